This design comes from an exercise in tuning for small area on the open sky130 flow, not from production work. Where RTL was checked, it was by simulation tests only, not by an equivalence proof against the original. The runs stand in the order in which they began. Some may have run side by side, so a run need not build on the results above it, and the first need not be the original design. Not every run is shown, and edits may drop behaviour that the tests do not exercise. The RTL of runs 4 and 5 was laid out without a check of its function. The flow treats the clock pin as an ideal source, which a real chip does not have. Power and IR drop assume default switching activity.

`flow/config.mk`:
```
export PLATFORM = sky130hd
export DESIGN_NAME = t11_cpu
export DESIGN_NICKNAME = t11_cpu
export VERILOG_FILES = /design/flow/design.v
export SDC_FILE = /design/flow/constraint.sdc
export NUM_CORES = 4
export LEC_CHECK = 0
export CAP_MARGIN = 20
export CORE_MARGIN = 2
export CORE_UTILIZATION = 40
export SLEW_MARGIN = 20
```
`flow/constraint.sdc`:
```
create_clock -name core_clock -period 11.0 [get_ports {clk}]
set_input_delay 2.2000 -clock core_clock [delete_from_list [all_inputs] [get_ports {clk}]]
set_output_delay 2.2000 -clock core_clock [all_outputs]
set_load 0.01 [all_outputs]
```
`flow/design.v`:
```
localparam na    = 4'h0;
localparam sel_a = 4'h0;  
localparam sel_b = 4'h1;  
localparam coma  = 4'h2;  
localparam adc_d = 4'h3;  
localparam adec  = 4'h4;  
localparam ainc  = 4'h5;  
localparam axorb = 4'h6;  
localparam aandb = 4'h7;  
localparam asifd = 4'h8;  
localparam alsfb = 4'h9;  
localparam aplsb = 4'ha;  
localparam aplb1 = 4'hb;  
localparam amnsb = 4'hc;  
localparam amns1 = 4'he;  
localparam mask  = 4'hf;  
localparam nwr = 2'b00;  
localparam wra = 2'b01;  
localparam wrb = 2'b10;  
localparam wen = 2'b11;  
localparam inc = 4'h0;  
localparam jmp = 4'h1;  
localparam jz  = 4'h2;  
localparam jnz = 4'h3;  
localparam jc  = 4'h4;  
localparam jnc = 4'h5;  
localparam js  = 4'h6;  
localparam jns = 4'h7;  
localparam cal = 4'h8;  
localparam ret = 4'h9;  
localparam cip = 4'ha;  
localparam csd = 4'hb;  
localparam cdd = 4'hc;  
localparam next = 13'h0;  
localparam sp_r0 = 4'h0;  
localparam sp_r1 = 4'h1;  
localparam sp_r2 = 4'h2;  
localparam sp_r3 = 4'h3;  
localparam sp_r4 = 4'h4;  
localparam sp_r5 = 4'h5;  
localparam sp_sp = 4'h6;  
localparam sp_pc = 4'h7;  
localparam sp_w1 = 4'h8;  
localparam sp_sc = 4'h9;  
localparam sp_di = 4'ha;  
localparam sp_dt = 4'hb;  
localparam sp_ir = 4'hc;  
localparam sp_ab = 4'hd;  
localparam sp_s1 = 4'he;  
localparam sp_s2 = 4'hf;  
localparam ps_carry    = 2'd0;
localparam ps_overflow = 2'd1;
localparam ps_zero     = 2'd2;
localparam ps_neg      = 2'd3;
module microrom(
  input clk,
  input [8:0] addr,
  output reg [26:0] data
);
localparam na    = 4'h0;
localparam sel_a = 4'h0;  
localparam sel_b = 4'h1;  
localparam coma  = 4'h2;  
localparam adc_d = 4'h3;  
localparam adec  = 4'h4;  
localparam ainc  = 4'h5;  
localparam axorb = 4'h6;  
localparam aandb = 4'h7;  
localparam asifd = 4'h8;  
localparam alsfb = 4'h9;  
localparam aplsb = 4'ha;  
localparam aplb1 = 4'hb;  
localparam amnsb = 4'hc;  
localparam amns1 = 4'he;  
localparam mask  = 4'hf;  
localparam nwr = 2'b00;  
localparam wra = 2'b01;  
localparam wrb = 2'b10;  
localparam wen = 2'b11;  
localparam inc = 4'h0;  
localparam jmp = 4'h1;  
localparam jz  = 4'h2;  
localparam jnz = 4'h3;  
localparam jc  = 4'h4;  
localparam jnc = 4'h5;  
localparam js  = 4'h6;  
localparam jns = 4'h7;  
localparam cal = 4'h8;  
localparam ret = 4'h9;  
localparam cip = 4'ha;  
localparam csd = 4'hb;  
localparam cdd = 4'hc;  
localparam next = 13'h0;  
localparam sp_r0 = 4'h0;  
localparam sp_r1 = 4'h1;  
localparam sp_r2 = 4'h2;  
localparam sp_r3 = 4'h3;  
localparam sp_r4 = 4'h4;  
localparam sp_r5 = 4'h5;  
localparam sp_sp = 4'h6;  
localparam sp_pc = 4'h7;  
localparam sp_w1 = 4'h8;  
localparam sp_sc = 4'h9;  
localparam sp_di = 4'ha;  
localparam sp_dt = 4'hb;  
localparam sp_ir = 4'hc;  
localparam sp_ab = 4'hd;  
localparam sp_s1 = 4'he;  
localparam sp_s2 = 4'hf;  
localparam ps_carry    = 2'd0;
localparam ps_overflow = 2'd1;
localparam ps_zero     = 2'd2;
localparam ps_neg      = 2'd3;
always @(*)
  case (addr)
    9'h000: data = { sel_a, sp_pc, sp_ab, wrb, next };
    9'h001: data = { sel_a, sp_di, sp_ir, wrb, next };
    9'h002: data = { ainc, sp_pc, sp_pc, wrb, cip, 9'h0 };
    9'h003: data = { na, na, na, nwr, jmp, 9'h0 };
    9'h008: data = { na, na, na, nwr, jz, 9'h00e };
    9'h009: data = { mask, na, sp_w1, wrb, next };
    9'h00a: data = { aandb, sp_ir, sp_w1, wrb, next };
    9'h00b: data = { aplsb, sp_w1, sp_w1, wrb, next };
    9'h00c: data = { coma, sp_w1, sp_w1, wrb, next };
    9'h00d: data = { aplb1, sp_pc, sp_w1, wra, ret, 9'h0 };
    9'h00e: data = { na, na, na, nwr, ret, 9'h0 };
    9'h028: data = { na, na, na, nwr, csd, 9'h0 };
    9'h029: data = { amns1, sp_w1, na, wra, next };
    9'h02a: data = { na, na, na, nwr, cdd, 9'h0 };
    9'h040: data = { na, na, na, nwr, csd, 9'h0 };
    9'h041: data = { na, na, na, nwr, cdd, 9'h0 };
    9'h042: data = { na, na, na, nwr, ret, 9'h0 };
    9'h100: data = { sel_a, sp_sc, sp_w1, wrb, ret, 9'h0 };
    9'h110: data = { sel_a, sp_w1, sp_dt, wrb, ret, 9'h0 };
    9'h120: data = { sel_a, sp_sc, sp_ab, wrb, next };
    9'h121: data = { sel_a, sp_di, sp_w1, wrb, ret, 9'h0 };
    9'h130: data = { sel_a, sp_dt, sp_ab, wen, ret, 9'h0 };
    9'h140: data = { sel_a, sp_sc, sp_ab, wrb, next };
    9'h141: data = { sel_a, sp_di, sp_w1, wrb, next };
    9'h142: data = { ainc, sp_sc, sp_sc, wrb, ret, 9'h0 };
    9'h150: data = { sel_a, sp_dt, sp_ab, wen, next };
    9'h151: data = { ainc, sp_dt, sp_dt, wrb, ret, 9'h0 };
    9'h160: data = { sel_a, sp_sc, sp_ab, wrb, next };
    9'h161: data = { sel_a, sp_di, sp_ab, wrb, next };
    9'h162: data = { sel_a, sp_di, sp_w1, wrb, next };
    9'h163: data = { ainc, sp_sc, sp_sc, wrb, ret, 9'h0 };
    9'h170: data = { sel_a, sp_dt, sp_ab, wrb, next };
    9'h171: data = { sel_a, sp_di, sp_ab, wen, next };
    9'h172: data = { ainc, sp_dt, sp_dt, wrb, ret, 9'h0 };
    9'h1a0: data = { sel_a, sp_sc, sp_ab, wrb, next };
    9'h1a1: data = { sel_a, sp_di, sp_ab, wrb, next };
    9'h1a2: data = { sel_a, sp_di, sp_w1, wrb, next };
    9'h1a3: data = { adec, sp_sc, sp_sc, wrb, ret, 9'h0 };
    9'h1b0: data = { sel_a, sp_dt, sp_ab, wrb, next };
    9'h1b1: data = { sel_a, sp_di, sp_ab, wen, next };
    9'h1b2: data = { adec, sp_dt, sp_dt, wrb, ret, 9'h0 };
    9'h180: data = { sel_a, sp_sc, sp_ab, wrb, next };
    9'h181: data = { sel_a, sp_di, sp_w1, wrb, next };
    9'h182: data = { adec, sp_sc, sp_sc, wra, ret, 9'h0 };
    9'h190: data = { sel_a, sp_dt, sp_ab, wen, next };
    9'h191: data = { adec, sp_dt, sp_dt, wra, ret, 9'h0 };
    9'h1ff: data = { na, na, na, nwr, jmp, 9'h0 };
    default: data = { na, na, na, nwr, jmp, 9'h0 };
  endcase
endmodule
module T11(
  input reset,
  input clk,
  output [15:0] addr,
  input [15:0] din,
  output [15:0] dout,
  output wr_n,
  output reg [8:0] microrom_addr,
  input [26:0] microrom_data
);
localparam na    = 4'h0;
localparam sel_a = 4'h0;  
localparam sel_b = 4'h1;  
localparam coma  = 4'h2;  
localparam adc_d = 4'h3;  
localparam adec  = 4'h4;  
localparam ainc  = 4'h5;  
localparam axorb = 4'h6;  
localparam aandb = 4'h7;  
localparam asifd = 4'h8;  
localparam alsfb = 4'h9;  
localparam aplsb = 4'ha;  
localparam aplb1 = 4'hb;  
localparam amnsb = 4'hc;  
localparam amns1 = 4'he;  
localparam mask  = 4'hf;  
localparam nwr = 2'b00;  
localparam wra = 2'b01;  
localparam wrb = 2'b10;  
localparam wen = 2'b11;  
localparam inc = 4'h0;  
localparam jmp = 4'h1;  
localparam jz  = 4'h2;  
localparam jnz = 4'h3;  
localparam jc  = 4'h4;  
localparam jnc = 4'h5;  
localparam js  = 4'h6;  
localparam jns = 4'h7;  
localparam cal = 4'h8;  
localparam ret = 4'h9;  
localparam cip = 4'ha;  
localparam csd = 4'hb;  
localparam cdd = 4'hc;  
localparam next = 13'h0;  
localparam sp_r0 = 4'h0;  
localparam sp_r1 = 4'h1;  
localparam sp_r2 = 4'h2;  
localparam sp_r3 = 4'h3;  
localparam sp_r4 = 4'h4;  
localparam sp_r5 = 4'h5;  
localparam sp_sp = 4'h6;  
localparam sp_pc = 4'h7;  
localparam sp_w1 = 4'h8;  
localparam sp_sc = 4'h9;  
localparam sp_di = 4'ha;  
localparam sp_dt = 4'hb;  
localparam sp_ir = 4'hc;  
localparam sp_ab = 4'hd;  
localparam sp_s1 = 4'he;  
localparam sp_s2 = 4'hf;  
localparam ps_carry    = 2'd0;
localparam ps_overflow = 2'd1;
localparam ps_zero     = 2'd2;
localparam ps_neg      = 2'd3;
reg [15:0] MR;   
reg [15:0] SP[15:0];  
wire [15:0] IR = SP[sp_ir];
wire       i6 = IR[15];
wire [2:0] i5 = IR[14:12];
wire [2:0] i4 = IR[11:9];
wire [3:0] i3 = IR[8:6];
wire [2:0] i2 = IR[5:3];
wire [3:0] i1 = IR[2:0];
wire [3:0] ALU_OPE   = microrom_data[26:23];  
wire [3:0] ALU_ASL   = microrom_data[22:19];  
wire [3:0] ALU_BSL   = microrom_data[18:15];  
wire [1:0] ALU_WB    = microrom_data[14:13];  
wire [3:0] MW_P1     = microrom_data[12:9];   
wire [8:0] MW_SEQ    = microrom_data[8:0];    
wire [8:0] ivect = i5 != 0 ? { i5, 6'd0 } : { 3'b0, i4, 3'd0 };
wire [8:0] next_seq =
  MW_P1 == cip ? ivect :
  MW_P1 == csd ? { 1'b1, i5 ? i4 : i2, 5'h0 } :  
  MW_P1 == cdd ? { 1'b1, i2, 5'h10 } :
  MW_P1 == ret ? SP[sp_s1] :
  MW_P1 == jmp || MW_P1 == cal  ? MW_SEQ :
  MW_P1 == jz  &  PSW[ps_zero]  ? MW_SEQ :
  MW_P1 == jnz & ~PSW[ps_zero]  ? MW_SEQ :
  MW_P1 == jc  &  PSW[ps_carry] ? MW_SEQ :
  MW_P1 == jnc & ~PSW[ps_carry] ? MW_SEQ :
  MW_P1 == js  &  PSW[ps_neg]   ? MW_SEQ :
  MW_P1 == jns & ~PSW[ps_neg]   ? MW_SEQ : microrom_addr + 9'd1;
wire call = MW_P1 == cip || MW_P1 == csd || MW_P1 == cdd || MW_P1 == cal;
assign addr = ALU_BSL == sp_ab ? AOUT : 16'd0;
assign dout = ALU_BSL == sp_ab ? SP[sp_w1] : 16'd0;
assign wr_n = ALU_WB == wen ? 1'b0 : 1'b1;
wire [15:0] AIN =
  ALU_ASL == sp_sc ? SP[i5 ? i3 : i1] :  
  ALU_ASL == sp_dt ? SP[i1] : SP[ALU_ASL];
wire [15:0] BIN =
  ALU_BSL == sp_sc ? SP[i5 ? i3 : i1] :  
  ALU_BSL == sp_dt ? SP[i1] : SP[ALU_BSL];
wire updateflags =
  ALU_OPE == aplsb |
  ALU_OPE == amnsb |
  ALU_OPE == amns1;
reg [15:0] PSW;
always @(posedge clk)
  if (updateflags)
    PSW <= {
      12'd0,
      AOUT[15],       
      AOUT == 15'd0,  
      1'b0,           
      AC              
    };
wire [15:0] winc = i6 && i1 != sp_pc && i1 != sp_sp ? 16'd1 : 16'd2;
wire AC;
wire [15:0] AOUT;
assign { AC, AOUT } =
  ALU_OPE == sel_a ? AIN :
  ALU_OPE == sel_b ? BIN :
  ALU_OPE == aplsb ? AIN + BIN :
  ALU_OPE == amnsb ? AIN - BIN :
  ALU_OPE == ainc ? AIN + winc :
  ALU_OPE == adec ? AIN - winc :
  ALU_OPE == amns1 ? AIN - 16'd1 :
  ALU_OPE == mask ? 16'hf :
  ALU_OPE == aandb ? AIN & BIN :
  ALU_OPE == coma ? ~AIN :
  ALU_OPE == aplb1 ? AIN + BIN + 16'd1 : 17'd0;
wire [3:0] AWB = ALU_ASL == sp_sc ? i3 : ALU_ASL == sp_dt ? i1 : ALU_ASL;
wire [3:0] BWB = ALU_BSL == sp_sc ? i3 : ALU_BSL == sp_dt ? i1 : ALU_BSL;
reg started, powered;
always @(posedge clk) begin
  if (reset) begin
    powered <= 1'b1;
    microrom_addr <= 9'h1ff;
    SP[sp_ir] <= 16'd0;
    MR <= din;
    SP[sp_pc] <=
      (MR[15:13] == 3'd0 ? 16'hc000 : 16'd0) |
      (MR[15:13] == 3'd1 ? 16'h8000 : 16'd0) |
      (MR[15:13] == 3'd3 ? 16'h2000 : 16'd0) |
      (MR[15:13] == 3'd2 ? 16'h4000 : 16'd0) |
      (MR[15:13] == 3'd4 ? 16'h1000 : 16'd0) |
      (MR[15:13] == 3'd5 ? 16'h0000 : 16'd0) |
      (MR[15:13] == 3'd6 ? 16'hf600 : 16'd0) |
      (MR[15:13] == 3'd7 ? 16'hf400 : 16'd0);
    if (started) SP[sp_pc][2] <= 1'b1;
  end
  else begin
    started <= powered;
    microrom_addr <= next_seq;
    SP[sp_di] <= din;
    if (ALU_WB[0]) SP[AWB] <= { i6 ? SP[AWB][15:8] : AOUT[15:8], AOUT[7:0] };
    if (ALU_WB[1]) SP[BWB] <= { i6 ? SP[BWB][15:8] : AOUT[15:8], AOUT[7:0] };
    if (call) { SP[sp_s2], SP[sp_s1] } <= { SP[sp_s1], {7'd0, microrom_addr+9'd1}};
    if (MW_P1 == ret) { SP[sp_s2], SP[sp_s1] } <= { 16'd0, SP[sp_s2] };
  end
end
wire [15:0] debug_sp0 = SP[4'h0];
wire [15:0] debug_sp1 = SP[4'h1];
wire [15:0] debug_sp2 = SP[4'h2];
wire [15:0] debug_sp3 = SP[4'h3];
wire [15:0] debug_sp4 = SP[4'h4];
wire [15:0] debug_sp5 = SP[4'h5];
wire [15:0] debug_sp6 = SP[4'h6];
wire [15:0] debug_sp7 = SP[4'h7];
wire [15:0] debug_sp8 = SP[4'h8];
wire [15:0] debug_sp9 = SP[4'h9];
wire [15:0] debug_spa = SP[4'ha];
wire [15:0] debug_spb = SP[4'hb];
wire [15:0] debug_spc = SP[4'hc];
wire [15:0] debug_spd = SP[4'hd];
wire [15:0] debug_spe = SP[4'he];
wire [15:0] debug_spf = SP[4'hf];
endmodule
module t11_cpu(
  input         clk,
  input         reset,
  output [15:0] addr,
  input  [15:0] din,
  output [15:0] dout,
  output        wr_n
);
wire [8:0]  microrom_addr;
wire [26:0] microrom_data;
T11 cpu(
  .reset(reset),
  .clk(clk),
  .addr(addr),
  .din(din),
  .dout(dout),
  .wr_n(wr_n),
  .microrom_addr(microrom_addr),
  .microrom_data(microrom_data)
);
microrom rom(
  .clk(clk),
  .addr(microrom_addr),
  .data(microrom_data)
);
endmodule
```
`flow/run.sh`:
```
#!/bin/bash
# synth_recipe.tcl (not shown) runs the flow's synth.tcl, then flattens the netlist and writes it again
# the make line also repeats each setting of config.mk as NAME=value (left out here)
make -C /OpenROAD-flow-scripts/flow DESIGN_CONFIG=/design/flow/config.mk WORK_HOME=/design/flow/orfs CLKGATE_MAP_FILE= SYNTH_SCRIPT=/design/flow/synth_recipe.tcl finish
```
==> results of run 1 <==
through the flow:
step	hold slack, ns	total power [W]
after global routing	0.605	0.00312
after floorplan	0.468	0.00167
final	0.567	0.00304
after detailed placement	0.558	0.00200
after global placement	0.557	0.00201
after CTS	0.572	0.00299
final cells by class:
| cell class | instances | share of cell area (%) |
|---|---|---|
| antenna | 1 | 0.0112 |
| clock buffer | 31 | 3.39 |
| clock inverter | 21 | 0.954 |
| inverter | 60 | 1.02 |
| multi-input combinational | 1770 | 50.9 |
| sequential | 252 | 33.6 |
| tap | 615 | 3.45 |
| timing repair buffer | 178 | 6.76 |
final timing paths:
kind                        startpoint                   end  slack [ns]  depth (start not counted)
hold / removal           cpu.SP[14][4]  cpu.microrom_addr[4]        0.57                          2
setup reg to reg  cpu.microrom_addr[2]            cpu.PSW[2]        2.58                         29
hold reg to reg          cpu.SP[14][4]  cpu.microrom_addr[4]        0.57                          2
setup / recovery  cpu.microrom_addr[2]              addr[15]        0.35                         27
flip-flops by register name, summed over array words and instances (netlist names):
name,cells
cpu.SP,239
cpu.PSW,1
cpu.microrom_addr,9
cpu.MR,3
cells by family after synthesis:
| kind of cell | after synthesis | synth area share, % |
|---|---|---|
| multiplexers | 95 | 7.15 |
| flip-flops | 252 | 38.3 |
| AO/OA/AOI/OAI | 604 | 21.5 |
| buffers and inverters | 231 | 5.12 |
| XOR/XNOR | 50 | 2.24 |
| adder cells (fa/ha/maj) | 29 | 1.97 |
| AND/OR/NAND/NOR | 976 | 23.7 |
| other | 1 | 0.0192 |
power groups by stage:
stage	registers [W]	logic [W]	clock network, W
finish	0.00114	0.000900	0.000998
global route	0.00114	0.000941	0.00104
CTS	0.00114	0.000847	0.00101
detailed placement	0.00116	0.000842	0
global placement	0.00116	0.000846	0
floorplan	0.00114	0.000535	0
layer usage:
metal	global-route usage (%)	share of wire, %	up-vias
met5	0	0.049	-
met4	17.6	6.3	6
met3	9.26	13	320
met2	51.6	42	1483
met1	47.9	39	9878
li1	-	-	8546
cells in the final DEF (no fill, tap or decap), drive strengths merged, types with 30 or more instances in the layout:
master / Yosys / routed
nand2: 403 / 403
edfxtp: 243 / 243
nor2: 167 / 168
nand3: 150 / 150
a21oi: 140 / 140
buf: 73 / 128
o21ai: 114 / 114
a211oi: 60 / 60
inv: 59 / 60
nor3: 54 / 54
clkdlybuf4s50: 0 / 50
and3: 41 / 41
xnor2: 36 / 36
a31oi: 36 / 36
mux2i: 35 / 35
a311oi: 35 / 35
mux4: 33 / 33
clkbuf: 98 / 31
a221oi: 30 / 30
critical path, delay by kind of cell, from the launching register on:
kind,cells,cell delay [ns]
xor+xnor,2,0.36
simple gates,5,0.84
compound gates,15,4.27
buf+inv,4,1.37
flops,1,0.69
fa+ha+maj,1,0.31
repair_timing:
| item | 4_1_cts | 5_1_grt |
|---|---|---|
| pin swaps | 0 | 4 |
| buffers inserted | 0 | 5 |
| hold endpoints to repair | 0 | 0 |
| gates cloned | 0 | 1 |
| resized for setup | 2 | 18 |
| endpoints found under the setup margin | 5 | 10 |
==> results.py, run 1 <==
metrics = {
    "status": {
        "run_status": "finished clean",
    },
    "sta": {
        "period_share_pct": 96.8,
        "fin_crit_ns": 10.65,
        "fin_setup_tns_ns": 0,
        "finalHoldViolCount": 0,
        "timing.final.ws_setup_ns": 0.351,
        "clock_skew_ns": 0.0167,
        "relSlewSlack_pct": 19.6,
        "setup_viol": 0,
        "max_freq_mhz": 93.9,
        "rsz0062_at_grt": "no",
        "tightestPinTransition_ns": 1.20,
        "slew_violations": 0,
    },
    "grt": {
        "track_usage_pct": 35.2,
        "antenna_found_initial": 4,
        "grt_max_degree": 54,
        "grt_pass1_wl_mm": 131,
        "grt_pass1_vias": 18620,
        "gr-total-overflow": 0,
    },
    "detailed_routing": {
        "drc_errors": 0,
        "wl_per_cell_um": 31.1,
        "first_pass_iters": 6,
        "num_vias": 20233,
        "first_iter_violations": 3155,
        "avgViaCountPerCell": 6.91,
        "ant_nets": 0,
        "drt-total-wl_mm": 91.0,
    },
    "cells_and_area": {
        "post-route-util_pct": 46.5,
        "drive_gt1_share_pct": 14.4,
        "final_cells": 2928,
        "finalNetCount": 2339,
        "multi_input_area_um2": 11300,
        "seq_area_um2": 7480,
        "syn2layout_area_growth_pct": 14.1,
        "finish.instance_area_um2": 22300,
        "fill_cells": 4583,
    },
    "critical_path": {
        "cp_slowest_cell": "a21oi_4",
        "worstSetupPathType": "register to primary output",
        "cp_slowest_stage_delay_ns": 0.82,
        "cp-start-kind": "register",
        "required_ns": 8.80,
        "cpMostUsedCell": "a21oi_1",
        "worst-path-max-fanout": 21,
        "worstSetupEndpointType": "primary output",
        "arrival_ns": 8.45,
    },
    "clock_network": {
        "clkLatencyLatePin_ns": 0.61,
        "cts_buffers": 30,
        "cts_root_buf": "clkbuf_16",
        "cts_tree": "done",
        "clockBufferDepth": 3,
        "tritoncts_num_sinks": 252,
        "htreeDepth": 1,
        "clkTransAtPathRegs_ns": 0.06,
        "cts_hold_buf": 0,
    },
    "floorplan": {
        "die_x_um": 225,
        "num_rows": 80,
        "initial_utilization_pct": 40.7,
        "dieArea_um2": 50600,
        "ios": 51,
        "die_h_um": 225,
        "core-area_um2": 47900,
    },
    "synthesis": {
        "yosysMostFrequentCell": "nand2_1",
        "postSynthAreaPerCell_um2": 8.73,
        "yosys-top-cells-area": "edfxtp_1 37%, nand2_1 7.7%, nand3_1 3.8%, mux4_2 3.8%, a21oi_1 3.6%",
        "synth_cell_types": 112,
        "synth-seq-area-share_pct": 38.3,
        "synth_top_area_share_pct": 37.4,
        "ys_ff_latch": 252,
        "synth-edff-count": 243,
        "synth_area_um2": 19500,
        "ys.warnings.count": 2,
        "synthCells": 2238,
        "netlist.top_cell.by_area": "edfxtp_1",
        "ys.flop_type": "edfxtp_1",
        "async_flop_share_pct": 0,
        "synthTopCellsByCount": "402 x nand2_1, 243 x edfxtp_1, 166 x nor2_1",
    },
    "placement": {
        "place_hpwl_mm": 66.6,
        "finalWeightedCongestion": 1.06,
        "post-place-ws_ns": 0.500,
        "portBuffers": 50,
        "post_dp_cell_area_um2": 21200,
        "numPlacedInstances": 2869,
    },
    "flow_run": {
        "cap_violations": 0,
    },
    "hold_path": {
        "worst_hold_path_type": "register to register",
    },
    "power_and_ir_drop": {
        "powerDensity_nw_per_um2": 136,
        "pwr-share-seq_pct": 37.5,
        "vdd_drop_max_mv": 0.129,
        "p_sw_w": 0.00108,
        "clkPwrFrac_pct": 32.8,
        "cellLeakagePower_nw": 7.80,
        "pwr-share-comb_pct": 29.6,
        "switching_share_pct": 35.4,
        "internal_power_w": 0.00196,
    },
}
==> inputs of run 2 (changes only) <==
==> flow/design.v (replaced) <==
module t11_cpu(
  input         clk,
  input         reset,
  output [15:0] addr,
  input  [15:0] din,
  output [15:0] dout,
  output        wr_n
);
localparam F0 = 5'd0;   
localparam F1 = 5'd1;   
localparam F2 = 5'd2;   
localparam J0 = 5'd3;   
localparam N2 = 5'd4;   
localparam B0 = 5'd5;   
localparam B1 = 5'd6;
localparam B2 = 5'd7;
localparam B3 = 5'd8;   
localparam B4 = 5'd9;
localparam B5 = 5'd10;  
localparam PS = 5'd11;  
localparam D1 = 5'd12;  
localparam PD = 5'd13;  
localparam S0 = 5'd16;
localparam T0 = 5'd20;
reg [127:0] RF;         
reg [15:0]  W1, IR, DI;
reg         Z;
reg [4:0]   st;
wire       i6 = IR[15];
wire [2:0] i5 = IR[14:12];
wire [2:0] i4 = IR[11:9];
wire [2:0] i3 = IR[8:6];
wire [2:0] i2 = IR[5:3];
wire [2:0] i1 = IR[2:0];
wire rt   = st[4];
wire dst  = st[2];
wire [1:0] step = st[1:0];
wire src  = rt & ~dst;
wire dstr = rt & dst;
wire [2:0] smode = i5 == 3'd0 ? i2 : i5 == 3'd1 ? i4 : {i5[1:0], 1'b0};
wire [2:0] mode  = dst ? i2 : smode;
wire m0   = mode == 3'd0;
wire m1   = mode == 3'd1;
wire m24  = mode == 3'd2 || mode == 3'd4;    
wire m35  = mode == 3'd3 || mode == 3'd5;    
wire mdec = mode[2];                          
wire m67  = mode[2] & mode[1];
wire s_addr_r  = (st == F0) | (rt & step == 2'd0 & ~m0 & ~m67);
wire s_addr_di = rt & step == 2'd1 & m35;
wire s_wr      = dstr & ((step == 2'd0 & (m1 | m24)) | (step == 2'd1 & m35));
wire s_w1_rd   = src & step == 2'd0 & m0;                        
wire s_w1_di   = src & ((step == 2'd1 & (m1 | m24)) | (step == 2'd2 & m35));
wire s_incdec  = rt & ((step == {~dst, dst} & m24) | (step == {1'b1, ~dst} & m35));
wire s_t0      = dstr & step == 2'd0 & m0;                       
wire last      = rt & (m0 | m67 & step == 2'd0 | s_incdec | (m1 & step == {1'b0, ~dst}));
wire use_pc = (st == F0) | (st == F2) | (st == B5);
wire [2:0] ridx = use_pc ? 3'd7 : (src & i5 == 3'd0) ? i1 : dst ? i1 : i3;
wire [15:0] rval = RF[ridx*16 +: 16];
wire sel_w1 = (st == D1) | s_t0;
wire sel_di = s_addr_di | s_w1_di;
wire [15:0] X = sel_w1 ? W1 : sel_di ? DI : rval;
wire w2 = ~i6 | (i1[2:1] == 2'b11);
wire sub = (s_incdec & mdec) | (st == D1) | (st == B5);
wire [4:0] K = (st == B5) ? {IR[3:0], 1'b0} :
               (st == F2 | s_incdec) ? {3'b000, w2, ~w2} :
               (st == D1) ? 5'd1 : 5'd0;
wire [15:0] Kx = {11'd0, K} ^ {16{sub}};
wire [15:0] ALU = X + Kx + {15'd0, sub};
assign addr = (s_addr_r | s_addr_di) ? X : 16'd0;
assign dout = W1;
assign wr_n = ~s_wr;
wire rf_we = ~reset & ((st == F2) | (st == B5) | s_incdec | s_t0);
wire [2:0] widx = use_pc ? 3'd7 : src ? i3 : i1;
reg [15:0] pc_rst;
always @(*)
  case (din[15:13])
    3'd0: pc_rst = 16'hc004;
    3'd1: pc_rst = 16'h8004;
    3'd2: pc_rst = 16'h4004;
    3'd3: pc_rst = 16'h2004;
    3'd4: pc_rst = 16'h1004;
    3'd5: pc_rst = 16'h0004;
    3'd6: pc_rst = 16'hf604;
    default: pc_rst = 16'hf404;
  endcase
integer r;
always @(posedge clk) begin
  for (r = 0; r < 8; r = r + 1) begin
    if (rf_we && widx == r) begin
      RF[r*16 +: 8] <= ALU[7:0];
      if (!i6) RF[r*16+8 +: 8] <= ALU[15:8];
    end
  end
  if (reset) RF[112 +: 16] <= pc_rst;
end
wire w1_we = ~reset & (s_w1_rd | s_w1_di | (st == D1));
always @(posedge clk) begin
  if (w1_we) W1[7:0] <= ALU[7:0];
  if (~reset & ~i6) begin
    if (w1_we) W1[15:8] <= ALU[15:8];
    else if (st == B1) W1[15:8] <= 8'h00;
    else if (st == B4) W1[15:8] <= 8'hff;
  end
end
always @(posedge clk) begin
  DI <= din;
  if (reset) IR <= 16'd0;
  else if (st == F1) IR <= {i6 ? IR[15:8] : DI[15:8], DI[7:0]};
end
always @(posedge clk) begin
  if (st == D1) Z <= ALU == 16'd0;
  else if (st == B3) Z <= IR[3:0] == 4'd0 && (~i6 || W1[14:8] == 7'd0);
end
reg [4:0] nst;
always @(*) begin
  case (st)
    F0: nst = F1;
    F1: nst = F2;
    F2: nst = i5 == 3'd0 ? (i4 == 3'd0 ? F0 : i4 == 3'd1 ? B0 : i4 == 3'd5 ? PS : J0) :
              i5 == 3'd1 ? PS :
              (i5 == 3'd4 || i5 == 3'd5 || i5 == 3'd6) ? S0 : J0;
    N2: nst = J0;
    B0: nst = Z ? N2 : B1;
    B1: nst = B2;
    B2: nst = B3;
    B3: nst = B4;
    B4: nst = B5;
    B5: nst = J0;
    PS: nst = S0;
    D1: nst = PD;
    PD: nst = T0;
    default:
      if (rt) begin
        if (m67 && step == 2'd0) nst = F0;
        else if (last) nst = dst ? (i5 == 3'd1 ? N2 : J0) :
                                   (i5 == 3'd1 ? PD : i5 == 3'd0 ? D1 : J0);
        else nst = st + 5'd1;
      end else nst = F0;    
  endcase
end
always @(posedge clk)
  if (reset) st <= J0;
  else st <= nst;
endmodule
--- a/flow/config.mk
+++ b/flow/config.mk
@@ -6,4 +6,5 @@
 export NUM_CORES = 4
 export LEC_CHECK = 0
+export ABC_AREA = 1
 export CAP_MARGIN = 20
 export CORE_MARGIN = 2
==> results.py, run 2 <==
metrics = {
    "critical_path": {
        "critPathTopFamily": "buffers and inverters",
        "r2r_start": "st[2]",
        "critical_path_buf_inv_count": 3,
        "r2r_cells": 30,
        "reg2reg_to": "Z",
        "worst-r2r-setup-slack_ns": 4.13,
        "path_depth": 12,
        "critPathCapture": "addr[6]",
        "crit_chain": "inv_2, nand2_2, nor2_2, nor2_8, nand3_4, inv_2, nand2_1, a32o_1, nand2_1, nand3_1, a211oi_1, clkdlybuf4s50_1",
        "worstSetupPathType": "register to primary output",
        "worst-path-max-fanout": 68,
        "arrival_ns": 5.04,
        "worstSetupEndpointType": "primary output",
        "cp_slowest_cell": "inv_2",
        "cp_slowest_stage_delay_ns": 0.98,
        "crit_start": "st[2]",
        "cp-start-kind": "register",
        "required_ns": 8.80,
    },
    "hold_path": {
        "worst_hold_path_type": "register to register",
    },
    "clock_network": {
        "cts_hold_buf": 0,
        "clkTransAtPathRegs_ns": 0.07,
        "htreeDepth": 4,
        "cts_buffers": 17,
        "clkLatencyLatePin_ns": 0.44,
        "clockBufferDepth": 2,
        "postCtsSetupRepairBufs": 0,
        "cts-resized-gates": 0,
        "cts_root_buf": "clkbuf_16",
        "tritoncts_num_sinks": 182,
        "cts_tree": "done",
    },
    "cells_and_area": {
        "final_common_cell": "nand2_1",
        "finalNetCount": 1078,
        "syn2layout_area_growth_pct": 15.1,
        "fill_cells": 2124,
        "drive_gt1_share_pct": 10.4,
        "top_register": "RF",
        "antenna_cells": 0,
        "post-route-util_pct": 46.8,
        "final_cells": 1342,
        "largest_register_ffs": 128,
        "mostFrequentLayoutCells": "230 x nand2_1, 145 x edfxtp_1, 97 x nor2_1",
    },
    "floorplan": {
        "core-area_um2": 22600,
        "die_x_um": 156,
        "initial_utilization_pct": 40.6,
        "dieArea_um2": 24200,
        "die_h_um": 156,
        "ios": 51,
        "num_rows": 55,
    },
    "sta": {
        "clock_skew_ns": 0.0125,
        "period_share_pct": 65.8,
        "tightestPinTransition_ns": 1.07,
        "slew_violations": 0,
        "fin_setup_tns_ns": 0,
        "relSlewSlack_pct": 28.1,
        "setup_viol": 0,
        "max_freq_mhz": 138,
        "finalHoldViolCount": 0,
        "rsz0062_at_grt": "no",
        "fin_crit_ns": 7.24,
    },
    "grt": {
        "antenna_found_initial": 0,
        "grt_pass1_wl_mm": 40.1,
        "track_usage_pct": 21.9,
        "grt_pass1_vias": 7124,
        "grt_max_degree": 69,
        "gr-total-overflow": 0,
    },
    "detailed_routing": {
        "top_layer_used": "met4",
        "drc_errors": 0,
        "first_iter_violations": 745,
        "num_vias": 7459,
        "wl_met1_mm": 11.1,
        "first_pass_iters": 5,
        "routed-wl-met2_mm": 12.4,
        "wl_per_cell_um": 19.3,
        "avgViaCountPerCell": 5.56,
        "ant_nets": 0,
        "drt-total-wl_mm": 25.9,
        "wl_met3_mm": 1.67,
    },
    "placement": {
        "place_hpwl_mm": 18.2,
        "numPlacedInstances": 1310,
        "portBuffers": 50,
        "finalWeightedCongestion": 0.973,
    },
    "synthesis": {
        "yosys-top-cells-area": "edfxtp_1 47%, nand2_1 9.4%, dfxtp_1 8.1%, nor2_1 4.0%, nand3_1 3.7%",
        "synth_cell_types": 50,
        "synthTopCellsByCount": "230 x nand2_1, 145 x edfxtp_1, 97 x nor2_1",
        "ys_ff_latch": 182,
        "async_flop_share_pct": 0,
        "synth-edff-count": 145,
        "postSynthAreaPerCell_um2": 9.17,
        "ys.flop_type": "edfxtp_1",
        "ys.warnings.count": 1,
        "synth_area_um2": 9200,
        "yosysMostFrequentCell": "nand2_1",
        "netlist.top_cell.by_area": "edfxtp_1",
        "synth_top_area_share_pct": 47.3,
        "synthCells": 1003,
        "synth-seq-area-share_pct": 55.4,
    },
    "status": {
        "run_status": "finished clean",
    },
    "flow_run": {
        "cap_violations": 0,
    },
}
[run 2: per-layer routing]
layer	up-vias	global-route usage, %
li1	3578	-
met4	0	8.30
met3	57	4.03
met1	3553	28.4
met5	-	0
met2	271	36.5
[run 2: layout make-up]
class | count | area (um2) | share of cell area, %
clock buffers | 18 | 429 | 4.05
clock inverters | 14 | 168 | 1.58
inverters | 84 | 320 | 3.02
multi-input cells | 699 | 3640 | 34.4
flip-flops and latches | 182 | 5090 | 48.1
well taps | 285 | 357 | 3.37
repair buffers | 60 | 576 | 5.44
[run 2: kinds of logic after synthesis]
family / share of synthesized area [%]
xor+xnor: 0.666
flops: 55.4
buf+inv: 5.36
compound gates: 12.4
simple gates: 24.0
fa+ha+maj: 2.26
[run 2: tightest hold or removal path: stages, from the launching register on]
cell and delay (ns):
dfxtp_1 0.30, inv_1 0.08, a21oi_1 0.06
[run 2: worst min-delay path by stage]
stage	slack [ns]	startpoint	to	cells after the start
after floorplan	0.43	IR[5]	IR[5]	2
after global placement	0.48	DI[15]	IR[15]	2
after detailed placement	0.48	IR[5]	IR[5]	2
after CTS	0.49	IR[5]	IR[5]	2
after global routing	0.51	IR[5]	IR[5]	2
final	0.49	IR[5]	IR[5]	2
[run 2: through the flow]
step / setup slack (ns) / area, um2 / hold WS (ns)
2_1_floorplan: 6.27 / 9200 / 0.430
3_3_place_gp: 4.36 / 9990 / 0.485
3_5_place_dp: 4.28 / 9990 / 0.480
4_1_cts: 3.82 / 10600 / 0.490
5_1_grt: 3.29 / 10600 / 0.509
6_report: 3.76 / 10600 / 0.490
Power of run 2 is not shown: default switching activity piles up to over one toggle a cycle in this logic, so the estimate is an artifact.
==> inputs of run 3 (changes only) <==
--- a/flow/config.mk
+++ b/flow/config.mk
@@ -6,5 +6,4 @@
 export NUM_CORES = 4
 export LEC_CHECK = 0
-export ABC_AREA = 1
 export CAP_MARGIN = 20
 export CORE_MARGIN = 2
==> results.py, run 3 <==
metrics = {
    "status": {
        "run_status": "finished clean",
    },
    "sta": {
        "slew_violations": 0,
        "rsz0062_at_grt": "no",
        "period_share_pct": 66.6,
        "fin_crit_ns": 7.33,
        "max_freq_mhz": 137,
        "clock_skew_ns": 0.0185,
        "fin_setup_tns_ns": 0,
        "finalHoldViolCount": 0,
        "setup_viol": 0,
        "relSlewSlack_pct": 24.6,
        "tightestPinTransition_ns": 1.13,
    },
    "floorplan": {
        "dieArea_um2": 23900,
        "die_h_um": 155,
        "initial_utilization_pct": 40.4,
        "core-area_um2": 22400,
        "die_x_um": 155,
        "num_rows": 55,
        "ios": 51,
    },
    "synthesis": {
        "synthTopCellsByCount": "170 x nand2_1, 145 x edfxtp_1, 60 x nor2_1",
        "yosysMostFrequentCell": "nand2_1",
        "synth-edff-count": 145,
        "synth_top_area_share_pct": 48.0,
        "ys_ff_latch": 182,
        "synth-seq-area-share_pct": 56.2,
        "postSynthAreaPerCell_um2": 10.3,
        "netlist.top_cell.by_area": "edfxtp_1",
        "synth_cell_types": 75,
        "synth_area_um2": 9070,
        "yosys-top-cells-area": "edfxtp_1 48%, dfxtp_1 8.2%, nand2_1 7.0%, mux2i_1 3.1%, a21oi_1 2.5%",
        "ys.warnings.count": 1,
        "async_flop_share_pct": 0,
        "ys.flop_type": "edfxtp_1",
        "synthCells": 877,
    },
    "clock_network": {
        "clkLatencyLatePin_ns": 0.44,
        "tritoncts_num_sinks": 182,
        "cts-resized-gates": 0,
        "clkTransAtPathRegs_ns": 0.08,
        "cts_tree": "done",
        "cts_root_buf": "clkbuf_16",
        "htreeDepth": 4,
        "postCtsSetupRepairBufs": 0,
        "cts_hold_buf": 0,
        "clockBufferDepth": 2,
        "cts_buffers": 17,
    },
    "grt": {
        "antenna_found_initial": 0,
        "grt_pass1_wl_mm": 40.4,
        "grt.busiest_layer": "met2",
        "track_usage_pct": 22.6,
        "grt_use_met2_pct": 34.8,
        "grt.met3_usage_pct": 4.48,
        "use_met1_pct": 30.9,
        "grt_max_degree": 53,
        "grt_pass1_vias": 6804,
        "gr-total-overflow": 0,
    },
    "detailed_routing": {
        "first_pass_iters": 6,
        "num_vias": 7023,
        "drc_errors": 0,
        "ant_nets": 0,
        "drt-total-wl_mm": 26.1,
        "first_iter_violations": 594,
        "avgViaCountPerCell": 5.81,
        "wl_per_cell_um": 21.6,
    },
    "cells_and_area": {
        "antenna_cells": 0,
        "finalNetCount": 945,
        "mostFrequentLayoutCells": "170 x nand2_1, 145 x edfxtp_1, 60 x nor2_1",
        "top_register": "RF",
        "syn2layout_area_growth_pct": 15.1,
        "largest_register_ffs": 128,
        "drive_gt1_share_pct": 8.01,
        "final_common_cell": "nand2_1",
    },
    "critical_path": {
        "critical_path_buf_inv_count": 2,
        "worstSetupEndpointType": "primary output",
        "worst-path-max-fanout": 28,
        "arrival_ns": 5.13,
        "cp_slowest_cell": "dfxtp_1",
        "cp_slowest_stage_delay_ns": 0.98,
        "cp-start-kind": "register",
        "critPathTopFamily": "compound AO/OA/AOI/OAI gates",
        "required_ns": 8.80,
        "crit_chain": "inv_1, a221oi_1, o21ai_2, o21a_1, o21a_2, or4_4, and3_1, nor2_1, clkdlybuf4s50_1",
        "worstSetupPathType": "register to primary output",
    },
    "hold_path": {
        "worst_hold_path_type": "register to register",
    },
    "flow_run": {
        "cap_violations": 0,
    },
    "placement": {
        "finalWeightedCongestion": 0.922,
        "place_hpwl_mm": 18.2,
        "portBuffers": 50,
    },
}
run 3: cell count changes after synthesis, moves of 20 or more:
cell     change
mux2i_1     +28
nand2_1     -60
nor2_1      -37
inv_1       -27
o21ai_0     -27
nand2_2     -20
nand3_1     -27
run 3: tightest hold or removal path: stages, from the launching register on:
cell and delay [ns]:
dfxtp_1 0.32, nand2_1 0.05, a21oi_1 0.06
run 3: cells by family (layout without fill, tap and decap cells):
kind of cell	count (synthesis)	in the layout	synth area share [%]
mux	30	30	3.34
xor+xnor	21	21	2.03
flops	182	182	56.2
buf+inv	90	137	4.12
simple gates	354	354	18.1
compound gates	184	184	14.0
fa+ha+maj	16	16	2.29
run 3: path summary, 6_finish.rpt:
kind / startpoint / cells after the start / slack (ns) / to
max: st[2] / 9 / 3.67 / addr[0]
min: IR[4] / 2 / 0.47 / IR[4]
max reg2reg: st[2] / 21 / 4.13 / Z
min reg2reg: IR[4] / 2 / 0.47 / IR[4]
run 3: metal layers:
layer / routed length (um) / vias up
met5: 0 / -
met4: 1030 / 0
met3: 1710 / 50
met2: 11900 / 293
met1: 11400 / 3416
li1: - / 3264
run 3: metrics by stage:
step / worst slack (ns) / util [%] / area (um2) / cells / hold WS, ns
floorplan: 5.45 / - / 9070 / 877 / 0.432
global placement: 4.28 / 43.8 / 9830 / 1177 / 0.450
detailed placement: 4.20 / 43.8 / 9830 / 1177 / 0.455
CTS: 3.72 / 46.6 / 10400 / 1209 / 0.467
global route: 3.42 / 46.6 / 10400 / 1209 / 0.501
finish: 3.67 / 46.6 / 10400 / 1209 / 0.467
run 3: final cells by class:
class                      count  area (um2)
tap                          285         357
sequential                   182        5090
clock inverter                15         190
fill                        2150       12000
timing repair buffer          62         591
clock buffer                  17         425
inverter                      43         161
multi-input combinational    605        3620
Power of run 3 is not shown: the default activity estimate is doubtful for this run.
==> inputs of run 4 (changes only) <==
--- a/flow/design.v
+++ b/flow/design.v
@@ -56,20 +56,8 @@
 wire use_pc = (st == F0) | (st == F2) | (st == B5);
 wire [2:0] ridx = use_pc ? 3'd7 : (src & i5 == 3'd0) ? i1 : dst ? i1 : i3;
-wire [15:0] rval = RF[ridx*16 +: 16];
 wire sel_w1 = (st == D1) | s_t0;
 wire sel_di = s_addr_di | s_w1_di;
-wire [15:0] X = sel_w1 ? W1 : sel_di ? DI : rval;
-wire w2 = ~i6 | (i1[2:1] == 2'b11);
-wire sub = (s_incdec & mdec) | (st == D1) | (st == B5);
-wire [4:0] K = (st == B5) ? {IR[3:0], 1'b0} :
-               (st == F2 | s_incdec) ? {3'b000, w2, ~w2} :
-               (st == D1) ? 5'd1 : 5'd0;
-wire [15:0] Kx = {11'd0, K} ^ {16{sub}};
-wire [15:0] ALU = X + Kx + {15'd0, sub};
-assign addr = (s_addr_r | s_addr_di) ? X : 16'd0;
-assign dout = W1;
-assign wr_n = ~s_wr;
-wire rf_we = ~reset & ((st == F2) | (st == B5) | s_incdec | s_t0);
-wire [2:0] widx = use_pc ? 3'd7 : src ? i3 : i1;
+wire sel_rf = use_pc | s_addr_r | s_w1_rd | s_incdec;
+wire sel_ps = reset & (st == J0);
 reg [15:0] pc_rst;
 always @(*)
@@ -84,27 +72,52 @@
     default: pc_rst = 16'hf404;
   endcase
+reg [15:0] X;
+integer k;
+always @(*) begin
+  X = ({16{sel_w1}} & W1) | ({16{sel_di}} & DI) | ({16{sel_ps}} & pc_rst);
+  for (k = 0; k < 8; k = k + 1)
+    X = X | ({16{sel_rf && ridx == k}} & RF[k*16 +: 16]);
+end
+wire w2 = ~i6 | (i1[2:1] == 2'b11);
+wire sub = (s_incdec & mdec) | (st == D1) | (st == B5) | (st == B4);
+wire [4:0] K = (st == B5) ? {IR[3:0], 1'b0} :
+               (st == F2 | s_incdec) ? {3'b000, w2, ~w2} :
+               (st == D1 | st == B4) ? 5'd1 : 5'd0;
+wire [15:0] Kx = {11'd0, K} ^ {16{sub}};
+reg [15:0] ALU;
+reg c;
+integer b;
+always @(*) begin
+  c = sub;
+  for (b = 0; b < 16; b = b + 1) begin
+    ALU[b] = X[b] ^ Kx[b] ^ c;
+    c = (X[b] & Kx[b]) | (c & (X[b] ^ Kx[b]));
+  end
+end
+assign addr = (s_addr_r | s_addr_di) ? X : 16'd0;
+assign dout = W1;
+assign wr_n = ~s_wr;
+wire rf_we = ~reset & ((st == F2) | (st == B5) | s_incdec | s_t0);
+wire [2:0] widx = use_pc ? 3'd7 : src ? i3 : i1;
 integer r;
 always @(posedge clk) begin
   for (r = 0; r < 8; r = r + 1) begin
-    if (rf_we && widx == r) begin
+    if ((rf_we && widx == r) || (reset && r == 7)) begin
       RF[r*16 +: 8] <= ALU[7:0];
-      if (!i6) RF[r*16+8 +: 8] <= ALU[15:8];
+      if (!i6 || reset) RF[r*16+8 +: 8] <= ALU[15:8];
     end
   end
-  if (reset) RF[112 +: 16] <= pc_rst;
 end
-wire w1_we = ~reset & (s_w1_rd | s_w1_di | (st == D1));
+wire w1_we = ~reset & (s_w1_rd | s_w1_di | (st == D1) | (st == B1) | (st == B4));
 always @(posedge clk) begin
   if (w1_we) W1[7:0] <= ALU[7:0];
-  if (~reset & ~i6) begin
-    if (w1_we) W1[15:8] <= ALU[15:8];
-    else if (st == B1) W1[15:8] <= 8'h00;
-    else if (st == B4) W1[15:8] <= 8'hff;
-  end
+  if (w1_we & ~i6) W1[15:8] <= ALU[15:8];
 end
 always @(posedge clk) begin
   DI <= din;
-  if (reset) IR <= 16'd0;
-  else if (st == F1) IR <= {i6 ? IR[15:8] : DI[15:8], DI[7:0]};
+  if (st == F1) IR[7:0] <= DI[7:0];
+  if (st == F1 && !i6) IR[14:8] <= DI[14:8];
+  if (reset) IR[15] <= 1'b0;
+  else if (st == F1 && !i6) IR[15] <= DI[15];
 end
 always @(posedge clk) begin
==> results.py, run 4 <==
metrics = {
    "hold_path": {
        "worst_hold_path_type": "register to register",
        "hp-start": "DI[10]",
        "holdPathEnd": "IR[10]",
        "hold_depth": 0,
    },
    "grt": {
        "grt_pass1_vias": 5642,
        "gr-total-overflow": 0,
        "antenna_found_initial": 0,
        "track_usage_pct": 21.3,
        "grt_pass1_wl_mm": 34.1,
        "grt_max_degree": 35,
    },
    "placement": {
        "place_hpwl_mm": 15.2,
        "finalWeightedCongestion": 0.887,
        "portBuffers": 50,
        "post-place-ws_ns": 0.931,
    },
    "sta": {
        "fin_setup_tns_ns": 0,
        "clock_skew_ns": 0.0151,
        "slew_violations": 0,
        "period_share_pct": 90.6,
        "finalHoldViolCount": 0,
        "max_freq_mhz": 100,
        "timing.final.ws_setup_ns": 1.03,
        "rsz0062_at_grt": "no",
        "relSlewSlack_pct": 21.0,
        "fin_crit_ns": 9.97,
        "setup_viol": 0,
        "tightestPinTransition_ns": 1.17,
    },
    "clock_network": {
        "clkTransAtPathRegs_ns": 0.07,
        "cts-resized-gates": 0,
        "cts_root_buf": "clkbuf_16",
        "postCtsSetupRepairBufs": 0,
        "htreeDepth": 4,
        "clkLatencyLatePin_ns": 0.44,
        "cts_buffers": 17,
        "clockBufferDepth": 2,
        "cts_tree": "done",
        "tritoncts_num_sinks": 182,
        "cts_hold_buf": 0,
    },
    "critical_path": {
        "worstSetupPathType": "register to register",
        "r2r_start": "IR[12]",
        "worst-path-max-fanout": 14,
        "r2r_cells": 29,
        "cpMostUsedCell": "fa_1",
        "cp-start-kind": "register",
        "cp_slowest_stage_delay_ns": 0.65,
        "worstSetupEndpointType": "register",
        "critPathTopFamily": "adder cells",
        "reg2reg_to": "Z",
        "worst-r2r-setup-slack_ns": 1.03,
        "arrival_ns": 10.14,
        "critical_path_buf_inv_count": 4,
        "required_ns": 11.17,
        "cp_slowest_cell": "o2111ai_2",
    },
    "floorplan": {
        "dieArea_um2": 21400,
        "die_x_um": 146,
        "die_h_um": 146,
        "num_rows": 52,
        "initial_utilization_pct": 40.4,
        "core-area_um2": 20000,
        "ios": 51,
    },
    "power_and_ir_drop": {
        "internal_power_w": 0.00154,
        "vdd_drop_max_mv": 0.118,
        "pwr-share-comb_pct": 31.6,
        "pwr-share-seq_pct": 43.4,
        "p_sw_w": 0.000882,
        "cellLeakagePower_nw": 3.27,
        "powerDensity_nw_per_um2": 253,
        "p_total_w": 0.00242,
        "switching_share_pct": 36.4,
        "clkPwrFrac_pct": 25.0,
    },
    "synthesis": {
        "ys_ff_latch": 182,
        "yosys-top-cells-area": "edfxtp_1 59%, dfxtp_1 5.4%, a222oi_1 4.2%, fa_1 3.5%, nand2_1 2.6%",
        "synthTopCellsByCount": "160 x edfxtp_1, 57 x nand2_1, 34 x a222oi_1",
        "ys.flop_type": "edfxtp_1",
        "synth_area_um2": 8090,
        "postSynthAreaPerCell_um2": 13.5,
        "synth-edff-count": 160,
        "synth_top_area_share_pct": 59.4,
        "async_flop_share_pct": 0,
        "synthCells": 599,
        "ys.warnings.count": 1,
        "synth-seq-area-share_pct": 64.8,
        "yosysMostFrequentCell": "edfxtp_1",
        "synth_cell_types": 72,
        "netlist.top_cell.by_area": "edfxtp_1",
    },
    "cells_and_area": {
        "final_common_cell": "edfxtp_1",
        "syn2layout_area_growth_pct": 18.5,
        "top_register": "RF",
        "drive_gt1_share_pct": 11.0,
        "finalNetCount": 697,
        "largest_register_ffs": 128,
        "mostFrequentLayoutCells": "160 x edfxtp_1, 57 x nand2_1, 50 x clkdlybuf4s50_1",
        "fill_cells": 1807,
        "post-route-util_pct": 47.9,
        "antenna_cells": 0,
    },
    "status": {
        "run_status": "finished clean",
    },
    "flow_run": {
        "cap_violations": 0,
    },
    "detailed_routing": {
        "first_pass_iters": 6,
        "ant_nets": 0,
        "avgViaCountPerCell": 6.04,
        "num_vias": 5697,
        "wl_per_cell_um": 23.8,
        "drc_errors": 0,
        "drt-total-wl_mm": 22.5,
        "first_iter_violations": 808,
    },
}
[run 4: cell count changes after synthesis, sizes merged, moves of 15 or more]
cell / previous run / this run
o21ai: 40 / 20
mux2i: 28 / 9
a21oi: 47 / 21
inv: 43 / 21
edfxtp: 145 / 160
nand2: 170 / 57
nand3: 41 / 14
nor2: 60 / 30
a222oi: 0 / 34
dfxtp: 37 / 22
[run 4: worst max path at each step]
stage / from / endpoint / cells past startpoint
2_1_floorplan: reset / Z / 24
3_3_place_gp: reset / Z / 25
3_5_place_dp: reset / Z / 25
4_1_cts: IR[12] / Z / 29
5_1_grt: IR[14] / Z / 29
6_report: IR[12] / Z / 29
[run 4: area by class of cell]
cell class                      count  area (um2)  area share [%]
Timing Repair Buffer               74         681            7.10
Multi-Input combinational cell    364        2640            27.5
Tap cell                          270         338            3.52
Clock buffer                       17         425            4.44
Clock inverter                     15         188            1.96
Inverter                           21        78.8           0.822
Sequential cell                   182        5250            54.7
[run 4: logic make-up after synthesis]
family,count (synthesis),share of synthesized area [%]
XOR/XNOR,8,0.866
AO/OA/AOI/OAI,144,14.4
flip-flops,182,64.8
adder cells (fa/ha/maj),19,4.24
multiplexers,11,1.39
AND/OR/NAND/NOR,182,11.6
buffers and inverters,53,2.72
[run 4: per-layer routing]
metal  global-route usage, %  part of all wire [%]  vias to the layer above
met2                    33.7                    48                      311
li1                        -                     -                     2500
met1                    29.1                    42                     2850
met3                    4.19                   8.2                       36
met4                    8.54                   2.5                        0
met5                       0                     0                        -
[run 4: power by group through the flow]
stage               logic (W)  registers [W]  clock network [W]
CTS                  0.000761        0.00105           0.000612
floorplan            0.000503        0.00104                  0
global route         0.000831        0.00106           0.000637
detailed placement   0.000757        0.00107                  0
global placement     0.000740        0.00106                  0
finish               0.000766        0.00105           0.000606
[run 4: through the flow]
stage          hold WS [ns]  instances  instance area [um2]
2_1_floorplan         0.407        599                 8090
3_3_place_gp          0.434        911                 8980
3_5_place_dp          0.436        911                 8980
4_1_cts               0.453        943                 9590
5_1_grt               0.459        943                 9590
6_report              0.448        943                 9590
==> inputs of run 5 (changes only) <==
==> flow/flow/run.sh (new file) <==
#!/bin/bash
cp standard.sh standard_sh_copy.log
export BUFFER_PORTS_ARGS="-buffer_cell sky130_fd_sc_hd__buf_1"
export CTS_ARGS="-sink_clustering_enable -repair_clock_nets -dont_use_dummy_load -buf_list sky130_fd_sc_hd__clkbuf_8"
bash standard.sh > standard_sh.log 2>&1
==> flow/standard.sh (new file) <==
#!/bin/bash
# synth_recipe.tcl (not shown) runs the flow's synth.tcl, then flattens the netlist and writes it again
# the make line also repeats each setting of config.mk as NAME=value (left out here)
make -C /OpenROAD-flow-scripts/flow DESIGN_CONFIG=/design/flow/config.mk WORK_HOME=/design/flow/orfs CLKGATE_MAP_FILE= SYNTH_SCRIPT=/design/flow/synth_recipe.tcl "${@:-finish}"
removed: flow/run.sh
==> results.py, run 5 <==
metrics = {
    "detailed_routing": {
        "drt-total-wl_mm": 22.6,
        "first_pass_iters": 6,
        "ant_nets": 0,
        "avgViaCountPerCell": 6.01,
        "drc_errors": 0,
        "num_vias": 5573,
        "first_iter_violations": 798,
        "wl_per_cell_um": 24.4,
    },
    "grt": {
        "gr-total-overflow": 0,
        "grt_max_degree": 34,
        "grt_pass1_wl_mm": 33.9,
        "grt_pass1_vias": 5497,
        "track_usage_pct": 21.4,
        "antenna_found_initial": 0,
    },
    "clock_network": {
        "clkLatencyLatePin_ns": 0.46,
        "htreeDepth": 4,
        "postCtsSetupRepairBufs": 0,
        "tritoncts_num_sinks": 182,
        "cts_buffers": 17,
        "clkTransAtPathRegs_ns": 0.08,
        "cts_root_buf": "clkbuf_8",
        "cts_tree": "done",
        "clockBufferDepth": 2,
        "cts_hold_buf": 0,
        "cts-resized-gates": 0,
    },
    "sta": {
        "clock_skew_ns": 0.0355,
        "slew_violations": 0,
        "setup_viol": 0,
        "fin_crit_ns": 9.93,
        "relSlewSlack_pct": 33.1,
        "tightestPinTransition_ns": 0.999,
        "rsz0062_at_grt": "no",
        "max_freq_mhz": 101,
        "finalHoldViolCount": 0,
        "period_share_pct": 90.3,
        "fin_setup_tns_ns": 0,
    },
    "hold_path": {
        "worst_hold_path_type": "register to register",
        "hp-start": "DI[9]",
    },
    "synthesis": {
        "ys.warnings.count": 1,
        "synth_top_family_by_area": "compound AO/OA/AOI/OAI gates",
        "synth_fa_ha_area_share_pct": 4.24,
        "async_flop_share_pct": 0,
        "yosys-top-cells-area": "edfxtp_1 59%, dfxtp_1 5.4%, a222oi_1 4.2%, fa_1 3.5%, nand2_1 2.6%",
        "yosysMostFrequentCell": "edfxtp_1",
        "synthXorXnorAreaFrac_pct": 0.866,
        "synth_top_area_share_pct": 59.4,
        "ys.flop_type": "edfxtp_1",
        "netlist.top_cell.by_area": "edfxtp_1",
        "synth-edff-count": 160,
        "synth_compound_area_share_pct": 14.4,
        "postSynthAreaPerCell_um2": 13.5,
        "synth_simple_gate_area_share_pct": 11.6,
        "synthTopCellsByCount": "160 x edfxtp_1, 57 x nand2_1, 34 x a222oi_1",
        "synth_cell_types": 72,
        "synth-seq-area-share_pct": 64.8,
        "ys_ff_latch": 182,
        "synth_area_um2": 8090,
        "synth.area.mux_share_pct": 1.39,
        "synthCells": 599,
    },
    "cells_and_area": {
        "antenna_cells": 0,
        "final_common_cell": "edfxtp_1",
        "final_cells": 927,
        "syn2layout_area_growth_pct": 9.89,
        "drive_gt1_share_pct": 8.83,
        "finalNetCount": 696,
        "mostFrequentLayoutCells": "160 x edfxtp_1, 57 x nand2_1, 50 x buf_1",
        "largest_register_ffs": 128,
        "top_register": "RF",
    },
    "floorplan": {
        "core-area_um2": 20000,
        "ios": 51,
        "die_h_um": 146,
        "num_rows": 52,
        "dieArea_um2": 21400,
        "die_x_um": 146,
        "initial_utilization_pct": 40.4,
    },
    "critical_path": {
        "r2r_start": "IR[12]",
        "required_ns": 11.17,
        "worst-path-max-fanout": 14,
        "cp_slowest_cell": "or4b_1",
        "crit_start": "IR[12]",
        "worstSetupPathType": "register to register",
        "arrival_ns": 10.10,
        "cpMostUsedCell": "fa_1",
        "cp_slowest_stage_delay_ns": 0.60,
        "cp-start-kind": "register",
        "worstSetupEndpointType": "register",
    },
    "status": {
        "run_status": "finished clean",
    },
    "power_and_ir_drop": {
        "vdd_drop_max_mv": 0.0965,
        "powerDensity_nw_per_um2": 242,
        "cellLeakagePower_nw": 2.96,
    },
    "placement": {
        "numPlacedInstances": 910,
        "portBuffers": 50,
        "place_hpwl_mm": 15.8,
        "finalWeightedCongestion": 0.952,
    },
    "flow_run": {
        "cap_violations": 0,
    },
}
run 5: cell counts after synthesis:
No cell type changed its count.
run 5: worst max-delay path, delay by kind of cell (launching register included):
kind,cells,cell delay [ns]
simple gates,3,1.19
xor+xnor,2,0.72
buf+inv,3,0.20
flops,1,0.54
mux,1,0.22
compound gates,5,1.66
fa+ha+maj,14,5.09
run 5: layer usage:
layer	vias up	routed length, um	track usage (%)
li1	2478	-	-
met1	2790	9630	29.4
met5	-	0	0
met2	269	10800	34.7
met3	36	1670	3.66
met4	0	480	7.23
run 5: kinds of logic after synthesis:
| family | Yosys count |
|---|---|
| flops | 182 |
| buf+inv | 53 |
| xor+xnor | 8 |
| simple gates | 182 |
| fa+ha+maj | 19 |
| mux | 11 |
| compound gates | 144 |
run 5: cell type report:
type                            instances  area [um2]
Clock buffer                           17         234
Fill cell                            1882       11100
Inverter                               21        78.8
Multi-Input combinational cell        364        2640
Sequential cell                       182        5250
Tap cell                              270         338
Timing Repair Buffer                   73         360
run 5: stage by stage:
stage	hold WS (ns)	worst slack [ns]	instance area [um2]	utilization [%]	total power, W
after floorplan	0.407	2.06	8090	-	0.00154
after global placement	0.432	1.35	8650	43.2	0.00180
after detailed placement	0.431	1.12	8650	43.2	0.00182
after CTS	0.454	1.07	8880	44.3	0.00215
after global routing	0.472	0.542	8890	44.4	0.00225
final	0.451	1.07	8890	44.4	0.00215
run 5: worst paths after layout:
kind         cells after the start  endpoint  slack (ns)
max                             28         Z        1.07
max reg2reg                     28         Z        1.07
min                              0     IR[9]        0.45
min reg2reg                      0     IR[9]        0.45
run 5: power breakdown:
group	total (W)	switching (W)	internal, W
Clock	0.000341	0.000205	0.000137
Combinational	0.000757	0.000534	0.000223
Sequential	0.00105	0.0000559	0.000995
==> inputs of run 6 (changes only) <==
--- a/flow/design.v
+++ b/flow/design.v
@@ -55,5 +55,5 @@
 wire last      = rt & (m0 | m67 & step == 2'd0 | s_incdec | (m1 & step == {1'b0, ~dst}));
 wire use_pc = (st == F0) | (st == F2) | (st == B5);
-wire [2:0] ridx = use_pc ? 3'd7 : (src & i5 == 3'd0) ? i1 : dst ? i1 : i3;
+wire [2:0] ridx = ~rt ? 3'd7 : (dst | i5 == 3'd0) ? i1 : i3;
 wire sel_w1 = (st == D1) | s_t0;
 wire sel_di = s_addr_di | s_w1_di;
@@ -122,5 +122,5 @@
 end
 always @(posedge clk) begin
-  if (st == D1) Z <= ALU == 16'd0;
+  if (st == D1) Z <= W1 == 16'd1;    
   else if (st == B3) Z <= IR[3:0] == 4'd0 && (~i6 || W1[14:8] == 7'd0);
 end
==> flow/flow/run.sh (replaced) <==
#!/bin/bash
cp standard.sh standard_sh_copy.log
export BUFFER_PORTS_ARGS="-buffer_cell sky130_fd_sc_hd__buf_1"
export CTS_ARGS="-sink_clustering_enable -repair_clock_nets -dont_use_dummy_load -buf_list sky130_fd_sc_hd__clkbuf_8 -sink_clustering_size 30 -sink_clustering_max_diameter 150"
bash standard.sh > standard_sh.log 2>&1
==> results.py, run 6 <==
metrics = {
    "synthesis": {
        "netlist.top_cell.by_area": "edfxtp_1",
        "synth_top_area_share_pct": 59.3,
        "synth_cell_types": 69,
        "yosys-top-cells-area": "edfxtp_1 59%, dfxtp_1 5.4%, fa_1 3.5%, a22oi_1 2.4%, nand2_1 2.2%",
        "synth-seq-area-share_pct": 64.7,
        "synthCells": 617,
        "postSynthAreaPerCell_um2": 13.1,
        "async_flop_share_pct": 0,
        "ys.warnings.count": 1,
        "ys.flop_type": "edfxtp_1",
        "yosysMostFrequentCell": "edfxtp_1",
        "ys_ff_latch": 182,
        "synthTopCellsByCount": "160 x edfxtp_1, 48 x nand2_1, 37 x nor2_1",
        "synth_area_um2": 8110,
        "synth-edff-count": 160,
    },
    "grt": {
        "gr-total-overflow": 0,
        "antenna_found_initial": 0,
        "grt_pass1_wl_mm": 32.3,
        "track_usage_pct": 20.2,
        "grt_pass1_vias": 5383,
        "grt_max_degree": 20,
    },
    "power_and_ir_drop": {
        "pwr-share-comb_pct": 36.3,
        "switching_share_pct": 36.5,
        "p_total_w": 0.00218,
        "vdd_drop_max_mv": 0.0998,
        "clkPwrFrac_pct": 15.3,
        "internal_power_w": 0.00138,
        "cellLeakagePower_nw": 2.94,
        "pwr-share-seq_pct": 48.4,
        "powerDensity_nw_per_um2": 248,
        "p_sw_w": 0.000797,
    },
    "floorplan": {
        "die_h_um": 146,
        "initial_utilization_pct": 40.5,
        "ios": 51,
        "core-area_um2": 20000,
        "dieArea_um2": 21400,
        "num_rows": 52,
        "die_x_um": 146,
    },
    "cells_and_area": {
        "final_common_cell": "edfxtp_1",
        "finalNetCount": 702,
        "top_register": "RF",
        "finish.instance_area_um2": 8810,
        "drive_gt1_share_pct": 6.34,
        "antenna_cells": 0,
        "syn2layout_area_growth_pct": 8.63,
        "post-route-util_pct": 43.9,
        "largest_register_ffs": 128,
        "mostFrequentLayoutCells": "160 x edfxtp_1, 50 x buf_1, 48 x nand2_1",
    },
    "sta": {
        "rsz0062_at_grt": "no",
        "finalHoldViolCount": 0,
        "clock_skew_ns": 0.0370,
        "fin_setup_tns_ns": 0,
        "slew_violations": 0,
        "timing.hold.ws_ns": 0.432,
        "setup_viol": 0,
        "period_share_pct": 94.3,
        "tightestPinTransition_ns": 1.01,
        "fin_crit_ns": 10.37,
        "max_freq_mhz": 96.5,
        "relSlewSlack_pct": 32.7,
    },
    "detailed_routing": {
        "first_iter_violations": 641,
        "drc_errors": 0,
        "avgViaCountPerCell": 5.99,
        "num_vias": 5584,
        "ant_nets": 0,
        "drt-total-wl_mm": 21.5,
        "wl_per_cell_um": 23.0,
        "first_pass_iters": 6,
    },
    "placement": {
        "place_hpwl_mm": 15.3,
        "portBuffers": 50,
        "finalWeightedCongestion": 0.933,
        "post_dp_cell_area_um2": 8560,
    },
    "critical_path": {
        "cp-start-kind": "register",
        "arrival_ns": 10.51,
        "worstSetupPathType": "register to register",
        "r2r_start": "IR[14]",
        "crit_start": "IR[14]",
        "required_ns": 11.14,
        "worst-path-max-fanout": 14,
        "worstSetupEndpointType": "register",
    },
    "clock_network": {
        "cts_root_buf": "clkbuf_8",
        "tritoncts_num_sinks": 182,
        "htreeDepth": 4,
        "clockBufferDepth": 2,
        "cts-resized-gates": 0,
        "clkLatencyLatePin_ns": 0.45,
        "cts_buffers": 17,
        "cts_tree": "done",
        "postCtsSetupRepairBufs": 0,
        "clkTransAtPathRegs_ns": 0.09,
        "cts_hold_buf": 0,
    },
    "hold_path": {
        "hp-start": "DI[12]",
        "worst_hold_path_type": "register to register",
    },
    "flow_run": {
        "cap_violations": 0,
    },
    "status": {
        "run_status": "finished clean",
    },
}
## run 6: changes by cell type after synthesis, moves of 9 or more
cell,delta
o21ai_1,+9
nand2_1,-9
a222oi_1,-17
inv_1,-11
a22oi_1,+22
a21oi_1,+10
## run 6: path summary, 6_finish.rpt
path                                to  depth (start not counted)  slack (ns)
worst max-delay path            W1[15]                         23        0.63
worst min-delay path            IR[12]                          0        0.43
worst max register to register  W1[15]                         23        0.63
worst min register to register  IR[12]                          0        0.43
## run 6: cell type report
type / instances / area (um2)
fill: 1859 / 11200
sequential: 182 / 5250
multi-input combinational: 389 / 2670
tap: 270 / 338
timing repair buffer: 62 / 278
clock buffer: 17 / 234
inverter: 12 / 45.0
## run 6: power by group through the flow
stage          combinational (W)  sequential, W  clock (W)
2_1_floorplan           0.000533        0.00104          0
5_1_grt                 0.000857        0.00106   0.000364
4_1_cts                 0.000783        0.00106   0.000340
3_5_place_dp            0.000779        0.00107          0
6_report                0.000791        0.00106   0.000334
3_3_place_gp            0.000769        0.00107          0
## run 6: critical path: stages, from the launching register on
cell and delay, ns:
edfxtp_1 0.53, nor3_2 0.50, nor4_1 0.12, o21a_1 0.43, a222oi_1 0.41, nor2_1 0.07
a2111oi_0 0.58, o21ai_1 0.23, fa_1 0.45, fa_1 0.46, fa_1 0.46, fa_1 0.46
fa_1 0.46, fa_1 0.46, fa_1 0.50, fa_1 0.48, fa_1 0.46, fa_1 0.46
fa_1 0.47, fa_1 0.46, fa_1 0.46, fa_1 0.44, xnor2_1 0.15, xnor2_1 0.54
## run 6: layer usage
metal  vias up  global-route usage [%]  wire, um  part of all wire, %
li1       2490                       -         -                    -
met1      2778                    25.1      8560                   40
met2       262                    33.8     10700                   50
met3        54                    5.13      1510                  7.0
met4         0                    8.30       755                  3.5
met5         -                       0         0                    0
## run 6: through the flow
| step | setup slack [ns] | cells |
|---|---|---|
| floorplan | 1.40 | 617 |
| global placement | 0.936 | 914 |
| detailed placement | 0.748 | 914 |
| CTS | 0.650 | 931 |
| global route | 0.0545 | 932 |
| finish | 0.632 | 932 |
## run 6: cells by family after synthesis
kind of cell / Yosys count / share of synthesized area (%)
compound gates: 173 / 15.5
xor+xnor: 7 / 0.756
fa+ha+maj: 20 / 4.38
buf+inv: 46 / 2.47
flops: 182 / 64.7
mux: 6 / 0.772
simple gates: 183 / 11.5
==> inputs of run 7 (changes only) <==
==> flow/flow/run.sh (replaced) <==
#!/bin/bash
cp standard.sh standard_sh_copy.log
export BUFFER_PORTS_ARGS="-buffer_cell sky130_fd_sc_hd__buf_1"
export CTS_ARGS="-sink_clustering_enable -repair_clock_nets -dont_use_dummy_load -buf_list sky130_fd_sc_hd__clkbuf_16 -sink_clustering_size 50 -sink_clustering_max_diameter 200"
bash standard.sh > standard_sh.log 2>&1
==> results.py, run 7 <==
metrics = {
    "cells_and_area": {
        "finalNetCount": 702,
        "final_common_cell": "edfxtp_1",
        "drive_gt1_share_pct": 6.34,
        "antenna_cells": 0,
        "largest_register_ffs": 128,
        "top_register": "RF",
        "post-route-util_pct": 44.9,
        "mostFrequentLayoutCells": "160 x edfxtp_1, 50 x buf_1, 48 x nand2_1",
        "syn2layout_area_growth_pct": 11.0,
    },
    "synthesis": {
        "yosysMostFrequentCell": "edfxtp_1",
        "synth_fa_ha_area_share_pct": 4.38,
        "synth_area_um2": 8110,
        "synth_cell_types": 69,
        "synth_compound_area_share_pct": 15.5,
        "async_flop_share_pct": 0,
        "ys_ff_latch": 182,
        "synthCells": 617,
        "ys.warnings.count": 1,
        "postSynthAreaPerCell_um2": 13.1,
        "synth.area.mux_share_pct": 0.772,
        "netlist.top_cell.by_area": "edfxtp_1",
        "synth-edff-count": 160,
        "synth-seq-area-share_pct": 64.7,
        "synthXorXnorAreaFrac_pct": 0.756,
        "yosys-top-cells-area": "edfxtp_1 59%, dfxtp_1 5.4%, fa_1 3.5%, a22oi_1 2.4%, nand2_1 2.2%",
        "synth_simple_gate_area_share_pct": 11.5,
        "synth_top_family_by_area": "compound AO/OA/AOI/OAI gates",
        "synth_top_area_share_pct": 59.3,
        "synthTopCellsByCount": "160 x edfxtp_1, 48 x nand2_1, 37 x nor2_1",
        "ys.flop_type": "edfxtp_1",
    },
    "critical_path": {
        "cp-start-kind": "register",
        "cp_slowest_stage_delay_ns": 0.57,
        "crit_chain": "nor3_2, nor4_1, o21a_1, a222oi_1, nor2_1, a2111oi_0, o21ai_1, fa_1, fa_1, fa_1, fa_1, fa_1, fa_1, fa_1, fa_1, fa_1, fa_1, fa_1, fa_1, fa_1, fa_1, xnor2_1, xnor2_1",
        "r2r_cells": 23,
        "path_depth": 23,
        "worstSetupPathType": "register to register",
        "worst-path-max-fanout": 14,
        "required_ns": 11.12,
        "cp_slowest_cell": "a2111oi_0",
        "critical_path_buf_inv_count": 0,
        "cpMostUsedCell": "fa_1",
        "arrival_ns": 10.47,
        "critPathTopFamily": "adder cells",
        "worstSetupEndpointType": "register",
    },
    "sta": {
        "clock_skew_ns": 0.0223,
        "period_share_pct": 94.1,
        "max_freq_mhz": 96.6,
        "timing.final.ws_setup_ns": 0.653,
        "tightestPinTransition_ns": 1.02,
        "setup_viol": 0,
        "timing.hold.ws_ns": 0.439,
        "slew_violations": 0,
        "fin_crit_ns": 10.35,
        "finalHoldViolCount": 0,
        "rsz0062_at_grt": "no",
        "relSlewSlack_pct": 31.7,
        "fin_setup_tns_ns": 0,
    },
    "hold_path": {
        "worst_hold_path_type": "register to register",
        "hold_depth": 0,
    },
    "detailed_routing": {
        "wl_per_cell_um": 23.2,
        "num_vias": 5639,
        "first_pass_iters": 7,
        "drc_errors": 0,
        "drt-total-wl_mm": 21.6,
        "avgViaCountPerCell": 6.05,
        "first_iter_violations": 595,
        "ant_nets": 0,
    },
    "power_and_ir_drop": {
        "powerDensity_nw_per_um2": 259,
        "cellLeakagePower_nw": 3.02,
        "p_total_w": 0.00233,
        "vdd_drop_max_mv": 0.128,
    },
    "clock_network": {
        "tritoncts_num_sinks": 182,
        "htreeDepth": 4,
        "clkLatencyLatePin_ns": 0.42,
        "cts_tree": "done",
        "cts_hold_buf": 0,
        "postCtsSetupRepairBufs": 0,
        "cts-resized-gates": 0,
        "clkTransAtPathRegs_ns": 0.06,
        "clockBufferDepth": 2,
        "cts_root_buf": "clkbuf_16",
        "cts_buffers": 17,
    },
    "floorplan": {
        "die_h_um": 146,
        "initial_utilization_pct": 40.5,
        "num_rows": 52,
        "core-area_um2": 20000,
        "die_x_um": 146,
        "dieArea_um2": 21400,
        "ios": 51,
    },
    "placement": {
        "portBuffers": 50,
        "post-place-ws_ns": 0.748,
        "place_hpwl_mm": 15.3,
        "finalWeightedCongestion": 0.933,
    },
    "grt": {
        "grt.busiest_layer": "met2",
        "track_usage_pct": 20.3,
        "antenna_found_initial": 0,
        "use_met1_pct": 25.0,
        "grt_pass1_vias": 5395,
        "grt_pass1_wl_mm": 32.5,
        "grt_use_met2_pct": 33.8,
        "grt.met3_usage_pct": 4.91,
        "gr-total-overflow": 0,
        "grt_max_degree": 20,
    },
    "status": {
        "run_status": "finished clean",
    },
    "flow_run": {
        "cap_violations": 0,
    },
}
==> run 7: cell count changes in the layout (fill, tap and decap cells not counted) <==
| cell | delta |
|---|---|
| clkbuf_8 | -17 |
| clkbuf_16 | +17 |
==> run 7: cells by family after synthesis <==
kind of cell	after synthesis
compound gates	173
xor+xnor	7
fa+ha+maj	20
buf+inv	46
flops	182
mux	6
simple gates	183
==> run 7: worst reg2reg max path: cells and delay by family, from the launching register on <==
| kind | cells | cell delay, ns |
|---|---|---|
| adders and majority gates | 14 | 6.52 |
| and+or+nand+nor | 3 | 0.67 |
| DFF | 1 | 0.52 |
| xor gates and xnor gates | 2 | 0.68 |
| AOI/OAI and AO/OA | 4 | 1.66 |
==> run 7: power by group <==
part / internal (W) / leakage [nW] / switching [W] / total [W]
clock network: 0.000269 / 0.209 / 0.000218 / 0.000487
logic: 0.000246 / 1.14 / 0.000542 / 0.000788
registers: 0.00100 / 1.67 / 0.0000537 / 0.00106
==> run 7: through the flow <==
stage	cells	instance area (um2)
floorplan	617	8110
global placement	914	8560
detailed placement	914	8560
CTS	931	8990
global route	932	9000
finish	932	9000
==> run 7: layout make-up <==
cell class	instances	area [um2]
inverter	12	45.0
tap	270	338
sequential	182	5250
timing repair buffer	62	278
multi-input combinational	389	2670
clock buffer	17	425
fill	1844	11000
==> run 7: metal layers <==
layer	routed length (um)	part of all wire (%)
met2	10700	50
met3	1690	7.8
met4	769	3.6
met5	0	0
met1	8430	39
==> run 7: final timing paths <==
check | start | end | slack, ns
worst max-delay path | IR[14] | W1[15] | 0.65
worst min-delay path | DI[3] | IR[3] | 0.44
worst max register to register | IR[14] | W1[15] | 0.65
worst min register to register | DI[3] | IR[3] | 0.44
==> inputs of run 8 (changes only) <==
==> flow/flow/run.sh (replaced) <==
#!/bin/bash
cp standard.sh standard_sh_copy.log
export BUFFER_PORTS_ARGS="-buffer_cell sky130_fd_sc_hd__buf_1"
export CTS_ARGS="-sink_clustering_enable -repair_clock_nets -dont_use_dummy_load -buf_list sky130_fd_sc_hd__clkbuf_16 -wire_unit 80"
bash standard.sh > standard_sh.log 2>&1
==> results.py, run 8 <==
metrics = {
    "status": {
        "run_status": "finished clean",
    },
    "cells_and_area": {
        "antenna_cells": 0,
        "drive_gt1_share_pct": 8.01,
        "top_register": "RF",
        "final_common_cell": "edfxtp_1",
        "mostFrequentLayoutCells": "160 x edfxtp_1, 50 x buf_1, 48 x nand2_1",
        "finalNetCount": 714,
        "syn2layout_area_growth_pct": 14.7,
        "largest_register_ffs": 128,
    },
    "clock_network": {
        "cts-resized-gates": 0,
        "clockBufferDepth": 4,
        "clkLatencyLatePin_ns": 0.55,
        "cts_hold_buf": 0,
        "htreeDepth": 4,
        "postCtsSetupRepairBufs": 0,
        "tritoncts_num_sinks": 182,
        "clkTransAtPathRegs_ns": 0.06,
        "cts_buffers": 29,
        "cts_root_buf": "clkbuf_16",
        "cts_tree": "done",
    },
    "detailed_routing": {
        "num_vias": 5746,
        "ant_nets": 0,
        "wl_per_cell_um": 23.3,
        "drt-total-wl_mm": 22.0,
        "first_pass_iters": 7,
        "drc_errors": 0,
        "first_iter_violations": 710,
        "avgViaCountPerCell": 6.09,
    },
    "grt": {
        "grt_pass1_vias": 5565,
        "grt_pass1_wl_mm": 33.0,
        "grt_max_degree": 20,
        "gr-total-overflow": 0,
        "antenna_found_initial": 0,
        "track_usage_pct": 20.5,
    },
    "critical_path": {
        "cp-start-kind": "register",
        "crit_start": "IR[14]",
        "required_ns": 11.23,
        "worstSetupEndpointType": "register",
        "r2r_start": "IR[14]",
        "arrival_ns": 10.74,
        "worst-r2r-setup-slack_ns": 0.50,
        "worstSetupPathType": "register to register",
        "worst-path-max-fanout": 14,
    },
    "placement": {
        "finalWeightedCongestion": 0.933,
        "place_hpwl_mm": 15.3,
        "post-place-ws_ns": 0.748,
        "portBuffers": 50,
    },
    "floorplan": {
        "num_rows": 52,
        "dieArea_um2": 21400,
        "initial_utilization_pct": 40.5,
        "die_h_um": 146,
        "ios": 51,
        "core-area_um2": 20000,
        "die_x_um": 146,
    },
    "sta": {
        "setup_viol": 0,
        "tightestPinTransition_ns": 1.01,
        "clock_skew_ns": 0.0306,
        "fin_crit_ns": 10.50,
        "timing.final.ws_setup_ns": 0.498,
        "finalHoldViolCount": 0,
        "rsz0062_at_grt": "no",
        "max_freq_mhz": 95.2,
        "fin_setup_tns_ns": 0,
        "period_share_pct": 95.5,
        "slew_violations": 0,
        "relSlewSlack_pct": 32.2,
    },
    "synthesis": {
        "postSynthAreaPerCell_um2": 13.1,
        "synth_top_family_by_area": "compound AO/OA/AOI/OAI gates",
        "synth_top_area_share_pct": 59.3,
        "synth_compound_area_share_pct": 15.5,
        "async_flop_share_pct": 0,
        "synthXorXnorAreaFrac_pct": 0.756,
        "ys_ff_latch": 182,
        "yosysMostFrequentCell": "edfxtp_1",
        "ys.warnings.count": 1,
        "synth-edff-count": 160,
        "netlist.top_cell.by_area": "edfxtp_1",
        "synth.area.mux_share_pct": 0.772,
        "synthTopCellsByCount": "160 x edfxtp_1, 48 x nand2_1, 37 x nor2_1",
        "synth-seq-area-share_pct": 64.7,
        "yosys-top-cells-area": "edfxtp_1 59%, dfxtp_1 5.4%, fa_1 3.5%, a22oi_1 2.4%, nand2_1 2.2%",
        "ys.flop_type": "edfxtp_1",
        "synth_area_um2": 8110,
        "synth_fa_ha_area_share_pct": 4.38,
        "synthCells": 617,
        "synth_cell_types": 69,
        "synth_simple_gate_area_share_pct": 11.5,
    },
    "flow_run": {
        "cap_violations": 0,
    },
    "hold_path": {
        "hp-start": "DI[9]",
        "worst_hold_path_type": "register to register",
    },
    "power_and_ir_drop": {
        "vdd_drop_max_mv": 0.0967,
        "cellLeakagePower_nw": 3.17,
        "powerDensity_nw_per_um2": 276,
    },
}
-- run 8: cell types whose count changed in the layout (fill, tap and decap cells not counted) --
| cell | change |
|---|---|
| clkbuf_16 | +12 |
-- run 8: critical path, stage by stage (launching register included) --
cell and delay (ns):
edfxtp_1 0.52, nor3_2 0.50, nor4_1 0.13, o21a_1 0.43
a222oi_1 0.42, nor2_1 0.07, a2111oi_0 0.59, o21ai_1 0.24
fa_1 0.45, fa_1 0.46, fa_1 0.49, fa_1 0.48
fa_1 0.46, fa_1 0.47, fa_1 0.52, fa_1 0.48
fa_1 0.46, fa_1 0.47, fa_1 0.48, fa_1 0.46
fa_1 0.46, fa_1 0.44, xnor2_1 0.15, xnor2_1 0.54
-- run 8: per-layer routing --
layer | wire length (um) | share of wire [%] | track usage (%)
met1 | 8740 | 40 | 25.3
met2 | 10900 | 49 | 34.2
met3 | 1640 | 7.5 | 5.72
met4 | 715 | 3.3 | 8.59
met5 | 0 | 0 | 0
-- run 8: report_power, final --
| group | switching [W] | leakage, nW | total (W) | internal, W |
|---|---|---|---|---|
| sequential | 0.0000544 | 1.67 | 0.00106 | 0.00100 |
| combinational | 0.000549 | 1.14 | 0.000795 | 0.000246 |
| clock | 0.000254 | 0.357 | 0.000715 | 0.000461 |
-- run 8: through the flow --
stage | cells | utilization, % | power [W] | area [um2] | hold WS [ns]
after floorplan | 617 | - | 0.00157 | 8110 | 0.408
after global placement | 914 | 42.7 | 0.00184 | 8560 | 0.444
after detailed placement | 914 | 42.7 | 0.00185 | 8560 | 0.428
after CTS | 943 | 46.3 | 0.00256 | 9290 | 0.432
after global routing | 944 | 46.4 | 0.00268 | 9300 | 0.442
final | 944 | 46.4 | 0.00257 | 9300 | 0.426
-- run 8: logic make-up after synthesis --
kind of cell,Yosys count
mux,6
flops,182
compound gates,173
fa+ha+maj,20
simple gates,183
buf+inv,46
xor+xnor,7
-- run 8: area by class of cell --
cell class | instances | area (um2)
clock buffers | 29 | 726
fillers | 1812 | 10700
inverters | 12 | 45.0
multi-input cells | 389 | 2670
flip-flops and latches | 182 | 5250
well taps | 270 | 338
repair buffers | 62 | 278
-- run 8: path summary, 6_finish.rpt --
path | cells past startpoint | endpoint
max | 23 | RF[95]
min | 0 | IR[9]
max reg2reg | 23 | RF[95]
min reg2reg | 0 | IR[9]
==> inputs of run 9 (changes only) <==
==> flow/flow/run.sh (replaced) <==
#!/bin/bash
cp standard.sh standard_sh_copy.log
export BUFFER_PORTS_ARGS="-buffer_cell sky130_fd_sc_hd__buf_1"
export CTS_ARGS="-sink_clustering_enable -repair_clock_nets -dont_use_dummy_load -buf_list sky130_fd_sc_hd__clkbuf_8 -wire_unit 40"
bash standard.sh > standard_sh.log 2>&1
==> results.py, run 9 <==
metrics = {
    "status": {
        "run_status": "finished clean",
    },
    "synthesis": {
        "synth_cell_types": 69,
        "yosys-top-cells-area": "edfxtp_1 59%, dfxtp_1 5.4%, fa_1 3.5%, a22oi_1 2.4%, nand2_1 2.2%",
        "netlist.top_cell.by_area": "edfxtp_1",
        "ys.warnings.count": 1,
        "synthTopCellsByCount": "160 x edfxtp_1, 48 x nand2_1, 37 x nor2_1",
        "postSynthAreaPerCell_um2": 13.1,
        "synthCells": 617,
        "yosysMostFrequentCell": "edfxtp_1",
        "async_flop_share_pct": 0,
        "synth_area_um2": 8110,
        "ys.flop_type": "edfxtp_1",
        "synth-edff-count": 160,
        "synth-seq-area-share_pct": 64.7,
        "synth_top_area_share_pct": 59.3,
        "ys_ff_latch": 182,
    },
    "critical_path": {
        "crit_start": "IR[14]",
        "worst-r2r-setup-slack_ns": 0.63,
        "worst-path-max-fanout": 14,
        "cp-start-kind": "register",
        "worstSetupEndpointType": "register",
        "r2r_cells": 23,
        "required_ns": 11.14,
        "r2r_start": "IR[14]",
        "worstSetupPathType": "register to register",
        "arrival_ns": 10.51,
        "reg2reg_to": "W1[15]",
    },
    "grt": {
        "grt_use_met2_pct": 33.8,
        "grt_pass1_wl_mm": 32.3,
        "grt.met3_usage_pct": 5.13,
        "use_met1_pct": 25.1,
        "track_usage_pct": 20.2,
        "grt_max_degree": 20,
        "antenna_found_initial": 0,
        "grt_pass1_vias": 5383,
        "gr-total-overflow": 0,
        "grt.busiest_layer": "met2",
    },
    "sta": {
        "relSlewSlack_pct": 32.7,
        "fin_crit_ns": 10.37,
        "tightestPinTransition_ns": 1.01,
        "setup_viol": 0,
        "fin_setup_tns_ns": 0,
        "rsz0062_at_grt": "no",
        "clock_skew_ns": 0.0370,
        "slew_violations": 0,
        "max_freq_mhz": 96.5,
        "period_share_pct": 94.3,
        "timing.hold.ws_ns": 0.432,
        "finalHoldViolCount": 0,
    },
    "hold_path": {
        "worst_hold_path_type": "register to register",
        "holdPathEnd": "IR[12]",
        "hold_depth": 0,
        "hp-start": "DI[12]",
    },
    "cells_and_area": {
        "mostFrequentLayoutCells": "160 x edfxtp_1, 50 x buf_1, 48 x nand2_1",
        "final_common_cell": "edfxtp_1",
        "drive_gt1_share_pct": 6.34,
        "fill_cells": 1859,
        "antenna_cells": 0,
        "largest_register_ffs": 128,
        "top_register": "RF",
        "seq_area_um2": 5250,
        "syn2layout_area_growth_pct": 8.63,
        "multi_input_area_um2": 2670,
        "finalNetCount": 702,
    },
    "placement": {
        "portBuffers": 50,
        "place_hpwl_mm": 15.3,
        "finalWeightedCongestion": 0.933,
    },
    "clock_network": {
        "cts-resized-gates": 0,
        "cts_root_buf": "clkbuf_8",
        "htreeDepth": 4,
        "postCtsSetupRepairBufs": 0,
        "clockBufferDepth": 2,
        "clkTransAtPathRegs_ns": 0.09,
        "cts_tree": "done",
        "clkLatencyLatePin_ns": 0.45,
        "tritoncts_num_sinks": 182,
        "cts_buffers": 17,
        "cts_hold_buf": 0,
    },
    "detailed_routing": {
        "drt-total-wl_mm": 21.5,
        "num_vias": 5584,
        "ant_nets": 0,
        "wl_per_cell_um": 23.0,
        "first_iter_violations": 641,
        "drc_errors": 0,
        "first_pass_iters": 6,
        "avgViaCountPerCell": 5.99,
    },
    "floorplan": {
        "die_x_um": 146,
        "die_h_um": 146,
        "initial_utilization_pct": 40.5,
        "ios": 51,
        "num_rows": 52,
        "core-area_um2": 20000,
        "dieArea_um2": 21400,
    },
    "power_and_ir_drop": {
        "vdd_drop_max_mv": 0.0998,
        "powerDensity_nw_per_um2": 248,
        "cellLeakagePower_nw": 2.94,
    },
    "flow_run": {
        "cap_violations": 0,
    },
}
-- run 9: stage by stage --
stage                     instance area, um2  cells  total power [W]  setup slack, ns  util (%)
after global placement                  8560    914          0.00184            0.936      42.7
final                                   8810    932          0.00218            0.632      43.9
after global routing                    8810    932          0.00229           0.0545      43.9
after CTS                               8790    931          0.00218            0.650      43.9
after detailed placement                8560    914          0.00185            0.748      42.7
after floorplan                         8110    617          0.00157             1.40         -
-- run 9: layout make-up --
class / instances / share of cell area, %
Inverter: 12 / 0.511
Multi-Input combinational cell: 389 / 30.3
Tap cell: 270 / 3.84
Timing Repair Buffer: 62 / 3.15
Sequential cell: 182 / 59.6
Clock buffer: 17 / 2.66
-- run 9: how the worst max path moves through the flow --
stage,endpoint
detailed placement,RF[31]
finish,W1[15]
floorplan,RF[111]
global placement,RF[47]
global route,RF[95]
CTS,W1[15]
-- run 9: layer usage --
metal / routed length, um / part of all wire, %
met5: 0 / 0
met3: 1510 / 7.0
met2: 10700 / 50
met1: 8560 / 40
met4: 755 / 3.5
-- run 9: worst max-delay path: stages (launching register included) --
cell and delay, ns:
edfxtp_1 0.53, nor3_2 0.50, nor4_1 0.12, o21a_1 0.43, a222oi_1 0.41, nor2_1 0.07, a2111oi_0 0.58, o21ai_1 0.23
fa_1 0.45, fa_1 0.46, fa_1 0.46, fa_1 0.46, fa_1 0.46, fa_1 0.46, fa_1 0.50, fa_1 0.48
fa_1 0.46, fa_1 0.46, fa_1 0.47, fa_1 0.46, fa_1 0.46, fa_1 0.44, xnor2_1 0.15, xnor2_1 0.54
-- run 9: cell families (layout without fill, tap and decap cells) --
family                   Yosys count  after routing  share of synthesized area (%)
AO/OA/AOI/OAI                    173            173                           15.5
XOR/XNOR                           7              7                          0.756
adder cells (fa/ha/maj)           20             20                           4.38
buffers and inverters             46             91                           2.47
flip-flops                       182            182                           64.7
multiplexers                       6              6                          0.772
AND/OR/NAND/NOR                  183            183                           11.5
-- run 9: where the power goes --
| part | internal [W] | switching [W] | leakage (nW) |
|---|---|---|---|
| logic | 0.000246 | 0.000546 | 1.14 |
| clock network | 0.000137 | 0.000198 | 0.122 |
| registers | 0.00100 | 0.0000540 | 1.67 |
==> inputs of run 10 (changes only) <==
==> flow/flow/run.sh (replaced) <==
#!/bin/bash
cp standard.sh standard_sh_copy.log
export BUFFER_PORTS_ARGS="-buffer_cell sky130_fd_sc_hd__buf_1"
export CTS_ARGS="-sink_clustering_enable -repair_clock_nets -dont_use_dummy_load -buf_list \"sky130_fd_sc_hd__clkbuf_4 sky130_fd_sc_hd__clkbuf_8\""
bash standard.sh > standard_sh.log 2>&1
==> results.py, run 10 <==
metrics = {
    "status": {
        "run_status": "finished clean",
    },
    "synthesis": {
        "synth_compound_area_share_pct": 15.5,
        "synthCells": 617,
        "synth-edff-count": 160,
        "synth_simple_gate_area_share_pct": 11.5,
        "ys_ff_latch": 182,
        "netlist.top_cell.by_area": "edfxtp_1",
        "async_flop_share_pct": 0,
        "synth_fa_ha_area_share_pct": 4.38,
        "synth_top_area_share_pct": 59.3,
        "synth-seq-area-share_pct": 64.7,
        "synth.area.mux_share_pct": 0.772,
        "postSynthAreaPerCell_um2": 13.1,
        "ys.warnings.count": 1,
        "synthXorXnorAreaFrac_pct": 0.756,
        "synth_cell_types": 69,
        "synth_area_um2": 8110,
        "synth_top_family_by_area": "compound AO/OA/AOI/OAI gates",
        "ys.flop_type": "edfxtp_1",
        "yosysMostFrequentCell": "edfxtp_1",
        "synthTopCellsByCount": "160 x edfxtp_1, 48 x nand2_1, 37 x nor2_1",
        "yosys-top-cells-area": "edfxtp_1 59%, dfxtp_1 5.4%, fa_1 3.5%, a22oi_1 2.4%, nand2_1 2.2%",
    },
    "sta": {
        "setup_viol": 0,
        "timing.hold.ws_ns": 0.432,
        "relSlewSlack_pct": 32.7,
        "finalHoldViolCount": 0,
        "rsz0062_at_grt": "no",
        "slew_violations": 0,
        "fin_setup_tns_ns": 0,
        "max_freq_mhz": 96.5,
        "period_share_pct": 94.3,
        "clock_skew_ns": 0.0370,
        "timing.final.ws_setup_ns": 0.632,
        "tightestPinTransition_ns": 1.01,
        "fin_crit_ns": 10.37,
    },
    "cells_and_area": {
        "mostFrequentLayoutCells": "160 x edfxtp_1, 50 x buf_1, 48 x nand2_1",
        "largest_register_ffs": 128,
        "syn2layout_area_growth_pct": 8.63,
        "multi_input_area_um2": 2670,
        "antenna_cells": 0,
        "fill_cells": 1859,
        "drive_gt1_share_pct": 6.34,
        "final_common_cell": "edfxtp_1",
        "top_register": "RF",
        "final_cells": 932,
        "finalNetCount": 702,
        "seq_area_um2": 5250,
    },
    "clock_network": {
        "clkTransAtPathRegs_ns": 0.09,
        "postCtsSetupRepairBufs": 0,
        "htreeDepth": 4,
        "cts_buffers": 17,
        "cts-resized-gates": 0,
        "clockBufferDepth": 2,
        "cts_root_buf": "clkbuf_8",
        "clkLatencyLatePin_ns": 0.45,
        "cts_tree": "done",
        "tritoncts_num_sinks": 182,
        "cts_hold_buf": 0,
    },
    "detailed_routing": {
        "drt-total-wl_mm": 21.5,
        "ant_nets": 0,
        "wl_per_cell_um": 23.0,
        "avgViaCountPerCell": 5.99,
        "num_vias": 5584,
        "drc_errors": 0,
        "first_iter_violations": 641,
        "first_pass_iters": 6,
    },
    "floorplan": {
        "core-area_um2": 20000,
        "dieArea_um2": 21400,
        "die_x_um": 146,
        "num_rows": 52,
        "initial_utilization_pct": 40.5,
        "ios": 51,
        "die_h_um": 146,
    },
    "grt": {
        "grt_pass1_wl_mm": 32.3,
        "grt_pass1_vias": 5383,
        "antenna_found_initial": 0,
        "track_usage_pct": 20.2,
        "grt_max_degree": 20,
        "gr-total-overflow": 0,
    },
    "placement": {
        "post-place-ws_ns": 0.748,
        "place_hpwl_mm": 15.3,
        "numPlacedInstances": 914,
        "portBuffers": 50,
        "finalWeightedCongestion": 0.933,
    },
    "hold_path": {
        "worst_hold_path_type": "register to register",
    },
    "critical_path": {
        "worstSetupPathType": "register to register",
        "worstSetupEndpointType": "register",
        "arrival_ns": 10.51,
        "worst-path-max-fanout": 14,
        "required_ns": 11.14,
        "cp-start-kind": "register",
    },
    "flow_run": {
        "cap_violations": 0,
    },
    "power_and_ir_drop": {
        "cellLeakagePower_nw": 2.94,
        "powerDensity_nw_per_um2": 248,
        "vdd_drop_max_mv": 0.0998,
    },
}
run 10: critical path: stages (launching register included):
cell and delay, ns:
edfxtp_1 0.53, nor3_2 0.50, nor4_1 0.12, o21a_1 0.43
a222oi_1 0.41, nor2_1 0.07, a2111oi_0 0.58, o21ai_1 0.23
fa_1 0.45, fa_1 0.46, fa_1 0.46, fa_1 0.46
fa_1 0.46, fa_1 0.46, fa_1 0.50, fa_1 0.48
fa_1 0.46, fa_1 0.46, fa_1 0.47, fa_1 0.46
fa_1 0.46, fa_1 0.44, xnor2_1 0.15, xnor2_1 0.54
run 10: layer usage:
layer / vias to the layer above / global-route usage (%) / share of wire [%]
met5: - / 0 / 0
met4: 0 / 8.30 / 3.5
met3: 54 / 5.13 / 7.0
met2: 262 / 33.8 / 50
met1: 2778 / 25.1 / 40
li1: 2490 / - / -
run 10: worst paths after layout:
path               start  endpoint  slack, ns  cells past startpoint
setup / recovery  IR[14]    W1[15]       0.63                     23
hold / removal    DI[12]    IR[12]       0.43                      0
setup reg to reg  IR[14]    W1[15]       0.63                     23
hold reg to reg   DI[12]    IR[12]       0.43                      0
run 10: final cells by class:
type / instances / area share, %
Tap cell: 270 / 3.84
Clock buffer: 17 / 2.66
Sequential cell: 182 / 59.6
Timing Repair Buffer: 62 / 3.15
Inverter: 12 / 0.511
Multi-Input combinational cell: 389 / 30.3
run 10: per-stage QoR:
stage / area (um2) / total power (W) / util, %
floorplan: 8110 / 0.00157 / -
global placement: 8560 / 0.00184 / 42.7
detailed placement: 8560 / 0.00185 / 42.7
CTS: 8790 / 0.00218 / 43.9
global route: 8810 / 0.00229 / 43.9
finish: 8810 / 0.00218 / 43.9
run 10: kinds of logic after synthesis:
group / count (synthesis)
and+or+nand+nor: 183
AOI/OAI and AO/OA: 173
muxes: 6
xor gates and xnor gates: 7
DFF: 182
buffers and inverters: 46
adders and majority gates: 20
run 10: power breakdown:
group | internal [W] | switching [W] | total [W]
combinational | 0.000246 | 0.000546 | 0.000791
clock | 0.000137 | 0.000198 | 0.000334
sequential | 0.00100 | 0.0000540 | 0.00106
total | 0.00138 | 0.000797 | 0.00218
==> inputs of run 11 (changes only) <==
==> flow/flow/run.sh (replaced) <==
#!/bin/bash
cp standard.sh standard_sh_copy.log
export BUFFER_PORTS_ARGS="-buffer_cell sky130_fd_sc_hd__buf_1"
export CTS_ARGS="-sink_clustering_enable -repair_clock_nets -dont_use_dummy_load -buf_list sky130_fd_sc_hd__clkbuf_8"
bash standard.sh > standard_sh.log 2>&1
--- a/flow/config.mk
+++ b/flow/config.mk
@@ -8,4 +8,4 @@
 export CAP_MARGIN = 20
 export CORE_MARGIN = 2
-export CORE_UTILIZATION = 40
+export CORE_UTILIZATION = 70
 export SLEW_MARGIN = 20
==> results.py, run 11 <==
metrics = {
    "critical_path": {
        "required_ns": 11.16,
        "worst-r2r-setup-slack_ns": 0.52,
        "worst-path-max-fanout": 13,
        "cp-start-kind": "register",
        "r2r_start": "IR[14]",
        "arrival_ns": 10.63,
        "worstSetupEndpointType": "register",
        "reg2reg_to": "RF[111]",
        "worstSetupPathType": "register to register",
        "r2r_cells": 25,
    },
    "synthesis": {
        "ys.warnings.count": 1,
        "ys.flop_type": "edfxtp_1",
        "yosysMostFrequentCell": "edfxtp_1",
        "synthTopCellsByCount": "160 x edfxtp_1, 48 x nand2_1, 37 x nor2_1",
        "netlist.top_cell.by_area": "edfxtp_1",
        "ys_ff_latch": 182,
        "async_flop_share_pct": 0,
        "synth-seq-area-share_pct": 64.7,
        "synth_cell_types": 69,
        "yosys-top-cells-area": "edfxtp_1 59%, dfxtp_1 5.4%, fa_1 3.5%, a22oi_1 2.4%, nand2_1 2.2%",
        "synth_top_area_share_pct": 59.3,
        "synth_area_um2": 8110,
        "postSynthAreaPerCell_um2": 13.1,
        "synthCells": 617,
        "synth-edff-count": 160,
    },
    "cells_and_area": {
        "post-route-util_pct": 76.1,
        "syn2layout_area_growth_pct": 6.67,
        "drive_gt1_share_pct": 6.34,
        "antenna_cells": 0,
        "top_register": "RF",
        "finalNetCount": 702,
        "final_common_cell": "edfxtp_1",
        "largest_register_ffs": 128,
        "mostFrequentLayoutCells": "160 x edfxtp_1, 50 x buf_1, 48 x nand2_1",
    },
    "floorplan": {
        "die_x_um": 112,
        "initial_utilization_pct": 71.3,
        "die_h_um": 112,
        "ios": 51,
        "dieArea_um2": 12500,
        "core-area_um2": 11400,
        "num_rows": 39,
    },
    "sta": {
        "slew_violations": 0,
        "rsz0062_at_grt": "no",
        "finalHoldViolCount": 0,
        "max_freq_mhz": 95.5,
        "tightestPinTransition_ns": 1.03,
        "timing.final.ws_setup_ns": 0.524,
        "relSlewSlack_pct": 30.7,
        "fin_crit_ns": 10.48,
        "fin_setup_tns_ns": 0,
        "clock_skew_ns": 0.0319,
        "period_share_pct": 95.2,
        "timing.hold.ws_ns": 0.443,
        "setup_viol": 0,
    },
    "detailed_routing": {
        "drt-total-wl_mm": 21.6,
        "drc_errors": 0,
        "num_vias": 5926,
        "avgViaCountPerCell": 7.36,
        "first_pass_iters": 8,
        "first_iter_violations": 1196,
        "ant_nets": 0,
        "wl_per_cell_um": 26.8,
    },
    "grt": {
        "track_usage_pct": 35.5,
        "grt_max_degree": 24,
        "grt_pass1_wl_mm": 32.8,
        "gr-total-overflow": 0,
        "antenna_found_initial": 0,
        "grt_pass1_vias": 5834,
    },
    "power_and_ir_drop": {
        "powerDensity_nw_per_um2": 254,
        "cellLeakagePower_nw": 2.94,
        "p_total_w": 0.00220,
        "vdd_drop_max_mv": 0.245,
    },
    "clock_network": {
        "clockBufferDepth": 2,
        "clkTransAtPathRegs_ns": 0.07,
        "cts_root_buf": "clkbuf_8",
        "cts-resized-gates": 0,
        "htreeDepth": 4,
        "tritoncts_num_sinks": 182,
        "cts_tree": "done",
        "postCtsSetupRepairBufs": 0,
        "cts_hold_buf": 0,
        "clkLatencyLatePin_ns": 0.48,
        "cts_buffers": 17,
    },
    "hold_path": {
        "holdPathEnd": "IR[14]",
        "worst_hold_path_type": "register to register",
        "hold_depth": 0,
        "hp-start": "DI[14]",
    },
    "placement": {
        "finalWeightedCongestion": 0.982,
        "post-place-ws_ns": 0.722,
        "place_hpwl_mm": 15.0,
        "portBuffers": 50,
    },
    "flow_run": {
        "cap_violations": 0,
    },
    "status": {
        "run_status": "finished clean",
    },
}
[run 11: routing by layer]
metal | up-vias | global-route usage, % | wire length (um)
met5 | - | 0 | 0
met1 | 2843 | 47.8 | 7920
met4 | 0 | 15.5 | 741
met3 | 84 | 9.15 | 2400
li1 | 2501 | - | -
met2 | 498 | 55.7 | 10500
[run 11: logic make-up after synthesis]
| kind of cell | Yosys count | synth area share (%) |
|---|---|---|
| AO/OA/AOI/OAI | 173 | 15.5 |
| XOR/XNOR | 7 | 0.756 |
| AND/OR/NAND/NOR | 183 | 11.5 |
| flip-flops | 182 | 64.7 |
| multiplexers | 6 | 0.772 |
| buffers and inverters | 46 | 2.47 |
| adder cells (fa/ha/maj) | 20 | 4.38 |
[run 11: report_power, final]
part | switching (W) | leakage, nW | internal, W
sequential | 0.0000557 | 1.67 | 0.00100
combinational | 0.000554 | 1.14 | 0.000246
clock | 0.000203 | 0.122 | 0.000137
total | 0.000813 | 2.94 | 0.00139
[run 11: worst max-delay path: stages (launching register included)]
cell and delay, ns:
edfxtp_1 0.53, nor3_2 0.54, o21ai_0 0.28, and2_1 0.38
buf_4 0.28, nand3_1 0.10, and3_1 0.19, nand3_1 0.11
a21oi_1 0.30, mux2i_1 0.16, fa_1 0.48, fa_1 0.47
fa_1 0.47, fa_1 0.46, fa_1 0.46, fa_1 0.46
fa_1 0.52, fa_1 0.48, fa_1 0.46, fa_1 0.47
fa_1 0.48, fa_1 0.48, fa_1 0.46, fa_1 0.44
xnor2_1 0.15, xnor2_1 0.56
[run 11: area by class of cell]
type / count / area (um2)
repair buffers: 62 / 278
clock buffers: 17 / 234
flip-flops and latches: 182 / 5250
fillers: 693 / 2720
multi-input cells: 389 / 2670
inverters: 12 / 45.0
well taps: 143 / 179
[run 11: worst max path at each step]
stage               startpoint       to  slack, ns  cells past startpoint
floorplan                reset  RF[111]       1.40                     20
global placement         st[2]   RF[47]       1.03                     25
detailed placement      IR[14]   W1[15]       0.72                     25
CTS                     IR[14]   RF[95]       0.58                     25
global route            IR[14]   W1[15]       0.04                     25
finish                  IR[14]  RF[111]       0.52                     25
[run 11: through the flow]
step,instances,area [um2]
finish,805,8650
global route,805,8650
CTS,805,8640
detailed placement,788,8410
global placement,788,8410
floorplan,617,8110
==> inputs of run 12 (changes only) <==
==> flow/flow/run.sh (replaced) <==
#!/bin/bash
# The standard layout (standard.sh) with three changes:
#  - synthesis maps the logic with ABC's area-oriented mapper (flow/abc_area.script,
#    used through ABC_AREA=1 from a copy of the ORFS scripts folder); the synthesis
#    script itself and every register it makes are unchanged;
#  - ports are buffered with the smallest buffer (buf_1);
#  - CTS builds its tree from clkbuf_8 and adds no dummy loads.
set -e
cp standard.sh standard_sh_copy.log
rm -rf scripts_abc_area
cp -r "$FLOW_HOME/scripts" scripts_abc_area
cp flow/abc_area.script scripts_abc_area/abc_area.script
SCRIPTS_DIR="$PWD/scripts_abc_area" bash standard.sh synth > standard_synth.log 2>&1
export BUFFER_PORTS_ARGS="-buffer_cell sky130_fd_sc_hd__buf_1"
export CTS_ARGS="-sink_clustering_enable -repair_clock_nets -dont_use_dummy_load -buf_list sky130_fd_sc_hd__clkbuf_8"
bash standard.sh > standard_finish.log 2>&1
==> flow/flow/abc_area.script (new file) <==
strash; dch -f; amap; topo; stime -c
--- a/flow/config.mk
+++ b/flow/config.mk
@@ -6,6 +6,8 @@
 export NUM_CORES = 4
 export LEC_CHECK = 0
-export CAP_MARGIN = 20
+export ABC_AREA = 1
+export CAP_MARGIN = 0
 export CORE_MARGIN = 2
-export CORE_UTILIZATION = 70
-export SLEW_MARGIN = 20
+export CORE_UTILIZATION = 40
+export GPL_TIMING_DRIVEN = 0
+export SLEW_MARGIN = 0
==> results.py, run 12 <==
metrics = {
    "cells_and_area": {
        "final_cells": 855,
        "final_common_cell": "edfxtp_1",
        "mostFrequentLayoutCells": "160 x edfxtp_1, 52 x nor2_1, 50 x buf_1",
        "top_register": "RF",
        "multi_input_area_um2": 2290,
        "finish.instance_area_um2": 8650,
        "finalNetCount": 661,
        "post-route-util_pct": 46.7,
        "largest_register_ffs": 128,
        "seq_area_um2": 5250,
        "syn2layout_area_growth_pct": 15.6,
        "drive_gt1_share_pct": 13.2,
        "antenna_cells": 0,
        "fill_cells": 1628,
    },
    "critical_path": {
        "crit_start": "IR[14]",
        "worst-path-max-fanout": 10,
        "cp_slowest_cell": "fa_1",
        "cp-start-kind": "register",
        "worstSetupPathType": "register to register",
        "r2r_start": "IR[14]",
        "cp_slowest_stage_delay_ns": 0.47,
        "cpMostUsedCell": "fa_2",
        "worstSetupEndpointType": "register",
        "arrival_ns": 10.80,
        "required_ns": 11.19,
        "r2r_cells": 38,
    },
    "synthesis": {
        "ys.flop_type": "edfxtp_1",
        "yosysMostFrequentCell": "edfxtp_1",
        "yosys-top-cells-area": "edfxtp_1 64%, dfxtp_1 5.9%, fa_1 3.7%, a222oi_1 3.6%, nor2_1 2.9%",
        "async_flop_share_pct": 0,
        "ys.warnings.count": 1,
        "synthCells": 528,
        "postSynthAreaPerCell_um2": 14.2,
        "netlist.top_cell.by_area": "edfxtp_1",
        "synth_area_um2": 7480,
        "ys_ff_latch": 182,
        "synth-seq-area-share_pct": 70.1,
        "synth_top_area_share_pct": 64.2,
        "synth-edff-count": 160,
        "synthTopCellsByCount": "160 x edfxtp_1, 57 x nor2_1, 38 x clkinv_1",
        "synth_cell_types": 38,
    },
    "sta": {
        "fin_crit_ns": 10.61,
        "finalHoldViolCount": 0,
        "rsz0062_at_grt": "no",
        "setup_viol": 0,
        "tightestPinTransition_ns": 1.44,
        "clock_skew_ns": 0.0428,
        "fin_setup_tns_ns": 0,
        "relSlewSlack_pct": 4.16,
        "timing.final.ws_setup_ns": 0.388,
        "max_freq_mhz": 94.2,
        "period_share_pct": 96.5,
        "slew_violations": 0,
    },
    "status": {
        "run_status": "finished clean",
    },
    "grt": {
        "grt_pass1_wl_mm": 30.1,
        "grt_max_degree": 18,
        "antenna_found_initial": 0,
        "gr-total-overflow": 0,
        "track_usage_pct": 20.5,
        "grt_pass1_vias": 5062,
    },
    "placement": {
        "post_dp_cell_area_um2": 8230,
        "numPlacedInstances": 828,
        "post-place-ws_ns": -1.96,
        "portBuffers": 50,
        "place_hpwl_mm": 13.9,
        "finalWeightedCongestion": 0.887,
    },
    "clock_network": {
        "clockBufferDepth": 2,
        "cts_buffers": 17,
        "cts_tree": "done",
        "clkTransAtPathRegs_ns": 0.07,
        "tritoncts_num_sinks": 182,
        "cts_root_buf": "clkbuf_8",
        "htreeDepth": 4,
        "clkLatencyLatePin_ns": 0.46,
    },
    "detailed_routing": {
        "ant_nets": 0,
        "avgViaCountPerCell": 6.09,
        "drc_errors": 0,
        "wl_per_cell_um": 23.4,
        "first_pass_iters": 6,
        "drt-total-wl_mm": 20.0,
        "first_iter_violations": 690,
        "num_vias": 5211,
    },
    "floorplan": {
        "die_h_um": 141,
        "core-area_um2": 18500,
        "num_rows": 50,
        "dieArea_um2": 19800,
        "die_x_um": 141,
        "initial_utilization_pct": 40.4,
        "ios": 51,
    },
    "flow_run": {
        "cap_violations": 0,
    },
    "hold_path": {
        "hp-start": "DI[14]",
        "hold_depth": 0,
        "worst_hold_path_type": "register to register",
    },
    "power_and_ir_drop": {
        "powerDensity_nw_per_um2": 257,
        "vdd_drop_max_mv": 0.0862,
        "cellLeakagePower_nw": 2.73,
    },
}
## run 12: changes by cell type after synthesis, moves of 18 or more
cell      delta
nor2_1      +20
nand2_1     -22
nor3_1      +21
clkbuf_1    -21
clkinv_1    +37
nand3_1     -18
## run 12: layout make-up
cell class / count / share of cell area [%]
Timing Repair Buffer: 76 / 5.16
Sequential cell: 182 / 60.6
Inverter: 38 / 1.68
Clock buffer: 17 / 2.70
Multi-Input combinational cell: 308 / 26.4
Tap cell: 234 / 3.38
## run 12: worst paths after layout
path	end	slack (ns)
setup reg to reg	W1[15]	0.39
setup / recovery	W1[15]	0.39
hold reg to reg	IR[14]	0.43
hold / removal	IR[14]	0.43
## run 12: cells by family (layout without fill, tap and decap cells)
kind of cell,count (synthesis),count (layout),share of synthesized area (%)
XOR/XNOR,1,1,0.117
buffers and inverters,38,131,1.91
flip-flops,182,182,70.1
AND/OR/NAND/NOR,163,163,10.4
adder cells (fa/ha/maj),20,20,4.75
AO/OA/AOI/OAI,124,124,12.8
## run 12: stage by stage
stage | total power [W] | hold slack [ns]
floorplan | 0.00154 | 0.407
global placement | 0.00175 | 0.421
detailed placement | 0.00181 | 0.420
CTS | 0.00221 | 0.428
global route | 0.00233 | 0.458
finish | 0.00222 | 0.426
## run 12: critical path, delay by kind of cell (launching register included)
kind,cells,cell delay [ns]
fa+ha+maj,14,6.10
simple gates,11,1.72
compound gates,6,1.15
buf+inv,6,0.86
flops,1,0.39
xor+xnor,1,0.17
## run 12: per-layer routing
metal	vias to the layer above	wire length, um	GRT usage [%]	share of wire, %
met5	-	0	0	0
met3	38	1560	3.50	7.8
met4	0	349	6.74	1.7
li1	2294	-	-	-
met2	254	10000	34.8	50
met1	2625	8070	27.1	40
## run 12: what timing repair did
| action | in CTS | in global routing |
|---|---|---|
| endpoints found under the setup margin | 45 | 18 |
| setup buffers | 8 | 2 |
| pin swaps | 5 | 3 |
| hold buffers | 0 | 0 |
| resized for setup | 25 | 9 |
## run 12: report_power, final
group | total, W | switching, W | internal [W] | leakage [nW]
logic | 0.000795 | 0.000522 | 0.000273 | 0.937
registers | 0.00109 | 0.0000491 | 0.00104 | 1.67
clock network | 0.000336 | 0.000199 | 0.000137 | 0.122
total | 0.00222 | 0.000770 | 0.00145 | 2.73
==> inputs of run 13 (changes only) <==
--- a/flow/config.mk
+++ b/flow/config.mk
@@ -7,7 +7,7 @@
 export LEC_CHECK = 0
 export ABC_AREA = 1
-export CAP_MARGIN = 0
+export CAP_MARGIN = 20
 export CORE_MARGIN = 2
 export CORE_UTILIZATION = 40
 export GPL_TIMING_DRIVEN = 0
-export SLEW_MARGIN = 0
+export SLEW_MARGIN = 20
==> results.py, run 13 <==
metrics = {
    "status": {
        "run_status": "finished clean",
    },
    "clock_network": {
        "clkTransAtPathRegs_ns": 0.06,
        "cts_tree": "done",
        "clockBufferDepth": 2,
        "clkLatencyLatePin_ns": 0.46,
        "cts_root_buf": "clkbuf_8",
        "tritoncts_num_sinks": 182,
        "cts_buffers": 17,
        "htreeDepth": 4,
    },
    "detailed_routing": {
        "first_iter_violations": 503,
        "first_pass_iters": 7,
        "avgViaCountPerCell": 6.00,
        "drt-total-wl_mm": 19.9,
        "num_vias": 5188,
        "wl_per_cell_um": 23.1,
        "drc_errors": 0,
        "ant_nets": 0,
    },
    "floorplan": {
        "num_rows": 50,
        "dieArea_um2": 19800,
        "die_x_um": 141,
        "die_h_um": 141,
        "core-area_um2": 18500,
        "initial_utilization_pct": 40.4,
        "ios": 51,
    },
    "cells_and_area": {
        "largest_register_ffs": 128,
        "drive_gt1_share_pct": 15.1,
        "antenna_cells": 0,
        "mostFrequentLayoutCells": "160 x edfxtp_1, 52 x nor2_1, 50 x buf_1",
        "syn2layout_area_growth_pct": 16.1,
        "finish.instance_area_um2": 8690,
        "fill_cells": 1640,
        "finalNetCount": 670,
        "final_common_cell": "edfxtp_1",
        "top_register": "RF",
    },
    "synthesis": {
        "ys_ff_latch": 182,
        "synth.area.mux_share_pct": 0,
        "synth-seq-area-share_pct": 70.1,
        "synth_compound_area_share_pct": 12.8,
        "synth_simple_gate_area_share_pct": 10.4,
        "synth_fa_ha_area_share_pct": 4.75,
        "synth_cell_types": 38,
        "yosys-top-cells-area": "edfxtp_1 64%, dfxtp_1 5.9%, fa_1 3.7%, a222oi_1 3.6%, nor2_1 2.9%",
        "synthTopCellsByCount": "160 x edfxtp_1, 57 x nor2_1, 38 x clkinv_1",
        "synthCells": 528,
        "synthXorXnorAreaFrac_pct": 0.117,
        "synth_area_um2": 7480,
        "netlist.top_cell.by_area": "edfxtp_1",
        "ys.flop_type": "edfxtp_1",
        "synth_top_area_share_pct": 64.2,
        "synth_top_family_by_area": "compound AO/OA/AOI/OAI gates",
        "yosysMostFrequentCell": "edfxtp_1",
        "async_flop_share_pct": 0,
        "postSynthAreaPerCell_um2": 14.2,
        "synth-edff-count": 160,
        "ys.warnings.count": 1,
    },
    "critical_path": {
        "worst-r2r-setup-slack_ns": 0.38,
        "worst-path-max-fanout": 7,
        "required_ns": 11.19,
        "cp_slowest_cell": "fa_1",
        "arrival_ns": 10.81,
        "worstSetupEndpointType": "register",
        "cpMostUsedCell": "fa_2",
        "r2r_cells": 36,
        "cp_slowest_stage_delay_ns": 0.48,
        "r2r_start": "IR[14]",
        "reg2reg_to": "RF[31]",
        "worstSetupPathType": "register to register",
        "cp-start-kind": "register",
        "crit_start": "IR[14]",
    },
    "grt": {
        "grt_max_degree": 19,
        "grt_pass1_vias": 5132,
        "gr-total-overflow": 0,
        "grt.busiest_layer": "met2",
        "track_usage_pct": 20.4,
        "antenna_found_initial": 0,
        "grt_use_met2_pct": 33.1,
        "grt.met3_usage_pct": 4.11,
        "grt_pass1_wl_mm": 29.8,
        "use_met1_pct": 26.6,
    },
    "hold_path": {
        "hold_depth": 0,
        "worst_hold_path_type": "register to register",
        "hp-start": "DI[14]",
        "holdPathEnd": "IR[14]",
    },
    "sta": {
        "clock_skew_ns": 0.0376,
        "relSlewSlack_pct": 34.3,
        "period_share_pct": 96.6,
        "finalHoldViolCount": 0,
        "max_freq_mhz": 94.1,
        "tightestPinTransition_ns": 0.981,
        "slew_violations": 0,
        "setup_viol": 0,
        "timing.hold.ws_ns": 0.432,
        "fin_crit_ns": 10.62,
    },
    "placement": {
        "portBuffers": 50,
        "finalWeightedCongestion": 0.887,
        "post_dp_cell_area_um2": 8250,
        "place_hpwl_mm": 14.2,
    },
    "power_and_ir_drop": {
        "powerDensity_nw_per_um2": 255,
        "vdd_drop_max_mv": 0.0956,
        "cellLeakagePower_nw": 2.77,
    },
    "flow_run": {
        "cap_violations": 0,
    },
}
## run 13: layout make-up
class | count | area, um2 | area share (%)
Clock buffer | 17 | 234 | 2.69
Inverter | 38 | 145 | 1.67
Multi-Input combinational cell | 308 | 2290 | 26.4
Sequential cell | 182 | 5250 | 60.4
Tap cell | 234 | 293 | 3.37
Timing Repair Buffer | 85 | 478 | 5.50
## run 13: worst max path at each step
stage | end | cells past startpoint
5_1_grt | RF[31] | 39
4_1_cts | RF[15] | 39
3_3_place_gp | RF[79] | 34
6_report | RF[31] | 36
3_5_place_dp | RF[127] | 35
2_1_floorplan | RF[111] | 33
## run 13: cells by family (layout without fill, tap and decap cells)
family	count (synthesis)	after routing
compound gates	124	124
xor+xnor	1	1
buf+inv	38	140
flops	182	182
fa+ha+maj	20	20
simple gates	163	163
## run 13: worst max-delay path, delay by kind of cell, from the launching register on
| kind | cells | cell delay (ns) |
|---|---|---|
| AO/OA/AOI/OAI | 7 | 1.40 |
| XOR/XNOR | 1 | 0.16 |
| adder cells (fa/ha/maj) | 14 | 6.17 |
| buffers and inverters | 5 | 0.76 |
| flip-flops | 1 | 0.41 |
| AND/OR/NAND/NOR | 9 | 1.46 |
## run 13: routing by layer
metal | vias to the layer above | part of all wire (%)
li1 | 2313 | -
met1 | 2586 | 40
met2 | 244 | 48
met3 | 45 | 7.7
met4 | 0 | 3.5
met5 | - | 0
## run 13: per-stage QoR
stage	utilization, %	std cells	worst slack, ns	total power [W]	setup TNS [ns]
3_5_place_dp	44.6	835	-1.95	0.00181	-46.47
3_3_place_gp	43.0	812	-1.99	0.00175	-48.57
4_1_cts	46.6	860	0.0000222	0.00220	0
2_1_floorplan	-	528	0.136	0.00154	0
6_report	46.9	864	0.377	0.00221	0
5_1_grt	46.9	864	-0.00171	0.00233	-0.00340
## run 13: report_power, final
part	internal, W	switching (W)
registers	0.00104	0.0000481
logic	0.000268	0.000518
clock network	0.000137	0.000198
## run 13: repair_timing
item,CTS,global route
resized for setup,23,11
pin swaps,5,2
hold buffers,0,0
endpoints found under the setup margin,45,18
buffers inserted,8,4
==> inputs of run 14 (changes only) <==
==> flow/flow/abc_area.script (replaced) <==
strash
dch -f
amap
topo
stime -c
buffer -c
upsize -c
dnsize -c
--- a/flow/config.mk
+++ b/flow/config.mk
@@ -10,4 +10,3 @@
 export CORE_MARGIN = 2
 export CORE_UTILIZATION = 40
-export GPL_TIMING_DRIVEN = 0
 export SLEW_MARGIN = 20
==> results.py, run 14 <==
metrics = {
    "hold_path": {
        "holdPathEnd": "IR[5]",
        "worst_hold_path_type": "register to register",
        "hp-start": "DI[5]",
        "hold_depth": 0,
    },
    "synthesis": {
        "netlist.top_cell.by_area": "edfxtp_1",
        "synth_cell_types": 56,
        "synth_area_um2": 7640,
        "synthCells": 544,
        "ys.warnings.count": 1,
        "postSynthAreaPerCell_um2": 14.0,
        "ys.flop_type": "edfxtp_1",
        "synth-edff-count": 160,
        "synthTopCellsByCount": "160 x edfxtp_1, 53 x nor2_1, 34 x inv_1",
        "async_flop_share_pct": 0,
        "synth_top_area_share_pct": 62.9,
        "yosysMostFrequentCell": "edfxtp_1",
        "yosys-top-cells-area": "edfxtp_1 63%, dfxtp_1 5.8%, fa_1 3.7%, a222oi_1 3.5%, nor2_1 2.6%",
        "synth-seq-area-share_pct": 68.7,
        "ys_ff_latch": 182,
    },
    "floorplan": {
        "die_x_um": 142,
        "num_rows": 50,
        "dieArea_um2": 20200,
        "core-area_um2": 18700,
        "initial_utilization_pct": 40.8,
        "die_h_um": 142,
        "ios": 51,
    },
    "critical_path": {
        "worst-path-max-fanout": 6,
        "cp_slowest_cell": "fa_1",
        "worstSetupPathType": "register to register",
        "worstSetupEndpointType": "register",
        "r2r_cells": 37,
        "required_ns": 11.15,
        "reg2reg_to": "RF[79]",
        "cpMostUsedCell": "fa_1",
        "cp_slowest_stage_delay_ns": 0.47,
        "r2r_start": "IR[14]",
        "arrival_ns": 10.62,
        "worst-r2r-setup-slack_ns": 0.53,
        "cp-start-kind": "register",
    },
    "sta": {
        "setup_viol": 0,
        "max_freq_mhz": 95.5,
        "tightestPinTransition_ns": 0.978,
        "fin_crit_ns": 10.47,
        "slew_violations": 0,
        "relSlewSlack_pct": 34.7,
        "finalHoldViolCount": 0,
        "fin_setup_tns_ns": 0,
        "timing.final.ws_setup_ns": 0.532,
        "period_share_pct": 95.2,
        "clock_skew_ns": 0.0404,
    },
    "placement": {
        "portBuffers": 50,
        "post_dp_cell_area_um2": 8270,
        "place_hpwl_mm": 13.8,
        "finalWeightedCongestion": 0.886,
        "numPlacedInstances": 833,
        "post-place-ws_ns": 0.243,
    },
    "detailed_routing": {
        "drc_errors": 0,
        "first_pass_iters": 6,
        "drt-total-wl_mm": 19.9,
        "first_iter_violations": 703,
        "ant_nets": 0,
        "num_vias": 4986,
        "avgViaCountPerCell": 5.84,
        "wl_per_cell_um": 23.3,
    },
    "grt": {
        "gr-total-overflow": 0,
        "grt_pass1_vias": 5056,
        "track_usage_pct": 20.4,
        "antenna_found_initial": 0,
        "grt_pass1_wl_mm": 29.7,
        "grt_max_degree": 19,
    },
    "flow_run": {
        "cap_violations": 0,
    },
    "clock_network": {
        "clkLatencyLatePin_ns": 0.47,
        "cts_buffers": 17,
        "tritoncts_num_sinks": 182,
        "htreeDepth": 4,
        "cts_tree": "done",
        "cts_root_buf": "clkbuf_8",
        "cts_hold_buf": 0,
        "clkTransAtPathRegs_ns": 0.08,
        "clockBufferDepth": 2,
    },
    "cells_and_area": {
        "top_register": "RF",
        "mostFrequentLayoutCells": "160 x edfxtp_1, 52 x nor2_1, 50 x buf_1",
        "finalNetCount": 660,
        "largest_register_ffs": 128,
        "syn2layout_area_growth_pct": 12.7,
        "final_common_cell": "edfxtp_1",
        "final_cells": 854,
        "drive_gt1_share_pct": 13.1,
        "finish.instance_area_um2": 8610,
        "antenna_cells": 0,
        "post-route-util_pct": 46.0,
    },
    "power_and_ir_drop": {
        "pwr-share-seq_pct": 49.0,
        "cellLeakagePower_nw": 2.83,
        "p_sw_w": 0.000789,
        "pwr-share-comb_pct": 36.0,
        "powerDensity_nw_per_um2": 259,
        "internal_power_w": 0.00144,
        "switching_share_pct": 35.4,
        "vdd_drop_max_mv": 0.0955,
        "clkPwrFrac_pct": 15.0,
    },
    "status": {
        "run_status": "finished clean",
    },
}
## run 14: cell count changes after synthesis, sizes merged
| cell | delta |
|---|---|
| clkinv | -36 |
| inv | +36 |
| clkbuf | +13 |
| buf | +3 |
## run 14: worst max path at each step
| stage | startpoint | to | cells after the start |
|---|---|---|---|
| 4_1_cts | IR[13] | RF[79] | 33 |
| 3_5_place_dp | IR[13] | RF[63] | 33 |
| 3_3_place_gp | IR[13] | W1[15] | 35 |
| 5_1_grt | IR[14] | RF[15] | 37 |
| 2_1_floorplan | IR[13] | RF[111] | 31 |
| 6_report | IR[14] | RF[79] | 37 |
## run 14: area by class of cell
class / instances / area [um2]
clock buffers: 17 / 234
fillers: 1673 / 10100
inverters: 38 / 145
multi-input cells: 309 / 2320
flip-flops and latches: 182 / 5250
well taps: 234 / 293
repair buffers: 74 / 372
## run 14: critical path: cells and delay by family (launching register included)
kind	cells	cell delay [ns]
AO/OA/AOI/OAI	6	1.05
XOR/XNOR	1	0.19
adder cells (fa/ha/maj)	14	6.38
buffers and inverters	4	0.36
flip-flops	1	0.40
AND/OR/NAND/NOR	12	1.79
## run 14: logic make-up after synthesis
family | after synthesis | synth area share [%]
simple gates | 163 | 10.8
compound gates | 124 | 12.9
buf+inv | 54 | 2.85
xor+xnor | 1 | 0.115
flops | 182 | 68.7
fa+ha+maj | 20 | 4.65
## run 14: routing by layer
layer,vias to the layer above,track usage (%),part of all wire [%]
met1,2450,27.0,42
met5,-,0,0
met3,34,4.31,7.1
met4,0,8.32,3.0
li1,2288,-,-
met2,214,32.9,48
## run 14: power groups by stage
stage	registers, W	clock network [W]	logic [W]
2_1_floorplan	0.00109	0	0.000485
3_3_place_gp	0.00110	0	0.000738
3_5_place_dp	0.00111	0	0.000757
4_1_cts	0.00109	0.000343	0.000759
5_1_grt	0.00110	0.000369	0.000881
6_report	0.00109	0.000335	0.000802
## run 14: repair_timing
action,in CTS,in global routing
resized for setup,0,14
setup buffers,0,3
endpoints found under the setup margin,0,18
hold endpoints to repair,0,0
## run 14: through the flow
step                hold slack (ns)  power [W]
global placement              0.439    0.00184
floorplan                     0.407    0.00157
finish                        0.437    0.00223
global route                  0.453    0.00235
CTS                           0.437    0.00220
detailed placement            0.418    0.00186
==> inputs of run 15 (changes only) <==
==> flow/flow/abc_area.script (replaced) <==
&get -n
&st
&dch -f
&nf -R 1000
&put
topo
stime -c
==> results.py, run 15 <==
metrics = {
    "cells_and_area": {
        "syn2layout_area_growth_pct": 14.9,
        "drive_gt1_share_pct": 12.4,
        "top_register": "RF",
        "final_cells": 865,
        "final_common_cell": "edfxtp_1",
        "fill_cells": 1640,
        "antenna_cells": 0,
        "post-route-util_pct": 46.6,
        "mostFrequentLayoutCells": "160 x edfxtp_1, 60 x nand2_1, 50 x buf_1",
        "seq_area_um2": 5250,
        "multi_input_area_um2": 2410,
        "finalNetCount": 671,
        "largest_register_ffs": 128,
    },
    "grt": {
        "grt_pass1_vias": 5077,
        "track_usage_pct": 20.6,
        "antenna_found_initial": 0,
        "gr-total-overflow": 0,
        "grt_max_degree": 20,
        "grt_pass1_wl_mm": 30.6,
    },
    "power_and_ir_drop": {
        "powerDensity_nw_per_um2": 247,
        "vdd_drop_max_mv": 0.0820,
        "clkPwrFrac_pct": 15.9,
        "p_sw_w": 0.000751,
        "pwr-share-comb_pct": 34.5,
        "pwr-share-seq_pct": 49.6,
        "cellLeakagePower_nw": 2.90,
        "internal_power_w": 0.00139,
        "switching_share_pct": 35.1,
    },
    "clock_network": {
        "clkLatencyLatePin_ns": 0.47,
        "cts_hold_buf": 0,
        "tritoncts_num_sinks": 182,
        "htreeDepth": 4,
        "clkTransAtPathRegs_ns": 0.07,
        "cts_tree": "done",
        "cts_root_buf": "clkbuf_8",
        "clockBufferDepth": 2,
        "cts_buffers": 17,
    },
    "sta": {
        "timing.final.ws_setup_ns": 0.444,
        "clock_skew_ns": 0.0521,
        "setup_viol": 0,
        "period_share_pct": 96.0,
        "slew_violations": 0,
        "finalHoldViolCount": 0,
        "fin_setup_tns_ns": 0,
        "relSlewSlack_pct": 27.9,
        "tightestPinTransition_ns": 1.08,
        "fin_crit_ns": 10.56,
        "max_freq_mhz": 94.7,
        "timing.hold.ws_ns": 0.432,
    },
    "critical_path": {
        "required_ns": 11.20,
        "arrival_ns": 10.75,
        "cp-start-kind": "register",
        "worst-r2r-setup-slack_ns": 0.44,
        "reg2reg_to": "RF[111]",
        "cpMostUsedCell": "fa_1",
        "cp_slowest_cell": "fa_1",
        "worstSetupEndpointType": "register",
        "cp_slowest_stage_delay_ns": 0.48,
        "worstSetupPathType": "register to register",
        "path_depth": 34,
        "critPathTopFamily": "adder cells",
        "worst-path-max-fanout": 5,
        "critical_path_buf_inv_count": 1,
        "critPathCapture": "RF[111]",
        "r2r_cells": 34,
        "r2r_start": "IR[14]",
        "crit_start": "IR[14]",
    },
    "detailed_routing": {
        "first_pass_iters": 7,
        "first_iter_violations": 593,
        "wl_per_cell_um": 23.4,
        "ant_nets": 0,
        "drt-total-wl_mm": 20.2,
        "avgViaCountPerCell": 6.00,
        "drc_errors": 0,
        "num_vias": 5189,
    },
    "synthesis": {
        "netlist.top_cell.by_area": "edfxtp_1",
        "yosysMostFrequentCell": "edfxtp_1",
        "synthTopCellsByCount": "160 x edfxtp_1, 60 x nand2_1, 28 x a22oi_1",
        "synth_cell_types": 41,
        "synth_area_um2": 7560,
        "ys.flop_type": "edfxtp_1",
        "synth-seq-area-share_pct": 69.4,
        "async_flop_share_pct": 0,
        "ys.warnings.count": 1,
        "postSynthAreaPerCell_um2": 14.4,
        "yosys-top-cells-area": "edfxtp_1 64%, dfxtp_1 5.8%, fa_1 3.7%, a222oi_1 3.3%, nand2_1 3.0%",
        "ys_ff_latch": 182,
        "synthCells": 526,
        "synth-edff-count": 160,
        "synth_top_area_share_pct": 63.6,
    },
    "placement": {
        "portBuffers": 50,
        "numPlacedInstances": 841,
        "post-place-ws_ns": -0.00872,
        "place_hpwl_mm": 14.0,
        "finalWeightedCongestion": 0.933,
    },
    "hold_path": {
        "worst_hold_path_type": "register to register",
    },
    "floorplan": {
        "core-area_um2": 18600,
        "ios": 51,
        "die_h_um": 141,
        "dieArea_um2": 20000,
        "num_rows": 50,
        "die_x_um": 141,
        "initial_utilization_pct": 40.5,
    },
    "flow_run": {
        "cap_violations": 0,
    },
    "status": {
        "run_status": "finished clean",
    },
}
-- run 15: worst register-to-register path, delay by kind of cell, from the launching register on --
kind                       cells  cell delay (ns)
AOI/OAI and AO/OA              5             1.06
adders and majority gates     14             6.50
xor gates and xnor gates       2             0.32
DFF                            1             0.41
buffers and inverters          1             0.17
muxes                          1             0.15
and+or+nand+nor               11             1.68
-- run 15: kinds of logic after synthesis --
group	after synthesis	synth area share, %
adder cells (fa/ha/maj)	20	4.70
AO/OA/AOI/OAI	125	12.4
buffers and inverters	8	0.397
AND/OR/NAND/NOR	180	11.7
flip-flops	182	69.4
XOR/XNOR	7	0.811
multiplexers	4	0.530
-- run 15: routing by layer --
metal	up-vias	track usage [%]	routed length [um]
li1	2334	-	-
met1	2626	28.3	8720
met2	206	34.2	9870
met3	23	3.24	1260
met4	0	6.00	350
met5	-	0	0
-- run 15: worst min path at each step --
stage                     startpoint  endpoint  slack [ns]  cells after the start
after global routing          DI[13]    IR[13]        0.44                      0
after CTS                      DI[1]     IR[1]        0.43                      0
after floorplan                DI[0]     IR[0]        0.41                      0
final                         DI[13]    IR[13]        0.43                      0
after global placement         DI[3]     IR[3]        0.43                      0
after detailed placement       DI[1]     IR[1]        0.42                      0
-- run 15: timing repair --
action	4_1_cts	5_1_grt
resized for setup	1	11
endpoints found under the setup margin	9	18
buffers inserted	0	7
pin swaps	0	4
endpoints found under the hold margin	0	0
-- run 15: layout make-up --
cell class | count | share of cell area, %
repair buffers | 88 | 5.44
flip-flops and latches | 182 | 60.4
multi-input cells | 336 | 27.8
well taps | 234 | 3.37
clock buffers | 17 | 2.69
inverters | 8 | 0.346
-- run 15: metrics by stage --
stage	power [W]	instance area [um2]
CTS	0.00211	8600
finish	0.00214	8690
detailed placement	0.00178	8360
global route	0.00224	8690
floorplan	0.00149	7560
global placement	0.00175	8350
-- run 15: power by group through the flow --
stage	clock network, W	registers (W)	logic (W)
6_report	0.000340	0.00106	0.000740
5_1_grt	0.000367	0.00107	0.000806
4_1_cts	0.000344	0.00106	0.000705
3_5_place_dp	0	0.00108	0.000698
3_3_place_gp	0	0.00107	0.000673
2_1_floorplan	0	0.00106	0.000431
==> inputs of run 16 (changes only) <==
==> flow/flow/abc_area.script (replaced) <==
strash; dch -f; amap; topo; stime -c
==> results.py, run 16 <==
metrics = {
    "sta": {
        "period_share_pct": 95.0,
        "clock_skew_ns": 0.0418,
        "max_freq_mhz": 95.7,
        "slew_violations": 0,
        "fin_crit_ns": 10.45,
        "timing.final.ws_setup_ns": 0.554,
        "relSlewSlack_pct": 28.1,
        "tightestPinTransition_ns": 1.08,
        "setup_viol": 0,
        "finalHoldViolCount": 0,
    },
    "cells_and_area": {
        "final_common_cell": "edfxtp_1",
        "drive_gt1_share_pct": 12.6,
        "syn2layout_area_growth_pct": 15.1,
        "multi_input_area_um2": 2270,
        "fill_cells": 1661,
        "seq_area_um2": 5250,
        "antenna_cells": 0,
        "largest_register_ffs": 128,
        "mostFrequentLayoutCells": "160 x edfxtp_1, 53 x nor2_1, 50 x buf_1",
        "top_register": "RF",
        "final_cells": 861,
        "finalNetCount": 667,
        "finish.instance_area_um2": 8620,
    },
    "floorplan": {
        "dieArea_um2": 19800,
        "die_h_um": 141,
        "core-area_um2": 18500,
        "num_rows": 50,
        "die_x_um": 141,
        "ios": 51,
        "initial_utilization_pct": 40.4,
    },
    "grt": {
        "antenna_found_initial": 0,
        "gr-total-overflow": 0,
        "grt_max_degree": 19,
        "grt_pass1_wl_mm": 30.8,
        "grt_pass1_vias": 5225,
        "track_usage_pct": 21.2,
    },
    "clock_network": {
        "tritoncts_num_sinks": 182,
        "cts_buffers": 17,
        "clockBufferDepth": 2,
        "cts_root_buf": "clkbuf_8",
        "clkLatencyLatePin_ns": 0.47,
        "clkTransAtPathRegs_ns": 0.08,
        "htreeDepth": 4,
        "cts_tree": "done",
    },
    "critical_path": {
        "r2r_start": "IR[14]",
        "required_ns": 11.13,
        "cpMostUsedCell": "fa_1",
        "worstSetupEndpointType": "register",
        "cp_slowest_cell": "fa_1",
        "arrival_ns": 10.58,
        "worst-path-max-fanout": 5,
        "cp-start-kind": "register",
        "worst-r2r-setup-slack_ns": 0.55,
        "worstSetupPathType": "register to register",
        "cp_slowest_stage_delay_ns": 0.47,
        "crit_start": "IR[14]",
    },
    "synthesis": {
        "synth-edff-count": 160,
        "netlist.top_cell.by_area": "edfxtp_1",
        "synthTopCellsByCount": "160 x edfxtp_1, 57 x nor2_1, 38 x clkinv_1",
        "synth_top_area_share_pct": 64.2,
        "synth_cell_types": 38,
        "synth_area_um2": 7480,
        "postSynthAreaPerCell_um2": 14.2,
        "ys.flop_type": "edfxtp_1",
        "yosys-top-cells-area": "edfxtp_1 64%, dfxtp_1 5.9%, fa_1 3.7%, a222oi_1 3.6%, nor2_1 2.9%",
        "ys_ff_latch": 182,
        "synthCells": 528,
        "async_flop_share_pct": 0,
        "ys.warnings.count": 1,
        "yosysMostFrequentCell": "edfxtp_1",
        "synth-seq-area-share_pct": 70.1,
    },
    "placement": {
        "portBuffers": 50,
        "place_hpwl_mm": 14.2,
        "post_dp_cell_area_um2": 8260,
        "numPlacedInstances": 841,
        "finalWeightedCongestion": 0.895,
        "post-place-ws_ns": -0.202,
    },
    "flow_run": {
        "cap_violations": 0,
    },
    "power_and_ir_drop": {
        "pwr-share-comb_pct": 35.8,
        "powerDensity_nw_per_um2": 257,
        "p_sw_w": 0.000777,
        "vdd_drop_max_mv": 0.0915,
        "cellLeakagePower_nw": 2.74,
        "clkPwrFrac_pct": 15.1,
        "pwr-share-seq_pct": 49.1,
        "switching_share_pct": 35.0,
        "internal_power_w": 0.00144,
    },
    "hold_path": {
        "hp-start": "DI[1]",
        "worst_hold_path_type": "register to register",
    },
    "status": {
        "run_status": "finished clean",
    },
    "detailed_routing": {
        "num_vias": 5133,
        "ant_nets": 0,
        "drt-total-wl_mm": 20.6,
        "wl_per_cell_um": 23.9,
        "drc_errors": 0,
        "first_pass_iters": 8,
        "avgViaCountPerCell": 5.96,
        "first_iter_violations": 610,
    },
}
[run 16: cell count changes after synthesis, sizes merged, moves of 7 or more]
| cell | delta |
|---|---|
| and3 | -14 |
| nor3 | +8 |
| nand2 | -34 |
| nand4 | +11 |
| nor2 | +37 |
| nor4 | -7 |
| a22oi | -8 |
| nand3 | -16 |
| clkinv | +30 |
| nor2b | +7 |
[run 16: worst paths after layout]
path             to  cells past startpoint
max          RF[31]                     34
min           IR[1]                      0
max reg2reg  RF[31]                     34
min reg2reg   IR[1]                      0
[run 16: per-stage QoR]
stage / TNS, ns / hold WS (ns) / power (W) / util [%]
4_1_cts: 0 / 0.443 / 0.00218 / 45.9
3_3_place_gp: -0.0399 / 0.435 / 0.00182 / 44.6
5_1_grt: -0.0327 / 0.461 / 0.00234 / 46.5
3_5_place_dp: -1.82 / 0.426 / 0.00185 / 44.6
2_1_floorplan: 0 / 0.407 / 0.00154 / -
6_report: 0 / 0.453 / 0.00222 / 46.5
[run 16: worst max-delay path: cells and delay by family, from the launching register on]
family	cells	cell delay (ns)
AO/OA/AOI/OAI	7	1.47
XOR/XNOR	1	0.17
adder cells (fa/ha/maj)	14	6.37
buffers and inverters	3	0.43
flip-flops	1	0.40
AND/OR/NAND/NOR	9	1.29
[run 16: layer usage]
metal	share of wire [%]	track usage (%)	vias to the layer above	wire, um
li1	-	-	2305	-
met1	40	27.7	2579	8280
met2	50	35.5	215	10300
met3	7.2	3.84	34	1480
met4	2.6	8.05	0	540
met5	0	0	-	0
[run 16: what timing repair did]
action,in CTS,in global routing
endpoints found under the setup margin,9,18
hold buffers,0,0
pin swaps,0,5
gates cloned,0,1
gates resized for setup,3,20
buffers inserted,0,2
[run 16: cells by family after synthesis]
| logic type | share of synthesized area (%) |
|---|---|
| fa+ha+maj | 4.75 |
| flops | 70.1 |
| compound gates | 12.8 |
| simple gates | 10.4 |
| xor+xnor | 0.117 |
| buf+inv | 1.91 |
[run 16: layout make-up]
cell class | count | area share, %
Inverter | 38 | 1.66
Clock buffer | 17 | 2.72
Timing Repair Buffer | 81 | 5.02
Sequential cell | 182 | 60.9
Multi-Input combinational cell | 309 | 26.3
Tap cell | 234 | 3.40
[run 16: power by group through the flow]
| stage | clock network (W) | logic (W) | registers [W] |
|---|---|---|---|
| after floorplan | 0 | 0.000455 | 0.00109 |
| after global placement | 0 | 0.000724 | 0.00110 |
| after detailed placement | 0 | 0.000742 | 0.00110 |
| after CTS | 0.000342 | 0.000749 | 0.00109 |
| after global routing | 0.000364 | 0.000875 | 0.00110 |
| final | 0.000335 | 0.000795 | 0.00109 |
==> inputs of run 17 (changes only) <==
--- a/flow/config.mk
+++ b/flow/config.mk
@@ -10,3 +10,4 @@
 export CORE_MARGIN = 2
 export CORE_UTILIZATION = 40
+export PLACE_DENSITY = 0.8
 export SLEW_MARGIN = 20
==> results.py, run 17 <==
metrics = {
    "synthesis": {
        "yosys-top-cells-area": "edfxtp_1 64%, dfxtp_1 5.9%, fa_1 3.7%, a222oi_1 3.6%, nor2_1 2.9%",
        "postSynthAreaPerCell_um2": 14.2,
        "yosysMostFrequentCell": "edfxtp_1",
        "synth_cell_types": 38,
        "ys.flop_type": "edfxtp_1",
        "ys_ff_latch": 182,
        "synthTopCellsByCount": "160 x edfxtp_1, 57 x nor2_1, 38 x clkinv_1",
        "synth_area_um2": 7480,
        "synth-seq-area-share_pct": 70.1,
        "ys.warnings.count": 1,
        "synth-edff-count": 160,
        "synth_top_area_share_pct": 64.2,
        "netlist.top_cell.by_area": "edfxtp_1",
        "synthCells": 528,
        "async_flop_share_pct": 0,
    },
    "floorplan": {
        "initial_utilization_pct": 40.4,
        "ios": 51,
        "die_h_um": 141,
        "num_rows": 50,
        "die_x_um": 141,
        "dieArea_um2": 19800,
        "core-area_um2": 18500,
    },
    "sta": {
        "setup_viol": 0,
        "tightestPinTransition_ns": 1.10,
        "relSlewSlack_pct": 26.7,
        "slew_violations": 0,
        "clock_skew_ns": 0.0292,
        "fin_crit_ns": 10.49,
        "period_share_pct": 95.3,
        "max_freq_mhz": 95.4,
        "timing.final.ws_setup_ns": 0.514,
        "finalHoldViolCount": 0,
    },
    "critical_path": {
        "worst-r2r-setup-slack_ns": 0.51,
        "reg2reg_to": "RF[31]",
        "arrival_ns": 10.64,
        "r2r_start": "IR[14]",
        "worstSetupEndpointType": "register",
        "cp-start-kind": "register",
        "cpMostUsedCell": "fa_1",
        "worst-path-max-fanout": 6,
        "r2r_cells": 35,
        "required_ns": 11.16,
        "cp_slowest_cell": "fa_1",
        "cp_slowest_stage_delay_ns": 0.48,
        "worstSetupPathType": "register to register",
    },
    "cells_and_area": {
        "post-route-util_pct": 46.4,
        "final_common_cell": "edfxtp_1",
        "antenna_cells": 0,
        "syn2layout_area_growth_pct": 14.8,
        "finalNetCount": 668,
        "largest_register_ffs": 128,
        "top_register": "RF",
        "mostFrequentLayoutCells": "160 x edfxtp_1, 54 x nor2_1, 50 x buf_1",
        "drive_gt1_share_pct": 12.4,
    },
    "detailed_routing": {
        "ant_nets": 0,
        "drt-total-wl_mm": 19.9,
        "avgViaCountPerCell": 6.10,
        "wl_per_cell_um": 23.1,
        "first_iter_violations": 641,
        "drc_errors": 0,
        "num_vias": 5259,
        "first_pass_iters": 6,
    },
    "hold_path": {
        "hp-start": "DI[9]",
        "worst_hold_path_type": "register to register",
        "hold_depth": 0,
        "holdPathEnd": "IR[9]",
    },
    "clock_network": {
        "htreeDepth": 4,
        "clkLatencyLatePin_ns": 0.47,
        "clockBufferDepth": 2,
        "cts_buffers": 17,
        "cts_tree": "done",
        "clkTransAtPathRegs_ns": 0.07,
        "cts_hold_buf": 0,
        "cts_root_buf": "clkbuf_8",
        "tritoncts_num_sinks": 182,
    },
    "power_and_ir_drop": {
        "internal_power_w": 0.00143,
        "pwr-share-comb_pct": 35.2,
        "cellLeakagePower_nw": 2.75,
        "powerDensity_nw_per_um2": 256,
        "clkPwrFrac_pct": 15.2,
        "switching_share_pct": 35.1,
        "pwr-share-seq_pct": 49.6,
        "vdd_drop_max_mv": 0.119,
        "p_sw_w": 0.000772,
    },
    "placement": {
        "post-place-ws_ns": -0.142,
        "place_hpwl_mm": 13.5,
        "finalWeightedCongestion": 0.952,
        "portBuffers": 50,
    },
    "grt": {
        "gr-total-overflow": 0,
        "grt_max_degree": 17,
        "grt_pass1_vias": 5080,
        "antenna_found_initial": 0,
        "grt_pass1_wl_mm": 29.7,
        "track_usage_pct": 20.5,
    },
    "status": {
        "run_status": "finished clean",
    },
    "flow_run": {
        "cap_violations": 0,
    },
}
## run 17: cell counts after synthesis
Identical to the previous run, type by type.
## run 17: logic make-up after synthesis
logic type      after synthesis  synth area share [%]
buf+inv                      38                  1.91
compound gates              124                  12.8
xor+xnor                      1                 0.117
simple gates                163                  10.4
fa+ha+maj                    20                  4.75
flops                       182                  70.1
## run 17: layer usage
metal / vias to the layer above / share of wire, % / wire [um] / global-route usage (%)
met5: - / 0 / 0 / 0
met1: 2545 / 37 / 7430 / 26.5
met4: 0 / 4.4 / 875 / 10.4
met2: 334 / 48 / 9480 / 31.8
li1: 2316 / - / - / -
met3: 64 / 11 / 2090 / 5.81
## run 17: how the worst max path moves through the flow
stage | from | to | slack [ns]
finish | IR[14] | RF[31] | 0.51
CTS | IR[14] | RF[63] | 0.02
global route | IR[13] | RF[63] | -0.04
global placement | IR[14] | RF[47] | 0.16
detailed placement | IR[14] | RF[47] | -0.14
floorplan | IR[14] | RF[111] | 0.14
## run 17: timing repair
| action | 4_1_cts | 5_1_grt |
|---|---|---|
| resized for setup | 2 | 18 |
| endpoints found under the setup margin | 9 | 18 |
| pin swaps | 0 | 4 |
| setup buffers | 0 | 4 |
| cloned | 0 | 1 |
## run 17: critical path: cells and delay by family (launching register included)
family / cells / cell delay [ns]
AOI/OAI and AO/OA: 7 / 1.30
buffers and inverters: 4 / 0.58
and+or+nand+nor: 9 / 1.25
DFF: 1 / 0.40
xor gates and xnor gates: 1 / 0.18
adders and majority gates: 14 / 6.46
## run 17: stage by stage
stage          setup TNS, ns  hold slack (ns)  instance area [um2]  total power (W)  cells
2_1_floorplan              0            0.407                 7490          0.00154    528
3_3_place_gp               0            0.457                 8240          0.00181    840
3_5_place_dp           -1.27            0.456                 8240          0.00182    840
4_1_cts                    0            0.468                 8490          0.00215    857
5_1_grt               -0.260            0.470                 8590          0.00231    862
6_report                   0            0.462                 8590          0.00220    862
## run 17: power by group through the flow
stage | logic, W | clock network, W | registers [W]
floorplan | 0.000455 | 0 | 0.00109
global placement | 0.000706 | 0 | 0.00110
detailed placement | 0.000719 | 0 | 0.00110
CTS | 0.000726 | 0.000339 | 0.00109
global route | 0.000846 | 0.000363 | 0.00110
finish | 0.000773 | 0.000334 | 0.00109
## run 17: final cells by class
| class | count | area, um2 |
|---|---|---|
| inverters | 38 | 143 |
| well taps | 234 | 293 |
| fillers | 1552 | 9930 |
| repair buffers | 82 | 428 |
| flip-flops and latches | 182 | 5250 |
| multi-input cells | 309 | 2250 |
| clock buffers | 17 | 234 |
==> inputs of run 18 (changes only) <==
--- a/flow/design.v
+++ b/flow/design.v
@@ -86,11 +86,15 @@
 wire [15:0] Kx = {11'd0, K} ^ {16{sub}};
 reg [15:0] ALU;
-reg c;
+reg [16:0] c;
 integer b;
 always @(*) begin
-  c = sub;
+  c[0] = sub;
   for (b = 0; b < 16; b = b + 1) begin
-    ALU[b] = X[b] ^ Kx[b] ^ c;
-    c = (X[b] & Kx[b]) | (c & (X[b] ^ Kx[b]));
+    ALU[b] = X[b] ^ Kx[b] ^ c[b];
+    c[b+1] = (X[b] & Kx[b]) | (c[b] & (X[b] ^ Kx[b]));
+    if (b == 8)
+      c[9] = sub ? (c[5] | (|X[8:5])) : (c[5] & (&X[8:5]));
+    if (b == 12)
+      c[13] = sub ? (c[9] | (|X[12:9])) : (c[9] & (&X[12:9]));
   end
 end
--- a/flow/config.mk
+++ b/flow/config.mk
@@ -10,4 +10,4 @@
 export CORE_MARGIN = 2
 export CORE_UTILIZATION = 40
-export PLACE_DENSITY = 0.8
+export GPL_TIMING_DRIVEN = 0
 export SLEW_MARGIN = 20
==> results.py, run 18 <==
metrics = {
    "floorplan": {
        "ios": 51,
        "dieArea_um2": 20000,
        "die_x_um": 141,
        "core-area_um2": 18600,
        "initial_utilization_pct": 40.5,
        "die_h_um": 141,
        "num_rows": 50,
    },
    "cells_and_area": {
        "top_register": "RF",
        "finalNetCount": 680,
        "largest_register_ffs": 128,
        "multi_input_area_um2": 2240,
        "drive_gt1_share_pct": 9.66,
        "mostFrequentLayoutCells": "160 x edfxtp_1, 58 x nor2_1, 50 x buf_1",
        "antenna_cells": 0,
        "post-route-util_pct": 46.1,
        "syn2layout_area_growth_pct": 13.7,
        "final_common_cell": "edfxtp_1",
        "seq_area_um2": 5250,
        "fill_cells": 1659,
    },
    "sta": {
        "clock_skew_ns": 0.0348,
        "max_freq_mhz": 106,
        "slew_violations": 0,
        "finalHoldViolCount": 0,
        "tightestPinTransition_ns": 1.18,
        "fin_setup_tns_ns": 0,
        "relSlewSlack_pct": 21.5,
        "fin_crit_ns": 9.39,
        "rsz0062_at_grt": "no",
        "setup_viol": 0,
        "period_share_pct": 85.4,
    },
    "detailed_routing": {
        "avgViaCountPerCell": 6.07,
        "first_iter_violations": 556,
        "ant_nets": 0,
        "drt-total-wl_mm": 20.7,
        "drc_errors": 0,
        "first_pass_iters": 8,
        "wl_per_cell_um": 23.6,
        "num_vias": 5320,
    },
    "clock_network": {
        "cts_buffers": 17,
        "cts-resized-gates": 0,
        "cts_tree": "done",
        "tritoncts_num_sinks": 182,
        "postCtsSetupRepairBufs": 0,
        "clkLatencyLatePin_ns": 0.47,
        "clockBufferDepth": 2,
        "cts_hold_buf": 0,
        "clkTransAtPathRegs_ns": 0.07,
        "htreeDepth": 4,
        "cts_root_buf": "clkbuf_8",
    },
    "placement": {
        "portBuffers": 50,
        "place_hpwl_mm": 15.0,
        "finalWeightedCongestion": 0.851,
    },
    "grt": {
        "gr-total-overflow": 0,
        "antenna_found_initial": 0,
        "grt_max_degree": 17,
        "track_usage_pct": 21.3,
        "grt_pass1_wl_mm": 31.1,
        "grt_pass1_vias": 5209,
    },
    "hold_path": {
        "worst_hold_path_type": "register to register",
    },
    "critical_path": {
        "worstSetupPathType": "register to register",
        "worstSetupEndpointType": "register",
        "cp_slowest_stage_delay_ns": 0.94,
        "critical_path_buf_inv_count": 3,
        "worst-path-max-fanout": 9,
        "cp_slowest_cell": "nor4_2",
        "cp-start-kind": "register",
        "cpMostUsedCell": "fa_1",
        "required_ns": 11.13,
        "critPathTopFamily": "adder cells",
        "arrival_ns": 9.53,
    },
    "synthesis": {
        "synth-edff-count": 160,
        "postSynthAreaPerCell_um2": 13.7,
        "async_flop_share_pct": 0,
        "synth_simple_gate_area_share_pct": 10.7,
        "yosysMostFrequentCell": "edfxtp_1",
        "netlist.top_cell.by_area": "edfxtp_1",
        "ys.flop_type": "edfxtp_1",
        "synthCells": 550,
        "synth_area_um2": 7560,
        "synth_top_area_share_pct": 63.6,
        "synthTopCellsByCount": "160 x edfxtp_1, 59 x nor2_1, 47 x clkinv_1",
        "synth_compound_area_share_pct": 13.3,
        "synth_top_family_by_area": "compound AO/OA/AOI/OAI gates",
        "synth-seq-area-share_pct": 69.4,
        "synth.area.mux_share_pct": 0,
        "ys_ff_latch": 182,
        "synth_fa_ha_area_share_pct": 4.17,
        "ys.warnings.count": 1,
        "synthXorXnorAreaFrac_pct": 0.116,
        "synth_cell_types": 38,
        "yosys-top-cells-area": "edfxtp_1 64%, dfxtp_1 5.8%, fa_1 3.2%, nor2_1 2.9%, a222oi_1 2.9%",
    },
    "power_and_ir_drop": {
        "powerDensity_nw_per_um2": 255,
        "cellLeakagePower_nw": 2.73,
        "vdd_drop_max_mv": 0.104,
    },
    "flow_run": {
        "cap_violations": 0,
    },
    "status": {
        "run_status": "finished clean",
    },
}
-- run 18: changes by cell type after synthesis, sizes merged, moves of 4 or more --
cell / before / now
clkinv: 38 / 47
o22ai: 6 / 12
a21oi: 19 / 14
a222oi: 27 / 22
a22o: 1 / 5
a22oi: 20 / 24
nor2b: 18 / 14
nor4: 6 / 10
-- run 18: area by class of cell --
class,instances,area share [%]
inverter,47,2.05
tap,234,3.41
timing repair buffer,75,4.76
multi-input combinational,321,26.1
sequential,182,61.0
clock buffer,17,2.72
-- run 18: kinds of logic after synthesis --
group	after synthesis
compound gates	132
xor+xnor	1
fa+ha+maj	18
buf+inv	47
flops	182
simple gates	170
-- run 18: per-layer routing --
layer	part of all wire [%]	track usage [%]	routed length, um
met4	2.9	9.32	604
met5	0	0	0
met3	7.7	4.22	1600
met1	41	28.2	8430
met2	49	34.2	10100
-- run 18: final timing paths --
| check | from | to | slack, ns | depth (start not counted) |
|---|---|---|---|---|
| worst min-delay path | DI[14] | IR[14] | 0.44 | 0 |
| worst max register to register | IR[13] | W1[12] | 1.61 | 25 |
| worst min register to register | DI[14] | IR[14] | 0.44 | 0 |
| worst max-delay path | IR[13] | W1[12] | 1.61 | 25 |
-- run 18: stage by stage --
stage	hold WS, ns	power [W]	worst slack [ns]	cells	area [um2]
3_3_place_gp	0.420	0.00179	1.34	834	8040
5_1_grt	0.447	0.00231	0.973	876	8600
4_1_cts	0.439	0.00220	1.63	876	8590
2_1_floorplan	0.407	0.00157	3.09	550	7560
3_5_place_dp	0.422	0.00186	1.68	859	8360
6_report	0.437	0.00219	1.61	876	8600
-- run 18: where the power goes --
part / internal, W / switching (W) / total, W
Sequential: 0.00104 / 0.0000462 / 0.00109
Clock: 0.000136 / 0.000199 / 0.000335
Combinational: 0.000224 / 0.000544 / 0.000769
Total: 0.00141 / 0.000789 / 0.00219
==> inputs of run 19 (changes only) <==
--- a/flow/config.mk
+++ b/flow/config.mk
@@ -7,7 +7,6 @@
 export LEC_CHECK = 0
 export ABC_AREA = 1
-export CAP_MARGIN = 20
+export CAP_MARGIN = 0
 export CORE_MARGIN = 2
 export CORE_UTILIZATION = 40
-export GPL_TIMING_DRIVEN = 0
-export SLEW_MARGIN = 20
+export SLEW_MARGIN = 0
==> results.py, run 19 <==
metrics = {
    "grt": {
        "grt_max_degree": 17,
        "track_usage_pct": 21.3,
        "gr-total-overflow": 0,
        "grt_pass1_vias": 5321,
        "antenna_found_initial": 0,
        "grt_pass1_wl_mm": 31.4,
    },
    "critical_path": {
        "worst-r2r-setup-slack_ns": 2.39,
        "worstSetupEndpointType": "register",
        "required_ns": 11.15,
        "worstSetupPathType": "register to register",
        "reg2reg_to": "RF[12]",
        "arrival_ns": 8.76,
        "r2r_cells": 26,
        "r2r_start": "IR[14]",
        "cp-start-kind": "register",
        "worst-path-max-fanout": 16,
    },
    "synthesis": {
        "synth.area.mux_share_pct": 0,
        "synth_simple_gate_area_share_pct": 10.7,
        "synth_top_area_share_pct": 63.6,
        "synth_area_um2": 7560,
        "postSynthAreaPerCell_um2": 13.7,
        "synthXorXnorAreaFrac_pct": 0.116,
        "synthTopCellsByCount": "160 x edfxtp_1, 59 x nor2_1, 47 x clkinv_1",
        "synthCells": 550,
        "synth_fa_ha_area_share_pct": 4.17,
        "ys.warnings.count": 1,
        "synth_top_family_by_area": "compound AO/OA/AOI/OAI gates",
        "synth_cell_types": 38,
        "ys_ff_latch": 182,
        "yosysMostFrequentCell": "edfxtp_1",
        "synth-edff-count": 160,
        "netlist.top_cell.by_area": "edfxtp_1",
        "synth_compound_area_share_pct": 13.3,
        "yosys-top-cells-area": "edfxtp_1 64%, dfxtp_1 5.8%, fa_1 3.2%, nor2_1 2.9%, a222oi_1 2.9%",
        "synth-seq-area-share_pct": 69.4,
        "ys.flop_type": "edfxtp_1",
        "async_flop_share_pct": 0,
    },
    "sta": {
        "fin_crit_ns": 8.61,
        "timing.hold.ws_ns": 0.448,
        "period_share_pct": 78.3,
        "tightestPinTransition_ns": 1.12,
        "setup_viol": 0,
        "max_freq_mhz": 116,
        "relSlewSlack_pct": 23.3,
        "fin_setup_tns_ns": 0,
        "slew_violations": 0,
        "finalHoldViolCount": 0,
        "clock_skew_ns": 0.0385,
        "rsz0062_at_grt": "no",
    },
    "detailed_routing": {
        "first_pass_iters": 5,
        "wl_per_cell_um": 23.8,
        "num_vias": 5240,
        "avgViaCountPerCell": 6.04,
        "drt-total-wl_mm": 20.7,
        "drc_errors": 0,
        "ant_nets": 0,
        "first_iter_violations": 756,
    },
    "clock_network": {
        "clockBufferDepth": 2,
        "postCtsSetupRepairBufs": 0,
        "htreeDepth": 4,
        "clkTransAtPathRegs_ns": 0.07,
        "clkLatencyLatePin_ns": 0.47,
        "tritoncts_num_sinks": 182,
        "cts_buffers": 17,
        "cts_hold_buf": 0,
        "cts_tree": "done",
        "cts_root_buf": "clkbuf_8",
        "cts-resized-gates": 0,
    },
    "floorplan": {
        "core-area_um2": 18600,
        "ios": 51,
        "die_x_um": 141,
        "die_h_um": 141,
        "num_rows": 50,
        "dieArea_um2": 20000,
        "initial_utilization_pct": 40.5,
    },
    "power_and_ir_drop": {
        "p_total_w": 0.00218,
        "vdd_drop_max_mv": 0.102,
        "powerDensity_nw_per_um2": 258,
        "cellLeakagePower_nw": 2.68,
    },
    "cells_and_area": {
        "seq_area_um2": 5250,
        "fill_cells": 1718,
        "syn2layout_area_growth_pct": 12.0,
        "top_register": "RF",
        "mostFrequentLayoutCells": "160 x edfxtp_1, 59 x nor2_1, 50 x buf_1",
        "multi_input_area_um2": 2200,
        "largest_register_ffs": 128,
        "final_common_cell": "edfxtp_1",
        "finalNetCount": 672,
        "antenna_cells": 0,
        "drive_gt1_share_pct": 7.26,
    },
    "flow_run": {
        "cap_violations": 0,
    },
    "hold_path": {
        "hp-start": "DI[14]",
        "hold_depth": 0,
        "holdPathEnd": "IR[14]",
        "worst_hold_path_type": "register to register",
    },
    "status": {
        "run_status": "finished clean",
    },
    "placement": {
        "place_hpwl_mm": 14.4,
        "portBuffers": 50,
        "finalWeightedCongestion": 0.880,
    },
}
-- run 19: changes by cell type in the layout (fill, tap and decap cells not counted), moves of 2 or more --
cell,previous run,this run
buf_6,7,0
nor3_2,17,10
nor3_1,13,19
a2111oi_0,1,3
a2111oi_1,2,0
or2_0,3,5
or2_1,2,0
-- run 19: layout make-up --
type	count	share of cell area (%)
clock buffer	17	2.76
inverter	47	2.08
multi-input combinational	321	26.0
sequential	182	61.9
tap	234	3.46
timing repair buffer	67	3.72
-- run 19: worst max-delay path by stage --
stage                       from      end  slack, ns  depth (start not counted)
final                     IR[14]   RF[12]       2.39                         26
after global routing      IR[13]   W1[12]       1.68                         26
after CTS                 IR[14]   W1[12]       2.37                         26
after detailed placement  IR[14]  RF[108]       2.38                         26
after global placement    IR[13]  RF[108]       2.74                         26
after floorplan           IR[14]  RF[108]       3.09                         25
-- run 19: critical path, cell delays in order (launching register included) --
cell	delay (ns)
edfxtp_1	0.36
or2_0	0.23
nor2_1	0.09
nor2_1	0.31
clkinv_1	0.25
a21boi_0	0.36
nand2_1	0.16
and3_1	0.24
a31oi_1	0.20
nor2_1	0.06
a21oi_1	0.13
nor2_1	0.07
or2_0	0.60
a222oi_1	0.49
nand4_1	0.18
clkinv_1	0.10
o22ai_1	0.11
fa_1	0.46
fa_1	0.47
fa_1	0.46
fa_1	0.50
nor4_1	0.20
o21ai_0	0.21
fa_1	0.49
fa_1	0.46
fa_1	0.44
o21ai_0	0.66
-- run 19: where the power goes --
group          total [W]  switching, W  internal (W)
Sequential       0.00109     0.0000464       0.00104
Combinational   0.000754      0.000540      0.000214
Clock           0.000337      0.000200      0.000137
-- run 19: stage by stage --
stage | setup slack [ns] | cells | utilization (%) | instance area [um2]
5_1_grt | 1.68 | 868 | 45.4 | 8470
6_report | 2.39 | 868 | 45.4 | 8470
3_3_place_gp | 2.74 | 851 | 44.2 | 8230
3_5_place_dp | 2.38 | 851 | 44.2 | 8230
4_1_cts | 2.37 | 868 | 45.4 | 8470
2_1_floorplan | 3.09 | 550 | - | 7560
-- run 19: routing by layer --
layer / vias up / part of all wire [%] / GRT usage, %
li1: 2362 / - / -
met1: 2592 / 41 / 28.3
met2: 250 / 49 / 34.8
met3: 36 / 7.6 / 4.72
met4: 0 / 2.2 / 7.47
met5: - / 0 / 0
-- run 19: logic make-up after synthesis --
kind of cell    Yosys count
compound gates          132
simple gates            170
fa+ha+maj                18
xor+xnor                  1
flops                   182
buf+inv                  47
==> inputs of run 20 (changes only) <==
--- a/flow/config.mk
+++ b/flow/config.mk
@@ -7,6 +7,7 @@
 export LEC_CHECK = 0
 export ABC_AREA = 1
-export CAP_MARGIN = 0
+export CAP_MARGIN = 20
 export CORE_MARGIN = 2
 export CORE_UTILIZATION = 40
-export SLEW_MARGIN = 0
+export PLACE_DENSITY = 0.8
+export SLEW_MARGIN = 20
==> results.py, run 20 <==
metrics = {
    "critical_path": {
        "arrival_ns": 8.67,
        "cp-start-kind": "register",
        "worstSetupEndpointType": "register",
        "required_ns": 11.16,
        "r2r_cells": 27,
        "worst-r2r-setup-slack_ns": 2.49,
        "cpMostUsedCell": "fa_1",
        "cp_slowest_stage_delay_ns": 0.66,
        "worstSetupPathType": "register to register",
        "worst-path-max-fanout": 16,
        "cp_slowest_cell": "o21ai_0",
    },
    "placement": {
        "portBuffers": 50,
        "numPlacedInstances": 857,
        "finalWeightedCongestion": 0.968,
        "post_dp_cell_area_um2": 8260,
        "place_hpwl_mm": 13.9,
        "post-place-ws_ns": 2.56,
    },
    "sta": {
        "timing.hold.ws_ns": 0.415,
        "fin_crit_ns": 8.51,
        "fin_setup_tns_ns": 0,
        "slew_violations": 0,
        "period_share_pct": 77.4,
        "rsz0062_at_grt": "no",
        "timing.final.ws_setup_ns": 2.49,
        "relSlewSlack_pct": 27.5,
        "max_freq_mhz": 117,
        "setup_viol": 0,
        "tightestPinTransition_ns": 1.08,
        "clock_skew_ns": 0.0402,
        "finalHoldViolCount": 0,
    },
    "detailed_routing": {
        "ant_nets": 0,
        "wl_per_cell_um": 22.7,
        "avgViaCountPerCell": 6.06,
        "drt-total-wl_mm": 19.9,
        "num_vias": 5298,
        "first_iter_violations": 778,
        "first_pass_iters": 6,
        "drc_errors": 0,
    },
    "hold_path": {
        "worst_hold_path_type": "register to register",
        "hold_depth": 0,
    },
    "cells_and_area": {
        "final_common_cell": "edfxtp_1",
        "drive_gt1_share_pct": 7.66,
        "syn2layout_area_growth_pct": 12.4,
        "antenna_cells": 0,
        "top_register": "RF",
        "fill_cells": 1625,
        "final_cells": 874,
        "mostFrequentLayoutCells": "160 x edfxtp_1, 59 x nor2_1, 50 x buf_1",
        "largest_register_ffs": 128,
        "finish.instance_area_um2": 8490,
        "finalNetCount": 678,
    },
    "synthesis": {
        "synth_cell_types": 38,
        "synth-edff-count": 160,
        "synth_area_um2": 7560,
        "yosys-top-cells-area": "edfxtp_1 64%, dfxtp_1 5.8%, fa_1 3.2%, nor2_1 2.9%, a222oi_1 2.9%",
        "synth_top_area_share_pct": 63.6,
        "async_flop_share_pct": 0,
        "synthCells": 550,
        "ys.warnings.count": 1,
        "yosysMostFrequentCell": "edfxtp_1",
        "synthTopCellsByCount": "160 x edfxtp_1, 59 x nor2_1, 47 x clkinv_1",
        "ys.flop_type": "edfxtp_1",
        "postSynthAreaPerCell_um2": 13.7,
        "ys_ff_latch": 182,
        "synth-seq-area-share_pct": 69.4,
        "netlist.top_cell.by_area": "edfxtp_1",
    },
    "grt": {
        "track_usage_pct": 20.3,
        "gr-total-overflow": 0,
        "grt_pass1_wl_mm": 30.3,
        "antenna_found_initial": 0,
        "grt_max_degree": 17,
        "grt_pass1_vias": 5137,
    },
    "floorplan": {
        "initial_utilization_pct": 40.5,
        "ios": 51,
        "die_h_um": 141,
        "dieArea_um2": 20000,
        "num_rows": 50,
        "core-area_um2": 18600,
        "die_x_um": 141,
    },
    "clock_network": {
        "clockBufferDepth": 2,
        "cts-resized-gates": 0,
        "htreeDepth": 4,
        "clkTransAtPathRegs_ns": 0.09,
        "cts_buffers": 17,
        "cts_tree": "done",
        "cts_hold_buf": 0,
        "postCtsSetupRepairBufs": 0,
        "cts_root_buf": "clkbuf_8",
        "clkLatencyLatePin_ns": 0.46,
        "tritoncts_num_sinks": 182,
    },
    "power_and_ir_drop": {
        "internal_power_w": 0.00140,
        "p_sw_w": 0.000786,
        "switching_share_pct": 36.0,
        "clkPwrFrac_pct": 15.4,
        "vdd_drop_max_mv": 0.0855,
        "cellLeakagePower_nw": 2.70,
        "pwr-share-comb_pct": 34.6,
        "pwr-share-seq_pct": 50.0,
        "powerDensity_nw_per_um2": 257,
    },
    "flow_run": {
        "cap_violations": 0,
    },
    "status": {
        "run_status": "finished clean",
    },
}
## run 20: cell count changes in the layout (fill, tap and decap cells not counted), sizes merged
cell	previous run	this run
buf	67	73
## run 20: final cells by class
class	instances	area [um2]	share of cell area, %
sequential	182	5250	61.8
multi-input combinational	321	2180	25.7
timing repair buffer	73	360	4.24
tap	234	293	3.45
clock buffer	17	234	2.75
inverter	47	176	2.08
## run 20: power by group through the flow
stage                     clock network, W  logic (W)  registers (W)
after floorplan                          0   0.000479        0.00109
after CTS                         0.000338   0.000749        0.00109
after detailed placement                 0   0.000746        0.00111
after global routing              0.000363   0.000836        0.00110
after global placement                   0   0.000720        0.00110
final                             0.000336   0.000757        0.00109
## run 20: layer usage
metal  global-route usage, %  share of wire [%]  vias up
met1                    26.9                 38     2595
li1                        -                  -     2364
met4                    9.53                3.5        0
met2                    32.9                 49      292
met5                       0                  0        -
met3                    3.37                8.9       47
## run 20: logic make-up (layout without fill, tap and decap cells)
logic type                 count (synthesis)  after routing  synth area share (%)
AOI/OAI and AO/OA                        132            132                  13.3
xor gates and xnor gates                   1              1                 0.116
adders and majority gates                 18             18                  4.17
buffers and inverters                     47            137                  2.33
DFF                                      182            182                  69.4
and+or+nand+nor                          170            170                  10.7
## run 20: final timing paths
check | start | end
min reg2reg | DI[9] | IR[9]
max reg2reg | IR[13] | W1[12]
min | DI[9] | IR[9]
max | IR[13] | W1[12]
## run 20: through the flow
step,power (W),util (%)
4_1_cts,0.00218,45.6
5_1_grt,0.00230,45.6
3_5_place_dp,0.00185,44.3
6_report,0.00219,45.6
3_3_place_gp,0.00182,44.3
2_1_floorplan,0.00157,-
## run 20: worst max-delay path, delay by kind of cell (launching register included)
family          cells  cell delay [ns]
simple gates       10             1.79
buf+inv             4             0.79
compound gates      6             1.95
fa+ha+maj           7             3.31
flops               1             0.37
==> inputs of run 21 (changes only) <==
--- a/flow/config.mk
+++ b/flow/config.mk
@@ -10,4 +10,3 @@
 export CORE_MARGIN = 2
 export CORE_UTILIZATION = 40
-export PLACE_DENSITY = 0.8
 export SLEW_MARGIN = 20
==> results.py, run 21 <==
metrics = {
    "sta": {
        "tightestPinTransition_ns": 1.11,
        "max_freq_mhz": 119,
        "clock_skew_ns": 0.0380,
        "setup_viol": 0,
        "fin_setup_tns_ns": 0,
        "relSlewSlack_pct": 25.6,
        "slew_violations": 0,
        "period_share_pct": 76.7,
        "finalHoldViolCount": 0,
        "rsz0062_at_grt": "no",
        "fin_crit_ns": 8.44,
    },
    "synthesis": {
        "synth_area_um2": 7560,
        "ys.flop_type": "edfxtp_1",
        "postSynthAreaPerCell_um2": 13.7,
        "yosysMostFrequentCell": "edfxtp_1",
        "synth-seq-area-share_pct": 69.4,
        "async_flop_share_pct": 0,
        "ys.warnings.count": 1,
        "ys_ff_latch": 182,
        "synthCells": 550,
        "yosys-top-cells-area": "edfxtp_1 64%, dfxtp_1 5.8%, fa_1 3.2%, nor2_1 2.9%, a222oi_1 2.9%",
        "netlist.top_cell.by_area": "edfxtp_1",
        "synth_top_area_share_pct": 63.6,
        "synth-edff-count": 160,
        "synthTopCellsByCount": "160 x edfxtp_1, 59 x nor2_1, 47 x clkinv_1",
        "synth_cell_types": 38,
    },
    "detailed_routing": {
        "num_vias": 5282,
        "drt-total-wl_mm": 20.7,
        "drc_errors": 0,
        "first_iter_violations": 793,
        "wl_per_cell_um": 23.8,
        "avgViaCountPerCell": 6.09,
        "ant_nets": 0,
        "first_pass_iters": 6,
    },
    "power_and_ir_drop": {
        "cellLeakagePower_nw": 2.68,
        "pwr-share-comb_pct": 34.6,
        "internal_power_w": 0.00140,
        "clkPwrFrac_pct": 15.4,
        "p_total_w": 0.00219,
        "pwr-share-seq_pct": 49.9,
        "powerDensity_nw_per_um2": 258,
        "vdd_drop_max_mv": 0.103,
        "p_sw_w": 0.000790,
        "switching_share_pct": 36.1,
    },
    "clock_network": {
        "cts_buffers": 17,
        "cts_tree": "done",
        "htreeDepth": 4,
        "clockBufferDepth": 2,
        "cts_root_buf": "clkbuf_8",
        "cts_hold_buf": 0,
        "postCtsSetupRepairBufs": 0,
        "cts-resized-gates": 0,
        "clkLatencyLatePin_ns": 0.47,
        "clkTransAtPathRegs_ns": 0.07,
        "tritoncts_num_sinks": 182,
    },
    "cells_and_area": {
        "fill_cells": 1718,
        "largest_register_ffs": 128,
        "seq_area_um2": 5250,
        "antenna_cells": 0,
        "top_register": "RF",
        "syn2layout_area_growth_pct": 12.1,
        "final_common_cell": "edfxtp_1",
        "mostFrequentLayoutCells": "160 x edfxtp_1, 59 x nor2_1, 50 x buf_1",
        "drive_gt1_share_pct": 7.26,
        "final_cells": 868,
        "finalNetCount": 672,
        "multi_input_area_um2": 2210,
    },
    "hold_path": {
        "hold_depth": 0,
        "worst_hold_path_type": "register to register",
    },
    "floorplan": {
        "initial_utilization_pct": 40.5,
        "ios": 51,
        "die_x_um": 141,
        "dieArea_um2": 20000,
        "die_h_um": 141,
        "num_rows": 50,
        "core-area_um2": 18600,
    },
    "critical_path": {
        "required_ns": 11.15,
        "worstSetupPathType": "register to register",
        "r2r_cells": 26,
        "cp-start-kind": "register",
        "worstSetupEndpointType": "register",
        "worst-path-max-fanout": 16,
        "cp_slowest_stage_delay_ns": 0.66,
        "cp_slowest_cell": "o21ai_0",
        "arrival_ns": 8.58,
        "cpMostUsedCell": "fa_1",
    },
    "grt": {
        "antenna_found_initial": 0,
        "gr-total-overflow": 0,
        "grt_pass1_vias": 5321,
        "grt_pass1_wl_mm": 31.4,
        "track_usage_pct": 21.3,
        "grt_max_degree": 17,
    },
    "flow_run": {
        "cap_violations": 0,
    },
    "placement": {
        "numPlacedInstances": 851,
        "place_hpwl_mm": 14.4,
        "portBuffers": 50,
        "finalWeightedCongestion": 0.880,
    },
    "status": {
        "run_status": "finished clean",
    },
}
==> run 21: cell types whose count changed in the layout (fill, tap and decap cells not counted) <==
cell | before | now
a2111oi_0 | 2 | 1
a2111oi_1 | 1 | 2
nor3_4 | 0 | 1
or2_1 | 0 | 1
buf_4 | 23 | 17
or2_0 | 5 | 4
nor3_1 | 22 | 19
nor3_2 | 8 | 10
==> run 21: area by class of cell <==
cell class / instances / share of cell area [%]
clock buffer: 17 / 2.76
inverter: 47 / 2.08
multi-input combinational: 321 / 26.1
sequential: 182 / 61.9
tap: 234 / 3.46
timing repair buffer: 67 / 3.72
==> run 21: kinds of logic (layout without fill, tap and decap cells) <==
logic type	count (synthesis)	in the layout	share of synthesized area (%)
DFF	182	182	69.4
and+or+nand+nor	170	170	10.7
AOI/OAI and AO/OA	132	132	13.3
buffers and inverters	47	131	2.33
adders and majority gates	18	18	4.17
xor gates and xnor gates	1	1	0.116
==> run 21: final timing paths <==
kind,slack [ns],from,endpoint
max reg2reg,2.56,IR[13],RF[12]
min reg2reg,0.45,DI[14],IR[14]
min,0.45,DI[14],IR[14]
max,2.56,IR[13],RF[12]
==> run 21: metrics by stage <==
stage | hold WS, ns | area (um2) | worst slack, ns | util [%]
finish | 0.446 | 8470 | 2.56 | 45.4
global route | 0.470 | 8470 | 1.81 | 45.4
CTS | 0.459 | 8470 | 2.37 | 45.4
detailed placement | 0.436 | 8230 | 2.38 | 44.2
global placement | 0.436 | 8230 | 2.74 | 44.2
floorplan | 0.407 | 7560 | 3.09 | -
==> run 21: worst max-delay path, delay by kind of cell, from the launching register on <==
family / cells / cell delay [ns]
and+or+nand+nor: 10 / 2.01
adders and majority gates: 7 / 3.28
buffers and inverters: 2 / 0.35
DFF: 1 / 0.36
AOI/OAI and AO/OA: 7 / 2.11
==> run 21: metal layers <==
layer  vias up  global-route usage [%]  share of wire (%)
met5         -                       0                  0
met2       265                    34.8                 48
met4         0                    7.47                2.5
met3        42                    4.72                7.9
met1      2615                    28.3                 41
li1       2360                       -                  -
==> run 21: power by group through the flow <==
stage               Clock (W)  Combinational, W  Sequential [W]
global placement            0          0.000734         0.00110
finish               0.000338          0.000757         0.00109
global route         0.000368          0.000837         0.00110
CTS                  0.000346          0.000759         0.00109
floorplan                   0          0.000479         0.00109
detailed placement          0          0.000756         0.00111
==> inputs of run 22 (changes only) <==
==> flow/flow/run.sh (replaced) <==
#!/bin/bash
# The standard layout (standard.sh) with four changes:
#  - synthesis maps the logic with ABC's area-oriented mapper (flow/abc_area.script,
#    used through ABC_AREA=1 from a copy of the ORFS scripts folder); the synthesis
#    script itself and every register it makes are unchanged;
#  - ports are buffered with the smallest buffer (buf_1);
#  - CTS builds its tree from clkbuf_8 and adds no dummy loads;
#  - after CTS, leaf clock buffers with few sinks become clkbuf_4
#    (flow/clk_leaf_resize.tcl).
set -e
cp standard.sh standard_sh_copy.log
rm -rf scripts_abc_area
cp -r "$FLOW_HOME/scripts" scripts_abc_area
cp flow/abc_area.script scripts_abc_area/abc_area.script
SCRIPTS_DIR="$PWD/scripts_abc_area" bash standard.sh synth > standard_synth.log 2>&1
export BUFFER_PORTS_ARGS="-buffer_cell sky130_fd_sc_hd__buf_1"
export CTS_ARGS="-sink_clustering_enable -repair_clock_nets -dont_use_dummy_load -buf_list sky130_fd_sc_hd__clkbuf_8"
bash standard.sh cts > standard_cts.log 2>&1
RES_DIR="$PWD/orfs/results/sky130hd/t11_cpu/base" openroad -no_init -exit flow/clk_leaf_resize.tcl > clk_leaf_resize.log 2>&1
bash standard.sh > standard_finish.log 2>&1
==> flow/flow/clk_leaf_resize.tcl (new file) <==
# After CTS: leaf clock buffers that drive at most LEAF_MAX flip-flop clock
# pins are swapped from clkbuf_8 to the smaller clkbuf_4 (same pins, same
# origin; the smaller cell stays inside the old one's sites).
set res $::env(RES_DIR)
set leaf_max 12
read_db $res/4_1_cts.odb
set db [ord::get_db]
set small [$db findMaster sky130_fd_sc_hd__clkbuf_4]
set n 0
foreach inst [[ord::get_db_block] getInsts] {
  if {[[$inst getMaster] getName] != "sky130_fd_sc_hd__clkbuf_8"} { continue }
  set net [[$inst findITerm X] getNet]
  set sinks 0
  set leaf 1
  foreach it [$net getITerms] {
    if {[$it getInst] == $inst} { continue }
    incr sinks
    if {[[$it getMTerm] getName] != "CLK"} { set leaf 0 }
  }
  if {$leaf && $sinks <= $leaf_max} {
    $inst swapMaster $small
    incr n
    puts "resized [$inst getName]: $sinks sinks"
  }
}
puts "clock leaf buffers resized: $n"
write_db $res/4_1_cts.odb
==> results.py, run 22 <==
metrics = {
    "floorplan": {
        "dieArea_um2": 20000,
        "initial_utilization_pct": 40.5,
        "die_x_um": 141,
        "core-area_um2": 18600,
        "ios": 51,
        "die_h_um": 141,
        "num_rows": 50,
    },
    "critical_path": {
        "cp-start-kind": "register",
        "arrival_ns": 8.60,
        "worstSetupPathType": "register to register",
        "worstSetupEndpointType": "register",
        "r2r_cells": 27,
        "required_ns": 11.13,
        "worst-path-max-fanout": 16,
    },
    "cells_and_area": {
        "finalNetCount": 672,
        "mostFrequentLayoutCells": "160 x edfxtp_1, 59 x nor2_1, 50 x buf_1",
        "top_register": "RF",
        "drive_gt1_share_pct": 7.26,
        "multi_input_area_um2": 2210,
        "final_cells": 868,
        "antenna_cells": 0,
        "fill_cells": 1729,
        "syn2layout_area_growth_pct": 11.2,
        "final_common_cell": "edfxtp_1",
        "seq_area_um2": 5250,
        "largest_register_ffs": 128,
    },
    "synthesis": {
        "synth-seq-area-share_pct": 69.4,
        "netlist.top_cell.by_area": "edfxtp_1",
        "ys_ff_latch": 182,
        "synth_area_um2": 7560,
        "ys.flop_type": "edfxtp_1",
        "ys.warnings.count": 1,
        "synthTopCellsByCount": "160 x edfxtp_1, 59 x nor2_1, 47 x clkinv_1",
        "synthCells": 550,
        "synth_cell_types": 38,
        "yosys-top-cells-area": "edfxtp_1 64%, dfxtp_1 5.8%, fa_1 3.2%, nor2_1 2.9%, a222oi_1 2.9%",
        "synth-edff-count": 160,
        "async_flop_share_pct": 0,
        "postSynthAreaPerCell_um2": 13.7,
        "synth_top_area_share_pct": 63.6,
        "yosysMostFrequentCell": "edfxtp_1",
    },
    "sta": {
        "finalHoldViolCount": 0,
        "setup_viol": 0,
        "period_share_pct": 77.0,
        "timing.hold.ws_ns": 0.455,
        "rsz0062_at_grt": "no",
        "fin_crit_ns": 8.47,
        "clock_skew_ns": 0.0394,
        "relSlewSlack_pct": 27.2,
        "fin_setup_tns_ns": 0,
        "slew_violations": 0,
        "tightestPinTransition_ns": 1.09,
        "max_freq_mhz": 118,
    },
    "clock_network": {
        "clockBufferDepth": 2,
        "postCtsSetupRepairBufs": 0,
        "cts-resized-gates": 0,
        "tritoncts_num_sinks": 182,
        "cts_tree": "done",
        "cts_buffers": 17,
        "clkTransAtPathRegs_ns": 0.10,
        "cts_root_buf": "clkbuf_8",
        "cts_hold_buf": 0,
        "htreeDepth": 4,
        "clkLatencyLatePin_ns": 0.46,
    },
    "detailed_routing": {
        "ant_nets": 0,
        "wl_met1_mm": 8.48,
        "top_layer_used": "met4",
        "avgViaCountPerCell": 6.07,
        "num_vias": 5273,
        "routed-wl-met2_mm": 9.96,
        "drc_errors": 0,
        "first_iter_violations": 763,
        "drt-total-wl_mm": 20.7,
        "first_pass_iters": 7,
        "wl_met3_mm": 1.73,
        "wl_per_cell_um": 23.8,
    },
    "power_and_ir_drop": {
        "powerDensity_nw_per_um2": 254,
        "vdd_drop_max_mv": 0.0985,
        "cellLeakagePower_nw": 2.65,
    },
    "placement": {
        "portBuffers": 50,
        "finalWeightedCongestion": 0.880,
        "place_hpwl_mm": 14.4,
        "numPlacedInstances": 851,
    },
    "grt": {
        "gr-total-overflow": 0,
        "antenna_found_initial": 0,
        "grt_pass1_wl_mm": 31.4,
        "grt_pass1_vias": 5321,
        "grt_max_degree": 17,
        "track_usage_pct": 21.3,
    },
    "flow_run": {
        "cap_violations": 0,
    },
    "hold_path": {
        "worst_hold_path_type": "register to register",
        "hold_depth": 0,
    },
    "status": {
        "run_status": "finished clean",
    },
}
run 22: cell counts after synthesis:
No cell type changed its count.
run 22: worst max-delay path, cell delays in order (launching register included):
cell      delay, ns
edfxtp_1       0.37
or2_0          0.24
nor2_1         0.10
nor2_1         0.30
clkinv_1       0.24
a21boi_0       0.35
nand2_1        0.16
and3_1         0.24
a31oi_1        0.16
nor2_1         0.12
nor4_1         0.19
buf_4          0.24
nor3_2         0.05
buf_4          0.21
a222oi_1       0.41
nand4_1        0.18
clkinv_1       0.10
o22ai_1        0.11
fa_1           0.46
fa_1           0.47
fa_1           0.46
fa_1           0.50
nor4_1         0.20
o21ai_0        0.21
fa_1           0.49
fa_1           0.46
fa_1           0.44
o21ai_0        0.68
run 22: kinds of logic after synthesis:
kind of cell    Yosys count  share of synthesized area, %
flops                   182                          69.4
simple gates            170                          10.7
compound gates          132                          13.3
buf+inv                  47                          2.33
fa+ha+maj                18                          4.17
xor+xnor                  1                         0.116
run 22: layout make-up:
class / instances / share of cell area (%)
Inverter: 47 / 2.10
Timing Repair Buffer: 67 / 3.75
Multi-Input combinational cell: 321 / 26.3
Sequential cell: 182 / 62.4
Tap cell: 234 / 3.48
Clock buffer: 17 / 2.04
run 22: power breakdown:
group          internal [W]  total [W]  leakage (nW)  switching, W
combinational      0.000215   0.000754         0.888      0.000539
clock             0.0000991   0.000295        0.0963      0.000196
sequential          0.00104    0.00109          1.67     0.0000464
run 22: stage by stage:
stage | setup slack (ns) | utilization [%] | cell area, um2 | total power, W
after CTS | 2.37 | 45.4 | 8470 | 0.00220
after global routing | 1.79 | 45.1 | 8410 | 0.00226
after detailed placement | 2.38 | 44.2 | 8230 | 0.00186
final | 2.53 | 45.1 | 8410 | 0.00214
after global placement | 2.74 | 44.2 | 8230 | 0.00184
after floorplan | 3.09 | - | 7560 | 0.00157
run 22: path summary, 6_finish.rpt:
| path | start | to | slack [ns] |
|---|---|---|---|
| max | IR[13] | RF[108] | 2.53 |
| min reg2reg | DI[2] | IR[2] | 0.46 |
| max reg2reg | IR[13] | RF[108] | 2.53 |
| min | DI[2] | IR[2] | 0.46 |
run 22: layer usage:
metal / up-vias / track usage, %
met1: 2607 / 28.3
met3: 37 / 4.72
met5: - / 0
met2: 269 / 34.8
met4: 0 / 7.47
li1: 2360 / -
==> inputs of run 23 (changes only) <==
--- a/flow/flow/clk_leaf_resize.tcl
+++ b/flow/flow/clk_leaf_resize.tcl
@@ -3,5 +3,5 @@
 # origin; the smaller cell stays inside the old one's sites).
 set res $::env(RES_DIR)
-set leaf_max 12
+set leaf_max 11
 read_db $res/4_1_cts.odb
 set db [ord::get_db]
==> results.py, run 23 <==
metrics = {
    "synthesis": {
        "postSynthAreaPerCell_um2": 13.7,
        "ys.warnings.count": 1,
        "synth_area_um2": 7560,
        "synth_cell_types": 38,
        "synthCells": 550,
        "yosysMostFrequentCell": "edfxtp_1",
        "synth_top_area_share_pct": 63.6,
        "ys_ff_latch": 182,
        "synth-seq-area-share_pct": 69.4,
        "async_flop_share_pct": 0,
        "synth-edff-count": 160,
        "synthTopCellsByCount": "160 x edfxtp_1, 59 x nor2_1, 47 x clkinv_1",
        "ys.flop_type": "edfxtp_1",
        "netlist.top_cell.by_area": "edfxtp_1",
        "yosys-top-cells-area": "edfxtp_1 64%, dfxtp_1 5.8%, fa_1 3.2%, nor2_1 2.9%, a222oi_1 2.9%",
    },
    "clock_network": {
        "postCtsSetupRepairBufs": 0,
        "htreeDepth": 4,
        "clkLatencyLatePin_ns": 0.46,
        "clockBufferDepth": 2,
        "clkTransAtPathRegs_ns": 0.10,
        "cts_tree": "done",
        "cts-resized-gates": 0,
        "cts_hold_buf": 0,
        "cts_buffers": 17,
        "tritoncts_num_sinks": 182,
        "cts_root_buf": "clkbuf_8",
    },
    "sta": {
        "fin_crit_ns": 8.46,
        "tightestPinTransition_ns": 1.09,
        "timing.hold.ws_ns": 0.455,
        "clock_skew_ns": 0.0376,
        "finalHoldViolCount": 0,
        "max_freq_mhz": 118,
        "relSlewSlack_pct": 27.4,
        "period_share_pct": 76.9,
        "setup_viol": 0,
        "rsz0062_at_grt": "no",
        "fin_setup_tns_ns": 0,
        "slew_violations": 0,
    },
    "grt": {
        "grt_pass1_vias": 5321,
        "grt_pass1_wl_mm": 31.4,
        "track_usage_pct": 21.3,
        "antenna_found_initial": 0,
        "gr-total-overflow": 0,
        "grt_max_degree": 17,
    },
    "floorplan": {
        "num_rows": 50,
        "die_x_um": 141,
        "dieArea_um2": 20000,
        "ios": 51,
        "core-area_um2": 18600,
        "die_h_um": 141,
        "initial_utilization_pct": 40.5,
    },
    "hold_path": {
        "worst_hold_path_type": "register to register",
    },
    "critical_path": {
        "worst-r2r-setup-slack_ns": 2.54,
        "worstSetupPathType": "register to register",
        "cp-start-kind": "register",
        "critPathTopFamily": "adder cells",
        "critical_path_buf_inv_count": 4,
        "worst-path-max-fanout": 16,
        "required_ns": 11.12,
        "arrival_ns": 8.58,
        "worstSetupEndpointType": "register",
        "cp_slowest_cell": "o21ai_0",
        "cp_slowest_stage_delay_ns": 0.66,
        "cpMostUsedCell": "fa_1",
    },
    "detailed_routing": {
        "num_vias": 5241,
        "wl_per_cell_um": 23.8,
        "avgViaCountPerCell": 6.04,
        "first_pass_iters": 6,
        "ant_nets": 0,
        "drc_errors": 0,
        "drt-total-wl_mm": 20.6,
        "first_iter_violations": 782,
    },
    "cells_and_area": {
        "drive_gt1_share_pct": 7.26,
        "final_common_cell": "edfxtp_1",
        "top_register": "RF",
        "mostFrequentLayoutCells": "160 x edfxtp_1, 59 x nor2_1, 50 x buf_1",
        "syn2layout_area_growth_pct": 11.5,
        "antenna_cells": 0,
        "finalNetCount": 672,
        "largest_register_ffs": 128,
    },
    "power_and_ir_drop": {
        "powerDensity_nw_per_um2": 256,
        "vdd_drop_max_mv": 0.0993,
        "cellLeakagePower_nw": 2.66,
        "p_total_w": 0.00215,
    },
    "placement": {
        "place_hpwl_mm": 14.4,
        "finalWeightedCongestion": 0.880,
        "portBuffers": 50,
    },
    "status": {
        "run_status": "finished clean",
    },
    "flow_run": {
        "cap_violations": 0,
    },
}
[run 23: per-stage QoR]
step / util, % / worst slack, ns / instances / area, um2
2_1_floorplan: - / 3.09 / 550 / 7560
3_3_place_gp: 44.2 / 2.74 / 851 / 8230
3_5_place_dp: 44.2 / 2.38 / 851 / 8230
4_1_cts: 45.4 / 2.37 / 868 / 8470
5_1_grt: 45.2 / 1.77 / 868 / 8430
6_report: 45.2 / 2.54 / 868 / 8430
[run 23: worst reg2reg max path: stages (launching register included)]
cell and delay (ns):
edfxtp_1 0.37, or2_0 0.23, nor2_1 0.10, nor2_1 0.30, clkinv_1 0.24, a21boi_0 0.35, nand2_1 0.16, and3_1 0.24
a31oi_1 0.16, nor2_1 0.12, nor4_1 0.19, buf_4 0.24, nor3_2 0.05, buf_4 0.21, a222oi_1 0.41, nand4_1 0.18
clkinv_1 0.10, o22ai_1 0.11, fa_1 0.46, fa_1 0.47, fa_1 0.46, fa_1 0.50, nor4_1 0.19, o21ai_0 0.21
fa_1 0.49, fa_1 0.46, fa_1 0.44, o21ai_0 0.66
[run 23: power breakdown]
part | internal [W] | switching [W] | total (W) | leakage, nW
clock | 0.000110 | 0.000198 | 0.000308 | 0.104
combinational | 0.000215 | 0.000540 | 0.000755 | 0.888
sequential | 0.00104 | 0.0000467 | 0.00109 | 1.67
[run 23: cells by family after synthesis]
logic type | Yosys count | share of synthesized area [%]
simple gates | 170 | 10.7
buf+inv | 47 | 2.33
xor+xnor | 1 | 0.116
compound gates | 132 | 13.3
fa+ha+maj | 18 | 4.17
flops | 182 | 69.4
[run 23: path summary, 6_finish.rpt]
kind | start | endpoint | cells after the start
setup reg to reg | IR[13] | RF[12] | 27
hold reg to reg | DI[14] | IR[14] | 0
hold / removal | DI[14] | IR[14] | 0
setup / recovery | IR[13] | RF[12] | 27
[run 23: cell type report]
cell class / instances / area [um2]
repair buffers: 67 / 315
clock buffers: 17 / 190
multi-input cells: 321 / 2210
well taps: 234 / 293
inverters: 47 / 176
flip-flops and latches: 182 / 5250
fillers: 1724 / 10200
[run 23: per-layer routing]
layer	share of wire [%]	up-vias	wire (um)	track usage, %
li1	-	2360	-	-
met1	42	2596	8630	28.4
met2	49	256	10000	34.8
met3	7.6	29	1560	4.72
met4	2.1	0	426	7.47
met5	0	-	0	0
==> inputs of run 24 (changes only) <==
--- a/flow/flow/run.sh
+++ b/flow/flow/run.sh
@@ -1,5 +1,6 @@
 #!/bin/bash
 # The standard layout (standard.sh) with four changes:
-#  - synthesis maps the logic with ABC's area-oriented mapper (flow/abc_area.script,
+#  - synthesis restructures the logic with ABC (&deepsyn, iteration-bound so it is
+#    deterministic) and maps it with the area-oriented mapper (flow/abc_area.script,
 #    used through ABC_AREA=1 from a copy of the ORFS scripts folder); the synthesis
 #    script itself and every register it makes are unchanged;
==> flow/flow/abc_area.script (replaced) <==
&get -n
&deepsyn -I 3 -J 200
&put
dch -f
amap
topo
stime -c
==> results.py, run 24 <==
metrics = {
    "floorplan": {
        "initial_utilization_pct": 40.4,
        "dieArea_um2": 19800,
        "core-area_um2": 18500,
        "ios": 51,
        "num_rows": 50,
        "die_h_um": 141,
        "die_x_um": 141,
    },
    "sta": {
        "slew_violations": 0,
        "fin_crit_ns": 9.99,
        "timing.final.ws_setup_ns": 1.01,
        "relSlewSlack_pct": 26.4,
        "period_share_pct": 90.8,
        "clock_skew_ns": 0.0358,
        "fin_setup_tns_ns": 0,
        "rsz0062_at_grt": "no",
        "max_freq_mhz": 100,
        "finalHoldViolCount": 0,
        "tightestPinTransition_ns": 1.10,
        "setup_viol": 0,
    },
    "placement": {
        "portBuffers": 50,
        "finalWeightedCongestion": 0.876,
        "place_hpwl_mm": 14.0,
        "post-place-ws_ns": 0.810,
    },
    "detailed_routing": {
        "drc_errors": 0,
        "first_pass_iters": 7,
        "avgViaCountPerCell": 6.03,
        "drt-total-wl_mm": 20.6,
        "first_iter_violations": 699,
        "wl_per_cell_um": 24.0,
        "ant_nets": 0,
        "num_vias": 5173,
    },
    "grt": {
        "antenna_found_initial": 0,
        "grt_max_degree": 21,
        "grt_pass1_wl_mm": 31.1,
        "gr-total-overflow": 0,
        "grt_pass1_vias": 5155,
        "track_usage_pct": 21.5,
    },
    "cells_and_area": {
        "antenna_cells": 0,
        "final_common_cell": "edfxtp_1",
        "largest_register_ffs": 128,
        "mostFrequentLayoutCells": "160 x edfxtp_1, 60 x nor2_1, 50 x buf_1",
        "drive_gt1_share_pct": 6.73,
        "finalNetCount": 662,
        "syn2layout_area_growth_pct": 11.1,
        "top_register": "RF",
    },
    "hold_path": {
        "hp-start": "DI[14]",
        "worst_hold_path_type": "register to register",
        "holdPathEnd": "IR[14]",
        "hold_depth": 0,
    },
    "synthesis": {
        "netlist.top_cell.by_area": "edfxtp_1",
        "synthTopCellsByCount": "160 x edfxtp_1, 60 x nor2_1, 43 x clkinv_1",
        "ys.warnings.count": 1,
        "ys.flop_type": "edfxtp_1",
        "synth_cell_types": 39,
        "synth_top_area_share_pct": 64.2,
        "ys_ff_latch": 182,
        "yosys-top-cells-area": "edfxtp_1 64%, dfxtp_1 5.9%, a222oi_1 4.5%, fa_1 3.2%, nor2_1 3.0%",
        "synth-seq-area-share_pct": 70.1,
        "async_flop_share_pct": 0,
        "synth-edff-count": 160,
        "synth_area_um2": 7480,
        "yosysMostFrequentCell": "edfxtp_1",
        "synthCells": 540,
        "postSynthAreaPerCell_um2": 13.9,
    },
    "status": {
        "run_status": "finished clean",
    },
    "critical_path": {
        "worst-r2r-setup-slack_ns": 1.01,
        "arrival_ns": 10.14,
        "r2r_cells": 31,
        "r2r_start": "st[2]",
        "critPathTopFamily": "adder cells",
        "cpMostUsedCell": "fa_1",
        "cp_slowest_stage_delay_ns": 0.62,
        "worstSetupEndpointType": "register",
        "cp-start-kind": "register",
        "worstSetupPathType": "register to register",
        "critical_path_buf_inv_count": 4,
        "worst-path-max-fanout": 16,
        "reg2reg_to": "RF[12]",
        "required_ns": 11.16,
        "cp_slowest_cell": "dfxtp_1",
    },
    "clock_network": {
        "cts_hold_buf": 0,
        "cts_root_buf": "clkbuf_8",
        "cts_tree": "done",
        "cts-resized-gates": 0,
        "tritoncts_num_sinks": 182,
        "cts_buffers": 17,
        "clockBufferDepth": 2,
        "htreeDepth": 4,
        "clkLatencyLatePin_ns": 0.45,
        "postCtsSetupRepairBufs": 0,
        "clkTransAtPathRegs_ns": 0.11,
    },
    "flow_run": {
        "cap_violations": 0,
    },
    "power_and_ir_drop": {
        "vdd_drop_max_mv": 0.0717,
        "cellLeakagePower_nw": 2.63,
        "powerDensity_nw_per_um2": 239,
    },
}
[run 24: changes by cell type in the layout (fill, tap and decap cells not counted), moves of 5 or more]
cell / before / now
a22oi_1: 24 / 11
a222oi_1: 22 / 34
nand3_1: 6 / 12
o21ai_0: 15 / 21
a221oi_1: 12 / 7
nor4_1: 9 / 4
[run 24: kinds of logic (layout without fill, tap and decap cells)]
family | count (synthesis) | count (layout) | synth area share (%)
buffers and inverters | 43 | 127 | 2.16
and+or+nand+nor | 170 | 170 | 10.7
AOI/OAI and AO/OA | 127 | 127 | 12.8
DFF | 182 | 182 | 70.1
adders and majority gates | 18 | 18 | 4.21
[run 24: power breakdown]
part           internal (W)  switching, W  total, W
combinational      0.000183      0.000465  0.000647
clock              0.000103      0.000195  0.000298
sequential         0.000997     0.0000421   0.00104
total               0.00128      0.000702   0.00198
[run 24: how the worst max path moves through the flow]
stage,start,endpoint,cells past startpoint
3_5_place_dp,st[2],RF[44],31
6_report,st[2],RF[12],31
5_1_grt,st[2],W1[12],31
3_3_place_gp,st[2],W1[12],31
4_1_cts,st[2],RF[12],31
2_1_floorplan,IR[14],RF[108],31
[run 24: metrics by stage]
| step | cell area (um2) | hold slack, ns | instances | power [W] | utilization (%) |
|---|---|---|---|---|---|
| after floorplan | 7480 | 0.407 | 540 | 0.00144 | - |
| after global placement | 8130 | 0.439 | 841 | 0.00168 | 43.9 |
| after detailed placement | 8130 | 0.429 | 841 | 0.00170 | 43.9 |
| after CTS | 8370 | 0.444 | 858 | 0.00203 | 45.2 |
| after global routing | 8320 | 0.447 | 858 | 0.00209 | 44.9 |
| final | 8320 | 0.434 | 858 | 0.00198 | 44.9 |
[run 24: area by class of cell]
cell class	count	area, um2
Clock buffer	17	178
Fill cell	1680	10200
Inverter	43	161
Multi-Input combinational cell	315	2120
Sequential cell	182	5250
Tap cell	234	293
Timing Repair Buffer	67	315
[run 24: per-layer routing]
metal | track usage [%] | wire, um | up-vias
met5 | 0 | 0 | -
met2 | 33.8 | 9770 | 245
met4 | 10.5 | 894 | 0
met3 | 3.63 | 1480 | 51
li1 | - | - | 2302
met1 | 29.2 | 8450 | 2575
[run 24: worst reg2reg max path, delay by kind of cell (launching register included)]
family,cells,cell delay [ns]
AO/OA/AOI/OAI,12,3.10
flip-flops,1,0.62
adder cells (fa/ha/maj),7,3.29
buffers and inverters,4,1.03
AND/OR/NAND/NOR,8,1.68
==> inputs of run 25 (changes only) <==
==> flow/flow/run.sh (replaced) <==
#!/bin/bash
set -e
cp standard.sh standard_sh_copy.log
rm -rf scripts_abc_area
cp -r "$FLOW_HOME/scripts" scripts_abc_area
cp flow/abc_area.script scripts_abc_area/abc_area.script
SCRIPTS_DIR="$PWD/scripts_abc_area" bash standard.sh synth > standard_synth.log 2>&1
export BUFFER_PORTS_ARGS="-buffer_cell sky130_fd_sc_hd__buf_1"
export CTS_ARGS="-sink_clustering_enable -repair_clock_nets -dont_use_dummy_load -buf_list sky130_fd_sc_hd__clkbuf_8"
bash standard.sh cts > standard_cts.log 2>&1
RES_DIR="$PWD/orfs/results/sky130hd/t11_cpu/base" openroad -no_init -exit flow/clk_leaf_resize.tcl > clk_leaf_resize.log 2>&1
bash standard.sh > standard_finish.log 2>&1
==> flow/flow/abc_area.script (replaced) <==
&get -n
&deepsyn -I 10 -J 200
&put
dch -f
amap
topo
stime -c
==> flow/flow/clk_leaf_resize.tcl (replaced) <==
set res $::env(RES_DIR)
set platform $::env(FLOW_HOME)/platforms/sky130hd
set out [expr {[info exists ::env(OUT_ODB)] ? $::env(OUT_ODB) : "$res/4_1_cts.odb"}]
set slew_max 0.112
read_liberty $platform/lib/sky130_fd_sc_hd__tt_025C_1v80.lib
read_db $res/4_1_cts.odb
read_sdc $res/4_cts.sdc
source $platform/setRC.tcl
set_propagated_clock [all_clocks]
set db [ord::get_db]
set small [$db findMaster sky130_fd_sc_hd__clkbuf_4]
set big [$db findMaster sky130_fd_sc_hd__clkbuf_8]

proc leaf_sinks {inst} {
  set pins {}
  foreach it [[[$inst findITerm X] getNet] getITerms] {
    if {[$it getInst] == $inst} { continue }
    if {[[$it getMTerm] getName] != "CLK"} { return {} }
    lappend pins "[[$it getInst] getName]/CLK"
  }
  return $pins
}
proc worst_slew {pins} {
  set w 0
  foreach p $pins {
    set s [get_property [get_pins $p] slew_max]
    if {$s > $w} { set w $s }
  }
  return $w
}

set cands {}
foreach inst [[ord::get_db_block] getInsts] {
  if {[$inst getMaster] != $big} { continue }
  set pins [leaf_sinks $inst]
  if {[llength $pins] == 0} { continue }
  lappend cands [list $inst $pins]
}
foreach c $cands { [lindex $c 0] swapMaster $small }
# revert the worst leaf until every small leaf meets the limit
while {1} {
  estimate_parasitics -placement
  set worst_c ""
  set worst_s 0
  foreach c $cands {
    if {[[lindex $c 0] getMaster] != $small} { continue }
    set s [worst_slew [lindex $c 1]]
    if {$s > $slew_max && $s > $worst_s} { set worst_s $s; set worst_c $c }
  }
  if {$worst_c == ""} { break }
  puts "keep clkbuf_8: [[lindex $worst_c 0] getName] (slew [format %.4f $worst_s] with clkbuf_4)"
  [lindex $worst_c 0] swapMaster $big
}
set n 0
foreach c $cands {
  set inst [lindex $c 0]
  set s [worst_slew [lindex $c 1]]
  puts "[$inst getName] [[$inst getMaster] getName] sinks [llength [lindex $c 1]] slew [format %.4f $s]"
  if {[$inst getMaster] == $small} { incr n }
}
puts "clock leaf buffers resized: $n of [llength $cands]"
write_db $out
==> results.py, run 25 <==
metrics = {
    "power_and_ir_drop": {
        "pwr-share-comb_pct": 31.7,
        "switching_share_pct": 35.2,
        "p_sw_w": 0.000694,
        "vdd_drop_max_mv": 0.0856,
        "cellLeakagePower_nw": 2.61,
        "clkPwrFrac_pct": 15.9,
        "pwr-share-seq_pct": 52.4,
        "internal_power_w": 0.00127,
        "powerDensity_nw_per_um2": 237,
    },
    "sta": {
        "finalHoldViolCount": 0,
        "fin_setup_tns_ns": 0,
        "period_share_pct": 86.3,
        "clock_skew_ns": 0.0357,
        "relSlewSlack_pct": 29.0,
        "slew_violations": 0,
        "max_freq_mhz": 105,
        "timing.final.ws_setup_ns": 1.50,
        "setup_viol": 0,
        "tightestPinTransition_ns": 1.06,
        "fin_crit_ns": 9.50,
        "timing.hold.ws_ns": 0.452,
        "rsz0062_at_grt": "no",
    },
    "synthesis": {
        "synthXorXnorAreaFrac_pct": 0,
        "yosys-top-cells-area": "edfxtp_1 64%, dfxtp_1 5.9%, a222oi_1 4.8%, fa_1 3.2%, nor2_1 2.8%",
        "yosysMostFrequentCell": "edfxtp_1",
        "synth_compound_area_share_pct": 12.9,
        "ys_ff_latch": 182,
        "synth_top_area_share_pct": 64.4,
        "ys.warnings.count": 1,
        "postSynthAreaPerCell_um2": 14.1,
        "synth-seq-area-share_pct": 70.3,
        "synth_area_um2": 7460,
        "synthTopCellsByCount": "160 x edfxtp_1, 56 x nor2_1, 39 x clkinv_1",
        "synth_simple_gate_area_share_pct": 10.6,
        "synth_top_family_by_area": "compound AO/OA/AOI/OAI gates",
        "synth_cell_types": 40,
        "netlist.top_cell.by_area": "edfxtp_1",
        "synthCells": 530,
        "synth.area.mux_share_pct": 0,
        "synth_fa_ha_area_share_pct": 4.23,
        "async_flop_share_pct": 0,
        "synth-edff-count": 160,
        "ys.flop_type": "edfxtp_1",
    },
    "clock_network": {
        "tritoncts_num_sinks": 182,
        "cts-resized-gates": 0,
        "clkLatencyLatePin_ns": 0.47,
        "cts_hold_buf": 0,
        "clockBufferDepth": 2,
        "cts_tree": "done",
        "htreeDepth": 4,
        "cts_buffers": 17,
        "postCtsSetupRepairBufs": 0,
        "clkTransAtPathRegs_ns": 0.10,
        "cts_root_buf": "clkbuf_8",
    },
    "cells_and_area": {
        "mostFrequentLayoutCells": "160 x edfxtp_1, 55 x nor2_1, 50 x buf_1",
        "multi_input_area_um2": 2120,
        "largest_register_ffs": 128,
        "drive_gt1_share_pct": 6.87,
        "finalNetCount": 649,
        "fill_cells": 1621,
        "finish.instance_area_um2": 8290,
        "seq_area_um2": 5250,
        "top_register": "RF",
        "syn2layout_area_growth_pct": 11.1,
        "antenna_cells": 0,
        "final_cells": 840,
        "final_common_cell": "edfxtp_1",
    },
    "critical_path": {
        "cpMostUsedCell": "fa_1",
        "worst-path-max-fanout": 16,
        "critPathTopFamily": "adder cells",
        "cp_slowest_stage_delay_ns": 0.65,
        "worstSetupEndpointType": "register",
        "critical_path_buf_inv_count": 4,
        "worst-r2r-setup-slack_ns": 1.50,
        "r2r_cells": 32,
        "r2r_start": "st[2]",
        "required_ns": 11.16,
        "arrival_ns": 9.66,
        "cp_slowest_cell": "o21ai_0",
        "worstSetupPathType": "register to register",
        "reg2reg_to": "RF[124]",
        "cp-start-kind": "register",
    },
    "placement": {
        "numPlacedInstances": 823,
        "finalWeightedCongestion": 0.891,
        "portBuffers": 50,
        "post-place-ws_ns": 1.71,
        "place_hpwl_mm": 14.4,
        "post_dp_cell_area_um2": 8090,
    },
    "grt": {
        "grt_pass1_vias": 5201,
        "grt_pass1_wl_mm": 31.8,
        "track_usage_pct": 21.8,
        "grt_max_degree": 19,
        "gr-total-overflow": 0,
        "antenna_found_initial": 0,
    },
    "floorplan": {
        "initial_utilization_pct": 41.1,
        "die_h_um": 141,
        "die_x_um": 141,
        "dieArea_um2": 19800,
        "num_rows": 49,
        "ios": 51,
        "core-area_um2": 18100,
    },
    "detailed_routing": {
        "wl_per_cell_um": 24.8,
        "num_vias": 5180,
        "ant_nets": 0,
        "first_iter_violations": 607,
        "avgViaCountPerCell": 6.17,
        "first_pass_iters": 7,
        "drc_errors": 0,
        "drt-total-wl_mm": 20.8,
    },
    "hold_path": {
        "holdPathEnd": "IR[14]",
        "worst_hold_path_type": "register to register",
        "hold_depth": 0,
        "hp-start": "DI[14]",
    },
    "status": {
        "run_status": "finished clean",
    },
    "flow_run": {
        "cap_violations": 0,
    },
}
[run 25: cell type report]
type	instances	area share (%)
well taps	229	3.46
clock buffers	17	2.37
multi-input cells	309	25.6
repair buffers	64	3.53
inverters	39	1.77
flip-flops and latches	182	63.3
[run 25: power by group through the flow]
| stage | sequential (W) | combinational [W] | clock [W] |
|---|---|---|---|
| final | 0.00103 | 0.000625 | 0.000313 |
| after detailed placement | 0.00105 | 0.000618 | 0 |
| after CTS | 0.00103 | 0.000621 | 0.000343 |
| after global placement | 0.00105 | 0.000609 | 0 |
| after floorplan | 0.00102 | 0.000389 | 0 |
| after global routing | 0.00104 | 0.000689 | 0.000340 |
[run 25: logic make-up after synthesis]
family	after synthesis
simple gates	163
buf+inv	39
flops	182
fa+ha+maj	18
compound gates	128
[run 25: per-layer routing]
layer	track usage (%)	vias to the layer above	share of wire (%)
met4	9.21	0	3.4
met2	34.5	278	48
met5	0	-	0
li1	-	2279	-
met3	4.82	50	8.3
met1	29.3	2573	40
[run 25: through the flow]
step	utilization, %	total power, W
4_1_cts	45.9	0.00199
2_1_floorplan	-	0.00141
3_5_place_dp	44.6	0.00166
3_3_place_gp	44.6	0.00165
6_report	45.7	0.00197
5_1_grt	45.7	0.00207
[run 25: worst max-delay path by stage]
stage / startpoint / to / slack (ns) / cells past startpoint
2_1_floorplan: IR[14] / RF[108] / 2.92 / 32
3_3_place_gp: st[2] / RF[124] / 2.08 / 32
3_5_place_dp: st[2] / RF[60] / 1.71 / 32
4_1_cts: st[2] / RF[92] / 1.63 / 32
5_1_grt: st[2] / W1[12] / 0.73 / 32
6_report: st[2] / RF[124] / 1.50 / 32
==> inputs of run 26 (changes only) <==
==> flow/flow/abc_area.script (replaced) <==
&get -n
&deepsyn -I 3 -J 200
&put
dch -f
amap
topo
stime -c
==> results.py, run 26 <==
metrics = {
    "synthesis": {
        "synth_area_um2": 7480,
        "async_flop_share_pct": 0,
        "synth_cell_types": 39,
        "synth_top_area_share_pct": 64.2,
        "synthTopCellsByCount": "160 x edfxtp_1, 60 x nor2_1, 43 x clkinv_1",
        "yosys-top-cells-area": "edfxtp_1 64%, dfxtp_1 5.9%, a222oi_1 4.5%, fa_1 3.2%, nor2_1 3.0%",
        "synth-seq-area-share_pct": 70.1,
        "synthCells": 540,
        "ys.warnings.count": 1,
        "ys_ff_latch": 182,
        "postSynthAreaPerCell_um2": 13.9,
        "yosysMostFrequentCell": "edfxtp_1",
        "ys.flop_type": "edfxtp_1",
        "netlist.top_cell.by_area": "edfxtp_1",
        "synth-edff-count": 160,
    },
    "sta": {
        "slew_violations": 0,
        "timing.final.ws_setup_ns": 1.01,
        "clock_skew_ns": 0.0358,
        "setup_viol": 0,
        "relSlewSlack_pct": 26.4,
        "finalHoldViolCount": 0,
        "timing.hold.ws_ns": 0.434,
        "period_share_pct": 90.8,
        "fin_setup_tns_ns": 0,
        "tightestPinTransition_ns": 1.10,
        "fin_crit_ns": 9.99,
        "max_freq_mhz": 100,
        "rsz0062_at_grt": "no",
    },
    "placement": {
        "place_hpwl_mm": 14.0,
        "numPlacedInstances": 841,
        "finalWeightedCongestion": 0.876,
        "post-place-ws_ns": 0.810,
        "portBuffers": 50,
    },
    "cells_and_area": {
        "fill_cells": 1680,
        "final_common_cell": "edfxtp_1",
        "top_register": "RF",
        "largest_register_ffs": 128,
        "final_cells": 858,
        "finalNetCount": 662,
        "mostFrequentLayoutCells": "160 x edfxtp_1, 60 x nor2_1, 50 x buf_1",
        "syn2layout_area_growth_pct": 11.1,
        "drive_gt1_share_pct": 6.73,
        "antenna_cells": 0,
    },
    "grt": {
        "grt_pass1_wl_mm": 31.1,
        "grt_pass1_vias": 5155,
        "antenna_found_initial": 0,
        "track_usage_pct": 21.5,
        "gr-total-overflow": 0,
        "grt_max_degree": 21,
    },
    "power_and_ir_drop": {
        "cellLeakagePower_nw": 2.63,
        "powerDensity_nw_per_um2": 239,
        "vdd_drop_max_mv": 0.0717,
    },
    "clock_network": {
        "tritoncts_num_sinks": 182,
        "clkLatencyLatePin_ns": 0.45,
        "clockBufferDepth": 2,
        "htreeDepth": 4,
        "cts_root_buf": "clkbuf_8",
        "cts_buffers": 17,
        "cts_tree": "done",
        "clkTransAtPathRegs_ns": 0.11,
        "cts-resized-gates": 0,
        "cts_hold_buf": 0,
        "postCtsSetupRepairBufs": 0,
    },
    "detailed_routing": {
        "avgViaCountPerCell": 6.03,
        "num_vias": 5173,
        "first_pass_iters": 7,
        "ant_nets": 0,
        "wl_per_cell_um": 24.0,
        "drc_errors": 0,
        "first_iter_violations": 699,
        "drt-total-wl_mm": 20.6,
    },
    "floorplan": {
        "ios": 51,
        "dieArea_um2": 19800,
        "die_h_um": 141,
        "core-area_um2": 18500,
        "die_x_um": 141,
        "initial_utilization_pct": 40.4,
        "num_rows": 50,
    },
    "critical_path": {
        "cp_slowest_cell": "dfxtp_1",
        "worst-path-max-fanout": 16,
        "arrival_ns": 10.14,
        "cpMostUsedCell": "fa_1",
        "worstSetupPathType": "register to register",
        "r2r_cells": 31,
        "worstSetupEndpointType": "register",
        "cp_slowest_stage_delay_ns": 0.62,
        "cp-start-kind": "register",
        "required_ns": 11.16,
    },
    "hold_path": {
        "hold_depth": 0,
        "worst_hold_path_type": "register to register",
    },
    "status": {
        "run_status": "finished clean",
    },
    "flow_run": {
        "cap_violations": 0,
    },
}
==> run 26: changes by cell type after synthesis, moves of 3 or more <==
| cell | before | now |
|---|---|---|
| nor2_1 | 56 | 60 |
| a2111oi_0 | 0 | 4 |
| nor2b_1 | 6 | 10 |
| or4_1 | 2 | 5 |
| and2_0 | 0 | 4 |
| nand2_1 | 26 | 30 |
| a22oi_1 | 20 | 11 |
| clkinv_1 | 39 | 43 |
| o21a_1 | 5 | 1 |
| nand4_1 | 14 | 9 |
| a221oi_1 | 4 | 7 |
| or2_0 | 9 | 6 |
==> run 26: logic make-up (layout without fill, tap and decap cells) <==
| kind of cell | Yosys count | count (layout) | synth area share (%) |
|---|---|---|---|
| DFF | 182 | 182 | 70.1 |
| and+or+nand+nor | 170 | 170 | 10.7 |
| AOI/OAI and AO/OA | 127 | 127 | 12.8 |
| buffers and inverters | 43 | 127 | 2.16 |
| adders and majority gates | 18 | 18 | 4.21 |
==> run 26: layout make-up <==
class | instances | area [um2] | area share, %
Inverter | 43 | 161 | 1.94
Clock buffer | 17 | 178 | 2.14
Tap cell | 234 | 293 | 3.52
Timing Repair Buffer | 67 | 315 | 3.79
Sequential cell | 182 | 5250 | 63.1
Multi-Input combinational cell | 315 | 2120 | 25.5
==> run 26: final timing paths <==
check	from	to	slack [ns]
max	st[2]	RF[12]	1.01
min	DI[14]	IR[14]	0.43
max reg2reg	st[2]	RF[12]	1.01
min reg2reg	DI[14]	IR[14]	0.43
==> run 26: through the flow <==
step,total power [W],area [um2],utilization [%]
after global routing,0.00209,8320,44.9
final,0.00198,8320,44.9
after detailed placement,0.00170,8130,43.9
after floorplan,0.00144,7480,-
after CTS,0.00203,8370,45.2
after global placement,0.00168,8130,43.9
==> run 26: routing by layer <==
metal / part of all wire, % / global-route usage [%] / up-vias
li1: - / - / 2302
met4: 4.3 / 10.5 / 0
met5: 0 / 0 / -
met1: 41 / 29.2 / 2575
met2: 47 / 33.8 / 245
met3: 7.2 / 3.63 / 51
==> run 26: worst max-delay path: cells and delay by family, from the launching register on <==
family          cells  cell delay [ns]
compound gates     12             3.08
flops               1             0.62
buf+inv             4             1.02
fa+ha+maj           7             3.29
simple gates        8             1.68
==> run 26: report_power, final <==
group | switching [W] | internal (W) | total [W]
combinational | 0.000465 | 0.000183 | 0.000647
clock | 0.000195 | 0.000103 | 0.000298
sequential | 0.0000421 | 0.000997 | 0.00104
total | 0.000702 | 0.00128 | 0.00198
==> inputs of run 27 (changes only) <==
--- a/flow/design.v
+++ b/flow/design.v
@@ -120,8 +120,6 @@
 always @(posedge clk) begin
   DI <= din;
-  if (st == F1) IR[7:0] <= DI[7:0];
-  if (st == F1 && !i6) IR[14:8] <= DI[14:8];
-  if (reset) IR[15] <= 1'b0;
-  else if (st == F1 && !i6) IR[15] <= DI[15];
+  if (reset) IR <= 16'd0;
+  else if (st == F1) IR <= {i6 ? IR[15:8] : DI[15:8], DI[7:0]};
 end
 always @(posedge clk) begin
==> flow/flow/abc_area.script (replaced) <==
&get -n
&deepsyn -I 10 -J 200
&put
dch -f
amap
topo
stime -c
==> results.py, run 27 <==
metrics = {
    "cells_and_area": {
        "final_cells": 897,
        "final_common_cell": "edfxtp_1",
        "mostFrequentLayoutCells": "145 x edfxtp_1, 70 x clkinv_1, 59 x nor2_1",
        "syn2layout_area_growth_pct": 10.5,
        "top_register": "RF",
        "antenna_cells": 0,
        "largest_register_ffs": 128,
        "fill_cells": 1701,
        "multi_input_area_um2": 2170,
        "finish.instance_area_um2": 8310,
        "seq_area_um2": 5090,
        "finalNetCount": 701,
        "drive_gt1_share_pct": 5.28,
    },
    "synthesis": {
        "synth-edff-count": 145,
        "synth_top_area_share_pct": 57.9,
        "yosys-top-cells-area": "edfxtp_1 58%, dfxtp_1 9.9%, a222oi_1 3.9%, clkinv_1 3.5%, fa_1 3.2%",
        "postSynthAreaPerCell_um2": 12.9,
        "ys_ff_latch": 182,
        "ys.flop_type": "edfxtp_1",
        "async_flop_share_pct": 0,
        "synth_cell_types": 38,
        "yosysMostFrequentCell": "edfxtp_1",
        "netlist.top_cell.by_area": "edfxtp_1",
        "synth-seq-area-share_pct": 67.8,
        "ys.warnings.count": 1,
        "synthTopCellsByCount": "145 x edfxtp_1, 70 x clkinv_1, 59 x nor2_1",
        "synth_area_um2": 7520,
        "synthCells": 581,
    },
    "critical_path": {
        "cp_slowest_cell": "dfxtp_1",
        "arrival_ns": 9.98,
        "worstSetupPathType": "register to register",
        "cp-start-kind": "register",
        "worst-path-max-fanout": 17,
        "required_ns": 11.13,
        "cp_slowest_stage_delay_ns": 0.73,
        "cpMostUsedCell": "fa_1",
        "worstSetupEndpointType": "register",
        "r2r_cells": 28,
    },
    "sta": {
        "slew_violations": 0,
        "fin_crit_ns": 9.85,
        "tightestPinTransition_ns": 1.07,
        "fin_setup_tns_ns": 0,
        "timing.final.ws_setup_ns": 1.15,
        "period_share_pct": 89.6,
        "max_freq_mhz": 102,
        "clock_skew_ns": 0.0416,
        "setup_viol": 0,
        "relSlewSlack_pct": 27.6,
        "rsz0062_at_grt": "no",
        "timing.hold.ws_ns": 0.474,
        "finalHoldViolCount": 0,
    },
    "power_and_ir_drop": {
        "powerDensity_nw_per_um2": 209,
        "vdd_drop_max_mv": 0.0718,
        "cellLeakagePower_nw": 2.66,
    },
    "detailed_routing": {
        "first_iter_violations": 661,
        "drt-total-wl_mm": 20.6,
        "top_layer_used": "met4",
        "routed-wl-met2_mm": 10.5,
        "wl_met1_mm": 8.31,
        "drc_errors": 0,
        "num_vias": 5394,
        "wl_met3_mm": 1.30,
        "first_pass_iters": 6,
        "avgViaCountPerCell": 6.01,
        "wl_per_cell_um": 23.0,
        "ant_nets": 0,
    },
    "clock_network": {
        "clkLatencyLatePin_ns": 0.46,
        "cts_root_buf": "clkbuf_8",
        "tritoncts_num_sinks": 182,
        "cts_buffers": 17,
        "clkTransAtPathRegs_ns": 0.11,
        "cts_tree": "done",
        "cts-resized-gates": 0,
        "clockBufferDepth": 2,
        "htreeDepth": 4,
        "cts_hold_buf": 0,
        "postCtsSetupRepairBufs": 0,
    },
    "grt": {
        "antenna_found_initial": 0,
        "track_usage_pct": 21.1,
        "grt_pass1_vias": 5329,
        "gr-total-overflow": 0,
        "grt_pass1_wl_mm": 31.1,
        "grt_max_degree": 20,
    },
    "hold_path": {
        "worst_hold_path_type": "register to register",
        "hold_depth": 2,
    },
    "placement": {
        "numPlacedInstances": 880,
        "post_dp_cell_area_um2": 8130,
        "portBuffers": 50,
        "post-place-ws_ns": 1.34,
        "place_hpwl_mm": 14.4,
        "finalWeightedCongestion": 0.942,
    },
    "flow_run": {
        "cap_violations": 0,
    },
    "floorplan": {
        "die_h_um": 141,
        "die_x_um": 141,
        "initial_utilization_pct": 40.5,
        "ios": 51,
        "dieArea_um2": 19900,
        "core-area_um2": 18600,
        "num_rows": 50,
    },
    "status": {
        "run_status": "finished clean",
    },
}
-- run 27: cell type report --
class / count / area share [%]
timing repair buffer: 65 / 3.61
sequential: 182 / 61.3
clock buffer: 17 / 2.21
multi-input combinational: 329 / 26.2
inverter: 70 / 3.16
tap: 234 / 3.52
-- run 27: power breakdown --
part           total (W)  internal [W]  leakage, nW  switching, W
Sequential      0.000945      0.000912         1.66     0.0000335
Clock           0.000302      0.000107        0.102      0.000195
Combinational   0.000493      0.000142        0.898      0.000351
Total            0.00174       0.00116         2.66      0.000579
-- run 27: worst paths after layout --
kind	startpoint	end	slack, ns
max	st[2]	RF[92]	1.15
min	IR[5]	IR[5]	0.47
max reg2reg	st[2]	RF[92]	1.15
min reg2reg	IR[5]	IR[5]	0.47
-- run 27: metal layers --
metal	global-route usage (%)	vias up
met5	0	-
met4	8.21	0
li1	-	2415
met1	26.6	2718
met2	36.0	226
met3	4.04	35
-- run 27: kinds of logic (layout without fill, tap and decap cells) --
group / count (synthesis) / in the layout / share of synthesized area, %
AO/OA/AOI/OAI: 148 / 148 / 14.3
adder cells (fa/ha/maj): 18 / 18 / 4.19
buffers and inverters: 70 / 152 / 3.50
flip-flops: 182 / 182 / 67.8
AND/OR/NAND/NOR: 163 / 163 / 10.2
-- run 27: worst max-delay path: cells and delay by family (launching register included) --
family,cells,cell delay (ns)
AO/OA/AOI/OAI,8,2.18
adder cells (fa/ha/maj),7,3.30
buffers and inverters,3,0.97
flip-flops,1,0.73
AND/OR/NAND/NOR,10,2.33
-- run 27: per-stage QoR --
stage               utilization (%)  total power [W]
global route                   44.7          0.00182
finish                         44.7          0.00174
CTS                            45.0          0.00177
global placement               43.7          0.00144
floorplan                         -          0.00127
detailed placement             43.7          0.00145
==> inputs of run 28 (changes only) <==
--- a/flow/design.v
+++ b/flow/design.v
@@ -120,6 +120,8 @@
 always @(posedge clk) begin
   DI <= din;
-  if (reset) IR <= 16'd0;
-  else if (st == F1) IR <= {i6 ? IR[15:8] : DI[15:8], DI[7:0]};
+  if (reset || st == F1) IR[7:0] <= DI[7:0];
+  if (reset || (st == F1 && !i6)) IR[14:8] <= DI[14:8];
+  if (reset) IR[15] <= 1'b0;
+  else if (st == F1 && !i6) IR[15] <= DI[15];
 end
 always @(posedge clk) begin
==> results.py, run 28 <==
metrics = {
    "placement": {
        "finalWeightedCongestion": 0.915,
        "portBuffers": 50,
        "post_dp_cell_area_um2": 8100,
        "place_hpwl_mm": 14.1,
        "post-place-ws_ns": 1.93,
    },
    "synthesis": {
        "yosys-top-cells-area": "edfxtp_1 64%, dfxtp_1 5.9%, a222oi_1 5.6%, fa_1 3.2%, nor2_1 2.4%",
        "synth-seq-area-share_pct": 70.3,
        "ys.warnings.count": 1,
        "synth-edff-count": 160,
        "async_flop_share_pct": 0,
        "synth_top_family_by_area": "compound AO/OA/AOI/OAI gates",
        "synth_area_um2": 7460,
        "postSynthAreaPerCell_um2": 14.1,
        "synth_cell_types": 40,
        "synth_compound_area_share_pct": 12.7,
        "synth.area.mux_share_pct": 0,
        "synth_simple_gate_area_share_pct": 10.8,
        "ys.flop_type": "edfxtp_1",
        "netlist.top_cell.by_area": "edfxtp_1",
        "ys_ff_latch": 182,
        "synth_top_area_share_pct": 64.4,
        "synth_fa_ha_area_share_pct": 4.22,
        "synthXorXnorAreaFrac_pct": 0,
        "yosysMostFrequentCell": "edfxtp_1",
        "synthTopCellsByCount": "160 x edfxtp_1, 48 x nor2_1, 42 x a222oi_1",
        "synthCells": 530,
    },
    "sta": {
        "max_freq_mhz": 108,
        "slew_violations": 0,
        "clock_skew_ns": 0.0376,
        "relSlewSlack_pct": 25.7,
        "period_share_pct": 84.5,
        "setup_viol": 0,
        "timing.final.ws_setup_ns": 1.71,
        "finalHoldViolCount": 0,
        "tightestPinTransition_ns": 1.11,
        "rsz0062_at_grt": "no",
        "fin_setup_tns_ns": 0,
        "fin_crit_ns": 9.29,
    },
    "critical_path": {
        "arrival_ns": 9.42,
        "worst-path-max-fanout": 16,
        "r2r_start": "st[2]",
        "cp_slowest_stage_delay_ns": 0.61,
        "r2r_cells": 30,
        "reg2reg_to": "RF[12]",
        "worstSetupPathType": "register to register",
        "worst-r2r-setup-slack_ns": 1.71,
        "worstSetupEndpointType": "register",
        "cp-start-kind": "register",
        "cpMostUsedCell": "fa_1",
        "cp_slowest_cell": "o21ai_0",
        "required_ns": 11.13,
    },
    "clock_network": {
        "htreeDepth": 4,
        "cts_root_buf": "clkbuf_8",
        "tritoncts_num_sinks": 182,
        "clockBufferDepth": 2,
        "clkLatencyLatePin_ns": 0.46,
        "cts_hold_buf": 0,
        "cts-resized-gates": 0,
        "cts_buffers": 17,
        "cts_tree": "done",
        "clkTransAtPathRegs_ns": 0.10,
        "postCtsSetupRepairBufs": 0,
    },
    "hold_path": {
        "hp-start": "DI[6]",
        "hold_depth": 0,
        "holdPathEnd": "IR[6]",
        "worst_hold_path_type": "register to register",
    },
    "status": {
        "run_status": "finished clean",
    },
    "cells_and_area": {
        "top_register": "RF",
        "syn2layout_area_growth_pct": 11.0,
        "finish.instance_area_um2": 8280,
        "drive_gt1_share_pct": 6.87,
        "final_common_cell": "edfxtp_1",
        "mostFrequentLayoutCells": "160 x edfxtp_1, 50 x buf_1, 48 x nor2_1",
        "antenna_cells": 0,
        "fill_cells": 1627,
        "largest_register_ffs": 128,
        "finalNetCount": 649,
    },
    "power_and_ir_drop": {
        "cellLeakagePower_nw": 2.64,
        "pwr-share-comb_pct": 33.3,
        "p_sw_w": 0.000712,
        "pwr-share-seq_pct": 51.8,
        "p_total_w": 0.00201,
        "powerDensity_nw_per_um2": 242,
        "vdd_drop_max_mv": 0.0988,
        "clkPwrFrac_pct": 14.9,
        "internal_power_w": 0.00129,
        "switching_share_pct": 35.5,
    },
    "detailed_routing": {
        "drc_errors": 0,
        "avgViaCountPerCell": 6.14,
        "first_pass_iters": 8,
        "num_vias": 5159,
        "drt-total-wl_mm": 20.2,
        "first_iter_violations": 593,
        "ant_nets": 0,
        "wl_per_cell_um": 24.1,
    },
    "grt": {
        "grt_max_degree": 17,
        "track_usage_pct": 21.3,
        "antenna_found_initial": 0,
        "grt_pass1_vias": 5124,
        "grt_pass1_wl_mm": 30.9,
        "gr-total-overflow": 0,
    },
    "floorplan": {
        "num_rows": 49,
        "initial_utilization_pct": 41.1,
        "dieArea_um2": 19800,
        "die_x_um": 141,
        "ios": 51,
        "die_h_um": 141,
        "core-area_um2": 18100,
    },
    "flow_run": {
        "cap_violations": 0,
    },
}
==> run 28: cell count changes in the layout (fill, tap and decap cells not counted), moves of 5 or more <==
cell	change
clkinv_1	-30
dfxtp_1	-15
edfxtp_1	+15
o22ai_1	-15
a222oi_1	+13
nand2_1	+11
nor2_1	-11
nor3_2	+9
nor2b_1	+7
a22oi_1	-6
nand4_1	-5
nor3_1	-5
==> run 28: how the worst max path moves through the flow <==
stage,from,slack (ns),endpoint,cells past startpoint
after floorplan,IR[14],2.95,RF[108],28
after global placement,st[2],2.32,RF[12],28
after detailed placement,st[2],1.93,RF[76],30
after CTS,st[2],1.89,RF[60],30
after global routing,IR[14],1.09,RF[92],30
final,st[2],1.71,RF[12],30
==> run 28: logic make-up (layout without fill, tap and decap cells) <==
family | count (synthesis) | after routing
buffers and inverters | 40 | 121
AND/OR/NAND/NOR | 169 | 169
adder cells (fa/ha/maj) | 18 | 18
AO/OA/AOI/OAI | 121 | 121
flip-flops | 182 | 182
==> run 28: power groups by stage <==
stage / clock network [W] / logic, W / registers [W]
3_5_place_dp: 0 / 0.000662 / 0.00106
5_1_grt: 0.000332 / 0.000732 / 0.00105
2_1_floorplan: 0 / 0.000423 / 0.00104
3_3_place_gp: 0 / 0.000651 / 0.00105
6_report: 0.000299 / 0.000668 / 0.00104
4_1_cts: 0.000339 / 0.000666 / 0.00104
==> run 28: layout make-up <==
type | count | area, um2 | area share (%)
Sequential cell | 182 | 5250 | 63.3
Inverter | 40 | 150 | 1.81
Multi-Input combinational cell | 308 | 2120 | 25.6
Tap cell | 229 | 287 | 3.46
Timing Repair Buffer | 64 | 293 | 3.54
Clock buffer | 17 | 184 | 2.22
==> run 28: metal layers <==
layer	up-vias	GRT usage [%]	wire, um
li1	2291	-	-
met1	2542	27.9	8150
met2	271	34.5	9840
met3	55	4.82	1570
met4	0	9.26	697
met5	-	0	0
==> run 28: metrics by stage <==
step           utilization, %  instances  hold WS (ns)
5_1_grt                  45.6        840         0.463
3_5_place_dp             44.6        823         0.446
2_1_floorplan               -        530         0.407
6_report                 45.6        840         0.453
4_1_cts                  45.9        840         0.433
3_3_place_gp             44.6        823         0.439
==> run 28: worst max-delay path, delay by kind of cell, from the launching register on <==
family          cells  cell delay [ns]
flops               1             0.58
buf+inv             4             1.03
compound gates      8             2.19
fa+ha+maj           7             3.27
simple gates       11             1.91

[afterwards: timing with drivers on the ports]
In the flow no input, the clock included, has a driving cell. The finished layouts below were timed again as built, in two steps.
Step 1 sets driving cells, clkbuf_16 on the clock port and buf_2 on the other inputs (assumed; they add their load-dependent delay and slew).
Step 2 adds t to the input delays and takes it off the output delays; t is the mean of the earliest and latest rising clock arrival at the registers after step 1. Input paths then give back, and output paths get back, about the clock's delay inside the block.
Three values: ideal ports, drivers, drivers and shift; two values: the first two.
run	t (ns)	setup slack, ns	worst hold slack (ns)	clock arrival spread, ns	worst data-port slew with drivers (ns)
run 1	0.656	0.351 / 0.298 / 0.954	0.567 / 0.567 / 0.567	0.017 / 0.016	0.07
run 2	0.476	3.765 / 3.719 / 4.131	0.490 / 0.490 / 0.490	0.013 / 0.012	0.03
run 3	0.482	3.675 / 3.627 / 4.110	0.467 / 0.467 / 0.467	0.019 / 0.019	0.05
run 4	0.478	1.030 / 1.030 / 0.894	0.448 / 0.448 / 0.448	0.015 / 0.016	0.04
run 5	0.487	1.068 / 1.068 / 1.068	0.451 / 0.451 / 0.451	0.036 / 0.036	0.04
run 6	0.481	0.632 / 0.632 / 0.632	0.432 / 0.432 / 0.432	0.037 / 0.037	0.04
run 7	0.462	0.653 / 0.653 / 0.653	0.439 / 0.439 / 0.439	0.022 / 0.022	0.04
run 8	0.583	0.498 / 0.498 / 0.498	0.426 / 0.426 / 0.426	0.031 / 0.031	0.04
run 9	0.481	0.632 / 0.632 / 0.632	0.432 / 0.432 / 0.432	0.037 / 0.037	0.04
run 10	0.481	0.632 / 0.632 / 0.632	0.432 / 0.432 / 0.432	0.037 / 0.037	0.04
run 11	0.496	0.524 / 0.524 / 0.524	0.443 / 0.443 / 0.443	0.032 / 0.032	0.05
run 12	0.474	0.388 / 0.388 / 0.388	0.426 / 0.426 / 0.426	0.043 / 0.043	0.03
run 13	0.485	0.377 / 0.377 / 0.377	0.432 / 0.432 / 0.432	0.038 / 0.038	0.03
run 14	0.489	0.532 / 0.532 / 0.532	0.437 / 0.437 / 0.437	0.040 / 0.040	0.03
run 15	0.481	0.444 / 0.444 / 0.444	0.432 / 0.432 / 0.432	0.052 / 0.052	0.03
run 16	0.484	0.554 / 0.554 / 0.554	0.453 / 0.453 / 0.453	0.042 / 0.042	0.03
run 17	0.490	0.514 / 0.514 / 0.514	0.462 / 0.462 / 0.462	0.030 / 0.029	0.03
run 18	0.493	1.607 / 1.607 / 1.607	0.437 / 0.437 / 0.437	0.035 / 0.035	0.03
run 19	0.489	2.386 / 2.386 / 2.386	0.448 / 0.448 / 0.448	0.039 / 0.038	0.04
run 20	0.480	2.489 / 2.489 / 2.489	0.415 / 0.415 / 0.415	0.041 / 0.041	0.04
run 21	0.492	2.562 / 2.562 / 2.562	0.446 / 0.446 / 0.446	0.038 / 0.038	0.04
run 22	0.479	2.534 / 2.534 / 2.534	0.455 / 0.455 / 0.455	0.039 / 0.039	0.04
run 23	0.482	2.541 / 2.541 / 2.541	0.455 / 0.455 / 0.455	0.038 / 0.037	0.04
run 24	0.479	1.014 / 1.014 / 1.014	0.434 / 0.434 / 0.434	0.036 / 0.035	0.03
run 25	0.491	1.505 / 1.505 / 1.505	0.452 / 0.452 / 0.452	0.036 / 0.035	0.04
run 26	0.479	1.014 / 1.014 / 1.014	0.434 / 0.434 / 0.434	0.036 / 0.035	0.03
run 27	0.485	1.148 / 1.148 / 1.148	0.474 / 0.474 / 0.474	0.042 / 0.041	0.03
run 28	0.481	1.706 / 1.706 / 1.706	0.453 / 0.453 / 0.453	0.037 / 0.038	0.04
After both steps setup and hold are still met in every run listed. The setup slack of run 4, which loses most, moves by 0.000 ns with the drivers and by -0.136 ns with both steps.
